Context: an optimization exercise on an open-source flow, tuned for small area and a short achievable clock period. The choices shown serve that exercise and are no tape-out recipe. At most, simulation tests tie the RTL to the original design; equivalence was not proved. The runs stand in the order in which they began. Some may have run side by side, so a run need not build on the results above it, and the first need not be the original design. Some runs may be left out. An edit can pass the tests and still lose a function that they never use. For run 1, only the layout was checked, not whether the RTL still works. No driver is modelled on the clock port, so clocking that relies on it looks cheaper here than on a real chip.

--- constraint.sdc ---
create_clock -name core_clock -period 5.0 [get_ports {clk}]
set_input_delay 1.0000 -clock core_clock [delete_from_list [all_inputs] [get_ports {clk}]]
set_output_delay 1.0000 -clock core_clock [all_outputs]
set_load 0.01 [all_outputs]
--- run.sh ---
#!/bin/bash
# synth_recipe.tcl (not shown) runs the flow's synth.tcl, then flattens the netlist and writes it again
# the make line also repeats each setting of config.mk as NAME=value (left out here)
make -C /OpenROAD-flow-scripts/flow DESIGN_CONFIG=/design/flow/config.mk WORK_HOME=/design/flow/orfs CLKGATE_MAP_FILE= SYNTH_SCRIPT=/design/flow/synth_recipe.tcl finish
--- design.v ---
`timescale 1ns/1ps
module FIFO#(
    parameter width = 32,
    parameter depth = 64,
    parameter ptr_w = 6
)
(
    clk, rstn,
    rd_en, wrt_en,
    data_in,
    read_ready,
    data_out,
    full, empty,
    out_valid
);
input clk, rstn;
input rd_en, wrt_en;
input [width-1 : 0] data_in;
input read_ready;
output [width-1 : 0] data_out;
output full, empty;
output out_valid;
reg full, empty;
reg [width-1 : 0] sram_mem [0 : depth-1];
reg [ptr_w-1 : 0] waddr, raddr;
wire rd_do, wr_do;
wire [ptr_w-1 : 0] waddr_inc, raddr_inc;
assign waddr_inc = waddr + 1'b1;
assign raddr_inc = raddr + 1'b1;
assign rd_do = rd_en & !empty & read_ready;
assign wr_do = (wrt_en & !full) || (full & wrt_en & rd_do);
assign data_out = rd_do ? sram_mem[raddr] : 0;
assign out_valid = rd_do;
integer i;
always@(posedge clk or negedge rstn) begin
    if(!rstn) begin
        for(i = 0; i < depth; i=i+1)begin
            sram_mem[i] <= 'b0;
        end
    end
    else begin
        if(wr_do)begin
            sram_mem[waddr] <= data_in;
        end
    end
end
always @(posedge clk or negedge rstn) begin
    if(!rstn)begin
        raddr <= 'b0;
    end
    else begin
        if(rd_do) begin
            raddr <= raddr_inc;
        end
    end
end
always @(posedge clk or negedge rstn) begin
    if(!rstn) begin
        waddr <= 'b0;
    end
    else begin
        if(wr_do) begin
            waddr <= waddr_inc;
        end
    end
end
always @(posedge clk or negedge rstn) begin
    if(!rstn) begin
        full <= 'b0;
    end
    else begin
        if((wr_do & !rd_do) && (waddr_inc == raddr)) begin 
            full <= 'b1;
        end
        else if(rd_do & !wr_do) begin 
            full <= 'b0;
        end
    end
end
always @(posedge clk or negedge rstn) begin
    if(!rstn) begin
        empty <= 'b1;
    end
    else begin
        if((rd_do & !wr_do) && (raddr_inc == waddr)) begin 
            empty <= 'b1;
        end
        else if(wr_do & !rd_do) begin 
            empty <= 'b0;
        end
    end
end
endmodule
`timescale 1ns/1ps
module serial_out#(
    parameter width = 32,
    parameter count_w = 5
)
(
    clk, rstn,
    rd_en,
    data_in,
    data_out,
    read_ready,
    data_valid
);
input clk ,rstn;
input [width-1 : 0] data_in;
input rd_en;
output data_out;
output read_ready;
output data_valid;
reg [width-1 : 0] data_reg;
reg [count_w-1 : 0] count;
reg data_valid;
reg read_ready;
integer i;
always@(posedge clk or negedge rstn) begin
    if(!rstn) begin
        count <= 'b0;
        data_reg <= 'b0;
        data_valid <= 'b0;
        read_ready <= 'b1;
    end
    else begin
        if(count == 'd31) begin
            data_valid <= 'b0;
            read_ready <= 'b1;
            count <= 'b0;
        end
        else begin
            if(rd_en & read_ready) begin
                data_valid <= 'b1;
                read_ready <= 'b0;
                data_reg <= data_in;
                count <= 'b0;
            end
            if(data_valid) begin
                count <= count + 'b1;
                data_reg <= data_reg >> 1;
            end
        end
    end
end
assign data_out = data_valid ? data_reg[0] : 0;
endmodule
`timescale 1ns/1ps
module PISO_SRAM#(
    parameter width = 32,
    parameter depth = 64,
    parameter ptr_w = 6
)
(
    clk, rstn,
    rd_en, wrt_en,
    data_in,
    data_out,
    full, empty,
    out_valid,
    read_ready
);
input clk, rstn;
input rd_en, wrt_en;
input [width-1 : 0] data_in;
output data_out;
output full, empty;
output out_valid;
output read_ready;
wire [width-1 : 0] trans_data;
wire trans_valid;
FIFO fifo0(
    .clk(clk), 
    .rstn(rstn),
    .rd_en(rd_en), 
    .wrt_en(wrt_en),
    .data_in(data_in),
    .read_ready(read_ready),
    .data_out(trans_data),
    .full(full), 
    .empty(empty),
    .out_valid(trans_valid));
serial_out so1(
    .clk(clk), .rstn(rstn),
    .rd_en(trans_valid),
    .data_in(trans_data),
    .data_out(data_out),
    .read_ready(read_ready),
    .data_valid(out_valid)
);
endmodule
--- config.mk ---
export PLATFORM = sky130hd
export DESIGN_NAME = PISO_SRAM
export DESIGN_NICKNAME = PISO_SRAM
export VERILOG_FILES = /design/flow/design.v
export SDC_FILE = /design/flow/constraint.sdc
export NUM_CORES = 4
export LEC_CHECK = 0
export CAP_MARGIN = 20
export CORE_MARGIN = 2
export CORE_UTILIZATION = 50
export PLACE_DENSITY = 0.6
export SLEW_MARGIN = 20
==> summary.txt, run 1 <==
Global route
  – GRT busiest layer: met2
  – Initial antenna violation count: 22
  – GRT overflow: 0
  – GR Util met1: 0.519
  – First-pass GRT wire length: 502 mm
  – GRT Overall Usage: 0.383
  – Vias in the first global route: 63600
  – Largest net degree at the start of global routing: 149
  – Grt met2 use: 0.563
  – Met3 usage: 0.0971

Logic synthesis
  – Post-synth EDFFs: 0
  – Synth Net Count: 6808
  – Ys flop type: dfrtp_1
  – Synth unique cells: 69
  – Async SR Flop Fraction: 1.00
  – Mapped Cells: 6762
  – Cell area after synthesis: 92100 um2
  – Seq cells post-synth: 2101
  – Mapped Avg Cell Area: 13.6 um2
  – Register area share after synthesis: 0.571
  – Yosys warns: 3

CTS
  – CTS tree: yes
  – Root buffer cell: clkbuf_16
  – TritonCTS Buffers: 217
  – CTS clk-pin slew, worst paths: 0.06 ns
  – Post-CTS sizing: 0
  – Clock sinks: 2101
  – Clock Latency Late Sink: 0.89 ns
  – Hold_buf cts: 0
  – CTS Buffer Depth: 3
  – Post-CTS setup buffers: 0
  – H-tree lvl count: 4

Finish
  – Most frequent cells in the layout: 2094 x dfrtp_1, 2035 x mux2_2, 356 x a22oi_1, 276 x a221oi_1, 234 x buf_4
  – NumNets Final: 6695
  – Largest register FFs: 2048
  – Ratio of cells with drive above 1 in the final layout: 0.422
  – Final Non-Filler Cells: 9290
  – Most common cell after layout, fill and taps aside: dfrtp_1
  – Fin area: 104000 um2
  – Layout area overhead: 13.4%

STA
  – Final worst slack: 0.594 ns
  – Max Slew Vio Count: 0
  – Max Clk Rate: 0.227 GHz
  – Fin. Hold Viols: 0
  – Worst slew pin tran: 1.27 ns
  – Slew Limit Headroom: 0.149
  – Min Clock Period, post-route: 4.41 ns
  – Skew final: 0.0683 ns
  – Setup_tns: 0 ns
  – Final setup viols: 0
  – Fin crit share: 0.881
  – RSZ-0062 raised after global routing: false

Critical path
  – Crit start category: register
  – Crit path capture type: register
  – Worst Path Required: 5.75 ns
  – Worst-path fanout max: 25
  – Critical path class: reg2reg
  – Crit path arrival time: 5.16 ns

Floorplanning
  – Die Area: 188000 um2
  – # rows: 157
  – Die height: 433 um
  – Die X: 433 um
  – # IOs: 41
  – Starting Density: 0.503
  – Core area: 183000 um2

Placement
  – Post-DP HPWL: 214 mm
  – Placed instance area: 97200 um2
  – Cell total after placement: 8894
  – Pre-CTS WS: 0.623 ns
  – Port Buf Inserts: 40
  – GPL Wtd Cong: 0.921

Route
  – Wire per inst: 38.7 um
  – Routed vias: 64800
  – Remaining routing DRC violations: 0
  – DRT antenna net count: 0
  – Starting DRT DRC Count: 8654
  – DRT Wirelength: 359 mm
  – Via density: 6.97
  – Length of the first detailed-routing pass in iterations: 6

Status
  – Status: complete, no violations

Flow run
  – Maxcap violations: 0

Worst hold path
  – Hold Path Class: in2async
## final timing paths
| check | depth (start not counted) | slack (ns) | startpoint | end |
|---|---|---|---|---|
| worst max-delay path | 9 | 0.59 | fifo0.raddr[1] | so1.data_reg[11] |
| worst min-delay path | 1 | 0.09 | rstn | fifo0.sram_mem[40][19] |
| worst max register to register | 9 | 0.59 | fifo0.raddr[1] | so1.data_reg[11] |
| worst min register to register | 1 | 0.49 | fifo0.sram_mem[12][26] | fifo0.sram_mem[12][26] |
| max in group asynchronous | 3 | 3.32 | rstn | fifo0.sram_mem[1][0] |
| min in group core_clock | 2 | 0.47 | data_in[0] | fifo0.sram_mem[27][0] |
## cell usage after synthesis, drive strengths merged, types with 76 or more instances
master | number | share of area
nand4 | 128 | 0.0087
dfrtp | 2099 | 0.57
clkbuf | 499 | 0.020
and3 | 195 | 0.013
a221oi | 276 | 0.026
mux2 | 2049 | 0.25
a22o | 233 | 0.022
a22oi | 356 | 0.029
nand2 | 76 | 0.0031
nand3 | 101 | 0.0055
buf | 190 | 0.0096
nor2 | 149 | 0.0061
## cell families (layout without fill, tap and decap cells)
| kind of cell | Yosys count | in the layout | synth area share |
|---|---|---|---|
| DFF | 2101 | 2101 | 0.571 |
| muxes | 2053 | 2053 | 0.251 |
| and+or+nand+nor | 785 | 785 | 0.0476 |
| other | 0 | 11 | 0 |
| buffers and inverters | 703 | 756 | 0.0305 |
| AOI/OAI and AO/OA | 1085 | 1085 | 0.0962 |
| adders and majority gates | 10 | 10 | 0.00136 |
| xor gates and xnor gates | 25 | 25 | 0.00238 |
## layer usage
| layer | up-vias | routed length (um) |
|---|---|---|
| li1 | 25200 | - |
| met1 | 34700 | 142000 |
| met2 | 3720 | 155000 |
| met3 | 1107 | 38000 |
| met4 | 8 | 24000 |
| met5 | - | 53 |
## area by class of cell
class	instances	area [um2]
Clock buffer	342	6510
Clock inverter	43	608
Fill cell	14900	78700
Timing Repair Buffer	357	3860
Sequential cell	2101	52600
Tap cell	2464	3080
Antenna cell	11	27.5
Inverter	14	52.6
Multi-Input combinational cell	3958	37700
## per-stage QoR
step / utilization / hold WS (ns)
global placement: 0.531 / 0.474
floorplan: - / 0.465
finish: 0.570 / 0.0919
detailed placement: 0.531 / 0.482
CTS: 0.570 / 0.126
global route: 0.570 / 0.108
## worst max-delay path: stages (launching register included)
cell and delay (ns):
dfrtp_1 0.46, inv_1 0.11, ha_1 0.41, and3b_2 0.64, and3_1 0.34, a2111oi_0 0.80
nand4_1 0.43, or4_1 0.68, o32ai_1 0.29, o22ai_1 0.11
Power of run 1 is not shown: the default activity estimate is doubtful for this run.
==> run 2, diff against run 1 <==
==> design.v (replaced) <==
`timescale 1ns/1ps
module FIFO#(
    parameter width = 32,
    parameter depth = 64,
    parameter ptr_w = 6
)
(
    clk, rstn,
    rd_en, wrt_en,
    data_in,
    read_ready,
    data_out,
    full, empty,
    out_valid
);
input clk, rstn;
input rd_en, wrt_en;
input [width-1 : 0] data_in;
input read_ready;
output [width-1 : 0] data_out;
output full, empty;
output out_valid;
reg full, empty;
reg [width-1 : 0] sram_mem [0 : depth-1];
reg [ptr_w-1 : 0] waddr, raddr;
wire rd_do, wr_do;
wire [ptr_w-1 : 0] waddr_inc, raddr_inc;
assign waddr_inc = waddr + 1'b1;
assign raddr_inc = raddr + 1'b1;
assign rd_do = rd_en & !empty & read_ready;
assign wr_do = wrt_en & (!full | rd_do);
wire slot_free = !full | (rd_en & read_ready);
assign out_valid = rd_do;
reg [width-1 : 0] rdata;
integer i;
always @(*) begin
    rdata = {width{1'b0}};
    for (i = 0; i < depth; i = i + 1)
        rdata = rdata | (sram_mem[i] & {width{raddr == i}});
end
assign data_out = rdata;
always @(posedge clk) begin
    if (slot_free)
        sram_mem[waddr] <= data_in;
end
always @(posedge clk or negedge rstn) begin
    if(!rstn)
        raddr <= 'b0;
    else if(rd_do)
        raddr <= raddr_inc;
end
always @(posedge clk or negedge rstn) begin
    if(!rstn)
        waddr <= 'b0;
    else if(wr_do)
        waddr <= waddr_inc;
end
always @(posedge clk or negedge rstn) begin
    if(!rstn)
        full <= 'b0;
    else if((wr_do & !rd_do) && (waddr_inc == raddr))
        full <= 'b1;
    else if(rd_do & !wr_do)
        full <= 'b0;
end
always @(posedge clk or negedge rstn) begin
    if(!rstn)
        empty <= 'b1;
    else if((rd_do & !wr_do) && (raddr_inc == waddr))
        empty <= 'b1;
    else if(wr_do & !rd_do)
        empty <= 'b0;
end
endmodule
`timescale 1ns/1ps
module serial_out#(
    parameter width = 32,
    parameter count_w = 5
)
(
    clk, rstn,
    rd_en,
    data_in,
    data_out,
    read_ready,
    data_valid
);
input clk ,rstn;
input [width-1 : 0] data_in;
input rd_en;
output data_out;
output read_ready;
output data_valid;
reg [width-1 : 1] data_hi;
reg data_lo;
reg [count_w-1 : 0] count;
reg data_valid;
reg read_ready;
wire last = (count == 'd31);
wire load = rd_en & read_ready;
wire keep = data_valid & !last;
always @(posedge clk) begin
    data_hi <= load ? data_in[width-1:1] : {data_hi[width-1], data_hi[width-1:2]};
end
always@(posedge clk or negedge rstn) begin
    if(!rstn) begin
        count <= 'b0;
        data_lo <= 'b0;
        data_valid <= 'b0;
        read_ready <= 'b1;
    end
    else begin
        data_lo <= load ? data_in[0] : (keep & data_hi[1]);
        if(last) begin
            data_valid <= 'b0;
            read_ready <= 'b1;
            count <= 'b0;
        end
        else if(load) begin
            data_valid <= 'b1;
            read_ready <= 'b0;
            count <= 'b0;
        end
        else if(data_valid)
            count <= count + 'b1;
    end
end
assign data_out = data_lo;
endmodule
`timescale 1ns/1ps
module PISO_SRAM#(
    parameter width = 32,
    parameter depth = 64,
    parameter ptr_w = 6
)
(
    clk, rstn,
    rd_en, wrt_en,
    data_in,
    data_out,
    full, empty,
    out_valid,
    read_ready
);
input clk, rstn;
input rd_en, wrt_en;
input [width-1 : 0] data_in;
output data_out;
output full, empty;
output out_valid;
output read_ready;
wire [width-1 : 0] trans_data;
wire trans_valid;
FIFO fifo0(
    .clk(clk),
    .rstn(rstn),
    .rd_en(rd_en),
    .wrt_en(wrt_en),
    .data_in(data_in),
    .read_ready(read_ready),
    .data_out(trans_data),
    .full(full),
    .empty(empty),
    .out_valid(trans_valid));
serial_out so1(
    .clk(clk), .rstn(rstn),
    .rd_en(trans_valid),
    .data_in(trans_data),
    .data_out(data_out),
    .read_ready(read_ready),
    .data_valid(out_valid)
);
endmodule
==> run 2 against run 1 <==
Hold slack better by 0.36 ns. Final cell count down 26%. Count of clock-buffer cells in the layout down 45. Cell area down 15%. Global-route usage up 5.9 points. Critical path type unchanged. Via count down 18%. Sequential cell count unchanged. Highest routed layer unchanged. Sequential share of layout area up 20 points. Maximum frequency down 0.13%.
==> summary.txt, run 2 <==
Status
  – Status: complete, no violations

STA
  – Fin crit share: 0.882 (+0.00111)
  – RSZ-0062 raised after global routing: false
  – Setup_tns: 0 ns (unchanged)
  – Min Clock Period, post-route: 4.41 ns (+0.00555 ns)
  – Max Clk Rate: 0.227 GHz (-0.13%)
  – Final worst slack: 0.588 ns (-0.00555 ns)
  – Max Slew Vio Count: 0 (unchanged)
  – Worst slew pin tran: 1.26 ns (-0.0120 ns)
  – Min Hold Slack: 0.452 ns (+0.360 ns)
  – Final setup viols: 0 (unchanged)
  – Fin. Hold Viols: 0 (unchanged)
  – Skew final: 0.0452 ns (-0.0231 ns)
  – Slew Limit Headroom: 0.153 (+0.00357)

Finish
  – Fin area: 89200 um2 (-15%)
  – Layout area overhead: 16.3%
  – NumNets Final: 4688 (-30%)
  – Ratio of cells with drive above 1 in the final layout: 0.171 (-0.251)
  – Reg with most FFs: fifo0.sram_mem
  – Largest register FFs: 2048 (unchanged)
  – Most frequent cells in the layout: 2049 x edfxtp_1, 816 x a22oi_1, 268 x buf_4, 208 x clkbuf_16, 179 x nand2_1
  – Most common cell after layout, fill and taps aside: edfxtp_1
  – # fillers: 11300 (-25%)

CTS
  – CTS clk-pin slew, worst paths: 0.06 ns (about the same)
  – Root buffer cell: clkbuf_16
  – Post-CTS setup buffers: 0 (unchanged)
  – H-tree lvl count: 4 (unchanged)
  – CTS Buffer Depth: 3 (unchanged)
  – CTS tree: yes
  – TritonCTS Buffers: 204 (-6.0%)
  – Clock sinks: 2101 (unchanged)
  – Post-CTS sizing: 0 (unchanged)
  – Clock Latency Late Sink: 0.87 ns (-0.02 ns)
  – Hold_buf cts: 0 (unchanged)

Route
  – Wire per inst: 50.9 um (+32%)
  – DRT antenna net count: 0 (unchanged)
  – Remaining routing DRC violations: 0 (unchanged)
  – Starting DRT DRC Count: 11900 (+38%)
  – Routed vias: 52900 (-18%)
  – Length of the first detailed-routing pass in iterations: 8 (+2)
  – Via density: 7.69 (+10%)
  – DRT Wirelength: 350 mm (-2.6%)

Global route
  – Initial antenna violation count: 29 (+32%)
  – Vias in the first global route: 47700 (-25%)
  – GRT overflow: 0 (unchanged)
  – GRT Overall Usage: 0.443 (+0.0595)
  – Largest net degree at the start of global routing: 65 (-56%)
  – First-pass GRT wire length: 452 mm (-10%)

Logic synthesis
  – Cell area after synthesis: 76700 um2 (-17%)
  – Mapped Avg Cell Area: 17.7 um2 (+30%)
  – Ys flop type: edfxtp_1
  – Async SR Flop Fraction: 0.0105 (-0.990)
  – Register area share after synthesis: 0.817 (+0.246)
  – Post-synth EDFFs: 2049 (+2049)
  – Yosys warns: 2 (-1)
  – Seq cells post-synth: 2101 (unchanged)
  – Synth area leader: edfxtp_1
  – Count leader, synth: edfxtp_1
  – Synth Net Count: 4366 (-36%)
  – Post-synth top area share: 0.802 (+0.231)
  – Synth top cells by count: 2049 x edfxtp_1, 816 x a22oi_1, 183 x clkbuf_1
  – Synth unique cells: 66 (-4.3%)
  – Top cells by area, synth: edfxtp_1 80%, a22oi_1 8.0%, nand4_1 0.97%
  – Mapped Cells: 4323 (-36%)

Critical path
  – Critical path class: reg2reg
  – Worst-path fanout max: 28 (+12%)
  – Worst Path Required: 5.74 ns (about the same)
  – Crit path arrival time: 5.16 ns (about the same)
  – Crit start category: register
  – Crit path capture type: register

Floorplanning
  – Die height: 396 um (-8.6%)
  – Die Area: 157000 um2 (-17%)
  – # rows: 143 (-8.9%)
  – # IOs: 41 (unchanged)
  – Core area: 152000 um2 (-17%)
  – Die X: 396 um (-8.6%)
  – Starting Density: 0.505 (+0.00155)

Placement
  – Placed instance area: 82600 um2 (-15%)
  – Post-DP HPWL: 207 mm (-3.2%)
  – Pre-CTS WS: 0.658 ns (+0.0351 ns)
  – GPL Wtd Cong: 1.01 (+10%)
  – Port Buf Inserts: 40 (unchanged)

Worst hold path
  – Hold Path Class: in2reg

Flow run
  – Maxcap violations: 0 (unchanged)
[run 2: area by class of cell]
| type | instances | area (um2) | share of cell area |
|---|---|---|---|
| Multi-Input combinational cell | 1974 | 14100 | 0.158 |
| Clock inverter | 83 | 708 | 0.00794 |
| Tap cell | 2030 | 2540 | 0.0285 |
| Inverter | 4 | 15.0 | 0.000168 |
| Timing Repair Buffer | 360 | 3300 | 0.0370 |
| Antenna cell | 31 | 77.6 | 0.000869 |
| Clock buffer | 297 | 5790 | 0.0649 |
| Sequential cell | 2101 | 62700 | 0.702 |
[run 2: final timing paths]
path                                 from                     end  slack, ns  cells after the start
hold reg to reg            so1.data_hi[9]          so1.data_hi[8]       0.47                      1
setup reg to reg           fifo0.raddr[4]          so1.data_hi[8]       0.59                      7
hold / removal                data_in[18]  fifo0.sram_mem[18][18]       0.45                      1
setup / recovery           fifo0.raddr[4]          so1.data_hi[8]       0.59                      7
min in group asynchronous            rstn             so1.data_lo       0.55                      2
max in group asynchronous            rstn          so1.read_ready       4.08                      2
[run 2: through the flow]
| stage | utilization | cells |
|---|---|---|
| 6_report | 0.587 | 6880 |
| 5_1_grt | 0.586 | 6851 |
| 4_1_cts | 0.586 | 6845 |
| 3_5_place_dp | 0.543 | 6465 |
| 3_3_place_gp | 0.543 | 6463 |
| 2_1_floorplan | - | 4323 |
[run 2: worst max-delay path, cell delays in order, from the launching register on]
cell       delay [ns]
dfrtp_2          1.00
buf_4            0.46
and3b_1          0.59
and3_1           0.38
a2111oi_0        0.54
nand3_1          0.37
or4_1            0.55
o32a_1           0.37
[run 2: layer usage]
layer / up-vias / share of wire / track usage
met3: 1583 / 0.18 / 0.189
met4: 18 / 0.088 / 0.309
li1: 18700 / - / -
met1: 26400 / 0.32 / 0.560
met2: 6296 / 0.41 / 0.614
met5: - / 0.00035 / 0
[run 2: cell families after synthesis]
family                     after synthesis  synth area share
buffers and inverters                  248            0.0129
and+or+nand+nor                        853            0.0569
xor gates and xnor gates                26           0.00297
adders and majority gates                7           0.00114
DFF                                   2101             0.817
AOI/OAI and AO/OA                     1050             0.104
muxes                                   38           0.00512
Power of run 2 is not shown: the default activity estimate is doubtful for this run.
==> run 3, diff against run 2 <==
--- a/design.v
+++ b/design.v
@@ -22,3 +22,4 @@
 output out_valid;
-reg full, empty;
+reg full, not_empty;
+assign empty = !not_empty;
 reg [width-1 : 0] sram_mem [0 : depth-1];
@@ -29,3 +30,3 @@
 assign raddr_inc = raddr + 1'b1;
-assign rd_do = rd_en & !empty & read_ready;
+assign rd_do = rd_en & not_empty & read_ready;
 assign wr_do = wrt_en & (!full | rd_do);
@@ -33,8 +34,25 @@
 assign out_valid = rd_do;
-reg [width-1 : 0] rdata;
-integer i;
+reg [3:0] rsel_hi;
+reg [15:0] rsel_lo;
+always @(posedge clk or negedge rstn) begin
+    if(!rstn) begin
+        rsel_hi <= 4'd1;
+        rsel_lo <= 16'd1;
+    end
+    else if(rd_do) begin
+        rsel_lo <= {rsel_lo[14:0], rsel_lo[15]};
+        if(rsel_lo[15])
+            rsel_hi <= {rsel_hi[2:0], rsel_hi[3]};
+    end
+end
+reg [width-1 : 0] rdata, grp;
+integer i, j;
 always @(*) begin
     rdata = {width{1'b0}};
-    for (i = 0; i < depth; i = i + 1)
-        rdata = rdata | (sram_mem[i] & {width{raddr == i}});
+    for (i = 0; i < 4; i = i + 1) begin
+        grp = {width{1'b0}};
+        for (j = 0; j < 16; j = j + 1)
+            grp = grp | (sram_mem[16*i+j] & {width{rsel_lo[j]}});
+        rdata = rdata | (grp & {width{rsel_hi[i]}});
+    end
 end
@@ -67,7 +85,7 @@
     if(!rstn)
-        empty <= 'b1;
+        not_empty <= 'b0;
     else if((rd_do & !wr_do) && (raddr_inc == waddr))
-        empty <= 'b1;
+        not_empty <= 'b0;
     else if(wr_do & !rd_do)
-        empty <= 'b0;
+        not_empty <= 'b1;
 end
@@ -97,3 +115,3 @@
 reg data_valid;
-reg read_ready;
+assign read_ready = !data_valid;
 wire last = (count == 'd31);
@@ -109,3 +127,2 @@
         data_valid <= 'b0;
-        read_ready <= 'b1;
     end
@@ -115,3 +132,2 @@
             data_valid <= 'b0;
-            read_ready <= 'b1;
             count <= 'b0;
@@ -120,3 +136,2 @@
             data_valid <= 'b1;
-            read_ready <= 'b0;
             count <= 'b0;
--- a/config.mk
+++ b/config.mk
@@ -10,3 +10,6 @@
 export CORE_UTILIZATION = 50
+export CTS_CLUSTER_DIAMETER = 100
+export CTS_CLUSTER_SIZE = 25
 export PLACE_DENSITY = 0.6
+export SETUP_SLACK_MARGIN = 2.5
 export SLEW_MARGIN = 20
==> run 3 against run 2 <==
Critical path depth is 2 higher. Clock skew up 0.00062 ns. Maximum frequency rose by 67%. Die area down 0.80%. Wire length is 29% lower. Cell area decreased by 2.5%. Register-to-register slack better by 1.8 ns. Non-clock buffer count increased by 63. Final cell count fell by 9.4%. Worst setup slack better by 1.8 ns. Sequential share of layout area is 2.4 points higher. Highest routed layer unchanged.
==> summary.txt, run 3 <==
STA
  – Final setup viols: 0 (unchanged)
  – Max Slew Vio Count: 0 (unchanged)
  – Slew Limit Headroom: 0.279 (+0.127)
  – Fin crit share: 0.529 (-0.353)
  – Min Clock Period, post-route: 2.65 ns (-1.77 ns)
  – Final worst slack: 2.35 ns (+1.77 ns)
  – Worst slew pin tran: 1.08 ns (-0.181 ns)
  – Setup_tns: 0 ns (unchanged)
  – Skew final: 0.0458 ns (+0.000624 ns)
  – RSZ-0062 raised after global routing: true
  – Min Hold Slack: 0.365 ns (-0.0863 ns)
  – Max Clk Rate: 0.378 GHz (+67%)
  – Fin. Hold Viols: 0 (unchanged)

Global route
  – Vias in the first global route: 40100 (-16%)
  – Grt met2 use: 0.482 (-0.132)
  – GRT Overall Usage: 0.311 (-0.131)
  – First-pass GRT wire length: 335 mm (-26%)
  – GRT overflow: 0 (unchanged)
  – Initial antenna violation count: 13 (-55%)
  – Met3 usage: 0.0555 (-0.134)
  – GRT busiest layer: met2
  – Largest net degree at the start of global routing: 65 (unchanged)
  – GR Util met1: 0.450 (-0.110)

Route
  – Wire per inst: 39.9 um (-22%)
  – Length of the first detailed-routing pass in iterations: 8 (unchanged)
  – DRT Wirelength: 249 mm (-29%)
  – Routed vias: 43600 (-18%)
  – Remaining routing DRC violations: 0 (unchanged)
  – Via density: 7.00 (-9.0%)
  – DRT antenna net count: 0 (unchanged)
  – Starting DRT DRC Count: 7056 (-41%)

CTS
  – CTS tree: yes
  – TritonCTS Buffers: 94 (-54%)
  – Clock Latency Late Sink: 0.78 ns (-0.09 ns)
  – Root buffer cell: clkbuf_16
  – H-tree lvl count: 3 (-1)
  – CTS clk-pin slew, worst paths: 0.11 ns (+0.05 ns)
  – CTS Buffer Depth: 3 (unchanged)
  – Hold_buf cts: 0 (unchanged)
  – Clock sinks: 2120 (+0.90%)

Finish
  – Final Non-Filler Cells: 6231 (-9.4%)
  – Layout area overhead: 14.4%
  – Most frequent cells in the layout: 2049 x edfxtp_1, 506 x a22o_1, 386 x a221oi_1, 211 x buf_4, 129 x nand4_1
  – Reg with most FFs: fifo0.sram_mem
  – NumNets Final: 4200 (-10%)
  – Ratio of cells with drive above 1 in the final layout: 0.193 (+0.0224)
  – # fillers: 11200 (-0.99%)
  – Largest register FFs: 2048 (unchanged)
  – Most common cell after layout, fill and taps aside: edfxtp_1

Critical path
  – Crit path capture type: register
  – Crit path arrival time: 3.29 ns (-1.87 ns)
  – Worst Path Required: 5.65 ns (-0.09 ns)
  – Worst-path fanout max: 7 (-75%)
  – Critical path class: reg2reg
  – Crit start category: register

Logic synthesis
  – Count leader, synth: edfxtp_1
  – Synth Net Count: 3942 (-9.7%)
  – Async SR Flop Fraction: 0.0193 (+0.00887)
  – Mux cell area share after synthesis: 0.000855 (-0.00427)
  – Yosys warns: 2 (unchanged)
  – Synth top cells by count: 2049 x edfxtp_1, 508 x a22o_1, 507 x a221oi_1
  – Mapped Avg Cell Area: 19.5 um2 (+9.9%)
  – Top cells by area, synth: edfxtp_1 81%, a22o_1 5.8%, a221oi_1 5.8%
  – Post-synth EDFFs: 2049 (unchanged)
  – Main combinational cell family by area after synthesis: compound AO/OA/AOI/OAI gates
  – Synth Area in Adders: 0.000658 (-0.000484)
  – Compound-Gate Fraction of Synth Area: 0.128 (+0.0240)
  – XOR/XNOR Fraction of Synth Area: 0.00219 (-0.000781)
  – Ys flop type: edfxtp_1
  – Post-synth top area share: 0.808 (+0.00655)
  – Synth area leader: edfxtp_1
  – Cell area after synthesis: 76100 um2 (-0.81%)
  – Register area share after synthesis: 0.830 (+0.0129)
  – Mapped Cells: 3902 (-9.7%)
  – Synth unique cells: 45 (-32%)
  – Seq cells post-synth: 2120 (+0.90%)
  – Simple-gate share of the synthesized area: 0.0232 (-0.0337)

Floorplanning
  – Die X: 394 um (-0.40%)
  – # rows: 143 (unchanged)
  – Core area: 152000 um2 (-0.35%)
  – Die height: 394 um (-0.40%)
  – Die Area: 155000 um2 (-0.80%)
  – Starting Density: 0.502 (-0.00232)
  – # IOs: 41 (unchanged)

Placement
  – Pre-CTS WS: 1.15 ns (+0.491 ns)
  – GPL Wtd Cong: 0.875 (-14%)
  – Port Buf Inserts: 40 (unchanged)
  – Cell total after placement: 5880 (-9.0%)
  – Post-DP HPWL: 121 mm (-42%)

Worst hold path
  – Hold Path Class: in2async

Flow run
  – Maxcap violations: 0 (unchanged)

Status
  – Status: complete, no violations
-- run 3: cell count changes in the layout (fill, tap and decap cells not counted), moves of 57 or more --
| cell | delta |
|---|---|
| nand2_1 | -115 |
| a221oi_2 | +116 |
| a22oi_1 | -790 |
| nand3_1 | -63 |
| buf_4 | -57 |
| a221oi_1 | +373 |
| a22o_1 | +468 |
| nor2_4 | -61 |
| clkbuf_16 | -101 |
| and3_1 | -111 |
-- run 3: kinds of logic (layout without fill, tap and decap cells) --
| group | count (synthesis) | after routing |
|---|---|---|
| other | 0 | 3 |
| adder cells (fa/ha/maj) | 4 | 4 |
| multiplexers | 6 | 6 |
| flip-flops | 2120 | 2120 |
| AO/OA/AOI/OAI | 1136 | 1136 |
| XOR/XNOR | 19 | 19 |
| buffers and inverters | 267 | 561 |
| AND/OR/NAND/NOR | 350 | 352 |
-- run 3: critical path: stages (launching register included) --
cell	delay (ns)
dfrtp_4	0.54
buf_12	0.18
buf_16	0.15
buf_4	0.16
buf_12	0.14
a22o_1	0.21
a221oi_2	0.24
nand4_1	0.44
a22oi_1	0.33
a31oi_1	0.11
-- run 3: per-layer routing --
metal | share of wire | wire length, um
met5 | 0.00020 | 50
met4 | 0.034 | 8480
met3 | 0.11 | 27500
met2 | 0.47 | 117000
met1 | 0.38 | 95800
-- run 3: per-stage QoR --
stage                     cell area (um2)   util
after floorplan                     76500      -
after global placement              79900  0.527
after detailed placement            79900  0.527
after CTS                           85800  0.566
after global routing                87000  0.574
final                               87000  0.574
-- run 3: worst paths after layout --
check                                       start                      to  slack (ns)  cells after the start
worst max-delay path            fifo0.rsel_lo[12]          so1.data_hi[5]        2.35                      9
worst min-delay path                         rstn            so1.count[3]        0.37                      1
worst max register to register  fifo0.rsel_lo[12]          so1.data_hi[5]        2.35                      9
worst min register to register    so1.data_hi[12]         so1.data_hi[11]        0.48                      2
max in group asynchronous                    rstn       fifo0.rsel_lo[11]        3.89                      1
min in group core_clock               data_in[18]  fifo0.sram_mem[27][18]        0.44                      1
-- run 3: layout make-up --
type | instances | area (um2) | area share
inverter | 4 | 17.5 | 0.000201
multi-input combinational | 1517 | 13500 | 0.155
antenna | 3 | 7.51 | 0.0000863
tap | 2030 | 2540 | 0.0292
clock buffer | 130 | 2590 | 0.0298
sequential | 2120 | 63200 | 0.727
timing repair buffer | 423 | 5140 | 0.0591
clock inverter | 4 | 37.5 | 0.000431
-- run 3: repair_timing --
item / CTS / global route
gates cloned: 18 / 8
endpoints found under the hold margin: 0 / 0
endpoints found under the setup margin: 1809 / 1010
gates resized for setup: 225 / 114
buffers inserted: 148 / 39
pin swaps: 96 / 115
Power of run 3 is not shown: the default activity estimate is doubtful for this run.
==> run 4, diff against run 3 <==
--- a/design.v
+++ b/design.v
@@ -26,2 +26,5 @@
 reg [ptr_w-1 : 0] waddr, raddr;
+reg pend;                       
+reg [width-1 : 0] din_q;        
+reg was_empty;                  
 wire rd_do, wr_do;
@@ -32,4 +35,36 @@
 assign wr_do = wrt_en & (!full | rd_do);
-wire slot_free = !full | (rd_en & read_ready);
 assign out_valid = rd_do;
+reg [3:0] wsel_hi;
+reg [15:0] wsel_lo;
+wire wr_move = (wr_do & !full) | pend;
+always @(posedge clk or negedge rstn) begin
+    if(!rstn) begin
+        wsel_hi <= 4'd1;
+        wsel_lo <= 16'd1;
+    end
+    else if(wr_move) begin
+        wsel_lo <= {wsel_lo[14:0], wsel_lo[15]};
+        if(wsel_lo[15])
+            wsel_hi <= {wsel_hi[2:0], wsel_hi[3]};
+    end
+end
+wire wen = !full | pend;
+wire [width-1 : 0] wdata = full ? din_q : data_in;
+wire [3:0] wgrp = wsel_hi & {4{wen}};
+integer w;
+always @(posedge clk) begin
+    for (w = 0; w < depth; w = w + 1)
+        if (wgrp[w/16] & wsel_lo[w%16])
+            sram_mem[w] <= wdata;
+end
+always @(posedge clk) begin
+    din_q <= data_in;
+    was_empty <= !not_empty;
+end
+always @(posedge clk or negedge rstn) begin
+    if(!rstn)
+        pend <= 1'b0;
+    else
+        pend <= full & wr_do;
+end
 reg [3:0] rsel_hi;
@@ -47,18 +82,23 @@
 end
-reg [width-1 : 0] rdata, grp;
+reg [width-1 : 0] grp [0 : 3];
+reg [width-1 : 0] grp_d [0 : 3];
 integer i, j;
 always @(*) begin
+    for (i = 0; i < 4; i = i + 1) begin
+        grp_d[i] = {width{1'b0}};
+        for (j = 0; j < 16; j = j + 1)
+            grp_d[i] = grp_d[i] | (sram_mem[16*i+j] & {width{rsel_lo[j]}});
+    end
+end
+always @(posedge clk) begin
+    for (i = 0; i < 4; i = i + 1)
+        grp[i] <= grp_d[i];
+end
+reg [width-1 : 0] rdata;
+always @(*) begin
     rdata = {width{1'b0}};
-    for (i = 0; i < 4; i = i + 1) begin
-        grp = {width{1'b0}};
-        for (j = 0; j < 16; j = j + 1)
-            grp = grp | (sram_mem[16*i+j] & {width{rsel_lo[j]}});
-        rdata = rdata | (grp & {width{rsel_hi[i]}});
-    end
-end
-assign data_out = rdata;
-always @(posedge clk) begin
-    if (slot_free)
-        sram_mem[waddr] <= data_in;
-end
+    for (i = 0; i < 4; i = i + 1)
+        rdata = rdata | (grp[i] & {width{rsel_hi[i]}});
+end
+assign data_out = was_empty ? din_q : rdata;
 always @(posedge clk or negedge rstn) begin
@@ -72,3 +112,3 @@
         waddr <= 'b0;
-    else if(wr_do)
+    else if(wr_move)
         waddr <= waddr_inc;
--- a/config.mk
+++ b/config.mk
@@ -13,3 +13,3 @@
 export PLACE_DENSITY = 0.6
-export SETUP_SLACK_MARGIN = 2.5
+export SETUP_SLACK_MARGIN = 2.4
 export SLEW_MARGIN = 20
==> run 4 against run 3 <==
Sequential share of layout area rose by 3.9 points. Die area increased by 6.1%. First-iteration DRC count down 1.5%. Clock skew decreased by 0.0042 ns. Worst setup slack got worse by 0.21 ns. Cell area up 0.47%. Sequential cell count grew 182. Still clean on timing, DRC and antenna.
==> summary.txt, run 4 <==
Status
  – Status: complete, no violations

Placement
  – Cell total after placement: 6291 (+7.0%)
  – Post-DP HPWL: 128 mm (+5.8%)
  – GPL Wtd Cong: 0.825 (-5.6%)
  – Port Buf Inserts: 40 (unchanged)
  – Pre-CTS WS: 1.89 ns (+0.744 ns)

STA
  – Max Slew Vio Count: 0 (unchanged)
  – Slew Limit Headroom: 0.228 (-0.0519)
  – Final worst slack: 2.14 ns (-0.209 ns)
  – Fin crit share: 0.571 (+0.0417)
  – Fin. Hold Viols: 0 (unchanged)
  – RSZ-0062 raised after global routing: true
  – Final setup viols: 0 (unchanged)
  – Skew final: 0.0417 ns (-0.00419 ns)
  – Min Clock Period, post-route: 2.86 ns (+0.209 ns)
  – Worst slew pin tran: 1.16 ns (+0.0778 ns)
  – Max Clk Rate: 0.350 GHz (-7.3%)
  – Setup_tns: 0 ns (unchanged)

Floorplanning
  – Starting Density: 0.503 (+0.00103)
  – Die Area: 165000 um2 (+6.1%)
  – Die X: 406 um (+3.0%)
  – # IOs: 41 (unchanged)
  – Die height: 406 um (+3.0%)
  – Core area: 161000 um2 (+6.0%)
  – # rows: 147 (+2.8%)

Critical path
  – Worst-path fanout max: 64 (+57)
  – Critical path, cell by cell: buf_4 > nand2b_1 > buf_6 > and3_2 > buf_4
  – Crit path capture type: register
  – Reg2reg setup slack: 2.14 ns (-0.21 ns)
  – Cell mode on critical path: buf_4
  – Worst Path Required: 5.44 ns (-0.21 ns)
  – Critical path's slowest cell: and3_2
  – Crit path arrival time: 3.30 ns (about the same)
  – Critical path class: reg2reg
  – Max incr delay on CP: 0.93 ns (+0.39 ns)
  – Crit start category: register

Global route
  – Initial antenna violation count: 9 (-4)
  – GRT overflow: 0 (unchanged)
  – GRT Overall Usage: 0.294 (-0.0166)
  – Largest net degree at the start of global routing: 92 (+42%)
  – First-pass GRT wire length: 335 mm (about the same)
  – Vias in the first global route: 41900 (+4.6%)

Finish
  – Post-layout util: 0.545 (-0.0297)
  – Largest register FFs: 2048 (unchanged)
  – Reg area: 67000 um2 (+5.9%)
  – Most frequent cells in the layout: 2049 x edfxtp_1, 512 x a22o_1, 512 x a221oi_1, 190 x dfxtp_1, 142 x buf_4
  – Most common cell after layout, fill and taps aside: edfxtp_1
  – # fillers: 12400 (+11%)
  – Layout area overhead: 8.21%
  – Area of the multi-input gates: 12900 um2 (-4.3%)
  – Final Non-Filler Cells: 6494 (+4.2%)
  – Reg with most FFs: fifo0.sram_mem
  – Ratio of cells with drive above 1 in the final layout: 0.0954 (-0.0978)
  – NumNets Final: 4283 (+2.0%)

Route
  – DRT antenna net count: 0 (unchanged)
  – Remaining routing DRC violations: 0 (unchanged)
  – Highest metal used: met5
  – Via density: 6.86 (-2.0%)
  – M1 WL: 99.9 mm (+4.3%)
  – DRT Wirelength: 246 mm (-1.1%)
  – Length of the first detailed-routing pass in iterations: 7 (-1)
  – Routed vias: 44600 (+2.2%)
  – WL met3: 27.1 mm (-1.5%)
  – Starting DRT DRC Count: 6951 (-1.5%)
  – Wire per inst: 37.9 um (-5.1%)
  – Met2 WL: 112 mm (-4.4%)

Logic synthesis
  – Post-synth EDFFs: 2049 (unchanged)
  – Synth top cells by count: 2049 x edfxtp_1, 512 x a221oi_1, 512 x a22o_1
  – Register area share after synthesis: 0.828 (-0.00180)
  – Count leader, synth: edfxtp_1
  – Yosys warns: 5 (+3)
  – Synth area leader: edfxtp_1
  – Mapped Cells: 4218 (+8.1%)
  – Seq cells post-synth: 2302 (+8.6%)
  – Ys flop type: edfxtp_1
  – Async SR Flop Fraction: 0.0269 (+0.00759)
  – Post-synth top area share: 0.761 (-0.0470)
  – Mapped Avg Cell Area: 19.2 um2 (-1.8%)
  – Top cells by area, synth: edfxtp_1 76%, a221oi_1 5.5%, a22o_1 5.5%
  – Cell area after synthesis: 80800 um2 (+6.2%)
  – Synth unique cells: 43 (-4.4%)
  – Synth Net Count: 4258 (+8.0%)

CTS
  – CTS clk-pin slew, worst paths: 0.10 ns (about the same)
  – CTS Buffer Depth: 3 (unchanged)
  – Root buffer cell: clkbuf_16
  – TritonCTS Buffers: 102 (+8.5%)
  – H-tree lvl count: 3 (unchanged)
  – CTS tree: yes
  – Clock sinks: 2302 (+8.6%)
  – Clock Latency Late Sink: 0.77 ns (about the same)

Worst hold path
  – Hold Path Class: in2async

Flow run
  – Maxcap violations: 0 (unchanged)
[run 4: changes by cell type after synthesis, moves of 18 or more]
cell      before  now
dfxtp_1       30  191
buf_1         48   30
nor2_1       101   12
buf_2        122  101
nand2_1       67  140
dfrtp_1       39   58
a31oi_1       30    0
mux2_2         4   42
o21ai_0        6   32
clkbuf_1      92  146
a21oi_1        5   66
and3_1         2   66
[run 4: layer usage]
metal  global-route usage  vias up
li1                     -    17800
met4               0.0834        4
met1                0.437    23800
met3               0.0531      303
met2                0.450     2672
met5                    0        -
[run 4: cell families after synthesis]
family | after synthesis | synth area share
adders and majority gates | 4 | 0.000619
and+or+nand+nor | 367 | 0.0238
buffers and inverters | 285 | 0.0151
xor gates and xnor gates | 24 | 0.00269
AOI/OAI and AO/OA | 1192 | 0.124
DFF | 2302 | 0.828
muxes | 44 | 0.00610
[run 4: repair_timing]
item                       CTS  global route
cloned                       1             0
buffers inserted             5             2
setup endpoints to repair  304          1027
gates resized for setup     16            23
hold buffers                 0             0
pin swaps                    0             5
[run 4: layout make-up]
| class | count | share of cell area |
|---|---|---|
| diodes | 3 | 0.0000859 |
| clock buffers | 186 | 0.0334 |
| clock inverters | 6 | 0.000758 |
| inverters | 4 | 0.000229 |
| multi-input cells | 1631 | 0.147 |
| flip-flops and latches | 2302 | 0.766 |
| well taps | 2160 | 0.0309 |
| repair buffers | 202 | 0.0214 |
[run 4: worst paths after layout]
kind | from | end | cells after the start
max in group asynchronous | rstn | fifo0.rsel_lo[2] | 2
worst max register to register | fifo0.full | fifo0.sram_mem[58][22] | 5
worst min register to register | so1.data_hi[7] | so1.data_hi[6] | 2
worst min-delay path | rstn | fifo0.pend | 1
worst max-delay path | fifo0.full | fifo0.sram_mem[58][22] | 5
min in group core_clock | so1.data_hi[7] | so1.data_hi[6] | 2
[run 4: metrics by stage]
stage / instance area (um2) / hold slack [ns]
floorplan: 80800 / 0.401
global placement: 84200 / 0.413
detailed placement: 84200 / 0.413
CTS: 87300 / 0.205
global route: 87400 / 0.250
finish: 87400 / 0.227
[run 4: worst max-delay path: cells and delay by family (launching register included)]
kind / cells / cell delay [ns]
simple gates: 2 / 1.07
flops: 1 / 0.44
buf+inv: 3 / 0.93
Power of run 4 is not shown: the default activity estimate is doubtful for this run.
==> run 5, diff against run 4 <==
--- a/design.v
+++ b/design.v
@@ -36,24 +36,7 @@
 assign out_valid = rd_do;
-reg [3:0] wsel_hi;
-reg [15:0] wsel_lo;
-wire wr_move = (wr_do & !full) | pend;
-always @(posedge clk or negedge rstn) begin
-    if(!rstn) begin
-        wsel_hi <= 4'd1;
-        wsel_lo <= 16'd1;
-    end
-    else if(wr_move) begin
-        wsel_lo <= {wsel_lo[14:0], wsel_lo[15]};
-        if(wsel_lo[15])
-            wsel_hi <= {wsel_hi[2:0], wsel_hi[3]};
-    end
-end
-wire wen = !full | pend;
-wire [width-1 : 0] wdata = full ? din_q : data_in;
-wire [3:0] wgrp = wsel_hi & {4{wen}};
-integer w;
-always @(posedge clk) begin
-    for (w = 0; w < depth; w = w + 1)
-        if (wgrp[w/16] & wsel_lo[w%16])
-            sram_mem[w] <= wdata;
+always @(posedge clk) begin
+    if (!full)
+        sram_mem[waddr] <= data_in;
+    else if (pend)
+        sram_mem[waddr] <= din_q;
 end
@@ -112,3 +95,3 @@
         waddr <= 'b0;
-    else if(wr_move)
+    else if((wr_do & !full) | pend)
         waddr <= waddr_inc;
==> run 5 against run 4 <==
Still clean. Die area decreased by 1.1%. Sequential share of layout area decreased by 1.7 points. Wire length decreased by 0.86%. Via count increased by 0.25%. Core utilization increased by 1.6 points. Global-route usage about the same. Synthesized cell count decreased by 1.3%. Count of clock-buffer cells in the layout increased by 1. First-iteration DRC count increased by 8.9%. Critical endpoint is now fifo0.sram_mem[58][5].
==> summary.txt, run 5 <==
CTS
  – CTS tree: yes
  – Root buffer cell: clkbuf_16
  – Clock Latency Late Sink: 0.77 ns (about the same)
  – CTS Buffer Depth: 3 (unchanged)
  – CTS clk-pin slew, worst paths: 0.10 ns (about the same)
  – TritonCTS Buffers: 101 (-0.98%)
  – Clock sinks: 2282 (-0.87%)
  – H-tree lvl count: 3 (unchanged)

STA
  – Slew Limit Headroom: 0.316 (+0.0884)
  – Setup_tns: 0 ns (unchanged)
  – Worst slew pin tran: 1.03 ns (-0.133 ns)
  – Fin. Hold Viols: 0 (unchanged)
  – Skew final: 0.0290 ns (-0.0127 ns)
  – Final setup viols: 0 (unchanged)
  – Max Slew Vio Count: 0 (unchanged)
  – Min Clock Period, post-route: 2.67 ns (-0.187 ns)
  – RSZ-0062 raised after global routing: true
  – Fin crit share: 0.534 (-0.0374)
  – Max Clk Rate: 0.375 GHz (+7.0%)

Route
  – Wire per inst: 37.5 um (-1.0%)
  – Starting DRT DRC Count: 7567 (+8.9%)
  – Length of the first detailed-routing pass in iterations: 6 (-1)
  – DRT Wirelength: 244 mm (-0.86%)
  – Remaining routing DRC violations: 0 (unchanged)
  – Via density: 6.87 (+0.11%)
  – Routed vias: 44700 (+0.25%)
  – DRT antenna net count: 0 (unchanged)

Critical path
  – Critical path class: reg2reg
  – Critical R2R Launch: fifo0.waddr[0]
  – Max incr delay on CP: 0.74 ns (-0.19 ns)
  – Critical path's slowest cell: or3b_2
  – Crit path capture type: register
  – Critical path, cell by cell: or3b_2 > nand2b_4 > nor2_4 > buf_4
  – Crit path arrival time: 3.08 ns (-0.22 ns)
  – Worst Path Required: 5.41 ns (-0.03 ns)
  – Worst-path fanout max: 19 (-70%)
  – Reg2reg setup slack: 2.33 ns (+0.19 ns)
  – Crit start category: register
  – R2r endpoint: fifo0.sram_mem[58][5]
  – Reg2reg path depth: 4 (-1)

Logic synthesis
  – Compound-Gate Fraction of Synth Area: 0.125 (+0.00178)
  – Top cells by area, synth: edfxtp_1 77%, a221oi_1 5.6%, a22o_1 5.6%
  – Post-synth top area share: 0.770 (+0.00825)
  – Yosys warns: 4 (-1)
  – Main combinational cell family by area after synthesis: compound AO/OA/AOI/OAI gates
  – Ys flop type: edfxtp_1
  – Mux cell area share after synthesis: 0.00548 (-0.000623)
  – Seq cells post-synth: 2282 (-0.87%)
  – Synth Net Count: 4205 (-1.2%)
  – Synth area leader: edfxtp_1
  – Mapped Cells: 4165 (-1.3%)
  – Synth unique cells: 44 (+2.3%)
  – Simple-gate share of the synthesized area: 0.0221 (-0.00175)
  – Post-synth EDFFs: 2049 (unchanged)
  – XOR/XNOR Fraction of Synth Area: 0.00219 (-0.000503)
  – Cell area after synthesis: 79900 um2 (-1.1%)
  – Count leader, synth: edfxtp_1
  – Async SR Flop Fraction: 0.0184 (-0.00853)
  – Synth Area in Adders: 0.000626 (+0.00000671)
  – Mapped Avg Cell Area: 19.2 um2 (+0.19%)
  – Synth top cells by count: 2049 x edfxtp_1, 512 x a221oi_1, 512 x a22o_1
  – Register area share after synthesis: 0.831 (+0.00268)

Placement
  – Post-DP HPWL: 127 mm (-0.51%)
  – Port Buf Inserts: 40 (unchanged)
  – GPL Wtd Cong: 0.858 (+4.0%)

Finish
  – NumNets Final: 4378 (+2.2%)
  – Ratio of cells with drive above 1 in the final layout: 0.126 (+0.0308)
  – Most common cell after layout, fill and taps aside: edfxtp_1
  – # fillers: 11900 (-3.7%)
  – Layout area overhead: 11.1%
  – Largest register FFs: 2048 (unchanged)
  – Most frequent cells in the layout: 2049 x edfxtp_1, 512 x a22o_1, 512 x a221oi_1, 225 x buf_4, 190 x dfxtp_1
  – Area of the multi-input gates: 13400 um2 (+4.2%)
  – Reg with most FFs: fifo0.sram_mem
  – Reg area: 66500 um2 (-0.75%)

Global route
  – Vias in the first global route: 41900 (-0.10%)
  – GRT overflow: 0 (unchanged)
  – First-pass GRT wire length: 335 mm (about the same)
  – Initial antenna violation count: 8 (-1)
  – Largest net degree at the start of global routing: 75 (-18%)
  – GRT Overall Usage: 0.294 (about the same)

Floorplanning
  – # IOs: 41 (unchanged)
  – # rows: 146 (-0.68%)
  – Core area: 159000 um2 (-1.2%)
  – Die Area: 163000 um2 (-1.1%)
  – Die X: 404 um (-0.53%)
  – Starting Density: 0.504 (+0.000905)
  – Die height: 404 um (-0.53%)

Worst hold path
  – Hold Path Class: in2async

Status
  – Status: complete, no violations

Flow run
  – Maxcap violations: 0 (unchanged)
==> run 5: cell count changes in the layout (fill, tap and decap cells not counted), sizes merged, moves of 4 or more <==
cell,delta
diode,+5
nand3b,+6
and3,-63
buf,+128
xor2,-7
dfrtp,-18
nand2b,+7
nand3,+4
nor2,+76
or3b,+4
nand2,-49
mux2,-4
==> run 5: metal layers <==
layer,GRT usage,routed length [um]
met1,0.435,98100
met2,0.446,110000
met3,0.0606,28000
met4,0.0867,7270
met5,0,9
==> run 5: kinds of logic (layout without fill, tap and decap cells) <==
| group | Yosys count | in the layout |
|---|---|---|
| and+or+nand+nor | 344 | 358 |
| adders and majority gates | 4 | 4 |
| other | 0 | 8 |
| buffers and inverters | 278 | 522 |
| AOI/OAI and AO/OA | 1198 | 1198 |
| muxes | 39 | 39 |
| xor gates and xnor gates | 20 | 20 |
| DFF | 2282 | 2282 |
==> run 5: worst max path at each step <==
stage / startpoint / to
global route: fifo0.waddr[0] / fifo0.sram_mem[58][5]
finish: fifo0.waddr[0] / fifo0.sram_mem[58][5]
detailed placement: fifo0.waddr[2] / fifo0.sram_mem[56][20]
CTS: fifo0.waddr[0] / fifo0.sram_mem[10][28]
global placement: fifo0.waddr[2] / fifo0.sram_mem[0][2]
floorplan: fifo0.waddr[1] / fifo0.sram_mem[12][0]
==> run 5: per-stage QoR <==
stage	utilization	worst slack (ns)	hold slack [ns]	cells	area, um2
final	0.560	2.33	0.216	6503	88800
after global routing	0.560	2.31	0.253	6496	88800
after CTS	0.556	1.88	0.417	6448	88200
after detailed placement	0.530	1.58	0.410	6149	84000
after global placement	0.528	1.56	0.409	6136	83600
after floorplan	-	2.03	0.401	4165	80000
==> run 5: final cells by class <==
type                       instances  area share
clock buffer                     187      0.0330
timing repair buffer             329      0.0376
tap                             2072      0.0292
multi-input combinational       1619       0.151
inverter                           5    0.000254
sequential                      2282       0.748
clock inverter                     1    0.000225
antenna                            8    0.000225
==> run 5: worst max-delay path: cells and delay by family, from the launching register on <==
kind	cells	cell delay, ns
buffers and inverters	1	0.40
flip-flops	1	0.56
AND/OR/NAND/NOR	3	1.33
==> run 5: repair_timing <==
| item | CTS | global route |
|---|---|---|
| resized for setup | 57 | 37 |
| setup buffers | 100 | 44 |
| cloned | 11 | 3 |
| hold buffers | 0 | 0 |
| endpoints found under the setup margin | 2932 | 1830 |
| pin swaps | 43 | 14 |
Power of run 5 is not shown: the default activity estimate is doubtful for this run.
==> run 6, diff against run 5 <==
--- a/design.v
+++ b/design.v
@@ -36,7 +36,28 @@
 assign out_valid = rd_do;
-always @(posedge clk) begin
-    if (!full)
-        sram_mem[waddr] <= data_in;
-    else if (pend)
-        sram_mem[waddr] <= din_q;
+reg [3:0] wsel_hi, wgrp;
+reg [15:0] wsel_lo;
+wire wr_move = (wr_do & !full) | pend;
+wire full_nxt = ((wr_do & !rd_do) && (waddr_inc == raddr)) ? 1'b1 :
+                (rd_do & !wr_do) ? 1'b0 : full;
+wire pend_nxt = full & wr_do;
+wire [3:0] wsel_hi_nxt = (wr_move & wsel_lo[15]) ? {wsel_hi[2:0], wsel_hi[3]} : wsel_hi;
+always @(posedge clk or negedge rstn) begin
+    if(!rstn) begin
+        wsel_hi <= 4'd1;
+        wsel_lo <= 16'd1;
+        wgrp <= 4'd1;
+    end
+    else begin
+        if(wr_move)
+            wsel_lo <= {wsel_lo[14:0], wsel_lo[15]};
+        wsel_hi <= wsel_hi_nxt;
+        wgrp <= wsel_hi_nxt & {4{!full_nxt | pend_nxt}};
+    end
+end
+wire [width-1 : 0] wdata = full ? din_q : data_in;
+integer w;
+always @(posedge clk) begin
+    for (w = 0; w < depth; w = w + 1)
+        if (wgrp[w/16] & wsel_lo[w%16])
+            sram_mem[w] <= wdata;
 end
@@ -50,3 +71,3 @@
     else
-        pend <= full & wr_do;
+        pend <= pend_nxt;
 end
@@ -95,3 +116,3 @@
         waddr <= 'b0;
-    else if((wr_do & !full) | pend)
+    else if(wr_move)
         waddr <= waddr_inc;
@@ -101,6 +122,4 @@
         full <= 'b0;
-    else if((wr_do & !rd_do) && (waddr_inc == raddr))
-        full <= 'b1;
-    else if(rd_do & !wr_do)
-        full <= 'b0;
+    else
+        full <= full_nxt;
 end
==> flow/run.sh (new file) <==
#!/bin/bash
# The standard layout (standard.sh, unchanged synthesis), with the port buffers
# that buffer_ports inserts made plain buf_4 cells instead of the delay cells it
# picks by default. Each tool's full output stays in orfs/logs; make's own
# output goes to standard.log here.
set -euo pipefail
export BUFFER_PORTS_ARGS="-buffer_cell sky130_fd_sc_hd__buf_4"
bash standard.sh > standard.log 2>&1
==> standard.sh (new file) <==
#!/bin/bash
# synth_recipe.tcl (not shown) runs the flow's synth.tcl, then flattens the netlist and writes it again
# the make line also repeats each setting of config.mk as NAME=value (left out here)
make -C /OpenROAD-flow-scripts/flow DESIGN_CONFIG=/design/flow/config.mk WORK_HOME=/design/flow/orfs CLKGATE_MAP_FILE= SYNTH_SCRIPT=/design/flow/synth_recipe.tcl "${@:-finish}"
--- a/config.mk
+++ b/config.mk
@@ -13,3 +13,3 @@
 export PLACE_DENSITY = 0.6
-export SETUP_SLACK_MARGIN = 2.4
+export SETUP_SLACK_MARGIN = 2.45
 export SLEW_MARGIN = 20
removed: run.sh
==> run 6 against run 5 <==
Core utilization decreased by 1.7 points. Global-route usage decreased by 0.37 points. Still clean. Via count decreased by 1.1%.
==> summary.txt, run 6 <==
Floorplanning
  – Starting Density: 0.503 (-0.000850)
  – Core area: 161000 um2 (+1.3%)
  – Die height: 406 um (+0.54%)
  – Die Area: 165000 um2 (+1.1%)
  – Die X: 406 um (+0.54%)
  – # IOs: 41 (unchanged)
  – # rows: 147 (+0.68%)

CTS
  – CTS Buffer Depth: 3 (unchanged)
  – H-tree lvl count: 3 (unchanged)
  – Root buffer cell: clkbuf_16
  – TritonCTS Buffers: 102 (+0.99%)
  – Clock sinks: 2306 (+1.1%)
  – CTS clk-pin slew, worst paths: 0.10 ns (about the same)
  – Clock Latency Late Sink: 0.76 ns (about the same)
  – CTS tree: yes

STA
  – Skew final: 0.0438 ns (+0.0148 ns)
  – Fin. Hold Viols: 0 (unchanged)
  – RSZ-0062 raised after global routing: false
  – Fin crit share: 0.500 (-0.0337)
  – Max Slew Vio Count: 0 (unchanged)
  – Min Clock Period, post-route: 2.50 ns (-0.169 ns)
  – Slew Limit Headroom: 0.267 (-0.0494)
  – Setup_tns: 0 ns (unchanged)
  – Final setup viols: 0 (unchanged)
  – Max Clk Rate: 0.400 GHz (+6.7%)
  – Worst slew pin tran: 1.10 ns (+0.0741 ns)

Logic synthesis
  – Mux cell area share after synthesis: 0.00819 (+0.00271)
  – Cell area after synthesis: 80800 um2 (+1.1%)
  – Count leader, synth: edfxtp_1
  – Post-synth top area share: 0.761 (-0.00833)
  – Synth top cells by count: 2049 x edfxtp_1, 512 x a221oi_1, 512 x a22o_1
  – XOR/XNOR Fraction of Synth Area: 0.00217 (-0.0000237)
  – Async SR Flop Fraction: 0.0286 (+0.0102)
  – Mapped Cells: 4187 (+0.53%)
  – Ys flop type: edfxtp_1
  – Post-synth EDFFs: 2049 (unchanged)
  – Yosys warns: 5 (+1)
  – Synth Net Count: 4227 (+0.52%)
  – Synth Area in Adders: 0.000619 (-0.00000678)
  – Top cells by area, synth: edfxtp_1 76%, a221oi_1 5.5%, a22o_1 5.5%
  – Register area share after synthesis: 0.829 (-0.00151)
  – Simple-gate share of the synthesized area: 0.0220 (-0.0000685)
  – Synth unique cells: 48 (+9.1%)
  – Mapped Avg Cell Area: 19.3 um2 (+0.56%)
  – Synth area leader: edfxtp_1
  – Seq cells post-synth: 2306 (+1.1%)
  – Main combinational cell family by area after synthesis: compound AO/OA/AOI/OAI gates
  – Compound-Gate Fraction of Synth Area: 0.124 (-0.000986)

Placement
  – Post-DP HPWL: 120 mm (-5.5%)
  – Cell total after placement: 6255 (+1.7%)
  – Port Buf Inserts: 40 (unchanged)
  – GPL Wtd Cong: 0.910 (+6.0%)

Critical path
  – Worst Path Required: 5.68 ns (+0.27 ns)
  – Crit start category: register
  – Crit path capture type: register
  – Crit path arrival time: 3.18 ns (+0.10 ns)
  – Worst-path fanout max: 29 (+10)
  – Critical path class: reg2reg

Finish
  – NumNets Final: 4247 (-3.0%)
  – Largest register FFs: 2048 (unchanged)
  – # fillers: 12500 (+4.5%)
  – Ratio of cells with drive above 1 in the final layout: 0.104 (-0.0217)
  – Most frequent cells in the layout: 2049 x edfxtp_1, 512 x a22o_1, 512 x a221oi_1, 190 x dfxtp_1, 172 x buf_4
  – Layout area overhead: 7.85%
  – Post-layout util: 0.543 (-0.0173)
  – Most common cell after layout, fill and taps aside: edfxtp_1
  – Reg with most FFs: fifo0.sram_mem
  – Final Non-Filler Cells: 6452 (-0.78%)

Status
  – Status: complete, no violations

Route
  – Wire per inst: 37.3 um (-0.46%)
  – DRT Wirelength: 241 mm (-1.2%)
  – Remaining routing DRC violations: 0 (unchanged)
  – Via density: 6.85 (-0.31%)
  – Routed vias: 44200 (-1.1%)
  – Starting DRT DRC Count: 6113 (-19%)
  – DRT antenna net count: 0 (unchanged)
  – Length of the first detailed-routing pass in iterations: 6 (unchanged)

Global route
  – Largest net degree at the start of global routing: 83 (+11%)
  – GRT Overall Usage: 0.291 (-0.00366)
  – GRT overflow: 0 (unchanged)
  – Initial antenna violation count: 5 (-3)
  – First-pass GRT wire length: 332 mm (-0.95%)
  – Vias in the first global route: 41600 (-0.61%)

Worst hold path
  – Hold Path Class: in2reg

Flow run
  – Maxcap violations: 0 (unchanged)
## run 6: cell types whose count changed after synthesis, moves of 4 or more
cell,change
mux2_2,+19
xor2_1,+5
nand2b_1,-9
dfrtp_1,+21
o211a_1,+4
and2_1,+63
nand3_1,-5
buf_1,+5
nand3b_1,-5
nor2_1,-64
clkbuf_1,-9
xnor2_1,-5
## run 6: what timing repair did
item,4_1_cts,5_1_grt
resized for setup,2,1
hold buffers,0,0
setup endpoints to repair,1026,2
setup buffers,6,2
## run 6: worst max-delay path, cell delays in order, from the launching register on
cell and delay, ns:
dfrtp_4 0.93, buf_4 0.55, buf_4 0.46, a22o_1 0.22, a221oi_1 0.05, nand4_1 0.15
## run 6: path summary, 6_finish.rpt
path	depth (start not counted)	end	slack (ns)	start
max in group asynchronous	1	fifo0.rsel_lo[11]	3.89	rstn
max reg2reg	5	fifo0.grp[0][15]	2.50	fifo0.rsel_lo[7]
max	5	fifo0.grp[0][15]	2.50	fifo0.rsel_lo[7]
min reg2reg	2	so1.data_hi[28]	0.41	so1.data_hi[29]
min in group asynchronous	1	fifo0.raddr[2]	0.37	rstn
min	1	fifo0.din_q[20]	0.35	data_in[20]
## run 6: stage by stage
step,worst slack [ns],instance area [um2],hold WS (ns)
after floorplan,2.96,80800,0.401
after global placement,2.16,84100,0.407
after detailed placement,2.15,84100,0.414
after CTS,2.46,87100,0.304
after global routing,2.46,87100,0.310
final,2.50,87200,0.345
## run 6: cell families (layout without fill, tap and decap cells)
group                    Yosys count  after routing
AND/OR/NAND/NOR                  320            320
other                              0              3
buffers and inverters            276            378
XOR/XNOR                          20             20
flip-flops                      2306           2306
multiplexers                      59             59
adder cells (fa/ha/maj)            4              4
AO/OA/AOI/OAI                   1202           1202
## run 6: area by class of cell
class | instances | area [um2] | area share
Inverter | 5 | 23.8 | 0.000273
Tap cell | 2160 | 2700 | 0.0310
Multi-Input combinational cell | 1605 | 12800 | 0.147
Clock inverter | 2 | 28.8 | 0.000330
Clock buffer | 184 | 2880 | 0.0331
Sequential cell | 2306 | 67100 | 0.770
Timing Repair Buffer | 187 | 1600 | 0.0183
Antenna cell | 3 | 7.51 | 0.0000861
## run 6: layer usage
metal  GRT usage  routed length [um]  vias to the layer above
met5           0                  13                        -
met4      0.0918                8440                        2
met3      0.0498               24100                      348
met2       0.444              110000                     2453
met1       0.430               97900                    23700
li1            -                   -                    17700
Power of run 6 is not shown: the default activity estimate is doubtful for this run.
==> run 7, diff against run 6 <==
==> run.sh (new file) <==
#!/bin/bash
# synth_recipe.tcl (not shown) runs the flow's synth.tcl, then flattens the netlist and writes it again
# the make line also repeats each setting of config.mk as NAME=value (left out here)
make -C /OpenROAD-flow-scripts/flow DESIGN_CONFIG=/design/flow/config.mk WORK_HOME=/design/flow/orfs CLKGATE_MAP_FILE= SYNTH_SCRIPT=/design/flow/synth_recipe.tcl finish
--- a/config.mk
+++ b/config.mk
@@ -13,3 +13,3 @@
 export PLACE_DENSITY = 0.6
-export SETUP_SLACK_MARGIN = 2.45
+export SETUP_SLACK_MARGIN = 2.4
 export SLEW_MARGIN = 20
removed: flow/run.sh
removed: standard.sh
==> run 7 against run 6 <==
Via count rose by 0.67%. Still clean on timing, DRC and antenna. Largest cell class unchanged. Critical path type unchanged. Synthesized cell count did not move. Clock skew fell by 0.0020 ns. Non-clock buffer count rose by 11. Critical path depth fell by 1. Cell area rose by 0.19%. Maximum frequency fell by 4.7%. Core utilization rose by 0.11 points.
==> summary.txt, run 7 <==
Logic synthesis
  – Synth top cells by count: 2049 x edfxtp_1, 512 x a221oi_1, 512 x a22o_1
  – Mapped Cells: 4187 (unchanged)
  – Async SR Flop Fraction: 0.0286 (unchanged)
  – Top cells by area, synth: edfxtp_1 76%, a221oi_1 5.5%, a22o_1 5.5%
  – Seq cells post-synth: 2306 (unchanged)
  – Yosys warns: 5 (unchanged)
  – Synth Net Count: 4227 (unchanged)
  – Count leader, synth: edfxtp_1
  – Post-synth top area share: 0.761 (unchanged)
  – Mapped Avg Cell Area: 19.3 um2 (unchanged)
  – Cell area after synthesis: 80800 um2 (unchanged)
  – Post-synth EDFFs: 2049 (unchanged)
  – Synth area leader: edfxtp_1
  – Register area share after synthesis: 0.829 (unchanged)
  – Ys flop type: edfxtp_1
  – Synth unique cells: 48 (unchanged)

Global route
  – Vias in the first global route: 41900 (+0.68%)
  – GRT Overall Usage: 0.295 (+0.00469)
  – Largest net degree at the start of global routing: 83 (unchanged)
  – GRT overflow: 0 (unchanged)
  – Initial antenna violation count: 6 (+1)
  – First-pass GRT wire length: 336 mm (+1.1%)

Flow run
  – Maxcap violations: 0 (unchanged)

Route
  – Remaining routing DRC violations: 0 (unchanged)
  – Starting DRT DRC Count: 6636 (+8.6%)
  – DRT Wirelength: 246 mm (+2.1%)
  – DRT antenna net count: 0 (unchanged)
  – Length of the first detailed-routing pass in iterations: 6 (unchanged)
  – Via density: 6.88 (+0.41%)
  – Routed vias: 44500 (+0.67%)
  – Wire per inst: 38.0 um (+1.8%)

Floorplanning
  – Die Area: 165000 um2 (unchanged)
  – # rows: 147 (unchanged)
  – Die X: 406 um (unchanged)
  – Core area: 161000 um2 (unchanged)
  – # IOs: 41 (unchanged)
  – Die height: 406 um (unchanged)
  – Starting Density: 0.503 (unchanged)

CTS
  – Clock Latency Late Sink: 0.77 ns (about the same)
  – Clock sinks: 2306 (unchanged)
  – TritonCTS Buffers: 102 (unchanged)
  – Root buffer cell: clkbuf_16
  – CTS Buffer Depth: 3 (unchanged)
  – Hold_buf cts: 0 (unchanged)
  – H-tree lvl count: 3 (unchanged)
  – CTS clk-pin slew, worst paths: 0.10 ns (about the same)
  – CTS tree: yes

Critical path
  – Worst Path Required: 5.50 ns (-0.18 ns)
  – Crit start category: register
  – Critical path class: reg2reg
  – Worst-path fanout max: 33 (+14%)
  – Crit path arrival time: 3.13 ns (-0.05 ns)
  – Crit path capture type: register

STA
  – Slew Limit Headroom: 0.188 (-0.0782)
  – Final setup viols: 0 (unchanged)
  – Skew final: 0.0418 ns (-0.00199 ns)
  – Max Clk Rate: 0.381 GHz (-4.7%)
  – Setup_tns: 0 ns (unchanged)
  – Max Slew Vio Count: 0 (unchanged)
  – Final worst slack: 2.38 ns (-0.124 ns)
  – RSZ-0062 raised after global routing: true
  – Fin. Hold Viols: 0 (unchanged)
  – Min Clock Period, post-route: 2.62 ns (+0.124 ns)
  – Worst slew pin tran: 1.22 ns (+0.117 ns)
  – Fin crit share: 0.525 (+0.0249)

Finish
  – Reg with most FFs: fifo0.sram_mem
  – Ratio of cells with drive above 1 in the final layout: 0.0980 (-0.00640)
  – Largest register FFs: 2048 (unchanged)
  – Most common cell after layout, fill and taps aside: edfxtp_1
  – Final Non-Filler Cells: 6469 (+0.26%)
  – Post-layout util: 0.544 (+0.00105)
  – NumNets Final: 4258 (+0.26%)
  – Layout area overhead: 8.06%
  – Most frequent cells in the layout: 2049 x edfxtp_1, 512 x a22o_1, 512 x a221oi_1, 190 x dfxtp_1, 150 x buf_4

Worst hold path
  – Hold Path Class: in2async

Placement
  – Pre-CTS WS: 1.92 ns (-0.234 ns)
  – GPL Wtd Cong: 0.818 (-10%)
  – Post-DP HPWL: 120 mm (about the same)
  – Port Buf Inserts: 40 (unchanged)
  – Cell total after placement: 6267 (+0.19%)

Status
  – Status: complete, no violations
==> run 7: per-stage QoR <==
step           cell area, um2  hold slack [ns]
2_1_floorplan           80800            0.401
3_3_place_gp            84200            0.415
3_5_place_dp            84200            0.414
4_1_cts                 87300            0.359
5_1_grt                 87300            0.398
6_report                87300            0.340
==> run 7: area by class of cell <==
| type | count | area [um2] |
|---|---|---|
| diodes | 5 | 12.5 |
| inverters | 5 | 23.8 |
| clock buffers | 189 | 2940 |
| flip-flops and latches | 2306 | 67100 |
| repair buffers | 198 | 1690 |
| fillers | 12300 | 73200 |
| multi-input cells | 1605 | 12800 |
| clock inverters | 1 | 20.0 |
| well taps | 2160 | 2700 |
==> run 7: kinds of logic after synthesis <==
family                   share of synthesized area
buffers and inverters                       0.0134
AND/OR/NAND/NOR                             0.0220
AO/OA/AOI/OAI                                0.124
adder cells (fa/ha/maj)                   0.000619
flip-flops                                   0.829
multiplexers                               0.00819
XOR/XNOR                                   0.00217
==> run 7: path summary, 6_finish.rpt <==
check	startpoint	to	slack, ns	cells past startpoint
setup / recovery	fifo0.full	fifo0.sram_mem[10][28]	2.38	4
hold / removal	rstn	so1.count[4]	0.34	1
setup reg to reg	fifo0.full	fifo0.sram_mem[10][28]	2.38	4
hold reg to reg	so1.data_hi[17]	so1.data_hi[16]	0.44	2
max in group asynchronous	rstn	fifo0.rsel_lo[5]	3.92	1
min in group core_clock	so1.data_hi[17]	so1.data_hi[16]	0.44	2
==> run 7: what timing repair did <==
item	CTS	global route
gates resized for setup	14	5
setup buffers	6	1
pin swaps	0	0
setup endpoints to repair	738	199
==> run 7: metal layers <==
layer  GRT usage  share of wire  up-vias
met2       0.466           0.47     2630
met3      0.0480           0.10      290
li1            -              -    17700
met4      0.0729          0.026        2
met1       0.433           0.40    23800
met5           0       0.000053        -
==> run 7: worst max-delay path, cell delays in order, from the launching register on <==
cell	delay [ns]
dfrtp_4	0.48
buf_4	0.29
buf_4	0.35
mux2_2	0.67
buf_4	0.49
Power of run 7 is not shown: the default activity estimate is doubtful for this run.
==> run 8, diff against run 7 <==
==> flow/run.sh (new file) <==
#!/bin/bash
# The standard layout (standard.sh, unchanged synthesis), with the port buffers
# that buffer_ports inserts made plain buf_4 cells instead of the delay cells it
# picks by default. Each tool's full output stays in orfs/logs; make's own
# output goes to standard.log here.
set -euo pipefail
export BUFFER_PORTS_ARGS="-buffer_cell sky130_fd_sc_hd__buf_4"
bash standard.sh > standard.log 2>&1
==> standard.sh (new file) <==
#!/bin/bash
# synth_recipe.tcl (not shown) runs the flow's synth.tcl, then flattens the netlist and writes it again
# the make line also repeats each setting of config.mk as NAME=value (left out here)
make -C /OpenROAD-flow-scripts/flow DESIGN_CONFIG=/design/flow/config.mk WORK_HOME=/design/flow/orfs CLKGATE_MAP_FILE= SYNTH_SCRIPT=/design/flow/synth_recipe.tcl "${@:-finish}"
--- a/config.mk
+++ b/config.mk
@@ -13,3 +13,3 @@
 export PLACE_DENSITY = 0.6
-export SETUP_SLACK_MARGIN = 2.4
+export SETUP_SLACK_MARGIN = 2.6
 export SLEW_MARGIN = 20
removed: run.sh
==> run 8 against run 7 <==
Still clean. Count of clock-buffer cells in the layout is 5 lower. Cell area hardly changed. Register-to-register slack better by 0.20 ns. Sequential cell count stayed put. Area after synthesis stayed put. Worst setup slack better by 0.20 ns. Sequential share of layout area hardly changed. Hold slack better by 0.0060 ns. Via count is 0.44% lower. Maximum frequency is 8.2% higher. Critical path depth stayed put. Critical endpoint is now fifo0.sram_mem[36][5]. Highest routed layer unchanged.
==> summary.txt, run 8 <==
Logic synthesis
  – Seq cells post-synth: 2306 (unchanged)
  – Synth top cells by count: 2049 x edfxtp_1, 512 x a221oi_1, 512 x a22o_1
  – Ys flop type: edfxtp_1
  – Post-synth EDFFs: 2049 (unchanged)
  – Mapped Cells: 4187 (unchanged)
  – Synth area leader: edfxtp_1
  – Async SR Flop Fraction: 0.0286 (unchanged)
  – Post-synth top area share: 0.761 (unchanged)
  – Synth unique cells: 48 (unchanged)
  – Register area share after synthesis: 0.829 (unchanged)
  – Synth Net Count: 4227 (unchanged)
  – Mux cell area share after synthesis: 0.00819 (unchanged)
  – Top cells by area, synth: edfxtp_1 76%, a221oi_1 5.5%, a22o_1 5.5%
  – Main combinational cell family by area after synthesis: compound AO/OA/AOI/OAI gates
  – Simple-gate share of the synthesized area: 0.0220 (unchanged)
  – Mapped Avg Cell Area: 19.3 um2 (unchanged)
  – Count leader, synth: edfxtp_1
  – XOR/XNOR Fraction of Synth Area: 0.00217 (unchanged)
  – Synth Area in Adders: 0.000619 (unchanged)
  – Yosys warns: 5 (unchanged)
  – Compound-Gate Fraction of Synth Area: 0.124 (unchanged)
  – Cell area after synthesis: 80800 um2 (unchanged)

CTS
  – H-tree lvl count: 3 (unchanged)
  – TritonCTS Buffers: 102 (unchanged)
  – CTS clk-pin slew, worst paths: 0.10 ns (about the same)
  – Root buffer cell: clkbuf_16
  – CTS Buffer Depth: 3 (unchanged)
  – CTS tree: yes
  – Clock Latency Late Sink: 0.76 ns (about the same)
  – Clock sinks: 2306 (unchanged)

Floorplanning
  – Core area: 161000 um2 (unchanged)
  – # IOs: 41 (unchanged)
  – Die height: 406 um (unchanged)
  – # rows: 147 (unchanged)
  – Die Area: 165000 um2 (unchanged)
  – Die X: 406 um (unchanged)
  – Starting Density: 0.503 (unchanged)

Global route
  – GRT overflow: 0 (unchanged)
  – GRT busiest layer: met2
  – Vias in the first global route: 41700 (-0.49%)
  – GRT Overall Usage: 0.293 (-0.00278)
  – GR Util met1: 0.432 (-0.000726)
  – First-pass GRT wire length: 334 mm (-0.61%)
  – Largest net degree at the start of global routing: 83 (unchanged)
  – Met3 usage: 0.0500 (+0.00196)
  – Initial antenna violation count: 5 (-1)
  – Grt met2 use: 0.447 (-0.0189)

Critical path
  – Reg2reg path depth: 4 (unchanged)
  – Critical R2R Launch: fifo0.full
  – Critical path class: reg2reg
  – R2r endpoint: fifo0.sram_mem[36][5]
  – Worst-path fanout max: 33 (unchanged)
  – Crit start category: register
  – Crit path arrival time: 2.92 ns (-0.21 ns)
  – Crit path capture type: register
  – Reg2reg setup slack: 2.57 ns (+0.20 ns)
  – Worst Path Required: 5.49 ns (about the same)

Worst hold path
  – Worst Hold Path EP: fifo0.din_q[20]
  – Hold path depth: 1
  – Hold Path Class: in2reg
  – Min-delay src: data_in[20]

STA
  – Final setup viols: 0 (unchanged)
  – Fin. Hold Viols: 0 (unchanged)
  – RSZ-0062 raised after global routing: true
  – Fin crit share: 0.485 (-0.0396)
  – Min Clock Period, post-route: 2.43 ns (-0.198 ns)
  – Max Clk Rate: 0.412 GHz (+8.2%)
  – Worst slew pin tran: 1.06 ns (-0.158 ns)
  – Setup_tns: 0 ns (unchanged)
  – Slew Limit Headroom: 0.294 (+0.105)
  – Skew final: 0.0416 ns (-0.000276 ns)
  – Max Slew Vio Count: 0 (unchanged)

Route
  – Wire per inst: 37.7 um (-0.69%)
  – Length of the first detailed-routing pass in iterations: 5 (-1)
  – DRT Wirelength: 244 mm (-0.83%)
  – Starting DRT DRC Count: 6283 (-5.3%)
  – Via density: 6.86 (-0.30%)
  – Remaining routing DRC violations: 0 (unchanged)
  – Routed vias: 44300 (-0.44%)
  – DRT antenna net count: 0 (unchanged)

Finish
  – Reg with most FFs: fifo0.sram_mem
  – Largest register FFs: 2048 (unchanged)
  – Layout area overhead: 8.12% (about the same)
  – Ratio of cells with drive above 1 in the final layout: 0.106 (+0.00830)
  – Most frequent cells in the layout: 2049 x edfxtp_1, 512 x a22o_1, 512 x a221oi_1, 190 x dfxtp_1, 172 x buf_4
  – NumNets Final: 4255 (-0.070%)
  – Most common cell after layout, fill and taps aside: edfxtp_1

Status
  – Status: complete, no violations

Placement
  – Post-DP HPWL: 120 mm (about the same)
  – Port Buf Inserts: 40 (unchanged)
  – GPL Wtd Cong: 0.910 (+11%)

Flow run
  – Maxcap violations: 0 (unchanged)
==> run 8: cell counts after synthesis <==
No cell type changed its count.
==> run 8: worst max-delay path by stage <==
stage	startpoint	depth (start not counted)	to	slack (ns)
2_1_floorplan	wrt_en	4	fifo0.wgrp[1]	2.96
3_3_place_gp	fifo0.full	2	fifo0.sram_mem[32][6]	2.16
3_5_place_dp	fifo0.full	2	fifo0.sram_mem[52][17]	2.15
4_1_cts	fifo0.full	1	full	2.57
5_1_grt	fifo0.full	4	fifo0.sram_mem[50][8]	2.53
6_report	fifo0.full	4	fifo0.sram_mem[36][5]	2.57
==> run 8: critical path, stage by stage, from the launching register on <==
cell,delay [ns]
dfrtp_4,0.50
buf_4,0.21
buf_12,0.19
mux2_2,0.70
buf_4,0.51
==> run 8: routing by layer <==
metal | wire length [um] | up-vias
li1 | - | 17700
met1 | 98600 | 23700
met2 | 111000 | 2558
met3 | 25200 | 345
met4 | 8760 | 2
met5 | 13 | -
==> run 8: area by class of cell <==
class	instances	area, um2
clock buffers	184	2880
flip-flops and latches	2306	67100
multi-input cells	1605	12900
clock inverters	2	28.8
inverters	5	26.3
well taps	2160	2700
diodes	3	7.51
fillers	12400	73200
repair buffers	195	1750
==> run 8: kinds of logic after synthesis <==
| family | count (synthesis) |
|---|---|
| AOI/OAI and AO/OA | 1202 |
| xor gates and xnor gates | 20 |
| adders and majority gates | 4 |
| buffers and inverters | 276 |
| DFF | 2306 |
| muxes | 59 |
| and+or+nand+nor | 320 |
==> run 8: repair_timing <==
| action | CTS | global route |
|---|---|---|
| setup endpoints to repair | 1351 | 552 |
| resized for setup | 10 | 19 |
| buffers inserted | 14 | 2 |
| pin swaps | 0 | 1 |
| hold buffers | 0 | 0 |
==> run 8: per-stage QoR <==
step / worst slack [ns] / hold WS, ns / instance area [um2] / cells / util
finish: 2.57 / 0.346 / 87400 / 6460 / 0.544
global route: 2.53 / 0.312 / 87400 / 6457 / 0.544
CTS: 2.57 / 0.304 / 87300 / 6455 / 0.543
detailed placement: 2.15 / 0.414 / 84100 / 6255 / 0.524
global placement: 2.16 / 0.407 / 84100 / 6255 / 0.524
floorplan: 2.96 / 0.401 / 80800 / 4187 / -
Power of run 8 is not shown: the default activity estimate is doubtful for this run.
==> run 9, diff against run 8 <==
==> flow/run.sh (replaced) <==
#!/bin/bash
# The standard layout (standard.sh, unchanged synthesis), with two changes:
# the port buffers that buffer_ports inserts are plain buf_4 cells instead of
# the delay cells it picks by default, and after CTS the setup repair is run
# again (flow/post_cts.tcl, through ORFS's POST_CTS_TCL hook). Each tool's
# full output stays in orfs/logs; make's own output goes to standard.log here.
set -euo pipefail
here=$(pwd)
export BUFFER_PORTS_ARGS="-buffer_cell sky130_fd_sc_hd__buf_4"
export POST_CTS_TCL="$here/flow/post_cts.tcl"
bash standard.sh > standard.log 2>&1
==> flow/post_cts.tcl (new file) <==
# Sourced by ORFS's cts.tcl (POST_CTS_TCL) after its own setup repair: the
# repair often stops early, so run it again from where it stopped, then
# legalize the placement as cts.tcl does.
log_cmd estimate_parasitics -placement
for {set pass 0} {$pass < 2} {incr pass} {
  repair_timing_helper
  log_cmd estimate_parasitics -placement
}
set result [catch { detailed_placement } msg]
if { $result != 0 } {
  error "Detailed placement failed after the extra repair: $msg"
}
check_placement -verbose
report_worst_slack
report_design_area
--- a/config.mk
+++ b/config.mk
@@ -13,3 +13,3 @@
 export PLACE_DENSITY = 0.6
-export SETUP_SLACK_MARGIN = 2.6
+export SETUP_SLACK_MARGIN = 2.65
 export SLEW_MARGIN = 20
==> run 9 against run 8 <==
The layout now fails its checks (antenna violations). Wire length up 0.68%. Global-route usage rose by 0.13 points. Via count is 0.31% higher. Maximum frequency rose by 2.1%. Critical path type is now reg2out. Cell area is 0.12% higher. Count of clock-buffer cells in the layout is the same.
==> summary.txt, run 9 <==
Worst hold path
  – Worst Hold Path EP: fifo0.din_q[20]
  – Hold path depth: 1 (unchanged)
  – Hold Path Class: in2reg
  – Min-delay src: data_in[20]

CTS
  – Clock Latency Late Sink: 0.76 ns (about the same)
  – CTS clk-pin slew, worst paths: 0.10 ns (about the same)
  – CTS tree: yes
  – Clock sinks: 2306 (unchanged)

Finish
  – Reg with most FFs: fifo0.sram_mem
  – Layout area overhead: 8.25%
  – Most frequent cells in the layout: 2049 x edfxtp_1, 512 x a22o_1, 512 x a221oi_1, 190 x dfxtp_1, 170 x buf_4
  – Largest register FFs: 2048 (unchanged)
  – Ratio of cells with drive above 1 in the final layout: 0.107 (+0.000831)
  – Most common cell after layout, fill and taps aside: edfxtp_1
  – NumNets Final: 4259 (+0.094%)

STA
  – Max Clk Rate: 0.421 GHz (+2.1%)
  – Fin crit share: 0.475 (-0.00992)
  – Slew Limit Headroom: 0.305 (+0.0111)
  – Final setup viols: 0 (unchanged)
  – RSZ-0062 raised after global routing: true
  – Setup_tns: 0 ns (unchanged)
  – Fin. Hold Viols: 0 (unchanged)
  – Skew final: 0.0373 ns (-0.00423 ns)
  – Min Clock Period, post-route: 2.38 ns (-0.0496 ns)
  – Worst slew pin tran: 1.04 ns (-0.0166 ns)
  – Max Slew Vio Count: 0 (unchanged)

Floorplanning
  – Starting Density: 0.503 (unchanged)
  – Die height: 406 um (unchanged)
  – # IOs: 41 (unchanged)
  – Die Area: 165000 um2 (unchanged)
  – Die X: 406 um (unchanged)
  – Core area: 161000 um2 (unchanged)
  – # rows: 147 (unchanged)

Global route
  – Initial antenna violation count: 5 (unchanged)
  – GRT overflow: 0 (unchanged)
  – Largest net degree at the start of global routing: 83 (unchanged)
  – GRT Overall Usage: 0.294 (+0.00131)
  – First-pass GRT wire length: 335 mm (+0.38%)
  – Vias in the first global route: 41700 (+0.062%)

Critical path
  – Critical path class: reg2out
  – Worst-path fanout max: 2 (-94%)
  – Worst Setup SP: fifo0.full
  – Crit path capture type: output port
  – Critical R2R Launch: fifo0.rsel_lo[5]
  – Reg2reg setup slack: 2.66 ns (+0.09 ns)
  – Reg2reg path depth: 4 (unchanged)
  – Worst Path Required: 4.00 ns (-1.49 ns)
  – WP buf/inv: 1 (-2)
  – Critical path's slowest cell: dfrtp_4
  – Crit path arrival time: 1.38 ns (-1.54 ns)
  – Critical path, cell by cell: buf_6
  – R2r endpoint: fifo0.grp[2][3]
  – Crit start category: register
  – Cell family with the largest share of critical-path delay: flip-flops
  – Max incr delay on CP: 0.51 ns (-0.19 ns)

Logic synthesis
  – Async SR Flop Fraction: 0.0286 (unchanged)
  – Count leader, synth: edfxtp_1
  – Mapped Cells: 4187 (unchanged)
  – Synth top cells by count: 2049 x edfxtp_1, 512 x a221oi_1, 512 x a22o_1
  – Yosys warns: 5 (unchanged)
  – Mapped Avg Cell Area: 19.3 um2 (unchanged)
  – Seq cells post-synth: 2306 (unchanged)
  – Ys flop type: edfxtp_1
  – Register area share after synthesis: 0.829 (unchanged)
  – Post-synth EDFFs: 2049 (unchanged)
  – Post-synth top area share: 0.761 (unchanged)
  – Top cells by area, synth: edfxtp_1 76%, a221oi_1 5.5%, a22o_1 5.5%
  – Synth Net Count: 4227 (unchanged)
  – Cell area after synthesis: 80800 um2 (unchanged)
  – Synth area leader: edfxtp_1
  – Synth unique cells: 48 (unchanged)

Placement
  – GPL Wtd Cong: 0.910 (unchanged)
  – Post-DP HPWL: 120 mm (unchanged)
  – Port Buf Inserts: 40 (unchanged)

Route
  – DRT Wirelength: 246 mm (+0.68%)
  – Length of the first detailed-routing pass in iterations: 6 (+1)
  – Routed vias: 44400 (+0.31%)
  – Via density: 6.87 (+0.20%)
  – Starting DRT DRC Count: 6396 (+1.8%)
  – Wire per inst: 38.0 um (+0.57%)
  – DRT antenna net count: 1 (+1)
  – Remaining routing DRC violations: 0 (unchanged)

Status
  – Status: finished with violations
  – SO Viols: antenna violations

Flow run
  – Maxcap violations: 0 (unchanged)
-- run 9: worst max-delay path by stage --
stage | depth (start not counted) | slack [ns] | endpoint
2_1_floorplan | 4 | 2.96 | fifo0.wgrp[1]
3_3_place_gp | 2 | 2.16 | fifo0.sram_mem[32][6]
3_5_place_dp | 2 | 2.15 | fifo0.sram_mem[52][17]
5_1_grt | 2 | 2.57 | read_ready
6_report | 1 | 2.62 | full
-- run 9: layout make-up --
| cell class | count | area [um2] |
|---|---|---|
| fill | 12400 | 73100 |
| sequential | 2306 | 67100 |
| multi-input combinational | 1606 | 12900 |
| clock buffer | 184 | 2880 |
| tap | 2160 | 2700 |
| timing repair buffer | 198 | 1820 |
| clock inverter | 2 | 28.8 |
| inverter | 5 | 26.3 |
| antenna | 6 | 15.0 |
-- run 9: cell families (layout without fill, tap and decap cells) --
family / after synthesis / in the layout / share of synthesized area
compound gates: 1202 / 1202 / 0.124
xor+xnor: 20 / 20 / 0.00217
fa+ha+maj: 4 / 4 / 0.000619
buf+inv: 276 / 389 / 0.0134
flops: 2306 / 2306 / 0.829
mux: 59 / 59 / 0.00819
other cells: 0 / 6 / 0
simple gates: 320 / 321 / 0.0220
-- run 9: through the flow --
step / util / instances / area [um2] / setup slack [ns] / hold slack, ns
global route: 0.545 / 6461 / 87500 / 2.57 / 0.311
global placement: 0.524 / 6255 / 84100 / 2.16 / 0.407
detailed placement: 0.524 / 6255 / 84100 / 2.15 / 0.414
floorplan: - / 4187 / 80800 / 2.96 / 0.401
finish: 0.545 / 6467 / 87500 / 2.62 / 0.346
-- run 9: routing by layer --
| metal | wire [um] | part of all wire | global-route usage |
|---|---|---|---|
| met4 | 8740 | 0.036 | 0.0937 |
| met3 | 25100 | 0.10 | 0.0507 |
| met2 | 112000 | 0.46 | 0.449 |
| met5 | 20 | 0.000081 | 0 |
| met1 | 99200 | 0.40 | 0.434 |
Power of run 9 is not shown: the default activity estimate is doubtful for this run.
==> run 10, diff against run 9 <==
--- a/design.v
+++ b/design.v
@@ -26,5 +26,4 @@
 reg [ptr_w-1 : 0] waddr, raddr;
-reg pend;                       
-reg [width-1 : 0] din_q;        
-reg was_empty;                  
+reg [width-1 : 0] din_q, din_qq;    
+reg was_empty, was_empty2;          
 wire rd_do, wr_do;
@@ -36,9 +35,10 @@
 assign out_valid = rd_do;
-reg [3:0] wsel_hi, wgrp;
-reg [15:0] wsel_lo;
-wire wr_move = (wr_do & !full) | pend;
-wire full_nxt = ((wr_do & !rd_do) && (waddr_inc == raddr)) ? 1'b1 :
-                (rd_do & !wr_do) ? 1'b0 : full;
-wire pend_nxt = full & wr_do;
-wire [3:0] wsel_hi_nxt = (wr_move & wsel_lo[15]) ? {wsel_hi[2:0], wsel_hi[3]} : wsel_hi;
+always @(posedge clk) begin
+    din_q <= data_in;
+    din_qq <= din_q;
+    was_empty <= !not_empty;
+    was_empty2 <= was_empty;
+end
+reg [3:0] wsel_hi, wcom_grp;
+reg [15:0] wsel_lo, wcom_lo;
 always @(posedge clk or negedge rstn) begin
@@ -47,12 +47,15 @@
         wsel_lo <= 16'd1;
-        wgrp <= 4'd1;
+        wcom_grp <= 4'd0;
     end
     else begin
-        if(wr_move)
+        if(wr_do) begin
             wsel_lo <= {wsel_lo[14:0], wsel_lo[15]};
-        wsel_hi <= wsel_hi_nxt;
-        wgrp <= wsel_hi_nxt & {4{!full_nxt | pend_nxt}};
-    end
-end
-wire [width-1 : 0] wdata = full ? din_q : data_in;
+            if(wsel_lo[15])
+                wsel_hi <= {wsel_hi[2:0], wsel_hi[3]};
+        end
+        wcom_grp <= wsel_hi & {4{wr_do}};
+    end
+end
+always @(posedge clk)
+    wcom_lo <= wsel_lo;
 integer w;
@@ -60,14 +63,4 @@
     for (w = 0; w < depth; w = w + 1)
-        if (wgrp[w/16] & wsel_lo[w%16])
-            sram_mem[w] <= wdata;
-end
-always @(posedge clk) begin
-    din_q <= data_in;
-    was_empty <= !not_empty;
-end
-always @(posedge clk or negedge rstn) begin
-    if(!rstn)
-        pend <= 1'b0;
-    else
-        pend <= pend_nxt;
+        if (wcom_grp[w/16] & wcom_lo[w%16])
+            sram_mem[w] <= din_q;
 end
@@ -106,3 +99,3 @@
 end
-assign data_out = was_empty ? din_q : rdata;
+assign data_out = was_empty ? din_q : was_empty2 ? din_qq : rdata;
 always @(posedge clk or negedge rstn) begin
@@ -116,3 +109,3 @@
         waddr <= 'b0;
-    else if(wr_move)
+    else if(wr_do)
         waddr <= waddr_inc;
@@ -122,4 +115,6 @@
         full <= 'b0;
-    else
-        full <= full_nxt;
+    else if((wr_do & !rd_do) && (waddr_inc == raddr))
+        full <= 'b1;
+    else if(rd_do & !wr_do)
+        full <= 'b0;
 end
==> run 10 against run 9 <==
The run now finishes clean. Largest cell class unchanged. Maximum frequency is 0.35% higher. Via count grew 0.11%. Count of clock-buffer cells in the layout is 5 higher. Sequential share of layout area up 0.40 points. Non-clock buffer count decreased by 3.
==> summary.txt, run 10 <==
Critical path
  – Worst Setup SP: so1.data_valid
  – Reg2reg path depth: 3 (-1)
  – Crit path arrival time: 1.37 ns (about the same)
  – Critical R2R Launch: fifo0.rsel_lo[8]
  – Cell family with the largest share of critical-path delay: flip-flops
  – Critical path's slowest cell: dfrtp_2
  – Worst Path Required: 4.00 ns (about the same)
  – Critical path class: reg2out
  – R2r endpoint: fifo0.grp[1][16]
  – Crit path capture type: output port
  – Crit start category: register
  – End of the critical path: read_ready
  – Crit path depth: 2 (+1)
  – Critical path, cell by cell: inv_2 > buf_6
  – Max incr delay on CP: 0.44 ns (-0.07 ns)
  – WP buf/inv: 2 (+1)
  – Reg2reg setup slack: 2.72 ns (+0.06 ns)
  – Worst-path fanout max: 4 (+2)

Logic synthesis
  – Cell area after synthesis: 81600 um2 (+1.0%)
  – Synth area leader: edfxtp_1
  – Mapped Cells: 4240 (+1.3%)
  – Async SR Flop Fraction: 0.0276 (-0.00101)
  – Synth top cells by count: 2049 x edfxtp_1, 512 x a221oi_1, 512 x a22o_1
  – Yosys warns: 5 (unchanged)
  – Top cells by area, synth: edfxtp_1 75%, dfxtp_1 5.9%, a221oi_1 5.5%
  – Mapped Avg Cell Area: 19.3 um2 (-0.25%)
  – Post-synth EDFFs: 2049 (unchanged)
  – Post-synth top area share: 0.754 (-0.00764)
  – Synth Net Count: 4280 (+1.3%)
  – Seq cells post-synth: 2354 (+2.1%)
  – Register area share after synthesis: 0.833 (+0.00337)
  – Count leader, synth: edfxtp_1
  – Ys flop type: edfxtp_1
  – Synth unique cells: 47 (-2.1%)

Finish
  – NumNets Final: 4309 (+1.2%)
  – Reg with most FFs: fifo0.sram_mem
  – Ratio of cells with drive above 1 in the final layout: 0.105 (-0.00248)
  – Most frequent cells in the layout: 2049 x edfxtp_1, 512 x a22o_1, 512 x a221oi_1, 208 x dfxtp_1, 171 x buf_4
  – Largest register FFs: 2048 (unchanged)
  – Layout area overhead: 8.17% (about the same)
  – Most common cell after layout, fill and taps aside: edfxtp_1

Route
  – Via density: 6.81 (-0.91%)
  – Wire per inst: 37.0 um (-2.4%)
  – DRT antenna net count: 0 (-1)
  – Length of the first detailed-routing pass in iterations: 6 (unchanged)
  – DRT Wirelength: 242 mm (-1.4%)
  – Starting DRT DRC Count: 6995 (+9.4%)
  – Routed vias: 44500 (+0.11%)
  – Remaining routing DRC violations: 0 (unchanged)

Floorplanning
  – Die height: 408 um (+0.50%)
  – Die X: 408 um (+0.50%)
  – Die Area: 167000 um2 (+1.0%)
  – Starting Density: 0.503 (-0.000634)
  – # IOs: 41 (unchanged)
  – Core area: 162000 um2 (+1.1%)
  – # rows: 148 (+0.68%)

Global route
  – Vias in the first global route: 42600 (+2.1%)
  – First-pass GRT wire length: 335 mm (about the same)
  – GRT overflow: 0 (unchanged)
  – Largest net degree at the start of global routing: 87 (+4.8%)
  – Grt met2 use: 0.446 (-0.00303)
  – Initial antenna violation count: 16 (+11)
  – GR Util met1: 0.422 (-0.0116)
  – GRT busiest layer: met2
  – Met3 usage: 0.0425 (-0.00824)
  – GRT Overall Usage: 0.285 (-0.00882)

Worst hold path
  – Hold Path Class: in2async

Placement
  – Post-DP HPWL: 115 mm (-4.7%)
  – GPL Wtd Cong: 0.869 (-4.5%)
  – Port Buf Inserts: 40 (unchanged)

CTS
  – Clock sinks: 2354 (+2.1%)
  – CTS tree: yes
  – CTS clk-pin slew, worst paths: 0.10 ns (about the same)
  – Clock Latency Late Sink: 0.77 ns (about the same)

Flow run
  – Maxcap violations: 0 (unchanged)

STA
  – Skew final: 0.0322 ns (-0.00512 ns)
  – Slew Limit Headroom: 0.371 (+0.0660)
  – Max Clk Rate: 0.422 GHz (+0.35%)
  – Setup_tns: 0 ns (unchanged)
  – RSZ-0062 raised after global routing: true
  – Fin crit share: 0.474 (-0.00168)
  – Worst slew pin tran: 0.944 ns (-0.0990 ns)
  – Max Slew Vio Count: 0 (unchanged)
  – Final setup viols: 0 (unchanged)
  – Min Clock Period, post-route: 2.37 ns (-0.00838 ns)
  – Fin. Hold Viols: 0 (unchanged)

Status
  – Status: complete, no violations
## run 10: cell types whose count changed in the layout (fill, tap and decap cells not counted), moves of 28 or more
cell / before / now
nor2_1: 9 / 37
nand2_1: 92 / 62
dfxtp_2: 0 / 32
o21ai_0: 36 / 6
nand3_1: 7 / 39
o211ai_1: 0 / 31
## run 10: stage by stage
stage | cells | util | cell area, um2 | setup slack, ns | hold slack, ns
after global placement | 6327 | 0.524 | 85100 | 2.05 | 0.374
after detailed placement | 6327 | 0.524 | 85100 | 2.02 | 0.374
final | 6533 | 0.544 | 88300 | 2.63 | 0.317
after floorplan | 4240 | - | 81600 | 3.00 | 0.329
after global routing | 6530 | 0.544 | 88300 | 2.57 | 0.285
## run 10: cell type report
type / instances / area [um2]
clock inverter: 3 / 55.1
timing repair buffer: 195 / 1740
sequential: 2354 / 68100
fill: 12600 / 74100
multi-input combinational: 1605 / 12700
inverter: 9 / 36.3
tap: 2175 / 2720
clock buffer: 189 / 3010
antenna: 3 / 7.51
## run 10: metal layers
layer / vias to the layer above / wire length (um)
li1: 17900 / -
met4: 6 / 7210
met5: - / 39
met3: 360 / 23600
met1: 23700 / 98000
met2: 2489 / 113000
## run 10: worst register-to-register path, stage by stage (launching register included)
cell,delay (ns)
dfrtp_4,0.77
buf_12,0.37
a221oi_1,0.41
nand4_1,0.45
## run 10: worst min-delay path by stage
stage	startpoint	end	slack [ns]	cells past startpoint
after floorplan	fifo0.was_empty	fifo0.was_empty2	0.33	0
after detailed placement	fifo0.wsel_lo[14]	fifo0.wcom_lo[14]	0.37	0
after global routing	data_in[13]	fifo0.din_q[13]	0.28	1
after global placement	fifo0.wsel_lo[1]	fifo0.wcom_lo[1]	0.37	0
final	rstn	fifo0.full	0.32	1
## run 10: logic make-up (layout without fill, tap and decap cells)
logic type	count (synthesis)	count (layout)	share of synthesized area
DFF	2354	2354	0.833
AOI/OAI and AO/OA	1203	1204	0.124
and+or+nand+nor	351	351	0.0235
buffers and inverters	282	396	0.0133
muxes	25	25	0.00343
xor gates and xnor gates	21	21	0.00225
adders and majority gates	4	4	0.000613
other	0	3	0
Power of run 10 is not shown: the default activity estimate is doubtful for this run.
==> run 11, diff against run 10 <==
--- a/config.mk
+++ b/config.mk
@@ -9,6 +9,6 @@
 export CORE_MARGIN = 2
-export CORE_UTILIZATION = 50
+export CORE_UTILIZATION = 65
 export CTS_CLUSTER_DIAMETER = 100
 export CTS_CLUSTER_SIZE = 25
-export PLACE_DENSITY = 0.6
+export PLACE_DENSITY = 0.75
 export SETUP_SLACK_MARGIN = 2.65
==> run 11 against run 10 <==
Highest routed layer unchanged. Die area is 23% lower. Clock skew is 0.0032 ns higher. Still clean on timing, DRC and antenna. Hold slack better by 0.039 ns. Non-clock buffer count is 4 lower. Final cell count is 8.1% lower. Critical path type unchanged.
==> summary.txt, run 11 <==
Critical path
  – Critical R2R Launch: fifo0.rsel_lo[9]
  – Max incr delay on CP: 0.46 ns (+0.02 ns)
  – Reg2reg setup slack: 2.67 ns (-0.05 ns)
  – Critical path, cell by cell: buf_6 > buf_6
  – Critical path's slowest cell: dfrtp_2
  – End of the critical path: out_valid
  – R2r endpoint: fifo0.grp[2][25]
  – Critical path class: reg2out
  – Worst-path fanout max: 5 (+1)
  – Worst Setup SP: so1.data_valid
  – Worst Path Required: 4.00 ns (about the same)
  – Crit path depth: 2 (unchanged)
  – Crit start category: register
  – WP buf/inv: 2 (unchanged)
  – Crit path arrival time: 1.43 ns (+0.06 ns)
  – Cell family with the largest share of critical-path delay: flip-flops
  – Cell mode on critical path: buf_6
  – Crit path capture type: output port
  – Reg2reg path depth: 4 (+1)

Placement
  – GPL Wtd Cong: 0.912 (+4.9%)
  – Cell total after placement: 5787 (-8.5%)
  – Placed instance area: 84300 um2 (-0.93%)
  – Post-DP HPWL: 105 mm (-8.3%)
  – Port Buf Inserts: 40 (unchanged)

Logic synthesis
  – Post-synth top area share: 0.754 (unchanged)
  – Cell area after synthesis: 81600 um2 (unchanged)
  – Synth area leader: edfxtp_1
  – Mapped Cells: 4240 (unchanged)
  – Synth unique cells: 47 (unchanged)
  – Ys flop type: edfxtp_1
  – Synth top cells by count: 2049 x edfxtp_1, 512 x a221oi_1, 512 x a22o_1
  – Post-synth EDFFs: 2049 (unchanged)
  – Count leader, synth: edfxtp_1
  – Mapped Avg Cell Area: 19.3 um2 (unchanged)
  – Async SR Flop Fraction: 0.0276 (unchanged)
  – Top cells by area, synth: edfxtp_1 75%, dfxtp_1 5.9%, a221oi_1 5.5%
  – Register area share after synthesis: 0.833 (unchanged)
  – Synth Net Count: 4280 (unchanged)
  – Seq cells post-synth: 2354 (unchanged)
  – Yosys warns: 5 (unchanged)

Finish
  – Ratio of cells with drive above 1 in the final layout: 0.104 (-0.000507)
  – # fillers: 7388 (-41%)
  – NumNets Final: 4305 (-0.093%)
  – Inserted Diodes: 0 (-3)
  – Most frequent cells in the layout: 2049 x edfxtp_1, 512 x a22o_1, 512 x a221oi_1, 208 x dfxtp_1, 165 x buf_4
  – Layout area overhead: 7.44%
  – Final Non-Filler Cells: 6007 (-8.1%)
  – Fin area: 87700 um2 (-0.68%)
  – Reg with most FFs: fifo0.sram_mem
  – Largest register FFs: 2048 (unchanged)
  – Most common cell after layout, fill and taps aside: edfxtp_1

Floorplanning
  – # rows: 130 (-12%)
  – Starting Density: 0.653 (+0.150)
  – Core area: 125000 um2 (-23%)
  – # IOs: 41 (unchanged)
  – Die height: 358 um (-12%)
  – Die X: 358 um (-12%)
  – Die Area: 128000 um2 (-23%)

Route
  – Via density: 7.51 (+10%)
  – Wire per inst: 38.0 um (+2.6%)
  – Remaining routing DRC violations: 0 (unchanged)
  – DRT antenna net count: 0 (unchanged)
  – Routed vias: 45100 (+1.4%)
  – Length of the first detailed-routing pass in iterations: 6 (unchanged)
  – DRT Wirelength: 228 mm (-5.7%)
  – Starting DRT DRC Count: 8102 (+16%)

STA
  – Max Clk Rate: 0.412 GHz (-2.4%)
  – Setup_tns: 0 ns (unchanged)
  – Final setup viols: 0 (unchanged)
  – Slew Limit Headroom: 0.261 (-0.109)
  – Min Clock Period, post-route: 2.43 ns (+0.0581 ns)
  – Max Slew Vio Count: 0 (unchanged)
  – RSZ-0062 raised after global routing: true
  – Worst slew pin tran: 1.11 ns (+0.164 ns)
  – Skew final: 0.0354 ns (+0.00323 ns)
  – Fin crit share: 0.485 (+0.0116)
  – Fin. Hold Viols: 0 (unchanged)

Global route
  – GRT Overall Usage: 0.356 (+0.0709)
  – Initial antenna violation count: 5 (-11)
  – First-pass GRT wire length: 317 mm (-5.2%)
  – Largest net degree at the start of global routing: 106 (+22%)
  – Vias in the first global route: 43400 (+1.9%)
  – GRT overflow: 0 (unchanged)

Flow run
  – Maxcap violations: 0 (unchanged)

Status
  – Status: complete, no violations

CTS
  – Clock sinks: 2354 (unchanged)
  – CTS clk-pin slew, worst paths: 0.10 ns (about the same)
  – CTS tree: yes
  – Clock Latency Late Sink: 0.74 ns (-0.03 ns)

Worst hold path
  – Hold Path Class: in2async
## run 11: cell types whose count changed in the layout (fill, tap and decap cells not counted), moves of 2 or more
cell / before / now
diode_2: 3 / 0
buf_6: 3 / 5
clkbuf_1: 81 / 86
buf_12: 21 / 19
clkbuf_16: 108 / 110
buf_4: 171 / 165
buf_16: 0 / 2
## run 11: how the worst min path moves through the flow
stage                              to  cells after the start  slack [ns]
global route          fifo0.din_q[29]                      1        0.34
floorplan            fifo0.was_empty2                      0        0.33
detailed placement  fifo0.wcom_lo[12]                      0        0.38
global placement     fifo0.wcom_lo[7]                      0        0.37
finish                   so1.count[2]                      1        0.36
## run 11: per-layer routing
metal | track usage | up-vias | part of all wire
met5 | 0 | - | 0.000035
met4 | 0.146 | 2 | 0.047
met3 | 0.0831 | 572 | 0.15
met2 | 0.544 | 3793 | 0.46
met1 | 0.505 | 22800 | 0.34
li1 | - | 17900 | -
## run 11: cell families after synthesis
group | share of synthesized area
AO/OA/AOI/OAI | 0.124
XOR/XNOR | 0.00225
adder cells (fa/ha/maj) | 0.000613
buffers and inverters | 0.0133
flip-flops | 0.833
multiplexers | 0.00343
AND/OR/NAND/NOR | 0.0235
## run 11: worst reg2reg max path, stage by stage (launching register included)
cell      delay [ns]
dfrtp_4         1.07
buf_4           0.66
a22o_1          0.22
a221oi_1        0.05
nand4_1         0.24
## run 11: stage by stage
step	hold WS, ns	setup WS (ns)	util
after floorplan	0.329	3.00	-
after global placement	0.374	1.72	0.674
after detailed placement	0.377	1.69	0.674
after global routing	0.337	2.54	0.701
final	0.356	2.57	0.701
## run 11: cell type report
cell class,count,area (um2),share of cell area
multi-input cells,1605,12700,0.145
flip-flops and latches,2354,68100,0.776
repair buffers,191,1730,0.0197
well taps,1650,2060,0.0235
clock buffers,196,3080,0.0351
inverters,9,38.8,0.000442
clock inverters,2,46.3,0.000528
Power of run 11 is not shown: the default activity estimate is doubtful for this run.
==> run 12, diff against run 11 <==
--- a/design.v
+++ b/design.v
@@ -66,27 +66,27 @@
 end
-reg [3:0] rsel_hi;
-reg [15:0] rsel_lo;
+reg [1:0] rsel_hi;
+reg [31:0] rsel_lo;
 always @(posedge clk or negedge rstn) begin
     if(!rstn) begin
-        rsel_hi <= 4'd1;
-        rsel_lo <= 16'd1;
+        rsel_hi <= 2'd1;
+        rsel_lo <= 32'd1;
     end
     else if(rd_do) begin
-        rsel_lo <= {rsel_lo[14:0], rsel_lo[15]};
-        if(rsel_lo[15])
-            rsel_hi <= {rsel_hi[2:0], rsel_hi[3]};
-    end
-end
-reg [width-1 : 0] grp [0 : 3];
-reg [width-1 : 0] grp_d [0 : 3];
+        rsel_lo <= {rsel_lo[30:0], rsel_lo[31]};
+        if(rsel_lo[31])
+            rsel_hi <= {rsel_hi[0], rsel_hi[1]};
+    end
+end
+reg [width-1 : 0] grp [0 : 1];
+reg [width-1 : 0] grp_d [0 : 1];
 integer i, j;
 always @(*) begin
-    for (i = 0; i < 4; i = i + 1) begin
+    for (i = 0; i < 2; i = i + 1) begin
         grp_d[i] = {width{1'b0}};
-        for (j = 0; j < 16; j = j + 1)
-            grp_d[i] = grp_d[i] | (sram_mem[16*i+j] & {width{rsel_lo[j]}});
-    end
-end
-always @(posedge clk) begin
-    for (i = 0; i < 4; i = i + 1)
+        for (j = 0; j < 32; j = j + 1)
+            grp_d[i] = grp_d[i] | (sram_mem[32*i+j] & {width{rsel_lo[j]}});
+    end
+end
+always @(posedge clk) begin
+    for (i = 0; i < 2; i = i + 1)
         grp[i] <= grp_d[i];
@@ -96,3 +96,3 @@
     rdata = {width{1'b0}};
-    for (i = 0; i < 4; i = i + 1)
+    for (i = 0; i < 2; i = i + 1)
         rdata = rdata | (grp[i] & {width{rsel_hi[i]}});
--- a/config.mk
+++ b/config.mk
@@ -9,6 +9,6 @@
 export CORE_MARGIN = 2
-export CORE_UTILIZATION = 65
+export CORE_UTILIZATION = 50
 export CTS_CLUSTER_DIAMETER = 100
 export CTS_CLUSTER_SIZE = 25
-export PLACE_DENSITY = 0.75
+export PLACE_DENSITY = 0.6
 export SETUP_SLACK_MARGIN = 2.65
==> run 12 against run 11 <==
Final cell count is 12% higher. Sequential share of layout area is 0.94 points lower. Count of clock-buffer cells in the layout is 13 lower. Hold slack worse by 0.14 ns. Synthesized cell count is 4.5% higher. Cell area hardly changed. Sequential cell count is 50 lower. Largest cell class unchanged. Via count is 4.8% higher. Global-route usage is 3.4 points lower. Highest routed layer unchanged. Critical path depth is 2 higher. Wire length is 20% higher. Register-to-register slack worse by 0.08 ns. Still clean on timing, DRC and antenna.
==> summary.txt, run 12 <==
Critical path
  – Reg2reg setup slack: 2.59 ns (-0.08 ns)
  – WP buf/inv: 1 (-1)
  – Critical R2R Launch: fifo0.rsel_lo[19]
  – Critical path's slowest cell: dfrtp_4
  – Worst Setup SP: fifo0.rsel_lo[19]
  – R2r endpoint: fifo0.grp[0][30]
  – Worst Path Required: 5.63 ns (+1.63 ns)
  – Max incr delay on CP: 0.79 ns (+0.33 ns)
  – Crit path capture type: register
  – Reg2reg path depth: 4 (unchanged)
  – Critical path class: reg2reg
  – Cell family with the largest share of critical-path delay: flip-flops
  – Critical path, cell by cell: buf_6 > a22oi_1 > nand4_1 > or4_1
  – Crit path arrival time: 3.03 ns (+1.60 ns)
  – Worst-path fanout max: 34 (+29)
  – Crit start category: register

STA
  – Max Clk Rate: 0.416 GHz (+0.83%)
  – Max Slew Vio Count: 0 (unchanged)
  – Slew Limit Headroom: 0.346 (+0.0843)
  – Min Clock Period, post-route: 2.41 ns (-0.0200 ns)
  – Setup_tns: 0 ns (unchanged)
  – Worst slew pin tran: 0.981 ns (-0.126 ns)
  – RSZ-0062 raised after global routing: true
  – Fin crit share: 0.481 (-0.00401)
  – Final setup viols: 0 (unchanged)
  – Skew final: 0.0279 ns (-0.00756 ns)
  – Fin. Hold Viols: 0 (unchanged)

Global route
  – Vias in the first global route: 43400 (-0.032%)
  – GRT Overall Usage: 0.322 (-0.0339)
  – First-pass GRT wire length: 362 mm (+14%)
  – Initial antenna violation count: 8 (+3)
  – Largest net degree at the start of global routing: 94 (-11%)
  – GRT overflow: 0 (unchanged)

Logic synthesis
  – Ys flop type: edfxtp_1
  – Synth unique cells: 49 (+4.3%)
  – Register area share after synthesis: 0.827 (-0.00537)
  – Post-synth EDFFs: 2049 (unchanged)
  – Async SR Flop Fraction: 0.0343 (+0.00668)
  – Mapped Cells: 4430 (+4.5%)
  – Mapped Avg Cell Area: 18.3 um2 (-5.0%)
  – Seq cells post-synth: 2304 (-2.1%)
  – Cell area after synthesis: 81000 um2 (-0.73%)
  – Post-synth top area share: 0.759 (+0.00554)
  – Yosys warns: 5 (unchanged)
  – Synth area leader: edfxtp_1
  – Synth Net Count: 4470 (+4.4%)
  – Top cells by area, synth: edfxtp_1 76%, a22oi_1 9.5%, dfxtp_1 4.3%
  – Synth top cells by count: 2049 x edfxtp_1, 1025 x a22oi_1, 256 x nand4_1
  – Count leader, synth: edfxtp_1

Finish
  – Reg with most FFs: fifo0.sram_mem
  – Most frequent cells in the layout: 2049 x edfxtp_1, 1025 x a22oi_1, 256 x nand4_1, 191 x nand2_1, 144 x buf_4
  – Layout area overhead: 8.20%
  – Most common cell after layout, fill and taps aside: edfxtp_1
  – # fillers: 12500 (+70%)
  – NumNets Final: 4505 (+4.6%)
  – Largest register FFs: 2048 (unchanged)
  – Ratio of cells with drive above 1 in the final layout: 0.102 (-0.00187)

Route
  – DRT Wirelength: 275 mm (+20%)
  – Starting DRT DRC Count: 8821 (+8.9%)
  – DRT antenna net count: 0 (unchanged)
  – Routed vias: 47300 (+4.8%)
  – Remaining routing DRC violations: 0 (unchanged)
  – Via density: 7.04 (-6.3%)
  – Length of the first detailed-routing pass in iterations: 7 (+1)
  – Wire per inst: 40.9 um (+7.6%)

Flow run
  – Maxcap violations: 0 (unchanged)

Floorplanning
  – Die height: 407 um (+13%)
  – Die Area: 165000 um2 (+29%)
  – Die X: 407 um (+13%)
  – # IOs: 41 (unchanged)
  – Core area: 161000 um2 (+29%)
  – Starting Density: 0.504 (-0.149)
  – # rows: 147 (+13%)

Placement
  – Port Buf Inserts: 40 (unchanged)
  – GPL Wtd Cong: 0.788 (-14%)
  – Post-DP HPWL: 127 mm (+21%)

Worst hold path
  – Hold Path Class: in2async

CTS
  – Clock Latency Late Sink: 0.77 ns (+0.03 ns)
  – CTS clk-pin slew, worst paths: 0.11 ns (about the same)
  – CTS tree: yes
  – Clock sinks: 2304 (-2.1%)

Status
  – Status: complete, no violations
==> run 12: kinds of logic (layout without fill, tap and decap cells) <==
| family | count (synthesis) | after routing | synth area share |
|---|---|---|---|
| xor+xnor | 19 | 19 | 0.00205 |
| compound gates | 1140 | 1140 | 0.104 |
| flops | 2304 | 2304 | 0.827 |
| buf+inv | 279 | 403 | 0.0183 |
| other cells | 0 | 5 | 0 |
| fa+ha+maj | 4 | 4 | 0.000618 |
| mux | 8 | 8 | 0.00108 |
| simple gates | 676 | 676 | 0.0467 |
==> run 12: area by class of cell <==
type	instances	area [um2]	area share
Multi-Input combinational cell	1847	12600	0.144
Inverter	6	22.5	0.000257
Sequential cell	2304	67200	0.767
Clock buffer	183	2890	0.0329
Tap cell	2160	2700	0.0308
Antenna cell	5	12.5	0.000143
Timing Repair Buffer	203	2030	0.0232
Clock inverter	11	166	0.00190
==> run 12: metal layers <==
layer  track usage  vias to the layer above  part of all wire
met5             0                        -           0.00032
met4         0.104                       12             0.041
met3        0.0679                      592              0.14
met2         0.492                     3718              0.45
met1         0.466                    24700              0.37
li1              -                    18300                 -
==> run 12: worst reg2reg max path, stage by stage, from the launching register on <==
cell	delay, ns
dfrtp_4	0.79
buf_6	0.41
a22oi_1	0.29
nand4_1	0.13
or4_1	0.64
==> run 12: how the worst max path moves through the flow <==
stage | to | slack [ns] | cells after the start
3_3_place_gp | so1.data_hi[19] | 2.45 | 4
3_5_place_dp | so1.data_hi[19] | 2.45 | 4
2_1_floorplan | fifo0.wsel_hi[1] | 3.14 | 4
6_report | fifo0.grp[0][30] | 2.59 | 4
5_1_grt | empty | 2.56 | 2
==> run 12: stage by stage <==
stage	utilization	std cells	area [um2]	setup WS (ns)	hold WS (ns)
6_report	0.545	6719	87700	2.59	0.212
3_5_place_dp	0.521	6486	83800	2.45	0.379
2_1_floorplan	-	4430	81000	3.14	0.329
3_3_place_gp	0.521	6485	83800	2.45	0.378
5_1_grt	0.545	6714	87700	2.56	0.228
Power of run 12 is not shown: the default activity estimate is doubtful for this run.
==> run 13, diff against run 12 <==
--- a/design.v
+++ b/design.v
@@ -13,3 +13,4 @@
     full, empty,
-    out_valid
+    out_valid,
+    empty_o
 );
@@ -22,2 +23,3 @@
 output out_valid;
+output empty_o;    
 reg full, not_empty;
@@ -66,27 +68,27 @@
 end
-reg [1:0] rsel_hi;
-reg [31:0] rsel_lo;
+reg [3:0] rsel_hi;
+reg [15:0] rsel_lo;
 always @(posedge clk or negedge rstn) begin
     if(!rstn) begin
-        rsel_hi <= 2'd1;
-        rsel_lo <= 32'd1;
+        rsel_hi <= 4'd1;
+        rsel_lo <= 16'd1;
     end
     else if(rd_do) begin
-        rsel_lo <= {rsel_lo[30:0], rsel_lo[31]};
-        if(rsel_lo[31])
-            rsel_hi <= {rsel_hi[0], rsel_hi[1]};
-    end
-end
-reg [width-1 : 0] grp [0 : 1];
-reg [width-1 : 0] grp_d [0 : 1];
+        rsel_lo <= {rsel_lo[14:0], rsel_lo[15]};
+        if(rsel_lo[15])
+            rsel_hi <= {rsel_hi[2:0], rsel_hi[3]};
+    end
+end
+reg [width-1 : 0] grp [0 : 3];
+reg [width-1 : 0] grp_d [0 : 3];
 integer i, j;
 always @(*) begin
-    for (i = 0; i < 2; i = i + 1) begin
+    for (i = 0; i < 4; i = i + 1) begin
         grp_d[i] = {width{1'b0}};
-        for (j = 0; j < 32; j = j + 1)
-            grp_d[i] = grp_d[i] | (sram_mem[32*i+j] & {width{rsel_lo[j]}});
-    end
-end
-always @(posedge clk) begin
-    for (i = 0; i < 2; i = i + 1)
+        for (j = 0; j < 16; j = j + 1)
+            grp_d[i] = grp_d[i] | (sram_mem[16*i+j] & {width{rsel_lo[j]}});
+    end
+end
+always @(posedge clk) begin
+    for (i = 0; i < 4; i = i + 1)
         grp[i] <= grp_d[i];
@@ -96,3 +98,3 @@
     rdata = {width{1'b0}};
-    for (i = 0; i < 2; i = i + 1)
+    for (i = 0; i < 4; i = i + 1)
         rdata = rdata | (grp[i] & {width{rsel_hi[i]}});
@@ -119,2 +121,10 @@
         full <= 'b0;
+end
+reg not_empty_o;
+assign empty_o = !not_empty_o;
+always @(posedge clk or negedge rstn) begin
+    if(!rstn)
+        not_empty_o <= 'b0;
+    else
+        not_empty_o <= (not_empty_o | (wr_do & !rd_do)) & !((rd_do & !wr_do) && (raddr_inc == waddr));
 end
@@ -140,3 +150,5 @@
     read_ready,
-    data_valid
+    data_valid,
+    read_ready_o,
+    data_valid_o
 );
@@ -148,2 +160,4 @@
 output data_valid;
+output read_ready_o;
+output data_valid_o;
 reg [width-1 : 1] data_hi;
@@ -153,2 +167,5 @@
 assign read_ready = !data_valid;
+reg valid_o, busy_o;
+assign data_valid_o = valid_o;
+assign read_ready_o = !busy_o;
 wire last = (count == 'd31);
@@ -164,2 +181,4 @@
         data_valid <= 'b0;
+        valid_o <= 'b0;
+        busy_o <= 'b0;
     end
@@ -167,2 +186,4 @@
         data_lo <= load ? data_in[0] : (keep & data_hi[1]);
+        valid_o <= load | (valid_o & !last);
+        busy_o <= (load | busy_o) & !last;
         if(last) begin
@@ -205,2 +226,3 @@
 wire trans_valid;
+wire ready_int, empty_int, valid_int;
 FIFO fifo0(
@@ -211,7 +233,8 @@
     .data_in(data_in),
-    .read_ready(read_ready),
+    .read_ready(ready_int),
     .data_out(trans_data),
     .full(full),
-    .empty(empty),
-    .out_valid(trans_valid));
+    .empty(empty_int),
+    .out_valid(trans_valid),
+    .empty_o(empty));
 serial_out so1(
@@ -221,4 +244,6 @@
     .data_out(data_out),
-    .read_ready(read_ready),
-    .data_valid(out_valid)
+    .read_ready(ready_int),
+    .data_valid(valid_int),
+    .read_ready_o(read_ready),
+    .data_valid_o(out_valid)
 );
==> run 13 against run 12 <==
First-iteration DRC count down 24%. Register-to-register slack better by 0.096 ns. Non-clock buffer count fell by 14. Hold slack better by 0.11 ns. Maximum frequency rose by 2.2%. Final cell count decreased by 2.2%.
==> summary.txt, run 13 <==
Critical path
  – Max incr delay on CP: 0.40 ns (-0.39 ns)
  – WP buf/inv: 2 (+1)
  – Worst-path fanout max: 2 (-94%)
  – Crit path arrival time: 1.35 ns (-1.68 ns)
  – Cell family with the largest share of critical-path delay: flip-flops
  – Critical path, cell by cell: inv_2 > buf_6
  – Crit path capture type: output port
  – Crit start category: register
  – Critical path's slowest cell: dfrtp_1
  – Critical path class: reg2out
  – Worst Path Required: 4.00 ns (-1.63 ns)

Finish
  – Largest register FFs: 2048 (unchanged)
  – Most common cell after layout, fill and taps aside: edfxtp_1
  – Area of the multi-input gates: 12700 um2 (+0.54%)
  – Post-layout util: 0.543 (-0.00246)
  – NumNets Final: 4344 (-3.6%)
  – Ratio of cells with drive above 1 in the final layout: 0.0991 (-0.00324)
  – Layout area overhead: 8.01%
  – Most frequent cells in the layout: 2049 x edfxtp_1, 512 x a22o_1, 512 x a221oi_1, 208 x dfxtp_1, 168 x buf_4
  – Reg with most FFs: fifo0.sram_mem
  – Reg area: 68100 um2 (+1.4%)
  – # fillers: 12700 (+1.2%)

Route
  – DRT antenna net count: 0 (unchanged)
  – DRT Wirelength: 243 mm (-12%)
  – Remaining routing DRC violations: 0 (unchanged)
  – Wire per inst: 36.9 um (-9.6%)
  – Via density: 6.78 (-3.7%)
  – Length of the first detailed-routing pass in iterations: 8 (+1)
  – Routed vias: 44500 (-5.8%)
  – Starting DRT DRC Count: 6711 (-24%)

STA
  – Max Clk Rate: 0.425 GHz (+2.2%)
  – Setup_tns: 0 ns (unchanged)
  – Worst slew pin tran: 1.13 ns (+0.152 ns)
  – Min Clock Period, post-route: 2.35 ns (-0.0515 ns)
  – RSZ-0062 raised after global routing: true
  – Slew Limit Headroom: 0.244 (-0.102)
  – Fin. Hold Viols: 0 (unchanged)
  – Fin crit share: 0.471 (-0.0103)
  – Final setup viols: 0 (unchanged)
  – Skew final: 0.0341 ns (+0.00625 ns)
  – Max Slew Vio Count: 0 (unchanged)

Logic synthesis
  – Post-synth EDFFs: 2049 (unchanged)
  – Top cells by area, synth: edfxtp_1 75%, dfxtp_1 5.9%, a221oi_1 5.5%
  – Cell area after synthesis: 81700 um2 (+0.86%)
  – Count leader, synth: edfxtp_1
  – Mapped Avg Cell Area: 19.1 um2 (+4.3%)
  – Register area share after synthesis: 0.832 (+0.00523)
  – Yosys warns: 5 (unchanged)
  – Synth unique cells: 46 (-6.1%)
  – Ys flop type: edfxtp_1
  – Mapped Cells: 4284 (-3.3%)
  – Seq cells post-synth: 2357 (+2.3%)
  – Post-synth top area share: 0.753 (-0.00650)
  – Synth Net Count: 4324 (-3.3%)
  – Synth area leader: edfxtp_1
  – Synth top cells by count: 2049 x edfxtp_1, 512 x a221oi_1, 512 x a22o_1
  – Async SR Flop Fraction: 0.0289 (-0.00544)

Status
  – Status: complete, no violations

Global route
  – First-pass GRT wire length: 334 mm (-7.7%)
  – Largest net degree at the start of global routing: 83 (-12%)
  – GRT overflow: 0 (unchanged)
  – Vias in the first global route: 42400 (-2.2%)
  – GRT Overall Usage: 0.285 (-0.0376)
  – Initial antenna violation count: 9 (+1)

Floorplanning
  – Die Area: 167000 um2 (+0.86%)
  – Core area: 163000 um2 (+1.1%)
  – # rows: 148 (+0.68%)
  – # IOs: 41 (unchanged)
  – Die height: 408 um (+0.43%)
  – Starting Density: 0.503 (-0.00139)
  – Die X: 408 um (+0.43%)

Placement
  – Port Buf Inserts: 40 (unchanged)
  – GPL Wtd Cong: 0.850 (+7.9%)
  – Post-DP HPWL: 112 mm (-12%)

CTS
  – Clock Latency Late Sink: 0.77 ns (about the same)
  – CTS tree: yes
  – Clock sinks: 2357 (+2.3%)
  – CTS clk-pin slew, worst paths: 0.10 ns (about the same)

Worst hold path
  – Hold Path Class: in2reg

Flow run
  – Maxcap violations: 0 (unchanged)
-- run 13: changes by cell type after synthesis, moves of 32 or more --
cell	previous run	this run
nor3_1	34	2
or4_1	64	0
clkbuf_1	99	236
buf_2	80	14
a22o_1	0	512
nand2_1	191	112
a221oi_1	31	512
buf_6	40	0
dfxtp_1	176	240
nand4_1	256	130
a22oi_1	1025	65
-- run 13: path summary, 6_finish.rpt --
path | start | to | slack, ns | cells after the start
max | fifo0.not_empty_o | empty | 2.65 | 2
min | data_in[20] | fifo0.din_q[20] | 0.33 | 1
max reg2reg | fifo0.rsel_lo[5] | fifo0.grp[1][26] | 2.69 | 4
min reg2reg | fifo0.wsel_lo[12] | fifo0.wcom_lo[12] | 0.40 | 0
max in group asynchronous | rstn | fifo0.rsel_lo[15] | 3.87 | 1
min in group asynchronous | rstn | so1.count[1] | 0.38 | 1
-- run 13: per-stage QoR --
stage	hold WS (ns)	area, um2	setup slack, ns	instances
floorplan	0.329	81700	2.98	4284
global placement	0.379	85100	2.04	6363
detailed placement	0.375	85100	2.02	6363
global route	0.310	88300	2.61	6565
finish	0.327	88300	2.65	6570
-- run 13: final cells by class --
cell class,count,area share
well taps,2175,0.0308
clock buffers,186,0.0332
inverters,11,0.000468
diodes,5,0.000142
clock inverters,6,0.000680
repair buffers,189,0.0190
multi-input cells,1641,0.144
flip-flops and latches,2357,0.772
-- run 13: kinds of logic (layout without fill, tap and decap cells) --
logic type / Yosys count / after routing / synth area share
AOI/OAI and AO/OA: 1205 / 1205 / 0.124
and+or+nand+nor: 400 / 402 / 0.0258
buffers and inverters: 288 / 392 / 0.0135
muxes: 9 / 9 / 0.00122
xor gates and xnor gates: 21 / 21 / 0.00225
adders and majority gates: 4 / 4 / 0.000612
DFF: 2357 / 2357 / 0.832
other: 0 / 5 / 0
-- run 13: metal layers --
metal | wire (um) | share of wire | up-vias | track usage
li1 | - | - | 18000 | -
met1 | 95800 | 0.39 | 23600 | 0.410
met2 | 116000 | 0.48 | 2553 | 0.463
met3 | 23800 | 0.098 | 323 | 0.0348
met4 | 6740 | 0.028 | 2 | 0.0770
met5 | 17 | 0.000070 | - | 0
Power of run 13 is not shown: the default activity estimate is doubtful for this run.
==> run 14, diff against run 13 <==
--- a/config.mk
+++ b/config.mk
@@ -13,3 +13,3 @@
 export PLACE_DENSITY = 0.6
-export SETUP_SLACK_MARGIN = 2.65
+export SETUP_SLACK_MARGIN = 2.75
 export SLEW_MARGIN = 20
==> run 14 against run 13 <==
Area after synthesis is the same. Final cell count is essentially flat. Wire length grew 0.65%. Clock skew grew 0.0021 ns. Sequential cell count is the same. Synthesized cell count is the same. Register-to-register slack gained 0.08 ns. Maximum frequency shrank 0.58%. Core utilization is essentially flat.
==> summary.txt, run 14 <==
Status
  – Status: complete, no violations

STA
  – Skew final: 0.0362 ns (+0.00207 ns)
  – Slew Limit Headroom: 0.244 (unchanged)
  – Fin. Hold Viols: 0 (unchanged)
  – Setup_tns: 0 ns (unchanged)
  – Fin crit share: 0.474 (+0.00275)
  – Final setup viols: 0 (unchanged)
  – Worst slew pin tran: 1.13 ns (-0.000000536 ns)
  – RSZ-0062 raised after global routing: true
  – Max Clk Rate: 0.422 GHz (-0.58%)
  – Min Clock Period, post-route: 2.37 ns (+0.0137 ns)
  – Max Slew Vio Count: 0 (unchanged)

Floorplanning
  – Core area: 163000 um2 (unchanged)
  – # rows: 148 (unchanged)
  – Die Area: 167000 um2 (unchanged)
  – Die X: 408 um (unchanged)
  – Die height: 408 um (unchanged)
  – Starting Density: 0.503 (unchanged)
  – # IOs: 41 (unchanged)

Critical path
  – Critical path's slowest cell: dfrtp_1
  – Worst-path fanout max: 2 (unchanged)
  – Crit start category: register
  – Critical path class: reg2out
  – Crit path capture type: output port
  – Worst Path Required: 4.00 ns (about the same)
  – Max incr delay on CP: 0.40 ns (about the same)
  – Reg2reg path depth: 4 (unchanged)
  – Reg2reg setup slack: 2.77 ns (+0.08 ns)
  – WP buf/inv: 2 (unchanged)
  – R2r endpoint: fifo0.grp[0][11]
  – Critical path, cell by cell: inv_2 > buf_6
  – Cell family with the largest share of critical-path delay: flip-flops
  – Crit path arrival time: 1.37 ns (+0.02 ns)
  – Critical R2R Launch: fifo0.rsel_lo[14]

Worst hold path
  – Hold Path Class: in2reg
  – Min-delay src: data_in[29]
  – Worst Hold Path EP: fifo0.din_q[29]
  – Hold path depth: 1 (unchanged)

Logic synthesis
  – Register area share after synthesis: 0.832 (unchanged)
  – Synth area leader: edfxtp_1
  – Synth unique cells: 46 (unchanged)
  – Post-synth top area share: 0.753 (unchanged)
  – Post-synth EDFFs: 2049 (unchanged)
  – Yosys warns: 5 (unchanged)
  – Mapped Avg Cell Area: 19.1 um2 (unchanged)
  – Ys flop type: edfxtp_1
  – Synth top cells by count: 2049 x edfxtp_1, 512 x a221oi_1, 512 x a22o_1
  – Top cells by area, synth: edfxtp_1 75%, dfxtp_1 5.9%, a221oi_1 5.5%
  – Async SR Flop Fraction: 0.0289 (unchanged)
  – Synth Net Count: 4324 (unchanged)
  – Seq cells post-synth: 2357 (unchanged)
  – Count leader, synth: edfxtp_1
  – Mapped Cells: 4284 (unchanged)
  – Cell area after synthesis: 81700 um2 (unchanged)

Finish
  – Largest register FFs: 2048 (unchanged)
  – Most common cell after layout, fill and taps aside: edfxtp_1
  – NumNets Final: 4347 (+0.069%)
  – Layout area overhead: 8.11% (about the same)
  – Reg with most FFs: fifo0.sram_mem
  – Ratio of cells with drive above 1 in the final layout: 0.0997 (+0.000615)
  – Most frequent cells in the layout: 2049 x edfxtp_1, 512 x a22o_1, 512 x a221oi_1, 208 x dfxtp_1, 164 x buf_4

Flow run
  – Maxcap violations: 0 (unchanged)

Global route
  – Vias in the first global route: 42500 (+0.016%)
  – Largest net degree at the start of global routing: 83 (unchanged)
  – First-pass GRT wire length: 337 mm (+0.96%)
  – GRT Overall Usage: 0.288 (+0.00352)
  – GRT overflow: 0 (unchanged)
  – Initial antenna violation count: 9 (unchanged)

Route
  – DRT Wirelength: 244 mm (+0.65%)
  – Remaining routing DRC violations: 0 (unchanged)
  – Routed vias: 44700 (+0.41%)
  – Starting DRT DRC Count: 6923 (+3.2%)
  – Via density: 6.80 (+0.38%)
  – Length of the first detailed-routing pass in iterations: 5 (-3)
  – DRT antenna net count: 0 (unchanged)
  – Wire per inst: 37.2 um (+0.62%)

CTS
  – CTS clk-pin slew, worst paths: 0.10 ns (about the same)
  – Clock sinks: 2357 (unchanged)
  – CTS tree: yes
  – Clock Latency Late Sink: 0.77 ns (about the same)

Placement
  – Port Buf Inserts: 40 (unchanged)
  – GPL Wtd Cong: 0.850 (unchanged)
  – Post-DP HPWL: 112 mm (unchanged)
==> run 14: cell counts after synthesis <==
Identical to the previous run, type by type.
==> run 14: final cells by class <==
cell class	instances	area [um2]
diodes	4	10.0
clock buffers	186	2930
clock inverters	6	60.1
fillers	12700	74200
inverters	11	41.3
multi-input cells	1641	12700
flip-flops and latches	2357	68100
well taps	2175	2720
repair buffers	192	1760
==> run 14: per-stage QoR <==
stage / instances / util / hold slack (ns) / worst slack [ns] / instance area, um2
global route: 6568 / 0.543 / 0.310 / 2.61 / 88400
floorplan: 4284 / - / 0.329 / 2.98 / 81700
global placement: 6363 / 0.523 / 0.379 / 2.04 / 85100
detailed placement: 6363 / 0.523 / 0.375 / 2.02 / 85100
finish: 6572 / 0.543 / 0.328 / 2.63 / 88400
==> run 14: cells by family after synthesis <==
| group | Yosys count | share of synthesized area |
|---|---|---|
| mux | 9 | 0.00122 |
| simple gates | 400 | 0.0258 |
| buf+inv | 288 | 0.0135 |
| fa+ha+maj | 4 | 0.000612 |
| xor+xnor | 21 | 0.00225 |
| compound gates | 1205 | 0.124 |
| flops | 2357 | 0.832 |
==> run 14: routing by layer <==
layer  GRT usage  vias to the layer above  share of wire
met2       0.467                     2541           0.48
met1       0.415                    23800           0.39
met5           0                        -       0.000070
met4      0.0812                        2          0.028
li1            -                    18000              -
met3      0.0361                      329          0.096
==> run 14: worst register-to-register path, cell delays in order (launching register included) <==
cell and delay [ns]:
dfrtp_4 0.76, buf_4 0.36, a22o_1 0.23, a221oi_1 0.23, nand4_1 0.38
==> run 14: worst max-delay path by stage <==
| stage | start | to | slack [ns] | cells after the start |
|---|---|---|---|---|
| global placement | rd_en | fifo0.wsel_hi[3] | 2.04 | 5 |
| detailed placement | rd_en | fifo0.waddr[4] | 2.02 | 8 |
| global route | fifo0.not_empty_o | empty | 2.61 | 2 |
| floorplan | rd_en | fifo0.not_empty | 2.98 | 4 |
| finish | fifo0.not_empty_o | empty | 2.63 | 2 |
Power of run 14 is not shown: the default activity estimate is doubtful for this run.
==> run 15, diff against run 14 <==
--- a/design.v
+++ b/design.v
@@ -14,3 +14,4 @@
     out_valid,
-    empty_o
+    empty_o,
+    full_o
 );
@@ -24,2 +25,3 @@
 output empty_o;    
+output full_o;     
 reg full, not_empty;
@@ -121,2 +123,9 @@
         full <= 'b0;
+end
+reg full_o;
+always @(posedge clk or negedge rstn) begin
+    if(!rstn)
+        full_o <= 'b0;
+    else
+        full_o <= (full_o | ((wr_do & !rd_do) && (waddr_inc == raddr))) & !(rd_do & !wr_do);
 end
@@ -226,3 +235,3 @@
 wire trans_valid;
-wire ready_int, empty_int, valid_int;
+wire ready_int, empty_int, valid_int, full_int;
 FIFO fifo0(
@@ -235,6 +244,7 @@
     .data_out(trans_data),
-    .full(full),
+    .full(full_int),
     .empty(empty_int),
     .out_valid(trans_valid),
-    .empty_o(empty));
+    .empty_o(empty),
+    .full_o(full));
 serial_out so1(
==> run 15 against run 14 <==
Area after synthesis about the same. Core utilization up 0.11 points. Synthesized cell count about the same. Critical path depth unchanged. Wire length up 0.89%. Die area about the same. Sequential share of layout area down 0.13 points. Sequential cell count up 1. Hold slack worse by 0.0018 ns. Cell area up 0.20%. Non-clock buffer count up 3. Worst setup slack worse by 0.089 ns.
==> summary.txt, run 15 <==
Status
  – Status: complete, no violations

Logic synthesis
  – Top cells by area, synth: edfxtp_1 75%, dfxtp_1 5.9%, a221oi_1 5.5%
  – Synth Net Count: 4326 (+0.046%)
  – Mux cell area share after synthesis: 0.00135 (+0.000122)
  – Register area share after synthesis: 0.833 (about the same)
  – Post-synth top area share: 0.753 (about the same)
  – Yosys warns: 5 (unchanged)
  – Async SR Flop Fraction: 0.0293 (+0.000412)
  – Compound-Gate Fraction of Synth Area: 0.124 (+0.000167)
  – Post-synth EDFFs: 2049 (unchanged)
  – Synth top cells by count: 2049 x edfxtp_1, 512 x a221oi_1, 512 x a22o_1
  – Cell area after synthesis: 81700 um2 (about the same)
  – XOR/XNOR Fraction of Synth Area: 0.00236 (+0.000107)
  – Simple-gate share of the synthesized area: 0.0257 (-0.000111)
  – Seq cells post-synth: 2358 (+0.042%)
  – Synth unique cells: 45 (-2.2%)
  – Ys flop type: edfxtp_1
  – Synth area leader: edfxtp_1
  – Count leader, synth: edfxtp_1
  – Main combinational cell family by area after synthesis: compound AO/OA/AOI/OAI gates
  – Mapped Cells: 4286 (+0.047%)
  – Synth Area in Adders: 0.000612 (about the same)
  – Mapped Avg Cell Area: 19.1 um2 (about the same)

Finish
  – # fillers: 12700 (+0.095%)
  – Final Non-Filler Cells: 6581 (+0.14%)
  – Most frequent cells in the layout: 2049 x edfxtp_1, 512 x a22o_1, 512 x a221oi_1, 207 x dfxtp_1, 162 x buf_4
  – Reg with most FFs: fifo0.sram_mem
  – NumNets Final: 4352 (+0.12%)
  – Layout area overhead: 8.31%
  – Most common cell after layout, fill and taps aside: edfxtp_1
  – Largest register FFs: 2048 (unchanged)
  – Ratio of cells with drive above 1 in the final layout: 0.101 (+0.00159)

Route
  – DRT antenna net count: 0 (unchanged)
  – Length of the first detailed-routing pass in iterations: 5 (unchanged)
  – Via density: 6.81 (+0.13%)
  – Routed vias: 44800 (+0.26%)
  – DRT Wirelength: 246 mm (+0.89%)
  – Wire per inst: 37.4 um (+0.75%)
  – Remaining routing DRC violations: 0 (unchanged)
  – Starting DRT DRC Count: 7347 (+6.1%)

STA
  – Max Slew Vio Count: 0 (unchanged)
  – Setup_tns: 0 ns (unchanged)
  – Fin crit share: 0.491 (+0.0178)
  – Max Clk Rate: 0.407 GHz (-3.6%)
  – Worst slew pin tran: 1.12 ns (-0.0174 ns)
  – Slew Limit Headroom: 0.256 (+0.0116)
  – Min Clock Period, post-route: 2.46 ns (+0.0890 ns)
  – RSZ-0062 raised after global routing: true
  – Fin. Hold Viols: 0 (unchanged)
  – Skew final: 0.0337 ns (-0.00250 ns)
  – Final setup viols: 0 (unchanged)

Critical path
  – Crit path capture type: output port
  – Worst-path fanout max: 2 (unchanged)
  – Critical path class: reg2out
  – Worst Path Required: 4.00 ns (about the same)
  – Critical R2R Launch: fifo0.rsel_hi[1]
  – Worst Setup SP: fifo0.not_empty_o
  – Reg2reg setup slack: 2.68 ns (-0.09 ns)
  – Crit path arrival time: 1.46 ns (+0.09 ns)
  – Crit start category: register

Global route
  – GR Util met1: 0.423 (+0.00853)
  – GRT Overall Usage: 0.289 (+0.000558)
  – Largest net degree at the start of global routing: 82 (-1.2%)
  – Vias in the first global route: 42400 (-0.17%)
  – Initial antenna violation count: 11 (+2)
  – Met3 usage: 0.0482 (+0.0122)
  – GRT busiest layer: met2
  – GRT overflow: 0 (unchanged)
  – First-pass GRT wire length: 337 mm (-0.15%)
  – Grt met2 use: 0.450 (-0.0169)

Placement
  – GPL Wtd Cong: 0.834 (-1.9%)
  – Post-DP HPWL: 115 mm (+2.2%)
  – Cell total after placement: 6366 (+0.047%)
  – Port Buf Inserts: 40 (unchanged)

Floorplanning
  – # IOs: 41 (unchanged)
  – Starting Density: 0.503 (about the same)
  – Die Area: 167000 um2 (about the same)
  – Die height: 408 um (about the same)
  – Die X: 408 um (about the same)
  – Core area: 163000 um2 (unchanged)
  – # rows: 148 (unchanged)

CTS
  – Clock sinks: 2358 (+0.042%)
  – CTS clk-pin slew, worst paths: 0.10 ns (about the same)
  – CTS tree: yes
  – Clock Latency Late Sink: 0.77 ns (about the same)

Worst hold path
  – Hold Path Class: in2async

Flow run
  – Maxcap violations: 0 (unchanged)
run 15: logic make-up after synthesis:
| logic type | Yosys count |
|---|---|
| fa+ha+maj | 4 |
| compound gates | 1201 |
| mux | 10 |
| simple gates | 409 |
| xor+xnor | 22 |
| buf+inv | 282 |
| flops | 2358 |
run 15: worst max-delay path, cell delays in order (launching register included):
cell     delay, ns
dfrtp_2       0.46
inv_2         0.11
buf_6         0.11
run 15: layout make-up:
type                            count  area (um2)  share of cell area
Tap cell                         2175        2720              0.0307
Inverter                            7        27.5            0.000311
Timing Repair Buffer              195        1830              0.0207
Clock inverter                      4        37.5            0.000424
Multi-Input combinational cell   1646       12700               0.143
Antenna cell                        3        7.51           0.0000848
Clock buffer                      193        3040              0.0344
Sequential cell                  2358       68200               0.770
run 15: per-stage QoR:
stage / setup WS (ns) / hold slack (ns) / util / area [um2]
after floorplan: 2.80 / 0.329 / - / 81700
after global placement: 2.16 / 0.376 / 0.524 / 85100
after detailed placement: 2.11 / 0.377 / 0.524 / 85100
after global routing: 2.52 / 0.312 / 0.545 / 88500
final: 2.54 / 0.326 / 0.545 / 88500
run 15: metal layers:
layer	up-vias	share of wire
met2	2702	0.47
met5	-	0
met1	23800	0.40
met4	0	0.028
met3	305	0.11
li1	18000	-
run 15: worst paths after layout:
kind | to | depth (start not counted)
worst min-delay path | so1.count[4] | 1
worst max-delay path | empty | 2
worst max register to register | so1.data_hi[22] | 5
min in group core_clock | fifo0.din_q[20] | 1
worst min register to register | fifo0.wcom_lo[4] | 0
max in group asynchronous | fifo0.rsel_lo[10] | 1
Power of run 15 is not shown: the default activity estimate is doubtful for this run.
==> run 16, diff against run 15 <==
--- a/config.mk
+++ b/config.mk
@@ -11,3 +11,3 @@
 export CTS_CLUSTER_DIAMETER = 100
-export CTS_CLUSTER_SIZE = 25
+export CTS_CLUSTER_SIZE = 28
 export PLACE_DENSITY = 0.6
==> run 16 against run 15 <==
Non-clock buffer count grew 1. Worst setup slack gained 0.018 ns. Area after synthesis is the same. Global-route usage is essentially flat. Largest cell class unchanged. Clock skew grew 0.0076 ns. Wire length shrank 0.12%. Hold slack gained 0.012 ns. Highest routed layer unchanged.
==> summary.txt, run 16 <==
Status
  – Status: complete, no violations

Route
  – DRT antenna net count: 0 (unchanged)
  – Via density: 6.79 (-0.25%)
  – Starting DRT DRC Count: 7345 (-0.027%)
  – Routed vias: 44500 (-0.62%)
  – Remaining routing DRC violations: 0 (unchanged)
  – Length of the first detailed-routing pass in iterations: 5 (unchanged)
  – Wire per inst: 37.5 um (+0.25%)
  – DRT Wirelength: 246 mm (-0.12%)

Logic synthesis
  – Simple-gate share of the synthesized area: 0.0257 (unchanged)
  – Post-synth top area share: 0.753 (unchanged)
  – Mux cell area share after synthesis: 0.00135 (unchanged)
  – Mapped Cells: 4286 (unchanged)
  – Cell area after synthesis: 81700 um2 (unchanged)
  – Mapped Avg Cell Area: 19.1 um2 (unchanged)
  – Synth area leader: edfxtp_1
  – Synth Area in Adders: 0.000612 (unchanged)
  – Synth top cells by count: 2049 x edfxtp_1, 512 x a221oi_1, 512 x a22o_1
  – Synth unique cells: 45 (unchanged)
  – Seq cells post-synth: 2358 (unchanged)
  – Yosys warns: 5 (unchanged)
  – Ys flop type: edfxtp_1
  – Post-synth EDFFs: 2049 (unchanged)
  – Synth Net Count: 4326 (unchanged)
  – Count leader, synth: edfxtp_1
  – Compound-Gate Fraction of Synth Area: 0.124 (unchanged)
  – Main combinational cell family by area after synthesis: compound AO/OA/AOI/OAI gates
  – Top cells by area, synth: edfxtp_1 75%, dfxtp_1 5.9%, a221oi_1 5.5%
  – Register area share after synthesis: 0.833 (unchanged)
  – XOR/XNOR Fraction of Synth Area: 0.00236 (unchanged)
  – Async SR Flop Fraction: 0.0293 (unchanged)

Floorplanning
  – # rows: 148 (unchanged)
  – Starting Density: 0.503 (unchanged)
  – Core area: 163000 um2 (unchanged)
  – Die X: 408 um (unchanged)
  – Die height: 408 um (unchanged)
  – Die Area: 167000 um2 (unchanged)
  – # IOs: 41 (unchanged)

Finish
  – Area of the multi-input gates: 12700 um2 (about the same)
  – Final Non-Filler Cells: 6557 (-0.36%)
  – Most frequent cells in the layout: 2049 x edfxtp_1, 512 x a22o_1, 512 x a221oi_1, 207 x dfxtp_1, 163 x buf_4
  – # fillers: 12700 (+0.079%)
  – Most common cell after layout, fill and taps aside: edfxtp_1
  – NumNets Final: 4343 (-0.21%)
  – Largest register FFs: 2048 (unchanged)
  – Layout area overhead: 7.90%
  – Reg with most FFs: fifo0.sram_mem
  – Reg area: 68200 um2 (about the same)
  – Ratio of cells with drive above 1 in the final layout: 0.0993 (-0.00200)

Critical path
  – Critical path, cell by cell: inv_2 > buf_6
  – Worst-path fanout max: 2 (unchanged)
  – Crit path capture type: output port
  – Cell family with the largest share of critical-path delay: flip-flops
  – Reg2reg setup slack: 2.74 ns (+0.06 ns)
  – Crit start category: register
  – Max incr delay on CP: 0.46 ns (about the same)
  – WP buf/inv: 2 (unchanged)
  – Critical path's slowest cell: dfrtp_2
  – Crit path arrival time: 1.44 ns (-0.02 ns)
  – Critical path class: reg2out
  – Worst Path Required: 4.00 ns (about the same)

STA
  – Max Slew Vio Count: 0 (unchanged)
  – Setup_tns: 0 ns (unchanged)
  – Skew final: 0.0413 ns (+0.00756 ns)
  – RSZ-0062 raised after global routing: true
  – Fin crit share: 0.488 (-0.00358)
  – Worst slew pin tran: 0.965 ns (-0.152 ns)
  – Max Clk Rate: 0.410 GHz (+0.73%)
  – Min Clock Period, post-route: 2.44 ns (-0.0179 ns)
  – Slew Limit Headroom: 0.357 (+0.101)
  – Min Hold Slack: 0.338 ns (+0.0123 ns)
  – Fin. Hold Viols: 0 (unchanged)
  – Final setup viols: 0 (unchanged)

Global route
  – Initial antenna violation count: 6 (-5)
  – GRT overflow: 0 (unchanged)
  – First-pass GRT wire length: 337 mm (about the same)
  – GRT Overall Usage: 0.289 (+0.000396)
  – Vias in the first global route: 42400 (-0.061%)
  – Largest net degree at the start of global routing: 82 (unchanged)

Placement
  – GPL Wtd Cong: 0.834 (unchanged)
  – Port Buf Inserts: 40 (unchanged)
  – Post-DP HPWL: 115 mm (unchanged)
  – Cell total after placement: 6366 (unchanged)

Worst hold path
  – Hold Path Class: in2reg

CTS
  – CTS tree: yes
  – Clock Latency Late Sink: 0.76 ns (about the same)
  – Clock sinks: 2358 (unchanged)
  – CTS clk-pin slew, worst paths: 0.11 ns (about the same)

Flow run
  – Maxcap violations: 0 (unchanged)
run 16: cell counts after synthesis:
Identical to the previous run, type by type.
run 16: path summary, 6_finish.rpt:
path,startpoint,endpoint,depth (start not counted)
min in group asynchronous,rstn,so1.count[4],1
hold reg to reg,fifo0.wsel_lo[12],fifo0.wcom_lo[12],0
setup / recovery,fifo0.not_empty_o,empty,2
hold / removal,data_in[31],fifo0.din_q[31],1
setup reg to reg,fifo0.rsel_hi[1],so1.data_hi[22],5
max in group asynchronous,rstn,fifo0.rsel_lo[5],1
run 16: logic make-up (layout without fill, tap and decap cells):
| logic type | count (synthesis) | in the layout |
|---|---|---|
| AOI/OAI and AO/OA | 1201 | 1201 |
| xor gates and xnor gates | 22 | 22 |
| adders and majority gates | 4 | 4 |
| buffers and inverters | 282 | 377 |
| DFF | 2358 | 2358 |
| muxes | 10 | 10 |
| other | 0 | 1 |
| and+or+nand+nor | 409 | 409 |
run 16: layer usage:
layer	track usage	wire [um]	up-vias
met5	0	0	-
met4	0.0832	7510	0
met3	0.0484	25200	324
met2	0.450	114000	2527
met1	0.423	99300	23700
li1	-	-	18000
run 16: cell type report:
cell class                      instances  share of cell area
Clock buffer                          172              0.0307
Antenna cell                            1           0.0000284
Tap cell                             2175              0.0309
Inverter                                7            0.000340
Timing Repair Buffer                  196              0.0209
Clock inverter                          2            0.000284
Multi-Input combinational cell       1646               0.144
Sequential cell                      2358               0.773
run 16: through the flow:
step / cell area, um2 / util / setup slack (ns)
after global routing: 88200 / 0.543 / 2.54
after floorplan: 81700 / - / 2.80
after detailed placement: 85100 / 0.524 / 2.11
after global placement: 85100 / 0.524 / 2.16
final: 88200 / 0.543 / 2.56
run 16: worst register-to-register path: cells and delay by family (launching register included):
kind,cells,cell delay (ns)
flops,1,0.55
buf+inv,1,0.33
compound gates,4,1.23
Power of run 16 is not shown: the default activity estimate is doubtful for this run.
==> run 17, diff against run 16 <==
--- a/design.v
+++ b/design.v
@@ -14,4 +14,3 @@
     out_valid,
-    empty_o,
-    full_o
+    empty_o
 );
@@ -25,3 +24,2 @@
 output empty_o;    
-output full_o;     
 reg full, not_empty;
@@ -123,9 +121,2 @@
         full <= 'b0;
-end
-reg full_o;
-always @(posedge clk or negedge rstn) begin
-    if(!rstn)
-        full_o <= 'b0;
-    else
-        full_o <= (full_o | ((wr_do & !rd_do) && (waddr_inc == raddr))) & !(rd_do & !wr_do);
 end
@@ -235,3 +226,3 @@
 wire trans_valid;
-wire ready_int, empty_int, valid_int, full_int;
+wire ready_int, empty_int, valid_int;
 FIFO fifo0(
@@ -244,7 +235,6 @@
     .data_out(trans_data),
-    .full(full_int),
+    .full(full),
     .empty(empty_int),
     .out_valid(trans_valid),
-    .empty_o(empty),
-    .full_o(full));
+    .empty_o(empty));
 serial_out so1(
--- a/config.mk
+++ b/config.mk
@@ -11,4 +11,4 @@
 export CTS_CLUSTER_DIAMETER = 100
-export CTS_CLUSTER_SIZE = 28
-export PLACE_DENSITY = 0.6
+export CTS_CLUSTER_SIZE = 25
+export PLACE_DENSITY = 0.7
 export SETUP_SLACK_MARGIN = 2.75
==> run 17 against run 16 <==
Still clean on timing, DRC and antenna. Global-route usage fell by 1.9 points. Synthesized cell count hardly changed. Clock skew decreased by 0.0070 ns. Non-clock buffer count fell by 9. Sequential share of layout area fell by 0.15 points. Via count up 1.3%. Cell area is 0.16% higher. Die area about the same. First-iteration DRC count up 4.4%. Critical path depth unchanged. Critical endpoint unchanged.
==> summary.txt, run 17 <==
Critical path
  – Reg2reg setup slack: 2.76 ns (+0.02 ns)
  – R2r endpoint: so1.data_hi[26]
  – Reg2reg path depth: 5 (unchanged)
  – Crit path arrival time: 1.36 ns (-0.08 ns)
  – Worst Path Required: 4.00 ns (about the same)
  – Critical path class: reg2out
  – Worst-path fanout max: 2 (unchanged)
  – Critical R2R Launch: fifo0.rsel_hi[1]
  – Crit start category: register
  – Crit path capture type: output port

Logic synthesis
  – Synth area leader: edfxtp_1
  – Synth Net Count: 4324 (-0.046%)
  – Synth top cells by count: 2049 x edfxtp_1, 512 x a221oi_1, 512 x a22o_1
  – Async SR Flop Fraction: 0.0289 (-0.000412)
  – Mapped Cells: 4284 (-0.047%)
  – Synth unique cells: 46 (+2.2%)
  – Mapped Avg Cell Area: 19.1 um2 (about the same)
  – Post-synth EDFFs: 2049 (unchanged)
  – Count leader, synth: edfxtp_1
  – Ys flop type: edfxtp_1
  – Yosys warns: 5 (unchanged)
  – Cell area after synthesis: 81700 um2 (about the same)
  – Seq cells post-synth: 2357 (-0.042%)
  – Register area share after synthesis: 0.832 (about the same)
  – Post-synth top area share: 0.753 (about the same)
  – Top cells by area, synth: edfxtp_1 75%, dfxtp_1 5.9%, a221oi_1 5.5%

STA
  – Slew Limit Headroom: 0.223 (-0.133)
  – Final setup viols: 0 (unchanged)
  – Worst slew pin tran: 1.17 ns (+0.200 ns)
  – Setup_tns: 0 ns (unchanged)
  – Skew final: 0.0342 ns (-0.00702 ns)
  – RSZ-0062 raised after global routing: true
  – Max Slew Vio Count: 0 (unchanged)
  – Max Clk Rate: 0.424 GHz (+3.5%)
  – Fin. Hold Viols: 0 (unchanged)
  – Min Clock Period, post-route: 2.36 ns (-0.0833 ns)
  – Fin crit share: 0.471 (-0.0167)

Finish
  – Most common cell after layout, fill and taps aside: edfxtp_1
  – Reg with most FFs: fifo0.sram_mem
  – Ratio of cells with drive above 1 in the final layout: 0.0985 (-0.000820)
  – Layout area overhead: 8.09%
  – Most frequent cells in the layout: 2049 x edfxtp_1, 512 x a22o_1, 512 x a221oi_1, 208 x dfxtp_1, 156 x buf_4
  – Post-layout util: 0.543 (+0.000877)
  – Largest register FFs: 2048 (unchanged)
  – NumNets Final: 4342 (-0.023%)

Global route
  – First-pass GRT wire length: 320 mm (-5.1%)
  – GRT overflow: 0 (unchanged)
  – Initial antenna violation count: 6 (unchanged)
  – Vias in the first global route: 42500 (+0.45%)
  – GRT Overall Usage: 0.270 (-0.0190)
  – Largest net degree at the start of global routing: 88 (+7.3%)

Route
  – Wire per inst: 35.5 um (-5.4%)
  – DRT Wirelength: 233 mm (-5.3%)
  – Via density: 6.88 (+1.2%)
  – Length of the first detailed-routing pass in iterations: 5 (unchanged)
  – Routed vias: 45100 (+1.3%)
  – DRT antenna net count: 0 (unchanged)
  – Remaining routing DRC violations: 0 (unchanged)
  – Starting DRT DRC Count: 7667 (+4.4%)

Worst hold path
  – Hold Path Class: in2reg
  – Min-delay src: data_in[16]
  – Worst Hold Path EP: fifo0.din_q[16]
  – Hold path depth: 1 (unchanged)

Floorplanning
  – # rows: 148 (unchanged)
  – Die X: 408 um (about the same)
  – Starting Density: 0.503 (about the same)
  – Die height: 408 um (about the same)
  – Core area: 163000 um2 (unchanged)
  – Die Area: 167000 um2 (about the same)
  – # IOs: 41 (unchanged)

Status
  – Status: complete, no violations

Placement
  – GPL Wtd Cong: 0.872 (+4.4%)
  – Port Buf Inserts: 40 (unchanged)
  – Post-DP HPWL: 107 mm (-7.1%)

CTS
  – Clock sinks: 2357 (-0.042%)
  – Clock Latency Late Sink: 0.77 ns (about the same)
  – CTS tree: yes
  – CTS clk-pin slew, worst paths: 0.10 ns (about the same)

Flow run
  – Maxcap violations: 0 (unchanged)
==> run 17: critical path, stage by stage (launching register included) <==
cell and delay (ns):
dfrtp_1 0.40, inv_2 0.10, buf_6 0.11
==> run 17: worst max path at each step <==
stage,end,slack (ns),cells after the start,from
detailed placement,fifo0.rsel_hi[3],1.91,6,rd_en
global route,empty,2.63,2,fifo0.not_empty_o
global placement,fifo0.rsel_hi[3],1.94,6,rd_en
finish,empty,2.64,2,fifo0.not_empty_o
floorplan,fifo0.not_empty,2.98,4,rd_en
==> run 17: per-layer routing <==
metal | wire length, um | track usage
met1 | 85800 | 0.378
met2 | 108000 | 0.425
met3 | 28900 | 0.0446
met4 | 10800 | 0.112
met5 | 61 | 0
==> run 17: cell families after synthesis <==
family / count (synthesis) / share of synthesized area
buf+inv: 288 / 0.0135
fa+ha+maj: 4 / 0.000612
xor+xnor: 21 / 0.00225
mux: 9 / 0.00122
simple gates: 400 / 0.0258
flops: 2357 / 0.832
compound gates: 1205 / 0.124
==> run 17: per-stage QoR <==
stage	hold slack, ns	cell area [um2]	setup slack [ns]	std cells
after floorplan	0.329	81700	2.98	4284
after global placement	0.379	85000	1.94	6354
after detailed placement	0.377	85100	1.91	6355
after global routing	0.314	88300	2.63	6562
final	0.325	88400	2.64	6564
==> run 17: cell type report <==
class                      instances  area [um2]
antenna                            2        5.00
clock buffer                     185        2930
clock inverter                     6        55.1
fill                           12300       74200
inverter                          11        41.3
multi-input combinational       1641       12700
sequential                      2357       68100
tap                             2175        2720
timing repair buffer             187        1750
Power of run 17 is not shown: the default activity estimate is doubtful for this run.
==> run 18, diff against run 17 <==
--- a/config.mk
+++ b/config.mk
@@ -12,4 +12,4 @@
 export CTS_CLUSTER_SIZE = 25
-export PLACE_DENSITY = 0.7
-export SETUP_SLACK_MARGIN = 2.75
+export PLACE_DENSITY = 0.6
+export SETUP_SLACK_MARGIN = 2.85
 export SLEW_MARGIN = 20
==> run 18 against run 17 <==
Area after synthesis is the same. Maximum frequency down 0.29%. Still clean on timing, DRC and antenna. Die area is the same. Via count fell by 0.92%. Highest routed layer unchanged. Synthesized cell count did not move. Count of clock-buffer cells in the layout increased by 1. Sequential share of layout area shrank 0.19 points. Wire length increased by 5.6%. Non-clock buffer count rose by 20. Global-route usage increased by 2.0 points. Cell area grew 0.24%.
==> summary.txt, run 18 <==
Worst hold path
  – Hold path depth: 1 (unchanged)
  – Min-delay src: data_in[20]
  – Worst Hold Path EP: fifo0.din_q[20]
  – Hold Path Class: in2reg

Logic synthesis
  – Count leader, synth: edfxtp_1
  – Synth top cells by count: 2049 x edfxtp_1, 512 x a221oi_1, 512 x a22o_1
  – Mapped Avg Cell Area: 19.1 um2 (unchanged)
  – Async SR Flop Fraction: 0.0289 (unchanged)
  – Post-synth top area share: 0.753 (unchanged)
  – Cell area after synthesis: 81700 um2 (unchanged)
  – Seq cells post-synth: 2357 (unchanged)
  – Synth area leader: edfxtp_1
  – Register area share after synthesis: 0.832 (unchanged)
  – Post-synth EDFFs: 2049 (unchanged)
  – Top cells by area, synth: edfxtp_1 75%, dfxtp_1 5.9%, a221oi_1 5.5%
  – Yosys warns: 5 (unchanged)
  – Ys flop type: edfxtp_1
  – Synth unique cells: 46 (unchanged)
  – Synth Net Count: 4324 (unchanged)
  – Mapped Cells: 4284 (unchanged)

Floorplanning
  – Die height: 408 um (unchanged)
  – # IOs: 41 (unchanged)
  – Die Area: 167000 um2 (unchanged)
  – Core area: 163000 um2 (unchanged)
  – # rows: 148 (unchanged)
  – Starting Density: 0.503 (unchanged)
  – Die X: 408 um (unchanged)

Route
  – DRT Wirelength: 246 mm (+5.6%)
  – Remaining routing DRC violations: 0 (unchanged)
  – WL met3: 24.3 mm (-16%)
  – Met2 WL: 117 mm (+8.5%)
  – Routed vias: 44700 (-0.92%)
  – DRT antenna net count: 0 (unchanged)
  – M1 WL: 96.7 mm (+13%)
  – Wire per inst: 37.4 um (+5.3%)
  – Highest metal used: met5
  – Length of the first detailed-routing pass in iterations: 6 (+1)
  – Via density: 6.79 (-1.2%)
  – Starting DRT DRC Count: 6791 (-11%)

STA
  – Setup_tns: 0 ns (unchanged)
  – Fin. Hold Viols: 0 (unchanged)
  – Fin crit share: 0.473 (+0.00137)
  – Max Slew Vio Count: 0 (unchanged)
  – Min Clock Period, post-route: 2.36 ns (+0.00686 ns)
  – Final setup viols: 0 (unchanged)
  – RSZ-0062 raised after global routing: true
  – Slew Limit Headroom: 0.240 (+0.0171)
  – Max Clk Rate: 0.423 GHz (-0.29%)
  – Worst slew pin tran: 1.14 ns (-0.0256 ns)
  – Skew final: 0.0374 ns (+0.00311 ns)

Finish
  – Layout area overhead: 8.35%
  – Most common cell after layout, fill and taps aside: edfxtp_1
  – Reg with most FFs: fifo0.sram_mem
  – Ratio of cells with drive above 1 in the final layout: 0.103 (+0.00429)
  – Most frequent cells in the layout: 2049 x edfxtp_1, 512 x a22o_1, 512 x a221oi_1, 208 x dfxtp_1, 170 x buf_4
  – Largest register FFs: 2048 (unchanged)
  – NumNets Final: 4362 (+0.46%)

Critical path
  – Worst-path fanout max: 2 (unchanged)
  – Crit path capture type: output port
  – Reg2reg setup slack: 2.86 ns (+0.10 ns)
  – Critical path class: reg2out
  – Crit path arrival time: 1.36 ns (about the same)
  – Reg2reg path depth: 5 (unchanged)
  – Worst Setup SP: fifo0.not_empty_o
  – Crit start category: register
  – R2r endpoint: so1.data_hi[26]
  – Critical R2R Launch: fifo0.rsel_hi[3]
  – Worst Path Required: 4.00 ns (about the same)

CTS
  – Clock Latency Late Sink: 0.77 ns (about the same)
  – Clock sinks: 2357 (unchanged)
  – CTS tree: yes
  – CTS clk-pin slew, worst paths: 0.10 ns (about the same)

Global route
  – Initial antenna violation count: 8 (+2)
  – GRT Overall Usage: 0.290 (+0.0195)
  – Largest net degree at the start of global routing: 83 (-5.7%)
  – Vias in the first global route: 42500 (-0.16%)
  – First-pass GRT wire length: 339 mm (+5.9%)
  – GRT overflow: 0 (unchanged)

Placement
  – Post-DP HPWL: 112 mm (+5.3%)
  – GPL Wtd Cong: 0.850 (-2.4%)
  – Port Buf Inserts: 40 (unchanged)

Status
  – Status: complete, no violations

Flow run
  – Maxcap violations: 0 (unchanged)
run 18: changes by cell type in the layout (fill, tap and decap cells not counted), moves of 2 or more:
cell	delta
buf_16	+2
buf_4	+14
and2_4	+2
and2_2	-2
buf_6	+4
run 18: metrics by stage:
stage | instances | cell area (um2) | hold WS [ns] | utilization | setup WS (ns)
floorplan | 4284 | 81700 | 0.329 | - | 2.98
global placement | 6363 | 85100 | 0.379 | 0.523 | 2.04
detailed placement | 6363 | 85100 | 0.375 | 0.523 | 2.02
global route | 6583 | 88600 | 0.310 | 0.545 | 2.61
finish | 6584 | 88600 | 0.327 | 0.545 | 2.64
run 18: worst max-delay path by stage:
| stage | to | slack (ns) |
|---|---|---|
| 2_1_floorplan | fifo0.not_empty | 2.98 |
| 3_3_place_gp | fifo0.wsel_hi[3] | 2.04 |
| 6_report | empty | 2.64 |
| 3_5_place_dp | fifo0.waddr[4] | 2.02 |
| 5_1_grt | empty | 2.61 |
run 18: critical path, stage by stage, from the launching register on:
cell and delay [ns]:
dfrtp_1 0.40, inv_2 0.10, buf_6 0.11
run 18: cell type report:
class,count,area (um2)
Inverter,11,41.3
Timing Repair Buffer,207,1960
Clock inverter,6,60.1
Antenna cell,1,2.50
Multi-Input combinational cell,1641,12700
Tap cell,2175,2720
Sequential cell,2357,68100
Clock buffer,186,2930
Fill cell,12600,74000
run 18: cells by family after synthesis:
logic type | count (synthesis) | share of synthesized area
adders and majority gates | 4 | 0.000612
muxes | 9 | 0.00122
and+or+nand+nor | 400 | 0.0258
xor gates and xnor gates | 21 | 0.00225
AOI/OAI and AO/OA | 1205 | 0.124
DFF | 2357 | 0.832
buffers and inverters | 288 | 0.0135
run 18: routing by layer:
metal | up-vias | global-route usage
met2 | 2613 | 0.465
met1 | 23700 | 0.415
li1 | 18000 | -
met3 | 382 | 0.0400
met4 | 4 | 0.0885
met5 | - | 0
Power of run 18 is not shown: the default activity estimate is doubtful for this run.

-- static timing again, ports no longer ideal --
The results above use ideal ports. As a check the final layouts listed here were re-extracted and re-timed, cells and wires unchanged. Step 1, drivers: a clkbuf_16 drives clk and a buf_2 each remaining input, both assumed. Step 2 adds t to the input delays and takes it off the output delays; t is the mean of the earliest and latest rising clock arrival at the registers after step 1. Input paths then give back, and output paths get back, about the clock's delay inside the block. Three values: ideal ports, drivers, drivers and shift; two values: the first two.
run	t (ns)	slack for setup (ns)	worst setup path at the end
run 1	0.955	0.594 / 0.594 / 0.594	register to register
run 2	0.927	0.588 / 0.588 / 0.357	input to register
run 3	0.845	2.353 / 2.353 / 2.017	input to register
run 4	0.842	2.145 / 2.145 / 1.807	input to register
run 5	0.830	2.332 / 2.332 / 1.787	input to register
run 6	0.825	2.500 / 2.485 / 2.183	input to register
run 7	0.830	2.376 / 2.310 / 1.907	input to register
run 8	0.825	2.574 / 2.524 / 2.245	input to register
run 9	0.821	2.624 / 2.545 / 2.388	input to register
run 10	0.851	2.632 / 2.543 / 2.279	input to register
run 11	0.801	2.574 / 2.493 / 2.096	input to register
run 12	0.841	2.594 / 2.554 / 2.418	input to register
run 13	0.843	2.646 / 2.554 / 2.356	input to register
run 14	0.841	2.632 / 2.542 / 2.360	input to register
run 15	0.843	2.543 / 2.454 / 2.381	input to register
run 16	0.826	2.561 / 2.475 / 2.377	input to register
run 17	0.843	2.644 / 2.557 / 2.297	input to register
run 18	0.843	2.637 / 2.547 / 2.393	input to register
For run 5, which loses most, drivers alone change the setup slack by 0.000 ns; drivers and shift together by -0.545 ns.
